From an optimization exercise on the open Yosys and OpenROAD flow, aimed at small area; shortcuts taken in it are not production practice.
The RTL was checked by simulation tests, not by an equivalence proof against the original design.
Order is by start time. A run may have started before the one above it ended, and the first run may already hold edits.
Some runs may be left out. An edit can pass the tests and still lose a function that they never use.
The clock cells of runs 5 to 17 come from the design's own scripts or RTL, not from TritonCTS.
The clock port is modelled as an ideal driver, which makes a skipped or thinned clock tree look cheaper than it is; a real chip needs a root buffer or a tree.

===== design/flow/config.mk =====
export PLATFORM = sky130hd
export DESIGN_NAME = KFSDRAM
export DESIGN_NICKNAME = KFSDRAM
export VERILOG_FILES = /design/flow/design.v
export SDC_FILE = /design/flow/constraint.sdc
export NUM_CORES = 4
export LEC_CHECK = 0
export CAP_MARGIN = 20
export CORE_MARGIN = 2
export CORE_UTILIZATION = 40
export SLEW_MARGIN = 20

===== design/flow/constraint.sdc =====
create_clock -name core_clock -period 10.0 [get_ports {sdram_clock}]
set_input_delay 2.0000 -clock core_clock [delete_from_list [all_inputs] [get_ports {sdram_clock}]]
set_output_delay 2.0000 -clock core_clock [all_outputs]
set_load 0.01 [all_outputs]

===== design/flow/design.v =====
module KFSDRAM #(
    parameter sdram_col_width       = 10,
    parameter sdram_row_width       = 13,
    parameter sdram_bank_width      = 2,
    parameter sdram_data_width      = 16,
    parameter sdram_no_refresh      = 1'b0,
    parameter sdram_trc             = 16'd5-16'd1,
    parameter sdram_tras            = 16'd8-16'd1,
    parameter sdram_trp             = 16'd2-16'd1,
    parameter sdram_tmrd            = 16'd2-16'd1,
    parameter sdram_trcd            = 16'd6-16'd1,
    parameter sdram_tdpl            = 16'd2-16'd1,
    parameter cas_latency           = 3'b011,
    parameter sdram_init_wait       = 16'd10000,
    parameter sdram_refresh_cycle   = 16'd00750
) (
    input   logic                               sdram_clock,
    input   logic                               sdram_reset,
    input   logic   [sdram_col_width
                    + sdram_row_width
                    + sdram_bank_width-1:0]     address,
    input   logic   [sdram_col_width-1:0]       access_num,
    input   logic   [sdram_data_width-1:0]      data_in,
    output  logic   [sdram_data_width-1:0]      data_out,
    input   logic                               write_request,
    input   logic                               read_request,
    output  logic                               write_flag,
    output  logic                               read_flag,
    output  logic                               idle,
    output  logic   [sdram_row_width-1:0]       sdram_address,
    output  logic                               sdram_cke,
    output  logic                               sdram_cs,
    output  logic                               sdram_ras,
    output  logic                               sdram_cas,
    output  logic                               sdram_we,
    output  logic   [sdram_bank_width-1:0]      sdram_ba,
    input   logic   [sdram_data_width-1:0]      sdram_dq_in,
    output  logic   [sdram_data_width-1:0]      sdram_dq_out,
    output  logic                               sdram_dq_io
);
    typedef enum { INIT, PALL, INIT_CBR_1, INIT_CBR_2, MRS, REFRESH, IDLE, WRITE_ACT, WRITE, PRECHARGE_WAIT, READ_ACT, READ, PRECHARGE } state_t;
    state_t                             state;
    state_t                             next_state;
    logic   [15:0]                      state_counter;
    logic   [15:0]                      refresh_counter;
    logic   [sdram_col_width-1:0]       access_counter;
    logic   [sdram_col_width-1:0]       read_counter;
    logic                               send_cmd_timing;
    logic                               end_read_cmd;
    logic                               read_flag_tmp;
    always_comb begin
        next_state = state;
        casez (state)
            INIT: begin
                if (state_counter == sdram_init_wait)
                    next_state = PALL;
            end
            PALL: begin
                if (state_counter == sdram_trp)
                    next_state = INIT_CBR_1;
            end
            INIT_CBR_1: begin
                if (state_counter == sdram_trc)
                    next_state = INIT_CBR_2;
            end
            INIT_CBR_2: begin
                if (state_counter == sdram_trc)
                    next_state = MRS;
            end
            MRS: begin
                if (state_counter == sdram_tmrd)
                    next_state = IDLE;
            end
            REFRESH: begin
                if (state_counter == sdram_trc)
                    next_state = IDLE;
            end
            IDLE: begin
                if (write_request)
                    next_state = WRITE_ACT;
                else if (read_request)
                    next_state = READ_ACT;
                else if ((~sdram_no_refresh) && (refresh_counter == sdram_refresh_cycle))
                    next_state = REFRESH;
            end
            WRITE_ACT: begin
                if (state_counter == sdram_trcd)
                    next_state = WRITE;
            end
            WRITE: begin
                if (access_counter == (access_num - 1))
                    next_state = PRECHARGE_WAIT;
            end
            PRECHARGE_WAIT: begin
                if (state_counter == sdram_tdpl)
                    next_state = PRECHARGE;
            end
            READ_ACT: begin
                if (state_counter == sdram_trcd)
                    next_state = READ;
            end
            READ: begin
                if ((end_read_cmd) && (read_counter == access_num))
                    next_state = PRECHARGE;
            end
            PRECHARGE: begin
                if (state_counter == sdram_trp)
                    next_state = IDLE;
            end
            default: begin
                next_state = INIT;
            end
        endcase
    end
    always_ff @(posedge sdram_clock, posedge sdram_reset) begin
        if (sdram_reset)
            state <= INIT;
        else
            state <= next_state;
    end
    always_ff @(posedge sdram_clock, posedge sdram_reset) begin
        if (sdram_reset)
            state_counter   <= 0;
        else if (next_state != state)
            state_counter   <= 0;
        else
            state_counter   <= state_counter + 16'h01;
    end
    always_ff @(posedge sdram_clock, posedge sdram_reset) begin
        if (sdram_reset)
            refresh_counter <= 0;
        else if ((~sdram_cs) && (~sdram_ras) & (~sdram_cas) & (sdram_we))
            refresh_counter <= 0;
        else if (refresh_counter != sdram_refresh_cycle)
            refresh_counter <= refresh_counter + 16'h01;
        else
            refresh_counter <= refresh_counter;
    end
    always_ff @(posedge sdram_clock, posedge sdram_reset) begin
        if (sdram_reset)
            access_counter  <= 0;
        else if ((state == WRITE) || (state == READ))
            access_counter  <= access_counter + 1;
        else
            access_counter  <= 0;
    end
    always_ff @(posedge sdram_clock, posedge sdram_reset) begin
        if (sdram_reset)
            read_counter    <= 0;
        else if (state != READ)
            read_counter    <= 0;
        else if (state_counter <= cas_latency)
            read_counter    <= 0;
        else if (read_counter != access_num)
            read_counter    <= read_counter + 1;
        else
            read_counter    <= read_counter;
    end
    assign  send_cmd_timing = state_counter == 0;
    assign  end_read_cmd    = state_counter >= access_num;
    always_ff @(posedge sdram_clock, posedge sdram_reset) begin
        if (sdram_reset) begin
            sdram_address   <= 0;
            sdram_cke       <= 1'b0;
            sdram_cs        <= 1'b1;
            sdram_ras       <= 1'b1;
            sdram_cas       <= 1'b1;
            sdram_we        <= 1'b1;
            sdram_ba        <= 0;
            sdram_dq_out    <= 0;
            sdram_dq_io     <= 1'b1;
        end
        else begin
            casez (state)
                INIT: begin
                    sdram_address   <= 0;
                    sdram_cke       <= 1'b1;
                    sdram_cs        <= 1'b0;
                    sdram_ras       <= 1'b1;
                    sdram_cas       <= 1'b1;
                    sdram_we        <= 1'b1;
                    sdram_ba        <= 0;
                    sdram_dq_out    <= 0;
                    sdram_dq_io     <= 1'b1;
                end
                PALL: begin
                    sdram_address[9:0]  <= 0;
                    sdram_address[10]   <= 1'b1;
                    sdram_address[sdram_row_width-1:11] <= 0;
                    sdram_cke       <= 1'b1;
                    sdram_cs        <= 1'b0;
                    sdram_ras       <= (send_cmd_timing) ? 1'b0 : 1'b1;
                    sdram_cas       <= 1'b1;
                    sdram_we        <= (send_cmd_timing) ? 1'b0 : 1'b1;
                    sdram_ba        <= 0;
                    sdram_dq_out    <= 0;
                    sdram_dq_io     <= 1'b1;
                end
                INIT_CBR_1: begin
                    sdram_address   <= 0;
                    sdram_cke       <= 1'b1;
                    sdram_cs        <= 1'b0;
                    sdram_ras       <= (send_cmd_timing) ? 1'b0 : 1'b1;
                    sdram_cas       <= (send_cmd_timing) ? 1'b0 : 1'b1;
                    sdram_we        <= 1'b1;
                    sdram_ba        <= 0;
                    sdram_dq_out    <= 0;
                    sdram_dq_io     <= 1'b1;
                end
                INIT_CBR_2: begin
                    sdram_address   <= 0;
                    sdram_cke       <= 1'b1;
                    sdram_cs        <= 1'b0;
                    sdram_ras       <= (send_cmd_timing) ? 1'b0 : 1'b1;
                    sdram_cas       <= (send_cmd_timing) ? 1'b0 : 1'b1;
                    sdram_we        <= 1'b1;
                    sdram_ba        <= 0;
                    sdram_dq_out    <= 0;
                    sdram_dq_io     <= 1'b1;
                end
                MRS: begin
                    sdram_address[9:0] <= (send_cmd_timing) ? {2'b000, cas_latency, 4'b0000} : 0;
                    sdram_address[sdram_row_width-1:10] <= 0;
                    sdram_cke       <= 1'b1;
                    sdram_cs        <= 1'b0;
                    sdram_ras       <= (send_cmd_timing) ? 1'b0 : 1'b1;
                    sdram_cas       <= (send_cmd_timing) ? 1'b0 : 1'b1;
                    sdram_we        <= (send_cmd_timing) ? 1'b0 : 1'b1;
                    sdram_ba        <= 0;
                    sdram_dq_out    <= 0;
                    sdram_dq_io     <= 1'b1;
                end
                REFRESH: begin
                    sdram_address   <= 0;
                    sdram_cke       <= 1'b1;
                    sdram_cs        <= 1'b0;
                    sdram_ras       <= (send_cmd_timing) ? 1'b0 : 1'b1;
                    sdram_cas       <= (send_cmd_timing) ? 1'b0 : 1'b1;
                    sdram_we        <= 1'b1;
                    sdram_ba        <= 0;
                    sdram_dq_out    <= 0;
                    sdram_dq_io     <= 1'b1;
                end
                IDLE : begin
                    sdram_address   <= 0;
                    sdram_cke       <= 1'b1;
                    sdram_cs        <= 1'b0;
                    sdram_ras       <= 1'b1;
                    sdram_cas       <= 1'b1;
                    sdram_we        <= 1'b1;
                    sdram_ba        <= 0;
                    sdram_dq_out    <= 0;
                    sdram_dq_io     <= 1'b1;
                end
                WRITE_ACT: begin
                    sdram_address   <= (send_cmd_timing) ? address[(sdram_col_width + sdram_row_width - 1):(sdram_col_width)] : 0;
                    sdram_cke       <= 1'b1;
                    sdram_cs        <= 1'b0;
                    sdram_ras       <= (send_cmd_timing) ? 1'b0 : 1'b1;
                    sdram_cas       <= 1'b1;
                    sdram_we        <= 1'b1;
                    sdram_ba        <= (send_cmd_timing) ? address[(sdram_col_width + sdram_row_width + sdram_bank_width - 1):(sdram_col_width + sdram_row_width)] : 0;
                    sdram_dq_out    <= 0;
                    sdram_dq_io     <= 1'b1;
                end
                WRITE: begin
                    sdram_address[sdram_col_width-1:0]  <= address[sdram_col_width-1:0] + access_counter;
                    sdram_address[sdram_row_width-1:sdram_col_width] <= 0;
                    sdram_cke       <= 1'b1;
                    sdram_cs        <= 1'b0;
                    sdram_ras       <= 1'b1;
                    sdram_cas       <= 1'b0;
                    sdram_we        <= 1'b0;
                    sdram_ba        <= address[(sdram_col_width + sdram_row_width + sdram_bank_width - 1):(sdram_col_width + sdram_row_width)];
                    sdram_dq_out    <= data_in;
                    sdram_dq_io     <= 1'b0;
                end
                PRECHARGE_WAIT: begin
                    sdram_address   <= 0;
                    sdram_cke       <= 1'b1;
                    sdram_cs        <= 1'b0;
                    sdram_ras       <= 1'b1;
                    sdram_cas       <= 1'b1;
                    sdram_we        <= 1'b1;
                    sdram_ba        <= 0;
                    sdram_dq_out    <= 0;
                    sdram_dq_io     <= 1'b1;
                end
                READ_ACT: begin
                    sdram_address   <= (send_cmd_timing) ? address[(sdram_col_width + sdram_row_width - 1):(sdram_col_width)] : 0;
                    sdram_cke       <= 1'b1;
                    sdram_cs        <= 1'b0;
                    sdram_ras       <= (send_cmd_timing) ? 1'b0 : 1'b1;
                    sdram_cas       <= 1'b1;
                    sdram_we        <= 1'b1;
                    sdram_ba        <= (send_cmd_timing) ? address[(sdram_col_width + sdram_row_width + sdram_bank_width - 1):(sdram_col_width + sdram_row_width)] : 0;
                    sdram_dq_out    <= 0;
                    sdram_dq_io     <= 1'b1;
                end
                READ: begin
                    sdram_address[sdram_col_width-1:0]  <= (~end_read_cmd) ? address[sdram_col_width-1:0] + access_counter : 0;
                    sdram_address[sdram_row_width-1:sdram_col_width] <= 0;
                    sdram_cke       <= 1'b1;
                    sdram_cs        <= 1'b0;
                    sdram_ras       <= 1'b1;
                    sdram_cas       <= (~end_read_cmd) ? 1'b0 : 1'b1;
                    sdram_we        <= 1'b1;
                    sdram_ba        <= (~end_read_cmd) ? address[(sdram_col_width + sdram_row_width + sdram_bank_width - 1):(sdram_col_width + sdram_row_width)] : 0;
                    sdram_dq_out    <= 0;
                    sdram_dq_io     <= 1'b1;
                end
                PRECHARGE: begin
                    sdram_address[9:0]  <= 0;
                    sdram_address[10]   <= 1'b1;
                    sdram_address[sdram_row_width-1:11] <= 0;
                    sdram_cke       <= 1'b1;
                    sdram_cs        <= 1'b0;
                    sdram_ras       <= (send_cmd_timing) ? 1'b0 : 1'b1;
                    sdram_cas       <= 1'b1;
                    sdram_we        <= (send_cmd_timing) ? 1'b0 : 1'b1;
                    sdram_ba        <= 0;
                    sdram_dq_out    <= 0;
                    sdram_dq_io     <= 1'b1;
                end
                default: begin
                    sdram_address   <= 0;
                    sdram_cke       <= 1'b0;
                    sdram_cs        <= 1'b1;
                    sdram_ras       <= 1'b1;
                    sdram_cas       <= 1'b1;
                    sdram_we        <= 1'b1;
                    sdram_ba        <= 0;
                    sdram_dq_out    <= 0;
                    sdram_dq_io     <= 1'b1;
                end
            endcase
        end
    end
    always_ff @(posedge sdram_clock, posedge sdram_reset) begin
        if (sdram_reset)
            data_out    <= 0;
        else
            data_out    <= sdram_dq_in;
    end
    assign  idle            = (state == IDLE);
    assign  write_flag      = (state == WRITE);
    assign  read_flag_tmp   = (state == READ) && (next_state == READ)  && (state_counter > cas_latency);
    always_ff @(posedge sdram_clock, posedge sdram_reset) begin
        if (sdram_reset)
            read_flag   <= 1'b0;
        else
            read_flag   <= read_flag_tmp;
    end
endmodule

===== design/flow/run.sh =====
#!/bin/bash
# synth_recipe.tcl (not shown) runs the flow's synth.tcl, then flattens the netlist and writes it again
# the make line also repeats each setting of config.mk as NAME=value (left out here)
make -C /OpenROAD-flow-scripts/flow DESIGN_CONFIG=/design/flow/config.mk WORK_HOME=/design/flow/orfs CLKGATE_MAP_FILE= SYNTH_SCRIPT=/design/flow/synth_recipe.tcl finish

==> out/metrics.cfg, run 1 <==
[timing]
slew_headroom = 0.306
setup_viol = 0
fin_crit_ns = 5.52
skew_ns = 0.0113
slew_violations = 0
setup_tns_ns = 0
rsz0062_at_grt = no
final_hold_viol_count = 0
tightest_slew_ns = 1.04
max_freq_ghz = 0.181
period_share = 0.552

[clocking]
numCtsBuffers = 17
cts_tree = yes
cts.hold.buffers_added = 0
clk_latency_ns = 0.42
cts.path.max_buffers = 2
postCtsSetupRepairBufs = 0
cts_resized = 0
cts_root_buffer = clkbuf_16
clk_pin_slew_worst_paths_ns = 0.06
cts_max_level = 4
clkSinkCount = 138

[final_layout]
final_cell_mix = dfrtp_1, clkdlybuf4s50_1, nor2_1, nand2_1, xor2_1
final_cell_area_mm2 = 0.00891
ff_latch_area_mm2 = 0.00346
final_common_cell = dfrtp_1
antenna_cells = 0
nets = 908
drive_gt1_frac = 0.0742
area_growth_syn_to_layout_pct = 31.9
multi_input_area_mm2 = 0.00319
n_fill_cell = 1439

[worst_setup_path]
cp_max_fo = 18
r2r-start = state_counter[1]
timing.rr.end = state_counter[1]
r2r_setup_slack_ns = 6.44
critPathArrivalTime_ns = 3.52
cp-start-kind = flip-flop
path_class = reg -> out
crit_required_ns = 8.00
end_kind = primary output
rr_worst_depth = 9

[hold_path]
hold_start = refresh_counter[5]
hold_end = refresh_counter[5]
hold_path.class = reg -> reg
hold_path_depth = 2

[synth]
synth_top_area_frac = 0.493
synth_edf_count = 0
synth_seq_area_share = 0.512
ys.flop_type = dfrtp_1
synth-seq-cells = 138
yosysTopAreaCell = dfrtp_1
async_flop_share = 1.00
ys_types = 67
synth.area.top_cells = dfrtp_1, xor2_1, ha_1
postSynthAreaPerCell_um2 = 10.3
syn-instance-count = 658
synth_area_mm2 = 0.00675
synthesis.yosys.warnings = 1

[placed_design]
numPortBuffers = 126
gp_congestion = 0.868
placed_cell_area_mm2 = 0.00832
dp_hpwl_mm = 11.9

[floorplan]
die_h_um = 134
core_mm2 = 0.0165
io_pins = 127
rows = 47
fp.dieArea_mm2 = 0.0179
start_util = 0.409
die_w_um = 134

[detailed_routing]
ant_nets = 0
drt_pass1_iterations = 5
drc = 0
drt-initial-drc-count = 213
routedWlPerCell_um = 15.7
vias = 5388
routed_wl_mm = 16.3
vias_per_cell = 5.17

[grt]
grt_pass1_wl_mm = 27.3
grt_overflow_total = 0
grt_max_degree = 80
grtUsageTotal = 0.193
first_global_vias = 5432
antenna_found_initial = 0

[flow_run]
maxCapViolations = 0

[run_status]
status = timing/DRC/antenna clean

## cell usage after synthesis, drive strengths merged, types with 4 or more instances
cell type	n
nand4	12
a211oi	7
or3	9
nor4	17
dfstp	5
buf	5
clkbuf	19
a22o	9
or4	5
nand2	48
nor2b	5
o21ai	20
ha	27
nor3	10
and3	29
nand3	22
xnor2	29
and2	5
xor2	39
and4	4
nor3b	4
dfrtp	133
o21a	4
a31oi	4
nor2	82
inv	28
nand2b	5
a21oi	23
## registers in the layout, summed over array words and instances, names as in the netlist
register,cells
read_flag,1
state,32
sdram_cas,1
sdram_we,1
read_counter,10
sdram_ba,2
sdram_cs,1
state_counter,16
access_counter,10
sdram_dq_io,1
sdram_address,13
sdram_cke,1
sdram_ras,1
sdram_dq_out,16
refresh_counter,16
data_out,16
## cells by family after synthesis
| group | synth area share |
|---|---|
| other cells | 0.000555 |
| buf+inv | 0.0315 |
| flops | 0.512 |
| mux | 0.00148 |
| fa+ha+maj | 0.0530 |
| simple gates | 0.214 |
| compound gates | 0.0993 |
| xor+xnor | 0.0882 |
## worst max-delay path: stages, from the launching register on
cell and delay (ns):
dfrtp_1 0.35, or4_1 0.58, nor4_1 0.64, and2_1 0.61, nand2_1 0.19, inv_1 0.17, clkdlybuf4s50_1 0.56
## layer usage
metal	global-route usage	routed length, µm	vias to the layer above
met1	0.248	7280	2607
met5	0	0	-
met4	0.0573	181	0
met3	0.0499	1050	13
li1	-	-	2587
met2	0.324	7840	181
## layout make-up
cell class | count | share of cell area
Tap cell | 220 | 0.0309
Clock buffer | 20 | 0.0513
Multi-Input combinational cell | 495 | 0.358
Sequential cell | 138 | 0.388
Clock inverter | 12 | 0.0145
Timing Repair Buffer | 129 | 0.145
Inverter | 28 | 0.0124
## how the worst max path moves through the flow
| stage | from | endpoint | slack [ns] | depth (start not counted) |
|---|---|---|---|---|
| after global routing | state[16] | write_flag | 4.12 | 7 |
| after global placement | access_num[9] | sdram_address[9] | 4.96 | 9 |
| final | state[8] | write_flag | 4.48 | 6 |
| after detailed placement | access_num[3] | state_counter[1] | 4.86 | 8 |
| after floorplan | sdram_reset | access_counter[0] | 4.31 | 1 |
| after CTS | state[16] | write_flag | 4.44 | 7 |
## metrics by stage
step	hold WS, ns	utilization	worst slack (ns)	cells
2_1_floorplan	0.491	-	4.31	685
3_3_place_gp	0.535	0.503	4.96	1010
3_5_place_dp	0.541	0.503	4.86	1010
4_1_cts	0.556	0.539	4.44	1042
5_1_grt	0.594	0.539	4.12	1042
6_report	0.556	0.539	4.48	1042
Power of run 1 is not shown: the default activity estimate is doubtful for this run.
==> inputs of run 2 (changes only) <==
==> design/flow/design.v (replaced) <==
module KFSDRAM (
    input   logic               sdram_clock,
    input   logic               sdram_reset,
    input   logic   [24:0]      address,
    input   logic   [9:0]       access_num,
    input   logic   [15:0]      data_in,
    output  logic   [15:0]      data_out,
    input   logic               write_request,
    input   logic               read_request,
    output  logic               write_flag,
    output  logic               read_flag,
    output  logic               idle,
    output  logic   [12:0]      sdram_address,
    output  logic               sdram_cke,
    output  logic               sdram_cs,
    output  logic               sdram_ras,
    output  logic               sdram_cas,
    output  logic               sdram_we,
    output  logic   [1:0]       sdram_ba,
    input   logic   [15:0]      sdram_dq_in,
    output  logic   [15:0]      sdram_dq_out,
    output  logic               sdram_dq_io
);
    localparam logic [2:0] P_R    = 3'd0;
    localparam logic [2:0] P_INIT = 3'd1;
    localparam logic [2:0] P_SEQI = 3'd2;
    localparam logic [2:0] P_IDLE = 3'd3;
    localparam logic [2:0] P_SEQ  = 3'd4;
    localparam logic [2:0] P_CMD  = 3'd5;
    localparam logic [2:0] P_TAIL = 3'd6;
    localparam logic [2:0] P_PRE  = 3'd7;
    localparam logic [9:0] LF_HIT  = 10'b1101110011;
    localparam logic [9:0] LF_INIT = 10'b1000011101;
    logic   [2:0]   ph;
    logic   [2:0]   ph_n;
    logic   [9:0]   k;
    logic   [9:0]   kp;
    logic   [9:0]   lf;
    logic           due;
    logic           tw;
    logic           tf;
    logic   [15:0]  dq;
    logic   pR, pINIT, pSEQI, pIDLE, pSEQ, pCMD, pTAIL, pPRE;
    logic   idl, req, hit, last, cbr, act, rw_wr;
    logic   [9:0]   col;
    assign pR    = (ph == P_R);
    assign pINIT = (ph == P_INIT);
    assign pSEQI = (ph == P_SEQI);
    assign pIDLE = (ph == P_IDLE);
    assign pSEQ  = (ph == P_SEQ);
    assign pCMD  = (ph == P_CMD);
    assign pTAIL = (ph == P_TAIL);
    assign pPRE  = (ph == P_PRE);
    assign idl  = pIDLE | (pPRE & k[0]);
    assign req  = write_request | read_request | due;
    assign hit  = (lf == LF_HIT);
    assign kp   = k + {9'd0, ~pINIT | hit};
    assign last = ((k + 10'd1) == access_num);
    assign cbr  = (pSEQI & ((k[3:0] == 4'd2) | (k[3:0] == 4'd7)))
                | (pSEQ & tf & k[0] & ~k[1]);
    assign act  = pSEQ & ~tf & k[0] & ~k[1] & ~k[2];
    assign rw_wr = pCMD & tw;
    always_comb begin
        ph_n = ph;
        case (ph)
            P_R:    ph_n = P_INIT;
            P_INIT: if (hit & k[3] & k[0]) ph_n = P_SEQI;
            P_SEQI: if (k[3] & k[2]) ph_n = P_IDLE;
            P_IDLE: if (req) ph_n = P_SEQ;
            P_SEQ:  if (tf ? k[2] : (k[2] & k[1])) ph_n = tf ? P_IDLE : P_CMD;
            P_CMD:  if (last) ph_n = P_TAIL;
            P_TAIL: if (tw ? k[0] : k[2]) ph_n = P_PRE;
            P_PRE:  if (k[0]) ph_n = req ? P_SEQ : P_IDLE;
            default: ph_n = P_R;
        endcase
    end
    always_ff @(posedge sdram_clock, posedge sdram_reset) begin
        if (sdram_reset)
            ph <= P_R;
        else
            ph <= ph_n;
    end
    always_ff @(posedge sdram_clock) begin
        k <= (ph_n != ph) ? 10'd0 : kp;
        if (pR)
            lf <= LF_INIT;
        else if (cbr)
            lf <= 10'd0;
        else
            lf <= {lf[8:0], ~(lf[9] ^ lf[6])};
        due <= ~cbr & (due | hit);
        if (idl) begin
            tw <= write_request;
            tf <= ~write_request & ~read_request;
        end
        dq <= data_in;
    end
    always_ff @(posedge sdram_clock, posedge sdram_reset) begin
        if (sdram_reset)
            data_out <= 16'd0;
        else
            data_out <= sdram_dq_in;
    end
    assign col = address[9:0] + k;
    always_comb begin
        sdram_address = 13'd0;
        if (act)
            sdram_address = address[22:10];
        else if (pCMD)
            sdram_address[9:0] = col;
        else if (pSEQI & (k[3] & k[2]))
            sdram_address[9:0] = 10'h030;
        if ((pSEQI & (k[3:1] == 3'd0)) | pPRE)
            sdram_address[10] = 1'b1;
    end
    assign sdram_ba     = (act | pCMD) ? address[24:23] : 2'd0;
    assign sdram_cke    = ~pR;
    assign sdram_cs     = pR;
    assign sdram_ras    = ~((pSEQI & ((k[3:0] == 4'd0) | (k[3] & k[2]))) | cbr | act | (pPRE & ~k[0]));
    assign sdram_cas    = ~(cbr | (pSEQI & k[3] & k[2]) | pCMD);
    assign sdram_we     = ~((pSEQI & ((k[3:0] == 4'd0) | (k[3] & k[2]))) | rw_wr | (pPRE & ~k[0]));
    assign sdram_dq_io  = ~rw_wr;
    assign sdram_dq_out = dq & {16{rw_wr}};
    assign idle         = idl;
    assign write_flag   = tw & ((pSEQ & k[2] & k[1]) | (pCMD & ~last));
    assign read_flag    = ~tw & ((pCMD & (|k[9:2]))
                               | (pTAIL & ~k[2] & ((|access_num[9:2])
                                                  | (k[1] & access_num[1])
                                                  | ((k[1] | access_num[1]) & k[0] & access_num[0]))));
endmodule
==> run 2 against run 1 <==
Still clean. Utilization rose by 6.5 points. Clock skew about the same. Clock-buffer cell count shrank 8. First-iteration DRC count shrank 31%. Final area shrank 48%. Non-clock buffer count shrank 2. Sequential cell count shrank 80. Critical endpoint is now sdram_address[8].
==> out/metrics.cfg, run 2 <==
[worst_setup_path]
crit_required_ns = 8.00  ; about the same
cp_max_fo = 2  ; -16
path_class = in -> out
worst_path_largest_cell_delay_ns = 0.47  ; -0.17 ns
rr_worst_depth = 8  ; -1
cp-start-kind = primary input
end_kind = primary output
crit_buf_inv = 2  ; unchanged
critPathArrivalTime_ns = 4.50  ; +0.98 ns
slowest_stage = clkdlybuf4s50_1
crit_family = buffers and inverters
crit_chain = clkdlybuf4s50_1 > ha_1 > fa_1 > a21o_1 > a21oi_1 > o21bai_1 > a31oi_1 > mux2i_1 > nand2_1 > clkdlybuf4s50_1
cp.depth = 10  ; +4
crit_top_cell = clkdlybuf4s50_1

[detailed_routing]
vias_per_cell = 5.11  ; -1.1%
drc = 0  ; unchanged
ant_nets = 0  ; unchanged
drt_pass1_iterations = 5  ; unchanged
routed_wl_mm = 8.57  ; -48%
vias = 2858  ; -47%
drt-initial-drc-count = 148  ; -31%
routedWlPerCell_um = 15.3  ; -2.3%

[synth]
synth.area.top_cells = dfxtp_1, dfrtp_1, ha_1
syn-instance-count = 335  ; -49%
ys_types = 61  ; -9.0%
synthTopCellsByCount = dfxtp_1, nand2_1, and3_1, a21oi_1, dfrtp_1
ys.flop_type = dfxtp_1
postSynthAreaPerCell_um2 = 9.23  ; -10%
synth_most_common_cell = dfxtp_1
synthXorXnorAreaFrac = 0.0793  ; -0.00888
synth_top_family_by_area = simple AND/OR/NAND/NOR gates
synthesis.yosys.warnings = 1  ; unchanged
synthAdderAreaFrac = 0.0664  ; +0.0134
synth-seq-cells = 58  ; -58%
yosysTopAreaCell = dfxtp_1
async_flop_share = 0.328  ; -0.672
synth.area.mux_share = 0.00688  ; +0.00540
synth_seq_area_share = 0.413  ; -0.0995
synth_compound_area_frac = 0.154  ; +0.0545
synthSimpleGateAreaFrac = 0.236  ; +0.0227
synth_edf_count = 2  ; +2
synth_top_area_frac = 0.240  ; -0.253
synth_area_mm2 = 0.00309  ; -54%

[placed_design]
gp_congestion = 0.827  ; -4.7%
dp_cells = 543  ; -46%
placed_cell_area_mm2 = 0.00438  ; -47%
numPortBuffers = 126  ; unchanged
dp_hpwl_mm = 6.36  ; -47%

[floorplan]
die_w_um = 91.9  ; -31%
fp.dieArea_mm2 = 0.00845  ; -53%
io_pins = 127  ; unchanged
start_util = 0.406  ; -0.00223
core_mm2 = 0.00761  ; -54%
die_h_um = 91.9  ; -31%
rows = 32  ; -32%

[timing]
max_freq_ghz = 0.154  ; -15%
final_hold_viol_count = 0  ; unchanged
rsz0062_at_grt = no
slew_violations = 0  ; unchanged
period_share = 0.650  ; +0.0982
fin_crit_ns = 6.50  ; +0.982 ns
tightest_slew_ns = 0.814  ; -0.223 ns
setup_viol = 0  ; unchanged
setup_tns_ns = 0  ; unchanged
hold_ws_ns = 0.431  ; -0.125 ns
skew_ns = 0.0108  ; -0.000435 ns
slew_headroom = 0.457  ; +0.151

[final_layout]
antenna_cells = 0  ; unchanged
nets = 538  ; -41%
area_growth_syn_to_layout_pct = 48.8
final_cell_mix = clkdlybuf4s50_1, dfxtp_1, nand2_1, and3_1, a21oi_1
drive_gt1_frac = 0.0547  ; -0.0195
reg_top3 = data_out x16, dq x16
n_fill_cell = 675  ; -53%
final_cell_area_mm2 = 0.00460  ; -48%
final_cells = 559  ; -46%
final_common_cell = clkdlybuf4s50_1

[clocking]
postCtsSetupRepairBufs = 0  ; unchanged
numCtsBuffers = 9  ; -8
cts_tree = yes
cts_root_buffer = clkbuf_8
cts.hold.buffers_added = 0  ; unchanged
clkSinkCount = 58  ; -58%
cts_max_level = 3  ; -1
cts_resized = 0  ; unchanged
cts.path.max_buffers = 2  ; unchanged
clk_latency_ns = 0.34  ; -0.08 ns
clk_pin_slew_worst_paths_ns = 0.07  ; about the same

[grt]
antenna_found_initial = 0  ; unchanged
grt_overflow_total = 0  ; unchanged
grt_max_degree = 26  ; -68%
grt_pass1_wl_mm = 13.7  ; -50%
first_global_vias = 2835  ; -48%
grtUsageTotal = 0.206  ; +0.0128

[run_status]
status = timing/DRC/antenna clean

[hold_path]
hold_path.class = reg -> reg
hold_path_depth = 2  ; unchanged

[flow_run]
maxCapViolations = 0  ; unchanged

-- run 2: cell count changes after synthesis, sizes merged, moves of 9 or more --
cell,before,now
xor2,39,10
nand3,22,13
nand2,48,28
dfrtp,133,19
inv,28,9
nor4,17,5
nand4,12,2
dfxtp,0,37
xnor2,29,18
nor2,82,16
ha,27,14
-- run 2: path summary, 6_finish.rpt --
check	slack, ns	end	startpoint
worst max-delay path	3.50	sdram_address[8]	address[0]
worst min-delay path	0.43	lf[9]	lf[8]
worst max register to register	7.25	k[7]	k[0]
worst min register to register	0.43	lf[9]	lf[8]
max in group asynchronous	7.48	data_out[4]	sdram_reset
min in group asynchronous	2.06	data_out[12]	sdram_reset
-- run 2: cells by family after synthesis --
logic type / Yosys count
buffers and inverters: 30
AND/OR/NAND/NOR: 129
multiplexers: 2
AO/OA/AOI/OAI: 72
XOR/XNOR: 28
flip-flops: 58
adder cells (fa/ha/maj): 16
-- run 2: through the flow --
step,utilization,worst slack [ns]
after global placement,0.576,3.50
after CTS,0.605,3.48
after floorplan,-,4.44
after detailed placement,0.576,3.50
final,0.605,3.50
after global routing,0.605,3.29
-- run 2: area by class of cell --
| class | instances | area (µm²) | share of cell area |
|---|---|---|---|
| Inverter | 9 | 33.8 | 0.00734 |
| Timing Repair Buffer | 127 | 1270 | 0.276 |
| Tap cell | 102 | 128 | 0.0277 |
| Clock buffer | 12 | 166 | 0.0362 |
| Clock inverter | 4 | 48.8 | 0.0106 |
| Multi-Input combinational cell | 247 | 1680 | 0.365 |
| Sequential cell | 58 | 1280 | 0.277 |
-- run 2: routing by layer --
layer,vias to the layer above,routed length (µm),global-route usage
li1,1422,-,-
met5,-,0,0
met3,16,491,0.0394
met1,1327,3790,0.264
met4,0,218,0.101
met2,93,4070,0.334
-- run 2: worst reg2reg max path, stage by stage, from the launching register on --
cell      delay [ns]
dfxtp_1         0.69
inv_1           0.20
ha_1            0.35
xor2_1          0.16
nor3_1          0.24
o211ai_1        0.18
nor4b_1         0.31
a21o_1          0.36
a21oi_1         0.12
Power of run 2 is not shown: the default activity estimate is doubtful for this run.
==> inputs of run 3 (changes only) <==
--- a/design/flow/design.v
+++ b/design/flow/design.v
@@ -54,8 +54,13 @@
     assign idl  = pIDLE | (pPRE & k[0]);
     assign req  = write_request | read_request | due;
     assign hit  = (lf == LF_HIT);
-    assign kp   = k + {9'd0, ~pINIT | hit};
-    assign last = ((k + 10'd1) == access_num);
+    logic   [10:0]  ic;
+    assign ic[0] = ~pINIT | hit;
+    for (genvar i = 0; i < 10; i++) begin : g_inc
+        assign kp[i]    = k[i] ^ ic[i];
+        assign ic[i+1]  = k[i] & ic[i];
+    end
+    assign last = (kp == access_num);
     assign cbr  = (pSEQI & ((k[3:0] == 4'd2) | (k[3:0] == 4'd7)))
                 | (pSEQ & tf & k[0] & ~k[1]);
     assign act  = pSEQ & ~tf & k[0] & ~k[1] & ~k[2];
@@ -101,7 +106,12 @@
         else
             data_out <= sdram_dq_in;
     end
-    assign col = address[9:0] + k;
+    logic   [10:0]  cy;
+    assign cy[0] = 1'b0;
+    for (genvar i = 0; i < 10; i++) begin : g_col
+        assign col[i]   = address[i] ^ k[i] ^ cy[i];
+        assign cy[i+1]  = (address[i] & k[i]) | (address[i] & cy[i]) | (k[i] & cy[i]);
+    end
     always_comb begin
         sdram_address = 13'd0;
         if (act)
==> design/flow/flow/run.sh (new file) <==
#!/bin/bash
# Standard ORFS layout (standard.sh, unchanged synthesis), with two knobs:
#  - every I/O port still gets its own buffer, but the smallest one (buf_1);
#  - CTS without dummy loads, clustering all sinks under few buffers.
set -euo pipefail
export BUFFER_PORTS_ARGS="-buffer_cell sky130_fd_sc_hd__buf_1"
export CTS_ARGS="-sink_clustering_enable -repair_clock_nets -dont_use_dummy_load -buf_list sky130_fd_sc_hd__clkbuf_8 -root_buf sky130_fd_sc_hd__clkbuf_8 -sink_clustering_size 30 -sink_clustering_max_diameter 100"
bash standard.sh > flow_make.log 2>&1
==> design/flow/standard.sh (new file) <==
#!/bin/bash
# synth_recipe.tcl (not shown) runs the flow's synth.tcl, then flattens the netlist and writes it again
# the make line also repeats each setting of config.mk as NAME=value (left out here)
make -C /OpenROAD-flow-scripts/flow DESIGN_CONFIG=/design/flow/config.mk WORK_HOME=/design/flow/orfs CLKGATE_MAP_FILE= SYNTH_SCRIPT=/design/flow/synth_recipe.tcl "${@:-finish}"
removed: design/flow/run.sh
==> run 3 against run 2 <==
Non-clock buffer count is 1 lower. Clock skew is 0.0084 ns higher. Die area is 10% lower. Synthesized area is 11% lower. Utilization is 10 points lower. Critical endpoint is now sdram_address[9]. Largest cell class unchanged. Highest routed layer unchanged.
==> out/metrics.cfg, run 3 <==
[worst_setup_path]
crit_family = adder cells
cp_max_fo = 1  ; -1
critPathArrivalTime_ns = 5.58  ; +1.08 ns
cp.depth = 17  ; +7
path_class = in -> out
slowest_stage = fa_1
crit_top_cell = fa_1
rr_worst_depth = 17  ; +9
crit_required_ns = 8.00  ; about the same
worst_path_largest_cell_delay_ns = 0.39  ; -0.08 ns
crit_chain = buf_1 > ha_1 > inv_1 > fa_1 > fa_1 > fa_1 > inv_1 > fa_1 > fa_1 > inv_1 > fa_1 > fa_1 > fa_1 > xnor2_1 > xnor2_1 > o21ai_0 > buf_1
end_kind = primary output
crit_buf_inv = 5  ; +3
cp-start-kind = primary input

[hold_path]
hold_path.class = reg -> reg
hold_path_depth = 2  ; unchanged

[synth]
yosysTopAreaCell = dfxtp_1
synthAdderAreaFrac = 0.107  ; +0.0406
synth_edf_count = 2  ; unchanged
synth_seq_area_share = 0.462  ; +0.0494
synth-seq-cells = 58  ; unchanged
synthXorXnorAreaFrac = 0.0526  ; -0.0268
synth.area.top_cells = dfxtp_1, dfrtp_1, fa_1
synth_compound_area_frac = 0.121  ; -0.0333
synth_most_common_cell = dfxtp_1
synth_area_mm2 = 0.00276  ; -11%
async_flop_share = 0.328  ; unchanged
synth_top_area_frac = 0.268  ; +0.0287
synth.area.mux_share = 0.00362  ; -0.00325
synthesis.yosys.warnings = 1  ; unchanged
syn-instance-count = 266  ; -21%
ys.flop_type = dfxtp_1
ys_types = 56  ; -8.2%
synth_top_family_by_area = simple AND/OR/NAND/NOR gates
postSynthAreaPerCell_um2 = 10.4  ; +12%
synthSimpleGateAreaFrac = 0.200  ; -0.0361
synthTopCellsByCount = dfxtp_1, nand2_1, and3_1, inv_1, dfrtp_1

[timing]
worst_slack_ns = 2.42  ; -1.08 ns
skew_ns = 0.0192  ; +0.00837 ns
setup_viol = 0  ; unchanged
max_freq_ghz = 0.132  ; -14%
final_hold_viol_count = 0  ; unchanged
period_share = 0.758  ; +0.108
fin_crit_ns = 7.58  ; +1.08 ns
slew_headroom = 0.331  ; -0.126
tightest_slew_ns = 0.997  ; +0.184 ns
rsz0062_at_grt = no
slew_violations = 0  ; unchanged
setup_tns_ns = 0  ; unchanged

[clocking]
cts_root_buffer = clkbuf_8
cts_tree = yes
numCtsBuffers = 9  ; unchanged
clkSinkCount = 58  ; unchanged
cts.path.max_buffers = 2  ; unchanged
cts.hold.buffers_added = 0  ; unchanged
postCtsSetupRepairBufs = 0  ; unchanged
cts_resized = 0  ; unchanged
clk_latency_ns = 0.33  ; about the same
cts_max_level = 3  ; unchanged
clk_pin_slew_worst_paths_ns = 0.07  ; about the same

[detailed_routing]
wl_met3_um = 504  ; +2.6%
routedWlPerCell_um = 14.4  ; -6.2%
vias = 2326  ; -19%
dr_wl_met2_mm = 3.00  ; -26%
vias_per_cell = 4.98  ; -2.6%
drt_pass1_iterations = 4  ; -1
topRoutingLayerUsed = met4
drc = 0  ; unchanged
m1WireLength_mm = 3.08  ; -19%
drt-initial-drc-count = 123  ; -17%
routed_wl_mm = 6.72  ; -22%
ant_nets = 0  ; unchanged

[final_layout]
n_fill_cell = 649  ; -3.9%
final_common_cell = buf_1
final_cell_mix = buf_1, dfxtp_1, nand2_1, and3_1, inv_1
area_growth_syn_to_layout_pct = 22.8
nets = 478  ; -11%
utilization = 0.505  ; -0.0998
antenna_cells = 0  ; unchanged
reg_top3 = data_out x16, dq x16
multi_input_area_mm2 = 0.00134  ; -20%
drive_gt1_frac = 0.0543  ; -0.000441
ff_latch_area_mm2 = 0.00128  ; unchanged

[placed_design]
dp_hpwl_mm = 5.08  ; -20%
numPortBuffers = 126  ; unchanged
place_worst_setup_slack_ns = 2.39  ; -1.11 ns
gp_congestion = 0.906  ; +9.5%

[flow_run]
maxCapViolations = 0  ; unchanged

[grt]
grtUsageTotal = 0.185  ; -0.0216
grt_max_degree = 26  ; unchanged
antenna_found_initial = 0  ; unchanged
grt_pass1_wl_mm = 10.6  ; -23%
first_global_vias = 2185  ; -23%
grt_overflow_total = 0  ; unchanged

[floorplan]
fp.dieArea_mm2 = 0.00758  ; -10%
io_pins = 127  ; unchanged
rows = 30  ; -6.3%
die_w_um = 87.1  ; -5.3%
core_mm2 = 0.00672  ; -12%
start_util = 0.411  ; +0.00457
die_h_um = 87.1  ; -5.3%

[run_status]
status = timing/DRC/antenna clean

run 3: kinds of logic after synthesis:
family | Yosys count
muxes | 1
AOI/OAI and AO/OA | 44
and+or+nand+nor | 93
xor gates and xnor gates | 15
adders and majority gates | 19
buffers and inverters | 36
DFF | 58
run 3: metal layers:
layer	up-vias	global-route usage
met4	0	0.0724
met2	101	0.285
met3	12	0.0569
li1	1162	-
met1	1051	0.241
met5	-	0
run 3: tightest hold or removal path: cells and delay by family, from the launching register on:
family           cells  cell delay, ns
DFF                  1            0.31
and+or+nand+nor      2            0.09
run 3: path summary, 6_finish.rpt:
| check | from | end | slack, ns |
|---|---|---|---|
| worst max-delay path | address[0] | sdram_address[9] | 2.42 |
| worst min register to register | lf[2] | lf[3] | 0.42 |
| worst min-delay path | lf[2] | lf[3] | 0.42 |
| worst max register to register | ph[0] | k[4] | 5.70 |
| min in group asynchronous | sdram_reset | data_out[9] | 1.73 |
| max in group asynchronous | sdram_reset | ph[1] | 7.80 |
run 3: stage by stage:
stage | area [µm²] | instances | hold slack, ns
finish | 3390 | 467 | 0.421
detailed placement | 3270 | 458 | 0.432
global route | 3390 | 467 | 0.453
floorplan | 2760 | 266 | 0.416
global placement | 3270 | 458 | 0.419
CTS | 3390 | 467 | 0.424
run 3: final cells by class:
class	instances	share of cell area
multi-input combinational	172	0.394
sequential	58	0.376
timing repair buffer	126	0.139
clock buffer	9	0.0365
tap	80	0.0295
inverter	22	0.0243
Power of run 3 is not shown: the default activity estimate is doubtful for this run.
==> inputs of run 4 (changes only) <==
==> design/flow/flow/run.sh (replaced) <==
#!/bin/bash
# The standard layout (standard.sh: unchanged synthesis and ORFS steps), with two knobs:
#  - every I/O port still gets its own buffer, but the smallest buffer cell (buf_1);
#  - CTS with clkbuf_4 buffers and no dummy loads.
# All tool output goes to flow_make.log here (ORFS keeps per-step logs under orfs/logs).
set -euo pipefail
export BUFFER_PORTS_ARGS="-buffer_cell sky130_fd_sc_hd__buf_1"
export CTS_ARGS="-sink_clustering_enable -repair_clock_nets -dont_use_dummy_load -buf_list sky130_fd_sc_hd__clkbuf_4 -root_buf sky130_fd_sc_hd__clkbuf_4"
bash standard.sh > flow_make.log 2>&1
==> run 4 against run 3 <==
Synthesized cell count did not move. Non-clock buffer count did not move. Setup slack about the same. Highest routed layer unchanged. Sequential cell count did not move.
==> out/metrics.cfg, run 4 <==
[timing]
setup_viol = 0  ; unchanged
fin_crit_ns = 7.58  ; +0.0000100 ns
period_share = 0.758  ; about the same
skew_ns = 0.0292  ; +0.0100 ns
slew_violations = 0  ; unchanged
worst_slack_ns = 2.42  ; -0.0000100 ns
final_hold_viol_count = 0  ; unchanged
rsz0062_at_grt = no
max_freq_ghz = 0.132  ; unchanged
setup_tns_ns = 0  ; unchanged
tightest_slew_ns = 1.02  ; +0.0232 ns
slew_headroom = 0.316  ; -0.0155

[detailed_routing]
drt-initial-drc-count = 98  ; -20%
drc = 0  ; unchanged
routed_wl_mm = 6.72  ; about the same
routedWlPerCell_um = 14.4  ; about the same
vias = 2359  ; +1.4%
ant_nets = 0  ; unchanged
vias_per_cell = 5.05  ; +1.4%
drt_pass1_iterations = 4  ; unchanged

[placed_design]
place_worst_setup_slack_ns = 2.39  ; unchanged
gp_congestion = 0.906  ; unchanged
numPortBuffers = 126  ; unchanged
dp_hpwl_mm = 5.08  ; unchanged

[worst_setup_path]
cp_max_fo = 1  ; unchanged
end_kind = primary output
r2r-start = ph[0]
rr_worst_depth = 17  ; unchanged
path_class = in -> out
crit_required_ns = 8.00  ; about the same
critPathArrivalTime_ns = 5.58  ; about the same
cp-start-kind = primary input
crit_path_start = address[0]

[floorplan]
rows = 30  ; unchanged
start_util = 0.411  ; unchanged
fp.dieArea_mm2 = 0.00758  ; unchanged
core_mm2 = 0.00672  ; unchanged
die_w_um = 87.1  ; unchanged
io_pins = 127  ; unchanged
die_h_um = 87.1  ; unchanged

[clocking]
clk_latency_ns = 0.41  ; +0.08 ns
clkSinkCount = 58  ; unchanged
cts_tree = yes
cts.hold.buffers_added = 0  ; unchanged
postCtsSetupRepairBufs = 0  ; unchanged
numCtsBuffers = 9  ; unchanged
cts_root_buffer = clkbuf_4
cts_resized = 0  ; unchanged
cts_max_level = 3  ; unchanged
clk_pin_slew_worst_paths_ns = 0.11  ; +0.04 ns
cts.path.max_buffers = 2  ; unchanged

[final_layout]
reg_top3 = data_out x16, dq x16
ff_latch_area_mm2 = 0.00128  ; unchanged
multi_input_area_mm2 = 0.00134  ; unchanged
final_cell_mix = buf_1, dfxtp_1, nand2_1, and3_1, inv_1
final_common_cell = buf_1
drive_gt1_frac = 0.0543  ; unchanged
area_growth_syn_to_layout_pct = 20.8
n_fill_cell = 646  ; -0.46%
antenna_cells = 0  ; unchanged
nets = 478  ; unchanged
utilization = 0.496  ; -0.00838

[hold_path]
hold_path_depth = 2  ; unchanged
hold_start = lf[2]
hold_path.class = reg -> reg

[grt]
grt_max_degree = 26  ; unchanged
antenna_found_initial = 0  ; unchanged
grt_pass1_wl_mm = 10.6  ; -0.13%
grtUsageTotal = 0.185  ; +0.000797
first_global_vias = 2174  ; -0.50%
grt_overflow_total = 0  ; unchanged

[synth]
syn-instance-count = 266  ; unchanged
synth_top_area_frac = 0.268  ; unchanged
synth_most_common_cell = dfxtp_1
synth-seq-cells = 58  ; unchanged
synth.area.top_cells = dfxtp_1, dfrtp_1, fa_1
yosysTopAreaCell = dfxtp_1
synth_seq_area_share = 0.462  ; unchanged
synthTopCellsByCount = dfxtp_1, nand2_1, and3_1, inv_1, dfrtp_1
synthesis.yosys.warnings = 1  ; unchanged
async_flop_share = 0.328  ; unchanged
synth_area_mm2 = 0.00276  ; unchanged
ys.flop_type = dfxtp_1
ys_types = 56  ; unchanged
synth_edf_count = 2  ; unchanged
postSynthAreaPerCell_um2 = 10.4  ; unchanged

[flow_run]
maxCapViolations = 0  ; unchanged

[run_status]
status = timing/DRC/antenna clean

run 4: worst max-delay path, stage by stage:
cell and delay, ns:
buf_1 0.07, ha_1 0.14, inv_1 0.05, fa_1 0.37, fa_1 0.39, fa_1 0.36, inv_1 0.07, fa_1 0.17
fa_1 0.17, inv_1 0.05, fa_1 0.37, fa_1 0.39, fa_1 0.39, xnor2_1 0.14, xnor2_1 0.13, o21ai_0 0.14
buf_1 0.17
run 4: kinds of logic after synthesis:
logic type                 count (synthesis)  synth area share
AOI/OAI and AO/OA                         44             0.121
DFF                                       58             0.462
muxes                                      1           0.00362
and+or+nand+nor                           93             0.200
xor gates and xnor gates                  15            0.0526
adders and majority gates                 19             0.107
buffers and inverters                     36            0.0539
run 4: cell type report:
type	count	area share
Tap cell	80	0.0300
Sequential cell	58	0.383
Inverter	22	0.0248
Timing Repair Buffer	126	0.142
Clock buffer	9	0.0203
Multi-Input combinational cell	172	0.401
run 4: layer usage:
metal	up-vias	track usage	routed length (µm)	share of wire
met5	-	0	0	0
met4	0	0.0909	172	0.026
met3	16	0.0483	499	0.074
met2	117	0.287	3010	0.45
met1	1061	0.240	3040	0.45
li1	1165	-	-	-
run 4: worst paths after layout:
check / end / slack (ns)
worst max-delay path: sdram_address[9] / 2.42
worst min-delay path: lf[3] / 0.41
worst max register to register: k[6] / 5.70
worst min register to register: lf[3] / 0.41
max in group asynchronous: ph[1] / 7.87
min in group asynchronous: data_out[9] / 1.65
run 4: per-stage QoR:
stage	area [µm²]	hold slack [ns]	instances
after global placement	3270	0.419	458
after CTS	3340	0.408	467
final	3340	0.409	467
after floorplan	2760	0.416	266
after global routing	3340	0.449	467
after detailed placement	3270	0.432	458
Power of run 4 is not shown: the default activity estimate is doubtful for this run.
==> inputs of run 5 (changes only) <==
==> design/flow/design.v (replaced) <==
module KFSDRAM (
    input   logic               sdram_clock,
    input   logic               sdram_reset,
    input   logic   [24:0]      address,
    input   logic   [9:0]       access_num,
    input   logic   [15:0]      data_in,
    output  logic   [15:0]      data_out,
    input   logic               write_request,
    input   logic               read_request,
    output  logic               write_flag,
    output  logic               read_flag,
    output  logic               idle,
    output  logic   [12:0]      sdram_address,
    output  logic               sdram_cke,
    output  logic               sdram_cs,
    output  logic               sdram_ras,
    output  logic               sdram_cas,
    output  logic               sdram_we,
    output  logic   [1:0]       sdram_ba,
    input   logic   [15:0]      sdram_dq_in,
    output  logic   [15:0]      sdram_dq_out,
    output  logic               sdram_dq_io
);
    localparam logic [3:0] P_R    = 4'b0000;
    localparam logic [3:0] P_INIT = 4'b0001;
    localparam logic [3:0] P_SEQI = 4'b0010;
    localparam logic [3:0] P_IDLE = 4'b0011;
    localparam logic [9:0] LF_CLR  = 10'b0010111100;
    localparam logic [9:0] LF_INIT = 10'b0011010110;
    logic   [3:0]   ph;
    logic   [3:0]   ph_n;
    logic   [9:0]   k;
    logic   [9:0]   kp;
    logic   [9:0]   lf;
    logic   [15:0]  dq;
    logic   pR, pINIT, pSEQI, pIDLE, pSEQF, pSEQ, pCMD, pTAIL, tw;
    logic   tail_pre, tail_end, idl, req, ones9, due, last, cbr, act, wcmd, adv;
    logic   [9:0]   col;
    assign pR    = (ph == P_R);
    assign pINIT = (ph == P_INIT);
    assign pSEQI = (ph == P_SEQI);
    assign pIDLE = (ph == P_IDLE);
    assign pSEQF = ph[3] & ~ph[1] & ~ph[0];
    assign pSEQ  = ph[3] & ~ph[1] &  ph[0];
    assign pCMD  = ph[3] &  ph[1] & ~ph[0];
    assign pTAIL = ph[3] &  ph[1] &  ph[0];
    assign tw    = ph[2];
    assign tail_pre = pTAIL & (tw ? (k[1] & ~k[0]) : (k[2] & k[0]));
    assign tail_end = pTAIL & (tw ? (k[1] &  k[0]) : (k[2] & k[1]));
    assign idl  = pIDLE | tail_end;
    assign req  = write_request | read_request | due;
    assign ones9 = &lf[8:0];
    assign due  = lf[9] & ones9;
    logic   [10:0]  ic;
    assign ic[0] = ~pINIT | due;
    for (genvar i = 0; i < 10; i++) begin : g_inc
        assign kp[i]    = k[i] ^ ic[i];
        assign ic[i+1]  = k[i] & ic[i];
    end
    assign last = (kp == access_num);
    assign cbr  = (pSEQI & ((k[3:0] == 4'd2) | (k[3:0] == 4'd7)))
                | (pSEQF & k[0] & ~k[1]);
    assign act  = pSEQ & k[0] & ~k[1] & ~k[2];
    assign wcmd = pCMD & tw;
    always_comb begin
        ph_n = ph;
        adv  = 1'b0;
        if (pR) begin
            ph_n = P_INIT;
            adv  = 1'b1;
        end
        if (pINIT & due & k[3] & k[2] & k[0]) begin
            ph_n = P_SEQI;
            adv  = 1'b1;
        end
        if (pSEQI & k[3] & k[2]) begin
            ph_n = P_IDLE;
            adv  = 1'b1;
        end
        if (idl) begin
            ph_n = req ? {1'b1, write_request, 1'b0, write_request | read_request} : P_IDLE;
            adv  = 1'b1;
        end
        if (pSEQF & k[2]) begin
            ph_n = P_IDLE;
            adv  = 1'b1;
        end
        if (pSEQ & k[2] & k[1]) begin
            ph_n = {1'b1, tw, 2'b10};
            adv  = 1'b1;
        end
        if (pCMD & last) begin
            ph_n = {1'b1, tw, 2'b11};
            adv  = 1'b1;
        end
    end
    always_ff @(posedge sdram_clock, posedge sdram_reset) begin
        if (sdram_reset)
            ph <= P_R;
        else
            ph <= ph_n;
    end
    always_ff @(posedge sdram_clock) begin
        k <= adv ? 10'd0 : kp;
        if (pR)
            lf <= LF_INIT;
        else if (cbr | (pINIT & due))
            lf <= LF_CLR;
        else
            lf <= {lf[8:0], ~(lf[9] ^ lf[6]) | ones9};
        dq <= data_in;
    end
    always_ff @(posedge sdram_clock, posedge sdram_reset) begin
        if (sdram_reset)
            data_out <= 16'd0;
        else
            data_out <= sdram_dq_in;
    end
    logic   [10:0]  cy;
    assign cy[0] = 1'b0;
    for (genvar i = 0; i < 10; i++) begin : g_col
        assign col[i]   = address[i] ^ k[i] ^ cy[i];
        assign cy[i+1]  = (address[i] & k[i]) | (address[i] & cy[i]) | (k[i] & cy[i]);
    end
    always_comb begin
        sdram_address = 13'd0;
        if (act)
            sdram_address = address[22:10];
        else if (pCMD)
            sdram_address[9:0] = col;
        else if (pSEQI & (k[3] & k[2]))
            sdram_address[9:0] = 10'h030;
        if ((pSEQI & (k[3:1] == 3'd0)) | tail_pre | tail_end)
            sdram_address[10] = 1'b1;
    end
    assign sdram_ba     = (act | pCMD) ? address[24:23] : 2'd0;
    assign sdram_cke    = ~pR;
    assign sdram_cs     = pR;
    assign sdram_ras    = ~((pSEQI & ((k[3:0] == 4'd0) | (k[3] & k[2]))) | cbr | act | tail_pre);
    assign sdram_cas    = ~(cbr | (pSEQI & k[3] & k[2]) | pCMD);
    assign sdram_we     = ~((pSEQI & ((k[3:0] == 4'd0) | (k[3] & k[2]))) | wcmd | tail_pre);
    assign sdram_dq_io  = ~wcmd;
    assign sdram_dq_out = dq & {16{wcmd}};
    assign idle         = idl;
    assign write_flag   = tw & ((pSEQ & k[2] & k[1]) | (pCMD & ~last));
    assign read_flag    = ~tw & ((pCMD & (|k[9:2]))
                               | (pTAIL & ~k[2] & ((|access_num[9:2])
                                                  | (k[1] & access_num[1])
                                                  | ((k[1] | access_num[1]) & k[0] & access_num[0]))));
endmodule
==> design/flow/flow/run.sh (replaced) <==
#!/bin/bash
# The standard layout (standard.sh: unchanged synthesis and ORFS steps), with two changes:
#  - every I/O port still gets its own buffer, but the smallest buffer cell (buf_1);
#  - clock tree: flow/cts_hook.tcl (sourced by ORFS as PRE_CTS_TCL) builds a balanced
#    two-level tree (port -> one root buffer -> one buffer per group of at most
#    CTS_GROUP nearby flip-flops) in place of TritonCTS.
# All tool output goes to flow_make.log here (ORFS keeps per-step logs under orfs/logs).
set -euo pipefail
export BUFFER_PORTS_ARGS="-buffer_cell sky130_fd_sc_hd__buf_1"
export PRE_CTS_TCL="$(pwd)/flow/cts_hook.tcl"
export CTS_GROUP=14
export CTS_LEAF=sky130_fd_sc_hd__clkbuf_8
export CTS_BIG=sky130_fd_sc_hd__clkbuf_16
bash standard.sh > flow_make.log 2>&1
==> design/flow/flow/cts_hook.tcl (new file) <==
# Sourced by ORFS cts.tcl as PRE_CTS_TCL. Replaces TritonCTS with a small
# two-level clock buffering: the clock port drives one root buffer, which
# drives one leaf buffer per group of nearby flip-flops (groups of at most
# CTS_GROUP sinks, split by recursive bisection so they are balanced).
# Every register gets the same number of buffers on its clock path.
rename clock_tree_synthesis _unused_clock_tree_synthesis

proc _cts_split {items k} {
  # items: list of {pin x y}; split into k groups by recursive bisection
  if {$k <= 1} { return [list $items] }
  set xs [lmap i $items {lindex $i 1}]
  set ys [lmap i $items {lindex $i 2}]
  set dx [expr {[tcl::mathfunc::max {*}$xs] - [tcl::mathfunc::min {*}$xs]}]
  set dy [expr {[tcl::mathfunc::max {*}$ys] - [tcl::mathfunc::min {*}$ys]}]
  set idx [expr {$dx >= $dy ? 1 : 2}]
  set sorted [lsort -real -index $idx $items]
  set k1 [expr {$k / 2}]
  set k2 [expr {$k - $k1}]
  set n [llength $sorted]
  set cut [expr {int(round(double($n) * $k1 / $k))}]
  return [concat [_cts_split [lrange $sorted 0 [expr {$cut - 1}]] $k1] \
                 [_cts_split [lrange $sorted $cut end] $k2]]
}

proc _cts_centroid {items} {
  set sx 0.0; set sy 0.0
  foreach i $items { set sx [expr {$sx + [lindex $i 1]}]; set sy [expr {$sy + [lindex $i 2]}] }
  set n [llength $items]
  return [list [expr {$sx / $n}] [expr {$sy / $n}]]
}

proc _cts_buffer {block cell name loc} {
  set dbu [$block getDbUnitsPerMicron]
  set inst [odb::dbInst_create $block [[ord::get_db] findMaster $cell] $name]
  $inst setLocation [expr {int([lindex $loc 0] * $dbu)}] [expr {int([lindex $loc 1] * $dbu)}]
  $inst setPlacementStatus PLACED
  return $inst
}

proc clock_tree_synthesis {args} {
  set group_max 10
  if {[info exists ::env(CTS_GROUP)]} { set group_max $::env(CTS_GROUP) }
  set leaf_cell sky130_fd_sc_hd__clkbuf_4
  if {[info exists ::env(CTS_LEAF)]} { set leaf_cell $::env(CTS_LEAF) }
  set big_cell sky130_fd_sc_hd__clkbuf_8
  if {[info exists ::env(CTS_BIG)]} { set big_cell $::env(CTS_BIG) }
  set root_cell sky130_fd_sc_hd__clkbuf_2
  set block [ord::get_db_block]
  set dbu [$block getDbUnitsPerMicron]
  set clk [lindex [all_clocks] 0]
  set port [lindex [get_property $clk sources] 0]
  set dbnet [[$block findBTerm [get_full_name $port]] getNet]
  set netname [$dbnet getName]
  set items {}
  foreach it [$dbnet getITerms] {
    set bb [[$it getInst] getBBox]
    lappend items [list $it \
      [expr {([$bb xMin] + [$bb xMax]) / 2.0 / $dbu}] \
      [expr {([$bb yMin] + [$bb yMax]) / 2.0 / $dbu}]]
  }
  set n [llength $items]
  set k [expr {($n + $group_max - 1) / $group_max}]
  puts "cts_hook: $n clock sinks in $k groups"
  set leaves {}
  set g 0
  foreach grp [_cts_split $items $k] {
    set loc [_cts_centroid $grp]
    set inst [_cts_buffer $block $leaf_cell clkleaf_$g $loc]
    set out [odb::dbNet_create $block clknet_leaf_$g]
    $out setSigType CLOCK
    foreach i $grp {
      set it [lindex $i 0]
      $it disconnect
      $it connect $out
    }
    [$inst findITerm A] connect $dbnet
    [$inst findITerm X] connect $out
    lappend leaves [list $inst {*}$loc]
    incr g
  }
  set root [_cts_buffer $block $root_cell clkroot [_cts_centroid $leaves]]
  set out [odb::dbNet_create $block clknet_root]
  $out setSigType CLOCK
  foreach l $leaves {
    set it [[lindex $l 0] findITerm A]
    $it disconnect
    $it connect $out
  }
  [$root findITerm A] connect $dbnet
  [$root findITerm X] connect $out
  set_propagated_clock [all_clocks]
  estimate_parasitics -placement
  # upsize a leaf whose sinks see a slow clock edge
  foreach inst [get_cells clkleaf_*] {
    set onet [get_nets -of_objects [get_pins -of_objects $inst -filter "direction==output"]]
    set worst 0.0
    foreach p [get_pins -of_objects $onet -filter "direction==input"] {
      set s [get_property $p slew_max]
      if {$s > $worst} { set worst $s }
    }
    puts "cts_hook: [get_full_name $inst] worst sink slew $worst"
    if {$worst > 0.095} {
      replace_cell $inst $big_cell
      puts "cts_hook: [get_full_name $inst] -> $big_cell"
    }
  }
  estimate_parasitics -placement
}
==> run 5 against run 4 <==
Die area rose by 2.5%. Wire length is 6.2% higher. Setup slack worse by 0.060 ns. Via count rose by 4.5%. Synthesized area rose by 2.6%. Global-route usage decreased by 1.6 points. Clock skew decreased by 0.018 ns. Utilization increased by 0.23 points. Register-to-register slack got worse by 0.30 ns. Final cell count increased by 4.7%. Final area rose by 2.1%. Hold slack gained 0.046 ns.
==> out/metrics.cfg, run 5 <==
[run_status]
status = timing/DRC/antenna clean

[detailed_routing]
vias_per_cell = 5.04  ; -0.21%
drt_pass1_iterations = 4  ; unchanged
ant_nets = 0  ; unchanged
vias = 2465  ; +4.5%
routedWlPerCell_um = 14.6  ; +1.4%
routed_wl_mm = 7.14  ; +6.2%
drc = 0  ; unchanged
drt-initial-drc-count = 126  ; +29%

[grt]
grt_overflow_total = 0  ; unchanged
grt_pass1_wl_mm = 10.9  ; +3.1%
first_global_vias = 2209  ; +1.6%
grt_max_degree = 27  ; +3.8%
antenna_found_initial = 0  ; unchanged
grtUsageTotal = 0.170  ; -0.0155

[placed_design]
dp_hpwl_mm = 5.37  ; +5.7%
gp_congestion = 0.805  ; -11%
place_worst_setup_slack_ns = 2.35  ; -0.0462 ns
numPortBuffers = 126  ; unchanged

[clocking]
postCtsSetupRepairBufs = 0  ; unchanged
clk_pin_slew_worst_paths_ns = 0.08  ; -0.03 ns
clk_latency_ns = 0.41  ; about the same
cts_resized = 0  ; unchanged
cts.hold.buffers_added = 0  ; unchanged

[final_layout]
ff_latch_area_mm2 = 0.00122  ; -4.3%
n_fill_cell = 696  ; +7.7%
final_cell_mix = buf_1, dfxtp_1, nand2_1, inv_1, dfrtp_1
final_common_cell = buf_1
multi_input_area_mm2 = 0.00144  ; +7.7%
reg_top3 = data_out x16, dq x16
area_growth_syn_to_layout_pct = 20.2
antenna_cells = 0  ; unchanged
nets = 484  ; +1.3%
drive_gt1_frac = 0.0662  ; +0.0119

[timing]
slew_violations = 0  ; unchanged
rsz0062_at_grt = no
max_freq_ghz = 0.131  ; -0.78%
tightest_slew_ns = 1.09  ; +0.0668 ns
worst_slack_ns = 2.36  ; -0.0595 ns
slew_headroom = 0.269  ; -0.0468
skew_ns = 0.0116  ; -0.0176 ns
final_hold_viol_count = 0  ; unchanged
fin_crit_ns = 7.64  ; +0.0595 ns
setup_tns_ns = 0  ; unchanged
period_share = 0.764  ; +0.00596
setup_viol = 0  ; unchanged

[floorplan]
core_mm2 = 0.00683  ; +1.7%
start_util = 0.415  ; +0.00385
fp.dieArea_mm2 = 0.00777  ; +2.5%
rows = 30  ; unchanged
die_h_um = 88.2  ; +1.2%
io_pins = 127  ; unchanged
die_w_um = 88.2  ; +1.2%

[worst_setup_path]
crit_required_ns = 8.00  ; about the same
critPathArrivalTime_ns = 5.64  ; +0.06 ns
timing.rr.end = ph[0]
cp-start-kind = primary input
worst_path_largest_cell_delay_ns = 0.40  ; about the same
end_kind = primary output
crit_path_start = address[0]
slowest_stage = fa_1
rr_worst_depth = 15  ; -2
path_class = in -> out
critPathCapture = sdram_address[9]
cp_max_fo = 1  ; unchanged
crit_top_cell = fa_1
crit_chain = buf_1 > ha_1 > inv_1 > fa_1 > fa_1 > fa_1 > inv_1 > fa_1 > fa_1 > inv_1 > fa_1 > fa_1 > fa_1 > xnor2_1 > xnor2_1 > o21ai_0 > buf_1
r2r-start = ph[2]
r2r_setup_slack_ns = 5.40  ; -0.30 ns

[synth]
synthesis.yosys.warnings = 1  ; unchanged
syn-instance-count = 280  ; +5.3%
synth_edf_count = 0  ; -2
postSynthAreaPerCell_um2 = 10.1  ; -2.5%
synth_most_common_cell = dfxtp_1
yosysTopAreaCell = dfxtp_1
ys.flop_type = dfxtp_1
synth_seq_area_share = 0.431  ; -0.0313
synth_top_area_frac = 0.254  ; -0.0139
async_flop_share = 0.357  ; +0.0296
ys_types = 50  ; -11%
synth-seq-cells = 56  ; -3.4%
synth_area_mm2 = 0.00283  ; +2.6%
synthTopCellsByCount = dfxtp_1, nand2_1, dfrtp_1, inv_1, and3_1
synth.area.top_cells = dfxtp_1, dfrtp_1, fa_1

[flow_run]
maxCapViolations = 0  ; unchanged

[hold_path]
hold_start = lf[1]
hold_path.class = reg -> reg

-- run 5: how the worst min path moves through the flow --
stage            end  slack, ns  depth (start not counted)
5_1_grt        lf[9]       0.49                          1
6_report       lf[2]       0.46                          1
4_1_cts        lf[2]       0.46                          1
3_3_place_gp   lf[4]       0.43                          1
3_5_place_dp   lf[4]       0.43                          1
2_1_floorplan  lf[2]       0.42                          1
-- run 5: critical path: cells and delay by family --
| family | cells | cell delay, ns |
|---|---|---|
| adder cells (fa/ha/maj) | 9 | 2.81 |
| buffers and inverters | 5 | 0.41 |
| AO/OA/AOI/OAI | 1 | 0.14 |
| XOR/XNOR | 2 | 0.27 |
-- run 5: cell families after synthesis --
family | count (synthesis) | share of synthesized area
AOI/OAI and AO/OA | 50 | 0.145
and+or+nand+nor | 99 | 0.201
muxes | 2 | 0.00751
buffers and inverters | 40 | 0.0636
adders and majority gates | 18 | 0.101
DFF | 56 | 0.431
xor gates and xnor gates | 15 | 0.0512
-- run 5: cell type report --
class,instances,share of cell area
Multi-Input combinational cell,184,0.422
Sequential cell,56,0.358
Timing Repair Buffer,126,0.139
Tap cell,96,0.0353
Inverter,22,0.0242
Buffer,5,0.0209
-- run 5: stage by stage --
step	cell area [µm²]	utilization	instances	hold WS (ns)
2_1_floorplan	2830	-	280	0.416
3_3_place_gp	3340	0.488	484	0.428
3_5_place_dp	3340	0.488	484	0.431
4_1_cts	3410	0.499	489	0.461
5_1_grt	3410	0.499	489	0.491
6_report	3410	0.499	489	0.455
-- run 5: per-layer routing --
metal / track usage / wire length (µm) / up-vias
met4: 0.0220 / 80 / 0
met3: 0.0160 / 447 / 11
met2: 0.269 / 3150 / 82
li1: - / - / 1227
met5: 0 / 0 / -
met1: 0.259 / 3460 / 1145
Power of run 5 is not shown: the default activity estimate is doubtful for this run.
==> inputs of run 6 (changes only) <==
==> design/flow/flow/run.sh (replaced) <==
#!/bin/bash
# The standard layout (standard.sh, ORFS steps unchanged) with these changes:
#  - synthesis: the standard flow's synthesis script, but ABC maps with flow/abc.script (area);
#  - every I/O port still gets its own buffer, but the smallest buffer cell (buf_1);
#  - clock tree: flow/cts_hook.tcl (sourced by ORFS as PRE_CTS_TCL) builds a balanced
#    two-level tree (port -> one root buffer -> one buffer per group of at most
#    CTS_GROUP nearby flip-flops) in place of TritonCTS.
# All tool output goes to flow_make.log here (ORFS keeps per-step logs under orfs/logs).
set -euo pipefail
W="$(pwd)"
orig=$(grep -o 'SYNTH_SCRIPT=[^ ]*' standard.sh | head -1 | cut -d= -f2)
export FLOW_SYNTH_SCRIPT="$orig"
export MY_ABC_SCRIPT="$W/flow/abc.script"
sed "s|SYNTH_SCRIPT=[^ ]*|SYNTH_SCRIPT=$W/flow/synth_wrap.tcl|" standard.sh > my_standard.sh
export BUFFER_PORTS_ARGS="-buffer_cell sky130_fd_sc_hd__buf_1"
export PRE_CTS_TCL="$W/flow/cts_hook.tcl"
export CTS_GROUP=14
export CTS_LEAF=sky130_fd_sc_hd__clkbuf_8
export CTS_BIG=sky130_fd_sc_hd__clkbuf_16
bash my_standard.sh > flow_make.log 2>&1
==> design/flow/flow/abc.script (new file) <==
&get -n
&st
&dch -f
&nf -a
&put
==> design/flow/flow/synth_wrap.tcl (new file) <==
# Synthesis wrapper: the standard flow's own synthesis script (FLOW_SYNTH_SCRIPT, which runs ORFS
# synth.tcl unchanged, flattens and renames) with one change: ABC maps the
# combinational logic with flow/abc.script (area-oriented) instead of ORFS's speed
# script. Registers are not touched by ABC, so they keep the standard names and cells.
proc abc {args} {
  set i [lsearch -exact $args -script]
  if {$i >= 0} { lset args [expr {$i + 1}] $::env(MY_ABC_SCRIPT) }
  yosys abc {*}$args
}
source $::env(FLOW_SYNTH_SCRIPT)
==> run 6 against run 5 <==
Sequential share of layout area up 2.9 points. Setup slack better by 0.12 ns. Largest cell class is now registers. Maximum frequency up 1.6%. Final area down 7.5%. Critical endpoint unchanged. Hold slack worse by 0.024 ns.
==> out/metrics.cfg, run 6 <==
[run_status]
status = timing/DRC/antenna clean

[synth]
postSynthAreaPerCell_um2 = 10.2  ; +0.72%
synth_top_area_frac = 0.290  ; +0.0354
async_flop_share = 0.357  ; unchanged
synthesis.yosys.warnings = 1  ; unchanged
syn-instance-count = 244  ; -13%
synth_compound_area_frac = 0.0946  ; -0.0507
synthXorXnorAreaFrac = 0.0528  ; +0.00160
synthSimpleGateAreaFrac = 0.212  ; +0.0114
synth_edf_count = 0  ; unchanged
ys_types = 37  ; -26%
synth_area_mm2 = 0.00249  ; -12%
yosysTopAreaCell = dfxtp_1
synth-seq-cells = 56  ; unchanged
synth.area.mux_share = 0.00453  ; -0.00298
synth_seq_area_share = 0.491  ; +0.0600
synth_most_common_cell = dfxtp_1
synthAdderAreaFrac = 0.115  ; +0.0140
synth.area.top_cells = dfxtp_1, dfrtp_1, fa_1
ys.flop_type = dfxtp_1
synth_top_family_by_area = simple AND/OR/NAND/NOR gates
synthTopCellsByCount = dfxtp_1, and3_1, clkinv_1, dfrtp_1, nand2_1

[worst_setup_path]
rr_worst_depth = 18  ; +3
crit_family = adder cells
crit_top_cell = fa_1
crit_buf_inv = 5  ; unchanged
cp-start-kind = primary input
cp_max_fo = 1  ; unchanged
path_class = in -> out
worst_path_largest_cell_delay_ns = 0.39  ; about the same
crit_required_ns = 8.00  ; about the same
end_kind = primary output
r2r-start = ph[2]
slowest_stage = fa_1
r2r_setup_slack_ns = 5.57  ; +0.17 ns
timing.rr.end = k[3]
crit_chain = buf_1 > ha_1 > clkinv_1 > fa_1 > fa_1 > fa_1 > clkinv_1 > fa_1 > fa_1 > clkinv_1 > fa_1 > fa_1 > fa_1 > xnor2_1 > o21ai_0 > buf_1
critPathArrivalTime_ns = 5.52  ; -0.12 ns

[final_layout]
reg_top3 = data_out x16, dq x16
antenna_cells = 0  ; unchanged
drive_gt1_frac = 0.0186  ; -0.0476
area_growth_syn_to_layout_pct = 26.7
final_cell_mix = buf_1, dfxtp_1, and3_1, clkinv_1, dfrtp_1
n_fill_cell = 576  ; -17%
final_common_cell = buf_1
nets = 468  ; -3.3%
ff_latch_area_mm2 = 0.00122  ; unchanged
multi_input_area_mm2 = 0.00119  ; -17%

[timing]
period_share = 0.752  ; -0.0122
worst_slack_ns = 2.48  ; +0.122 ns
slew_violations = 0  ; unchanged
final_hold_viol_count = 0  ; unchanged
tightest_slew_ns = 0.892  ; -0.196 ns
setup_tns_ns = 0  ; unchanged
rsz0062_at_grt = no
max_freq_ghz = 0.133  ; +1.6%
setup_viol = 0  ; unchanged
fin_crit_ns = 7.52  ; -0.122 ns
slew_headroom = 0.406  ; +0.137
skew_ns = 0.0123  ; +0.000639 ns

[detailed_routing]
ant_nets = 0  ; unchanged
routedWlPerCell_um = 13.3  ; -8.7%
drt_pass1_iterations = 4  ; unchanged
drc = 0  ; unchanged
vias_per_cell = 4.94  ; -2.0%
routed_wl_mm = 6.02  ; -16%
vias = 2232  ; -9.5%
drt-initial-drc-count = 92  ; -27%

[floorplan]
die_w_um = 82.9  ; -6.0%
core_mm2 = 0.00596  ; -13%
rows = 28  ; -6.7%
die_h_um = 82.9  ; -6.0%
start_util = 0.418  ; +0.00281
io_pins = 127  ; unchanged
fp.dieArea_mm2 = 0.00686  ; -12%

[clocking]
cts.hold.buffers_added = 0  ; unchanged
cts_resized = 0  ; unchanged
postCtsSetupRepairBufs = 0  ; unchanged
clk_pin_slew_worst_paths_ns = 0.08  ; about the same
clk_latency_ns = 0.39  ; -0.02 ns

[grt]
busiest_layer = met2
grt_max_degree = 27  ; unchanged
antenna_found_initial = 0  ; unchanged
first_global_vias = 2108  ; -4.6%
grt_overflow_total = 0  ; unchanged
met3_usage = 0.0249  ; +0.00883
grt_pass1_wl_mm = 10.2  ; -6.7%
grtUsageTotal = 0.172  ; +0.00258
gr-usage-met1 = 0.259  ; -0.000271
grt_use_met2 = 0.271  ; +0.00190

[flow_run]
maxCapViolations = 0  ; unchanged

[hold_path]
hold_path.class = reg -> reg
hold_start = lf[5]
hold_path_depth = 2  ; +1
hold_end = lf[6]

[placed_design]
numPortBuffers = 126  ; unchanged
gp_congestion = 0.785  ; -2.6%
dp_hpwl_mm = 4.79  ; -11%
place_worst_setup_slack_ns = 2.46  ; +0.110 ns

[run 6: cell count changes after synthesis, moves of 8 or more]
cell / change
and2_0: +13
and3_1: +8
clkbuf_1: -8
clkinv_1: +20
inv_1: -20
nor4_1: -12
o211ai_2: -11
o21ai_0: +8
o21ai_1: -11
[run 6: worst register-to-register path: cells and delay by family (launching register included)]
kind	cells	cell delay, ns
XOR/XNOR	2	0.33
buffers and inverters	1	0.25
adder cells (fa/ha/maj)	9	1.65
AO/OA/AOI/OAI	1	0.25
flip-flops	1	0.63
AND/OR/NAND/NOR	5	1.25
[run 6: metrics by stage]
step	area (µm²)	instances	util	hold slack, ns
finish	3150	452	0.529	0.431
global route	3150	452	0.529	0.453
detailed placement	3070	447	0.515	0.437
global placement	3070	447	0.515	0.430
floorplan	2490	244	-	0.410
CTS	3150	452	0.529	0.430
[run 6: layout make-up]
cell class / instances / area share
multi-input cells: 168 / 0.378
repair buffers: 128 / 0.155
well taps: 75 / 0.0298
plain buffers: 5 / 0.0262
flip-flops and latches: 56 / 0.387
inverters: 20 / 0.0238
[run 6: layer usage]
metal / part of all wire / vias up / wire length, µm
met5: 0 / - / 0
met4: 0.012 / 0 / 74
met3: 0.077 / 8 / 464
met2: 0.45 / 92 / 2700
met1: 0.46 / 1008 / 2780
li1: - / 1124 / -
[run 6: cell families after synthesis]
logic type / Yosys count
simple gates: 98
flops: 56
compound gates: 36
buf+inv: 20
fa+ha+maj: 18
xor+xnor: 15
mux: 1
[run 6: worst max path at each step]
| stage | slack (ns) | end | cells past startpoint | start |
|---|---|---|---|---|
| detailed placement | 2.46 | sdram_address[9] | 16 | address[0] |
| global route | 2.29 | sdram_address[9] | 16 | address[0] |
| CTS | 2.46 | sdram_address[9] | 16 | address[0] |
| floorplan | 2.72 | sdram_address[9] | 14 | address[0] |
| finish | 2.48 | sdram_address[9] | 16 | address[0] |
| global placement | 2.52 | sdram_address[9] | 16 | address[0] |
Power of run 6 is not shown: the default activity estimate is doubtful for this run.
==> inputs of run 7 (changes only) <==
--- a/design/flow/flow/run.sh
+++ b/design/flow/flow/run.sh
@@ -3,7 +3,8 @@
 #  - synthesis: the standard flow's synthesis script, but ABC maps with flow/abc.script (area);
 #  - every I/O port still gets its own buffer, but the smallest buffer cell (buf_1);
 #  - clock tree: flow/cts_hook.tcl (sourced by ORFS as PRE_CTS_TCL) builds a balanced
-#    two-level tree (port -> one root buffer -> one buffer per group of at most
+#    tree (port -> [one root buffer if more than 4 groups] -> one buffer, sized for slew,
+#    per group of at most
 #    CTS_GROUP nearby flip-flops) in place of TritonCTS.
 # All tool output goes to flow_make.log here (ORFS keeps per-step logs under orfs/logs).
 set -euo pipefail
@@ -15,6 +16,4 @@
 export BUFFER_PORTS_ARGS="-buffer_cell sky130_fd_sc_hd__buf_1"
 export PRE_CTS_TCL="$W/flow/cts_hook.tcl"
 export CTS_GROUP=14
-export CTS_LEAF=sky130_fd_sc_hd__clkbuf_8
-export CTS_BIG=sky130_fd_sc_hd__clkbuf_16
 bash my_standard.sh > flow_make.log 2>&1
--- a/design/flow/flow/cts_hook.tcl
+++ b/design/flow/flow/cts_hook.tcl
@@ -1,6 +1,6 @@
 # Sourced by ORFS cts.tcl as PRE_CTS_TCL. Replaces TritonCTS with a small
-# two-level clock buffering: the clock port drives one root buffer, which
-# drives one leaf buffer per group of nearby flip-flops (groups of at most
+# clock buffering: the clock port drives (through one root buffer when there are more than
+# four groups) one leaf buffer per group of nearby flip-flops (groups of at most
 # CTS_GROUP sinks, split by recursive bisection so they are balanced).
 # Every register gets the same number of buffers on its clock path.
 rename clock_tree_synthesis _unused_clock_tree_synthesis
@@ -40,10 +40,11 @@
 proc clock_tree_synthesis {args} {
   set group_max 10
   if {[info exists ::env(CTS_GROUP)]} { set group_max $::env(CTS_GROUP) }
-  set leaf_cell sky130_fd_sc_hd__clkbuf_4
-  if {[info exists ::env(CTS_LEAF)]} { set leaf_cell $::env(CTS_LEAF) }
-  set big_cell sky130_fd_sc_hd__clkbuf_8
-  if {[info exists ::env(CTS_BIG)]} { set big_cell $::env(CTS_BIG) }
+  set leaf_cells {sky130_fd_sc_hd__clkbuf_2 sky130_fd_sc_hd__clkbuf_4 sky130_fd_sc_hd__clkbuf_8 sky130_fd_sc_hd__clkbuf_16}
+  set leaf_cell [lindex $leaf_cells end]
+  set slew_target 0.110
+  if {[info exists ::env(CTS_SLEW)]} { set slew_target $::env(CTS_SLEW) }
+  set max_direct 4
   set root_cell sky130_fd_sc_hd__clkbuf_2
   set block [ord::get_db_block]
   set dbu [$block getDbUnitsPerMicron]
@@ -78,31 +79,33 @@
     lappend leaves [list $inst {*}$loc]
     incr g
   }
-  set root [_cts_buffer $block $root_cell clkroot [_cts_centroid $leaves]]
-  set out [odb::dbNet_create $block clknet_root]
-  $out setSigType CLOCK
-  foreach l $leaves {
-    set it [[lindex $l 0] findITerm A]
-    $it disconnect
-    $it connect $out
+  if {[llength $leaves] > $max_direct} {
+    set root [_cts_buffer $block $root_cell clkroot [_cts_centroid $leaves]]
+    set out [odb::dbNet_create $block clknet_root]
+    $out setSigType CLOCK
+    foreach l $leaves {
+      set it [[lindex $l 0] findITerm A]
+      $it disconnect
+      $it connect $out
+    }
+    [$root findITerm A] connect $dbnet
+    [$root findITerm X] connect $out
   }
-  [$root findITerm A] connect $dbnet
-  [$root findITerm X] connect $out
   set_propagated_clock [all_clocks]
   estimate_parasitics -placement
-  # upsize a leaf whose sinks see a slow clock edge
   foreach inst [get_cells clkleaf_*] {
     set onet [get_nets -of_objects [get_pins -of_objects $inst -filter "direction==output"]]
-    set worst 0.0
-    foreach p [get_pins -of_objects $onet -filter "direction==input"] {
-      set s [get_property $p slew_max]
-      if {$s > $worst} { set worst $s }
+    foreach cell $leaf_cells {
+      replace_cell $inst $cell
+      estimate_parasitics -placement
+      set worst 0.0
+      foreach p [get_pins -of_objects $onet -filter "direction==input"] {
+        set s [get_property $p slew_max]
+        if {$s > $worst} { set worst $s }
+      }
+      if {$worst <= $slew_target} { break }
     }
-    puts "cts_hook: [get_full_name $inst] worst sink slew $worst"
-    if {$worst > 0.095} {
-      replace_cell $inst $big_cell
-      puts "cts_hook: [get_full_name $inst] -> $big_cell"
-    }
+    puts "cts_hook: [get_full_name $inst] $cell worst sink slew $worst"
   }
   estimate_parasitics -placement
 }
==> run 7 against run 6 <==
Die area is the same. Maximum frequency is essentially flat. Clock skew shrank 0.00050 ns. Synthesized cell count is the same. Register-to-register slack is essentially flat. Utilization shrank 0.46 points. Global-route usage is essentially flat. Final cell count shrank 0.22%. Hold slack gained 0.012 ns. Setup slack is essentially flat. Sequential cell count is the same.
==> out/metrics.cfg, run 7 <==
[run_status]
status = timing/DRC/antenna clean

[synth]
synth_area_mm2 = 0.00249  ; unchanged
synthTopCellsByCount = dfxtp_1, and3_1, clkinv_1, dfrtp_1, nand2_1
ys.flop_type = dfxtp_1
synth_most_common_cell = dfxtp_1
yosysTopAreaCell = dfxtp_1
postSynthAreaPerCell_um2 = 10.2  ; unchanged
ys_types = 37  ; unchanged
synth_top_area_frac = 0.290  ; unchanged
synth-seq-cells = 56  ; unchanged
synth_edf_count = 0  ; unchanged
synth.area.top_cells = dfxtp_1, dfrtp_1, fa_1
synthesis.yosys.warnings = 1  ; unchanged
syn-instance-count = 244  ; unchanged
async_flop_share = 0.357  ; unchanged
synth_seq_area_share = 0.491  ; unchanged

[timing]
skew_ns = 0.0118  ; -0.000502 ns
slew_headroom = 0.412  ; +0.00653
final_hold_viol_count = 0  ; unchanged
rsz0062_at_grt = no
period_share = 0.752  ; about the same
setup_tns_ns = 0  ; unchanged
setup_viol = 0  ; unchanged
max_freq_ghz = 0.133  ; about the same
hold_ws_ns = 0.443  ; +0.0119 ns
tightest_slew_ns = 0.882  ; -0.00979 ns
fin_crit_ns = 7.52  ; +0.0000800 ns
slew_violations = 0  ; unchanged

[worst_setup_path]
crit_required_ns = 8.00  ; about the same
end_kind = primary output
critPathArrivalTime_ns = 5.52  ; about the same
path_class = in -> out
crit_top_cell = fa_1
worst_path_largest_cell_delay_ns = 0.39  ; about the same
r2r_setup_slack_ns = 5.57  ; about the same
slowest_stage = fa_1
crit_chain = buf_1 > ha_1 > clkinv_1 > fa_1 > fa_1 > fa_1 > clkinv_1 > fa_1 > fa_1 > clkinv_1 > fa_1 > fa_1 > fa_1 > xnor2_1 > o21ai_0 > buf_1
crit_buf_inv = 5  ; unchanged
cp_max_fo = 1  ; unchanged
crit_family = adder cells
cp-start-kind = primary input

[placed_design]
numPortBuffers = 126  ; unchanged
placed_cell_area_mm2 = 0.00307  ; unchanged
gp_congestion = 0.785  ; unchanged
dp_hpwl_mm = 4.79  ; unchanged

[grt]
grt_pass1_wl_mm = 10.1  ; -0.27%
antenna_found_initial = 0  ; unchanged
grt_max_degree = 27  ; unchanged
first_global_vias = 2109  ; +0.047%
grt_overflow_total = 0  ; unchanged
grtUsageTotal = 0.172  ; -0.000423

[final_layout]
reg_top3 = data_out x16, dq x16
final_common_cell = buf_1
area_growth_syn_to_layout_pct = 25.6
utilization = 0.525  ; -0.00462
multi_input_area_mm2 = 0.00119  ; unchanged
final_cell_mix = buf_1, dfxtp_1, and3_1, clkinv_1, dfrtp_1
final_cell_area_mm2 = 0.00312  ; -0.87%
n_fill_cell = 581  ; +0.87%
nets = 467  ; -0.21%
drive_gt1_frac = 0.0160  ; -0.00261
antenna_cells = 0  ; unchanged
ff_latch_area_mm2 = 0.00122  ; unchanged

[clocking]
clk_pin_slew_worst_paths_ns = 0.09  ; about the same
postCtsSetupRepairBufs = 0  ; unchanged
cts.hold.buffers_added = 0  ; unchanged
cts_resized = 0  ; unchanged
clk_latency_ns = 0.15  ; -0.24 ns

[detailed_routing]
ant_nets = 0  ; unchanged
m1WireLength_mm = 2.81  ; +0.90%
routed_wl_mm = 6.03  ; +0.17%
vias = 2232  ; unchanged
drc = 0  ; unchanged
drt_pass1_iterations = 4  ; unchanged
vias_per_cell = 4.95  ; +0.22%
routedWlPerCell_um = 13.4  ; +0.39%
topRoutingLayerUsed = met4
drt-initial-drc-count = 110  ; +20%
wl_met3_um = 425  ; -8.4%
dr_wl_met2_mm = 2.70  ; about the same

[floorplan]
start_util = 0.418  ; unchanged
die_w_um = 82.9  ; unchanged
die_h_um = 82.9  ; unchanged
fp.dieArea_mm2 = 0.00686  ; unchanged
rows = 28  ; unchanged
core_mm2 = 0.00596  ; unchanged
io_pins = 127  ; unchanged

[hold_path]
hold_path.class = reg -> reg

[flow_run]
maxCapViolations = 0  ; unchanged

==> run 7: cell counts after synthesis <==
Identical to the previous run, type by type.
==> run 7: stage by stage <==
| step | worst slack, ns | std cells |
|---|---|---|
| final | 2.48 | 451 |
| after global routing | 2.29 | 451 |
| after CTS | 2.46 | 451 |
| after detailed placement | 2.46 | 447 |
| after global placement | 2.52 | 447 |
| after floorplan | 2.72 | 244 |
==> run 7: per-layer routing <==
metal / vias to the layer above / GRT usage
met4: 0 / 0.0268
met1: 1020 / 0.255
met2: 84 / 0.276
li1: 1118 / -
met5: - / 0
met3: 10 / 0.0219
==> run 7: path summary, 6_finish.rpt <==
kind | start | to | depth (start not counted)
worst min register to register | lf[1] | lf[2] | 1
min in group asynchronous | sdram_reset | ph[3] | 2
worst min-delay path | lf[1] | lf[2] | 1
worst max-delay path | address[0] | sdram_address[9] | 16
max in group asynchronous | sdram_reset | data_out[2] | 2
worst max register to register | ph[2] | k[6] | 18
==> run 7: kinds of logic (layout without fill, tap and decap cells) <==
kind of cell / Yosys count / after routing / share of synthesized area
fa+ha+maj: 18 / 18 / 0.115
mux: 1 / 1 / 0.00453
flops: 56 / 56 / 0.491
compound gates: 36 / 36 / 0.0946
xor+xnor: 15 / 15 / 0.0528
simple gates: 98 / 98 / 0.212
buf+inv: 20 / 152 / 0.0302
==> run 7: layout make-up <==
| type | count | area share |
|---|---|---|
| flip-flops and latches | 56 | 0.391 |
| multi-input cells | 168 | 0.381 |
| repair buffers | 128 | 0.156 |
| well taps | 75 | 0.0300 |
| inverters | 20 | 0.0240 |
| plain buffers | 4 | 0.0176 |
Power of run 7 is not shown: the default activity estimate is doubtful for this run.
==> inputs of run 8 (changes only) <==
--- a/design/flow/config.mk
+++ b/design/flow/config.mk
@@ -5,7 +5,7 @@
 export SDC_FILE = /design/flow/constraint.sdc
 export NUM_CORES = 4
 export LEC_CHECK = 0
-export CAP_MARGIN = 20
+export CAP_MARGIN = 0
 export CORE_MARGIN = 2
 export CORE_UTILIZATION = 40
-export SLEW_MARGIN = 20
+export SLEW_MARGIN = 0
==> run 8 against run 7 <==
Critical path type unchanged. Final area unchanged. Setup slack unchanged. Global-route usage unchanged. Clock skew unchanged. Hold slack unchanged. First-iteration DRC count unchanged.
==> out/metrics.cfg, run 8 <==
[run_status]
status = timing/DRC/antenna clean

[timing]
slew_violations = 0  ; unchanged
period_share = 0.752  ; unchanged
fin_crit_ns = 7.52  ; unchanged
setup_viol = 0  ; unchanged
tightest_slew_ns = 0.882  ; unchanged
final_hold_viol_count = 0  ; unchanged
skew_ns = 0.0118  ; unchanged
max_freq_ghz = 0.133  ; unchanged
slew_headroom = 0.412  ; unchanged
setup_tns_ns = 0  ; unchanged
rsz0062_at_grt = no

[clocking]
postCtsSetupRepairBufs = 0  ; unchanged
cts_resized = 0  ; unchanged
clk_latency_ns = 0.15  ; about the same
clk_pin_slew_worst_paths_ns = 0.09  ; about the same
cts.hold.buffers_added = 0  ; unchanged

[detailed_routing]
vias_per_cell = 4.95  ; unchanged
routedWlPerCell_um = 13.4  ; unchanged
vias = 2232  ; unchanged
routed_wl_mm = 6.03  ; unchanged
drt-initial-drc-count = 110  ; unchanged
drt_pass1_iterations = 4  ; unchanged
drc = 0  ; unchanged
ant_nets = 0  ; unchanged

[grt]
grt_pass1_wl_mm = 10.1  ; unchanged
first_global_vias = 2109  ; unchanged
grt_overflow_total = 0  ; unchanged
antenna_found_initial = 0  ; unchanged
grtUsageTotal = 0.172  ; unchanged
grt_max_degree = 27  ; unchanged

[final_layout]
area_growth_syn_to_layout_pct = 25.6  ; unchanged
n_fill_cell = 581  ; unchanged
drive_gt1_frac = 0.0160  ; unchanged
reg_top3 = data_out x16, dq x16
nets = 467  ; unchanged
final_cell_mix = buf_1, dfxtp_1, and3_1, clkinv_1, dfrtp_1
ff_latch_area_mm2 = 0.00122  ; unchanged
antenna_cells = 0  ; unchanged
multi_input_area_mm2 = 0.00119  ; unchanged
final_common_cell = buf_1

[hold_path]
hold_path.class = reg -> reg
hold_path_depth = 1  ; unchanged
hold_end = lf[2]
hold_start = lf[1]

[synth]
synth_top_area_frac = 0.290  ; unchanged
syn-instance-count = 244  ; unchanged
synth_edf_count = 0  ; unchanged
ys.flop_type = dfxtp_1
async_flop_share = 0.357  ; unchanged
synth_most_common_cell = dfxtp_1
synthesis.yosys.warnings = 1  ; unchanged
synth_seq_area_share = 0.491  ; unchanged
synth_area_mm2 = 0.00249  ; unchanged
postSynthAreaPerCell_um2 = 10.2  ; unchanged
ys_types = 37  ; unchanged
yosysTopAreaCell = dfxtp_1
synthTopCellsByCount = dfxtp_1, and3_1, clkinv_1, dfrtp_1, nand2_1
synth.area.top_cells = dfxtp_1, dfrtp_1, fa_1
synth-seq-cells = 56  ; unchanged

[floorplan]
rows = 28  ; unchanged
start_util = 0.418  ; unchanged
core_mm2 = 0.00596  ; unchanged
die_h_um = 82.9  ; unchanged
fp.dieArea_mm2 = 0.00686  ; unchanged
die_w_um = 82.9  ; unchanged
io_pins = 127  ; unchanged

[worst_setup_path]
r2r_setup_slack_ns = 5.57  ; about the same
critPathArrivalTime_ns = 5.52  ; about the same
end_kind = primary output
cp-start-kind = primary input
crit_family = adder cells
worst_path_largest_cell_delay_ns = 0.39  ; about the same
timing.rr.end = k[6]
rr_worst_depth = 18  ; unchanged
r2r-start = ph[2]
crit_buf_inv = 5  ; unchanged
cp_max_fo = 1  ; unchanged
crit_required_ns = 8.00  ; about the same
path_class = in -> out
slowest_stage = fa_1
crit_chain = buf_1 > ha_1 > clkinv_1 > fa_1 > fa_1 > fa_1 > clkinv_1 > fa_1 > fa_1 > clkinv_1 > fa_1 > fa_1 > fa_1 > xnor2_1 > o21ai_0 > buf_1
crit_top_cell = fa_1

[placed_design]
numPortBuffers = 126  ; unchanged
gp_congestion = 0.785  ; unchanged
dp_hpwl_mm = 4.79  ; unchanged

[flow_run]
maxCapViolations = 0  ; unchanged

## run 8: cell counts after synthesis
Identical to the previous run, type by type.
## run 8: worst reg2reg max path, delay by kind of cell (launching register included)
kind                       cells  cell delay (ns)
adders and majority gates      9             1.65
and+or+nand+nor                5             1.23
buffers and inverters          1             0.25
xor gates and xnor gates       2             0.33
AOI/OAI and AO/OA              1             0.25
DFF                            1             0.64
## run 8: routing by layer
layer / global-route usage / vias up / wire [µm]
li1: - / 1118 / -
met1: 0.255 / 1020 / 2810
met2: 0.276 / 84 / 2700
met3: 0.0219 / 10 / 425
met4: 0.0268 / 0 / 97
met5: 0 / - / 0
## run 8: metrics by stage
step                hold WS (ns)  cells   util  instance area (µm²)  setup slack (ns)
CTS                        0.460    451  0.525                 3120              2.46
detailed placement         0.437    447  0.515                 3070              2.46
floorplan                  0.410    244      -                 2490              2.72
finish                     0.443    451  0.525                 3120              2.48
global placement           0.430    447  0.515                 3070              2.52
global route               0.488    451  0.525                 3120              2.29
## run 8: layout make-up
type                            count  share of cell area
Inverter                           20              0.0240
Sequential cell                    56               0.391
Buffer                              4              0.0176
Multi-Input combinational cell    168               0.381
Timing Repair Buffer              128               0.156
Tap cell                           75              0.0300
## run 8: kinds of logic after synthesis
logic type,synth area share
buf+inv,0.0302
mux,0.00453
fa+ha+maj,0.115
compound gates,0.0946
simple gates,0.212
flops,0.491
xor+xnor,0.0528
## run 8: worst max-delay path by stage
stage	depth (start not counted)	to	from	slack, ns
finish	16	sdram_address[9]	address[0]	2.48
global route	16	sdram_address[9]	address[0]	2.29
CTS	16	sdram_address[9]	address[0]	2.46
detailed placement	16	sdram_address[9]	address[0]	2.46
global placement	16	sdram_address[9]	address[0]	2.52
floorplan	14	sdram_address[9]	address[0]	2.72
Power of run 8 is not shown: the default activity estimate is doubtful for this run.
==> inputs of run 9 (changes only) <==
--- a/design/flow/config.mk
+++ b/design/flow/config.mk
@@ -5,7 +5,8 @@
 export SDC_FILE = /design/flow/constraint.sdc
 export NUM_CORES = 4
 export LEC_CHECK = 0
-export CAP_MARGIN = 0
+export CAP_MARGIN = 20
 export CORE_MARGIN = 2
 export CORE_UTILIZATION = 40
-export SLEW_MARGIN = 0
+export GPL_TIMING_DRIVEN = 0
+export SLEW_MARGIN = 20
==> run 9 against run 8 <==
Wire length up 1.9%. Sequential cell count is the same. Critical path type unchanged. Die area unchanged. Sequential share of layout area about the same. Critical path depth did not move. Register-to-register slack got worse by 0.11 ns. Final cell count fell by 0.22%.
==> out/metrics.cfg, run 9 <==
[timing]
period_share = 0.752  ; about the same
worst_slack_ns = 2.48  ; +0.00105 ns
final_hold_viol_count = 0  ; unchanged
setup_tns_ns = 0  ; unchanged
skew_ns = 0.0122  ; +0.000395 ns
rsz0062_at_grt = no
max_freq_ghz = 0.133  ; about the same
fin_crit_ns = 7.52  ; -0.00105 ns
slew_headroom = 0.411  ; -0.00120
slew_violations = 0  ; unchanged
tightest_slew_ns = 0.884  ; +0.00180 ns
setup_viol = 0  ; unchanged

[final_layout]
drive_gt1_frac = 0.0187  ; +0.00271
reg_top3 = data_out x16, dq x16
final_common_cell = buf_1
final_cell_area_mm2 = 0.00313  ; about the same
n_fill_cell = 600  ; +3.3%
final_cell_mix = buf_1, dfxtp_1, and3_1, clkinv_1, dfrtp_1
ff_latch_area_mm2 = 0.00122  ; unchanged
area_growth_syn_to_layout_pct = 25.7  ; about the same
antenna_cells = 0  ; unchanged
nets = 466  ; -0.21%
multi_input_area_mm2 = 0.00120  ; +0.84%

[synth]
synth_most_common_cell = dfxtp_1
ys_types = 37  ; unchanged
synth-seq-cells = 56  ; unchanged
yosysTopAreaCell = dfxtp_1
synth.area.top_cells = dfxtp_1, dfrtp_1, fa_1
postSynthAreaPerCell_um2 = 10.2  ; unchanged
synth_top_area_frac = 0.290  ; unchanged
synth.area.mux_share = 0.00453  ; unchanged
synthAdderAreaFrac = 0.115  ; unchanged
async_flop_share = 0.357  ; unchanged
synth_top_family_by_area = simple AND/OR/NAND/NOR gates
synth_seq_area_share = 0.491  ; unchanged
synthXorXnorAreaFrac = 0.0528  ; unchanged
synth_area_mm2 = 0.00249  ; unchanged
synth_compound_area_frac = 0.0946  ; unchanged
ys.flop_type = dfxtp_1
synthSimpleGateAreaFrac = 0.212  ; unchanged
synthTopCellsByCount = dfxtp_1, and3_1, clkinv_1, dfrtp_1, nand2_1
synth_edf_count = 0  ; unchanged
synthesis.yosys.warnings = 1  ; unchanged
syn-instance-count = 244  ; unchanged

[worst_setup_path]
crit_family = adder cells
end_kind = primary output
cp_max_fo = 1  ; unchanged
crit_chain = buf_1 > ha_1 > clkinv_1 > fa_1 > fa_1 > fa_1 > clkinv_1 > fa_1 > fa_1 > clkinv_1 > fa_1 > fa_1 > fa_1 > xnor2_1 > o21ai_0 > buf_1
cp.depth = 16  ; unchanged
cp-start-kind = primary input
crit_buf_inv = 5  ; unchanged
crit_required_ns = 8.00  ; about the same
r2r-start = ph[2]
slowest_stage = fa_1
path_class = in -> out
crit_top_cell = fa_1
critPathArrivalTime_ns = 5.52  ; about the same
worst_path_largest_cell_delay_ns = 0.39  ; about the same
crit_path_start = address[0]
rr_worst_depth = 17  ; -1

[detailed_routing]
ant_nets = 0  ; unchanged
routedWlPerCell_um = 13.7  ; +2.1%
drt-initial-drc-count = 98  ; -11%
routed_wl_mm = 6.15  ; +1.9%
drc = 0  ; unchanged
vias = 2182  ; -2.2%
vias_per_cell = 4.85  ; -2.0%
drt_pass1_iterations = 4  ; unchanged

[run_status]
status = timing/DRC/antenna clean

[grt]
grt_overflow_total = 0  ; unchanged
met3_usage = 0.0209  ; -0.000994
grt_pass1_wl_mm = 10.4  ; +2.6%
grtUsageTotal = 0.178  ; +0.00630
antenna_found_initial = 0  ; unchanged
grt_use_met2 = 0.298  ; +0.0220
grt_max_degree = 27  ; unchanged
gr-usage-met1 = 0.261  ; +0.00561
busiest_layer = met2
first_global_vias = 2146  ; +1.8%

[floorplan]
start_util = 0.418  ; unchanged
io_pins = 127  ; unchanged
die_w_um = 82.9  ; unchanged
rows = 28  ; unchanged
fp.dieArea_mm2 = 0.00686  ; unchanged
die_h_um = 82.9  ; unchanged
core_mm2 = 0.00596  ; unchanged

[placed_design]
dp_hpwl_mm = 4.89  ; +2.1%
numPortBuffers = 126  ; unchanged
placed_cell_area_mm2 = 0.00307  ; about the same
gp_congestion = 0.778  ; -0.90%
place_worst_setup_slack_ns = 2.46  ; +0.00368 ns

[clocking]
clk_latency_ns = 0.15  ; about the same
clk_pin_slew_worst_paths_ns = 0.09  ; about the same
postCtsSetupRepairBufs = 0  ; unchanged
cts.hold.buffers_added = 0  ; unchanged
cts_resized = 0  ; unchanged

[hold_path]
hold_path.class = reg -> reg
hold_path_depth = 2  ; +1
hold_start = lf[0]

[flow_run]
maxCapViolations = 0  ; unchanged

-- run 9: logic make-up (layout without fill, tap and decap cells) --
logic type | count (synthesis) | in the layout
simple gates | 98 | 98
xor+xnor | 15 | 15
mux | 1 | 1
compound gates | 36 | 36
flops | 56 | 56
fa+ha+maj | 18 | 18
buf+inv | 20 | 151
-- run 9: layer usage --
layer | vias up | share of wire
li1 | 1107 | -
met1 | 984 | 0.46
met2 | 85 | 0.46
met3 | 6 | 0.074
met4 | 0 | 0.0068
met5 | - | 0
-- run 9: worst register-to-register path, stage by stage (launching register included) --
cell	delay [ns]
dfrtp_1	0.65
nor2_1	0.28
nand3_1	0.16
nand2b_1	0.18
ha_1	0.18
ha_1	0.18
ha_1	0.18
ha_1	0.18
ha_1	0.17
ha_1	0.18
ha_1	0.18
ha_1	0.19
ha_1	0.19
xnor2_1	0.23
xnor2_1	0.09
nor4_1	0.62
a211oi_2	0.33
a21o_1	0.27
-- run 9: per-stage QoR --
step / std cells / hold slack (ns) / util
2_1_floorplan: 244 / 0.410 / -
3_3_place_gp: 445 / 0.423 / 0.513
3_5_place_dp: 446 / 0.432 / 0.516
4_1_cts: 450 / 0.450 / 0.525
5_1_grt: 450 / 0.489 / 0.525
6_report: 450 / 0.446 / 0.525
-- run 9: final timing paths --
| path | slack [ns] | endpoint |
|---|---|---|
| max in group asynchronous | 7.82 | data_out[15] |
| worst min-delay path | 0.45 | lf[1] |
| worst max register to register | 5.46 | ph[3] |
| worst min register to register | 0.45 | lf[1] |
| min in group asynchronous | 1.83 | ph[1] |
| worst max-delay path | 2.48 | sdram_address[9] |
-- run 9: final cells by class --
class	instances	area share
multi-input combinational	168	0.384
inverter	20	0.0240
timing repair buffer	127	0.154
tap	75	0.0300
sequential	56	0.391
buffer	4	0.0176
Power of run 9 is not shown: the default activity estimate is doubtful for this run.
==> inputs of run 10 (changes only) <==
--- a/design/flow/design.v
+++ b/design/flow/design.v
@@ -23,8 +23,8 @@
 );
     localparam logic [3:0] P_R    = 4'b0000;
     localparam logic [3:0] P_INIT = 4'b0001;
-    localparam logic [3:0] P_SEQI = 4'b0010;
-    localparam logic [3:0] P_IDLE = 4'b0011;
+    localparam logic [3:0] P_SEQI = 4'b0011;
+    localparam logic [3:0] P_IDLE = 4'b0010;
     localparam logic [9:0] LF_CLR  = 10'b0010111100;
     localparam logic [9:0] LF_INIT = 10'b0011010110;
     logic   [3:0]   ph;
@@ -42,8 +42,8 @@
     assign pIDLE = (ph == P_IDLE);
     assign pSEQF = ph[3] & ~ph[1] & ~ph[0];
     assign pSEQ  = ph[3] & ~ph[1] &  ph[0];
-    assign pCMD  = ph[3] &  ph[1] & ~ph[0];
-    assign pTAIL = ph[3] &  ph[1] &  ph[0];
+    assign pCMD  = ph[3] &  ph[1] &  ph[0];
+    assign pTAIL = ph[3] &  ph[1] & ~ph[0];
     assign tw    = ph[2];
     assign tail_pre = pTAIL & (tw ? (k[1] & ~k[0]) : (k[2] & k[0]));
     assign tail_end = pTAIL & (tw ? (k[1] &  k[0]) : (k[2] & k[1]));
@@ -62,37 +62,20 @@
                 | (pSEQF & k[0] & ~k[1]);
     assign act  = pSEQ & k[0] & ~k[1] & ~k[2];
     assign wcmd = pCMD & tw;
+    logic step, go, rest;
+    assign step = pR | (pINIT & due & k[3] & k[2] & k[0]) | (pSEQI & k[3] & k[2])
+                | (pSEQ & k[2] & k[1]) | (pCMD & last);
+    assign go   = idl & req;
+    assign rest = (idl & ~req) | (pSEQF & k[2]);
+    assign adv  = step | idl | (pSEQF & k[2]);
     always_comb begin
         ph_n = ph;
-        adv  = 1'b0;
-        if (pR) begin
-            ph_n = P_INIT;
-            adv  = 1'b1;
-        end
-        if (pINIT & due & k[3] & k[2] & k[0]) begin
-            ph_n = P_SEQI;
-            adv  = 1'b1;
-        end
-        if (pSEQI & k[3] & k[2]) begin
+        if (step)
+            ph_n[1:0] = {ph[0], ~ph[1]};
+        if (go)
+            ph_n = {1'b1, write_request, 1'b0, write_request | read_request};
+        if (rest)
             ph_n = P_IDLE;
-            adv  = 1'b1;
-        end
-        if (idl) begin
-            ph_n = req ? {1'b1, write_request, 1'b0, write_request | read_request} : P_IDLE;
-            adv  = 1'b1;
-        end
-        if (pSEQF & k[2]) begin
-            ph_n = P_IDLE;
-            adv  = 1'b1;
-        end
-        if (pSEQ & k[2] & k[1]) begin
-            ph_n = {1'b1, tw, 2'b10};
-            adv  = 1'b1;
-        end
-        if (pCMD & last) begin
-            ph_n = {1'b1, tw, 2'b11};
-            adv  = 1'b1;
-        end
     end
     always_ff @(posedge sdram_clock, posedge sdram_reset) begin
         if (sdram_reset)
--- a/design/flow/config.mk
+++ b/design/flow/config.mk
@@ -8,5 +8,4 @@
 export CAP_MARGIN = 20
 export CORE_MARGIN = 2
 export CORE_UTILIZATION = 40
-export GPL_TIMING_DRIVEN = 0
 export SLEW_MARGIN = 20
==> run 10 against run 9 <==
Global-route usage fell by 1.1 points. Register-to-register slack got worse by 0.14 ns. Maximum frequency rose by 0.36%. Sequential share of layout area barely moved. Sequential cell count did not move. Clock skew rose by 0.0019 ns. Hold slack improved by 0.0035 ns. First-iteration DRC count did not move. Utilization fell by 0.063 points. Setup slack improved by 0.027 ns. Critical endpoint is now sdram_address[8].
==> out/metrics.cfg, run 10 <==
[clocking]
cts.hold.buffers_added = 0  ; unchanged
postCtsSetupRepairBufs = 0  ; unchanged
clk_latency_ns = 0.15  ; about the same
clk_pin_slew_worst_paths_ns = 0.08  ; about the same
cts_resized = 0  ; unchanged

[worst_setup_path]
crit_required_ns = 8.00  ; about the same
slowest_stage = fa_1
rr_worst_depth = 18  ; +1
critPathArrivalTime_ns = 5.49  ; -0.03 ns
r2r-start = ph[2]
path_class = in -> out
end_kind = primary output
crit_top_cell = fa_1
crit_path_start = address[0]
crit_chain = buf_1 > ha_1 > clkinv_1 > fa_1 > fa_1 > fa_1 > clkinv_1 > fa_1 > fa_1 > clkinv_1 > fa_1 > fa_1 > clkinv_1 > fa_1 > a22o_1 > buf_1
cp-start-kind = primary input
worst_path_largest_cell_delay_ns = 0.40  ; about the same
cp_max_fo = 1  ; unchanged

[timing]
fin_crit_ns = 7.49  ; -0.0273 ns
slew_headroom = 0.464  ; +0.0533
max_freq_ghz = 0.134  ; +0.36%
slew_violations = 0  ; unchanged
worst_slack_ns = 2.51  ; +0.0273 ns
period_share = 0.749  ; -0.00273
final_hold_viol_count = 0  ; unchanged
setup_tns_ns = 0  ; unchanged
setup_viol = 0  ; unchanged
tightest_slew_ns = 0.804  ; -0.0799 ns
rsz0062_at_grt = no
skew_ns = 0.0141  ; +0.00193 ns

[detailed_routing]
routed_wl_mm = 5.87  ; -4.4%
routedWlPerCell_um = 13.2  ; -3.4%
vias_per_cell = 4.88  ; +0.71%
drc = 0  ; unchanged
vias = 2173  ; -0.41%
ant_nets = 0  ; unchanged
drt-initial-drc-count = 98  ; unchanged
drt_pass1_iterations = 4  ; unchanged

[flow_run]
maxCapViolations = 0  ; unchanged

[floorplan]
fp.dieArea_mm2 = 0.00687  ; about the same
start_util = 0.418  ; about the same
core_mm2 = 0.00596  ; unchanged
rows = 28  ; unchanged
die_w_um = 82.9  ; about the same
die_h_um = 82.9  ; about the same
io_pins = 127  ; unchanged

[synth]
synth.area.top_cells = dfxtp_1, dfrtp_1, fa_1
synth_area_mm2 = 0.00249  ; about the same
postSynthAreaPerCell_um2 = 10.5  ; +2.6%
synth_top_area_frac = 0.290  ; about the same
synth-seq-cells = 56  ; unchanged
synthesis.yosys.warnings = 1  ; unchanged
synthTopCellsByCount = dfxtp_1, clkinv_1, dfrtp_1, and3_1, and2_0
yosysTopAreaCell = dfxtp_1
ys.flop_type = dfxtp_1
synth_most_common_cell = dfxtp_1
synth_seq_area_share = 0.491  ; about the same
async_flop_share = 0.357  ; unchanged
synth_edf_count = 0  ; unchanged
ys_types = 37  ; unchanged
syn-instance-count = 238  ; -2.5%

[final_layout]
drive_gt1_frac = 0.0162  ; -0.00245
ff_latch_area_mm2 = 0.00122  ; unchanged
final_cell_area_mm2 = 0.00312  ; -0.12%
reg_top3 = data_out x16, dq x16
nets = 461  ; -1.1%
multi_input_area_mm2 = 0.00119  ; -0.73%
final_cell_mix = buf_1, dfxtp_1, clkinv_1, dfrtp_1, and3_1
area_growth_syn_to_layout_pct = 25.5
final_common_cell = buf_1
antenna_cells = 0  ; unchanged
utilization = 0.524  ; -0.000630
n_fill_cell = 570  ; -5.0%

[placed_design]
placed_cell_area_mm2 = 0.00307  ; -0.12%
dp_hpwl_mm = 4.75  ; -2.9%
gp_congestion = 0.833  ; +7.1%
numPortBuffers = 126  ; unchanged
place_worst_setup_slack_ns = 2.51  ; +0.0438 ns

[grt]
grt_overflow_total = 0  ; unchanged
antenna_found_initial = 0  ; unchanged
first_global_vias = 2114  ; -1.5%
grt_max_degree = 26  ; -3.7%
grt_pass1_wl_mm = 9.97  ; -4.1%
grtUsageTotal = 0.167  ; -0.0114

[run_status]
status = timing/DRC/antenna clean

[hold_path]
hold_path.class = reg -> reg
hold_path_depth = 1  ; -1
hold_start = lf[1]

-- run 10: changes by cell type in the layout (fill, tap and decap cells not counted), moves of 3 or more --
cell	change
a21oi_1	-5
a22o_1	+3
and3_1	-7
nand2_1	-6
or2_0	-3
or3_1	+3
-- run 10: logic make-up after synthesis --
family	synth area share
buf+inv	0.0302
compound gates	0.0890
flops	0.491
xor+xnor	0.0528
fa+ha+maj	0.115
simple gates	0.209
mux	0.0136
-- run 10: worst paths after layout --
check | to | slack [ns]
min in group asynchronous | ph[3] | 1.82
setup / recovery | sdram_address[8] | 2.51
setup reg to reg | ph[0] | 5.32
max in group asynchronous | data_out[11] | 7.83
hold / removal | lf[2] | 0.45
hold reg to reg | lf[2] | 0.45
-- run 10: per-layer routing --
layer	part of all wire	wire length [µm]	global-route usage	vias to the layer above
li1	-	-	-	1094
met1	0.43	2530	0.220	995
met2	0.50	2920	0.307	77
met3	0.064	373	0.0189	7
met4	0.0087	51	0.0119	0
met5	0	0	0	-
-- run 10: final cells by class --
cell class                      count  share of cell area
Tap cell                           75              0.0300
Inverter                           20              0.0240
Multi-Input combinational cell    162               0.382
Timing Repair Buffer              128               0.155
Buffer                              4              0.0176
Sequential cell                    56               0.391
-- run 10: worst max-delay path: cells and delay by family --
kind | cells | cell delay, ns
compound gates | 1 | 0.21
fa+ha+maj | 9 | 2.80
buf+inv | 6 | 0.48
-- run 10: through the flow --
step | hold WS [ns] | std cells
6_report | 0.449 | 445
5_1_grt | 0.471 | 445
4_1_cts | 0.458 | 445
3_5_place_dp | 0.436 | 441
3_3_place_gp | 0.432 | 440
2_1_floorplan | 0.416 | 238
Power of run 10 is not shown: the default activity estimate is doubtful for this run.
==> inputs of run 11 (changes only) <==
--- a/design/flow/flow/run.sh
+++ b/design/flow/flow/run.sh
@@ -1,6 +1,7 @@
 #!/bin/bash
 # The standard layout (standard.sh, ORFS steps unchanged) with these changes:
-#  - synthesis: the standard flow's synthesis script, but ABC maps with flow/abc.script (area);
+#  - synthesis: the standard flow's synthesis script, but at the ABC step inverted full adders are
+#    flipped (flow/fa_flip.py) and ABC maps with flow/abc.script (area);
 #  - every I/O port still gets its own buffer, but the smallest buffer cell (buf_1);
 #  - clock tree: flow/cts_hook.tcl (sourced by ORFS as PRE_CTS_TCL) builds a balanced
 #    tree (port -> [one root buffer if more than 4 groups] -> one buffer, sized for slew,
@@ -12,6 +13,7 @@
 orig=$(grep -o 'SYNTH_SCRIPT=[^ ]*' standard.sh | head -1 | cut -d= -f2)
 export FLOW_SYNTH_SCRIPT="$orig"
 export MY_ABC_SCRIPT="$W/flow/abc.script"
+export MY_FAFLIP="$W/flow/fa_flip.py"
 sed "s|SYNTH_SCRIPT=[^ ]*|SYNTH_SCRIPT=$W/flow/synth_wrap.tcl|" standard.sh > my_standard.sh
 export BUFFER_PORTS_ARGS="-buffer_cell sky130_fd_sc_hd__buf_1"
 export PRE_CTS_TCL="$W/flow/cts_hook.tcl"
==> design/flow/flow/fa_flip.py (new file) <==
#!/usr/bin/env python3
"""Flip full adders whose A and B inputs both come from inverters.

fa(~a, ~b, ~c) = (~cout, ~sum): such a cell is rewired to take a, b and ~c and
its two outputs are inverted again, so the netlist computes the same function.
ABC then removes the inverter pairs this leaves between adder cells and folds
the others into the logic around them."""
import json, sys
src, dst, top = sys.argv[1], sys.argv[2], sys.argv[3]
d = json.load(open(src))
m = d['modules'][top]
cells = m['cells']
nid = [max([b for n in m['netnames'].values() for b in n['bits'] if isinstance(b, int)] + [0]) + 1]
def newbit():
    nid[0] += 1
    return nid[0]
drv = {}
for name, c in cells.items():
    for p, dirn in c.get('port_directions', {}).items():
        if dirn == 'output':
            for b in c['connections'][p]:
                drv[b] = (name, p)
def not_input(bit):
    x = drv.get(bit)
    if x and cells[x[0]]['type'] == '$_NOT_':
        return cells[x[0]]['connections']['A'][0]
    return None
added = 0
for name, c in list(cells.items()):
    if c['type'] != 'sky130_fd_sc_hd__fa_1':
        continue
    con = c['connections']
    a = not_input(con['A'][0]); b = not_input(con['B'][0])
    if a is None or b is None:
        continue
    cin = con['CIN'][0]
    ci = not_input(cin)
    if ci is None:
        ci = newbit()
        cells[f'$faflip${added}'] = {'hide_name': 1, 'type': '$_NOT_', 'parameters': {}, 'attributes': {},
            'port_directions': {'A': 'input', 'Y': 'output'}, 'connections': {'A': [cin], 'Y': [ci]}}
        added += 1
    con['A'] = [a]; con['B'] = [b]; con['CIN'] = [ci]
    for p in ('COUT', 'SUM'):
        old = con[p][0]; nb = newbit()
        con[p] = [nb]
        cells[f'$faflip${added}'] = {'hide_name': 1, 'type': '$_NOT_', 'parameters': {}, 'attributes': {},
            'port_directions': {'A': 'input', 'Y': 'output'}, 'connections': {'A': [nb], 'Y': [old]}}
        added += 1
    sys.stderr.write(f'fa_flip: flipped {name}\n')
d['modules'] = {top: m}
json.dump(d, open(dst, 'w'))
==> design/flow/flow/synth_wrap.tcl (replaced) <==
# Synthesis wrapper: the standard flow's own synthesis script (FLOW_SYNTH_SCRIPT, which runs ORFS
# synth.tcl unchanged, flattens and renames) with two changes at ORFS's ABC step:
#  - full adders that extract_fa left with inverters on their inputs are flipped
#    (flow/fa_flip.py, same function), so ABC can fold the inverters away;
#  - ABC maps the combinational logic with flow/abc.script (area-oriented) instead of
#    ORFS's speed script.
# Registers are not touched, so they keep the standard names and cells.
proc abc {args} {
  set i [lsearch -exact $args -script]
  if {$i >= 0} { lset args [expr {$i + 1}] $::env(MY_ABC_SCRIPT) }
  if {[info exists ::env(MY_FAFLIP)]} {
    set top $::env(DESIGN_NAME)
    set j1 $::env(RESULTS_DIR)/pre_faflip.json
    set j2 $::env(RESULTS_DIR)/post_faflip.json
    yosys write_json $j1
    exec python3 $::env(MY_FAFLIP) $j1 $j2 $top 2> $::env(RESULTS_DIR)/faflip.log
    yosys delete $top
    yosys read_json $j2
    yosys hierarchy -top $top
  }
  yosys abc {*}$args
}
source $::env(FLOW_SYNTH_SCRIPT)
==> run 11 against run 10 <==
Highest routed layer unchanged. Utilization is 1.8 points lower. Setup slack worse by 0.47 ns. Final cell count down 2.9%. Largest cell class is now multi-input gates. Global-route usage fell by 0.45 points. Clock skew decreased by 0.0051 ns. Sequential share of layout area is 0.48 points lower. Final area up 1.2%. Still clean on timing, DRC and antenna. Register-to-register slack lost 0.25 ns. Maximum frequency decreased by 5.9%. Critical endpoint is now sdram_address[9].
==> out/metrics.cfg, run 11 <==
[detailed_routing]
drc = 0  ; unchanged
drt_pass1_iterations = 4  ; unchanged
vias = 2205  ; +1.5%
routed_wl_mm = 6.01  ; +2.4%
routedWlPerCell_um = 13.9  ; +5.4%
drt-initial-drc-count = 138  ; +41%
ant_nets = 0  ; unchanged
vias_per_cell = 5.10  ; +4.5%

[synth]
ys_types = 43  ; +16%
synthXorXnorAreaFrac = 0.0576  ; +0.00476
synth_top_area_frac = 0.283  ; -0.00627
postSynthAreaPerCell_um2 = 11.1  ; +6.2%
synth.area.top_cells = dfxtp_1, dfrtp_1, fa_1
synth_top_family_by_area = simple AND/OR/NAND/NOR gates
synth_edf_count = 0  ; unchanged
synth_compound_area_frac = 0.0994  ; +0.0104
ys.flop_type = dfxtp_1
synth_seq_area_share = 0.480  ; -0.0106
yosysTopAreaCell = dfxtp_1
synth-seq-cells = 56  ; unchanged
synth.area.mux_share = 0.0133  ; -0.000294
synth_area_mm2 = 0.00254  ; +2.2%
synthesis.yosys.warnings = 1  ; unchanged
synthSimpleGateAreaFrac = 0.221  ; +0.0122
syn-instance-count = 229  ; -3.8%
synth_most_common_cell = dfxtp_1
async_flop_share = 0.357  ; unchanged
synthTopCellsByCount = dfxtp_1, dfrtp_1, and3_1, and2_0, xnor2_1
synthAdderAreaFrac = 0.112  ; -0.00248

[timing]
tightest_slew_ns = 1.04  ; +0.235 ns
fin_crit_ns = 7.96  ; +0.468 ns
final_hold_viol_count = 0  ; unchanged
slew_violations = 0  ; unchanged
rsz0062_at_grt = no
worst_slack_ns = 2.04  ; -0.468 ns
skew_ns = 0.00897  ; -0.00513 ns
slew_headroom = 0.308  ; -0.156
setup_tns_ns = 0  ; unchanged
setup_viol = 0  ; unchanged
max_freq_ghz = 0.126  ; -5.9%
period_share = 0.796  ; +0.0468

[flow_run]
maxCapViolations = 0  ; unchanged

[final_layout]
multi_input_area_mm2 = 0.00129  ; +7.9%
final_cell_area_mm2 = 0.00316  ; +1.2%
nets = 446  ; -3.3%
reg_top3 = data_out x16, dq x16
ff_latch_area_mm2 = 0.00122  ; unchanged
area_growth_syn_to_layout_pct = 24.3
n_fill_cell = 633  ; +11%
final_cell_mix = buf_1, dfxtp_1, dfrtp_1, and3_1, and2_0
drive_gt1_frac = 0.0169  ; +0.000685
antenna_cells = 0  ; unchanged
final_common_cell = buf_1

[grt]
grtUsageTotal = 0.162  ; -0.00454
grt_overflow_total = 0  ; unchanged
antenna_found_initial = 0  ; unchanged
first_global_vias = 2004  ; -5.2%
grt_max_degree = 33  ; +27%
grt_pass1_wl_mm = 9.65  ; -3.2%

[placed_design]
place_worst_setup_slack_ns = 2.01  ; -0.492 ns
numPortBuffers = 126  ; unchanged
gp_congestion = 0.809  ; -2.8%
placed_cell_area_mm2 = 0.00311  ; +1.3%
dp_hpwl_mm = 4.70  ; -0.89%

[floorplan]
die_w_um = 83.7  ; +1.0%
rows = 29  ; +3.6%
die_h_um = 83.7  ; +1.0%
io_pins = 127  ; unchanged
fp.dieArea_mm2 = 0.00701  ; +2.1%
core_mm2 = 0.00624  ; +4.8%
start_util = 0.408  ; -0.0103

[clocking]
cts_resized = 0  ; unchanged
clk_latency_ns = 0.15  ; about the same
cts.hold.buffers_added = 0  ; unchanged
postCtsSetupRepairBufs = 0  ; unchanged
clk_pin_slew_worst_paths_ns = 0.08  ; about the same

[worst_setup_path]
end_kind = primary output
path_class = in -> out
cp_max_fo = 1  ; unchanged
critPathArrivalTime_ns = 5.96  ; +0.47 ns
cp-start-kind = primary input
crit_required_ns = 8.00  ; about the same

[hold_path]
hold_path.class = reg -> reg

[run_status]
status = timing/DRC/antenna clean

[run 11: metrics by stage]
step	hold slack, ns	util	instances
floorplan	0.421	-	229
global route	0.497	0.507	432
CTS	0.455	0.507	432
finish	0.450	0.507	432
global placement	0.442	0.497	428
detailed placement	0.440	0.498	428
[run 11: worst paths after layout]
kind | to | cells past startpoint | start | slack (ns)
max | sdram_address[9] | 14 | address[0] | 2.04
min | lf[9] | 2 | lf[8] | 0.45
max reg2reg | ph[1] | 16 | ph[2] | 5.07
min reg2reg | lf[9] | 2 | lf[8] | 0.45
max in group asynchronous | data_out[6] | 2 | sdram_reset | 7.83
min in group asynchronous | ph[0] | 2 | sdram_reset | 1.83
[run 11: layer usage]
layer  global-route usage  vias up  routed length [µm]  share of wire
met1                0.225     1035                2750           0.46
li1                     -     1092                   -              -
met3               0.0168       12                 318          0.053
met2                0.280       66                2830           0.47
met5                    0        -                   0              0
met4               0.0264        0                 110          0.018
[run 11: logic make-up (layout without fill, tap and decap cells)]
family,Yosys count,in the layout
buffers and inverters,11,137
muxes,3,3
and+or+nand+nor,93,93
adders and majority gates,18,18
DFF,56,56
xor gates and xnor gates,15,15
AOI/OAI and AO/OA,33,33
[run 11: final cells by class]
type / count / area share
multi-input combinational: 162 / 0.407
sequential: 56 / 0.386
timing repair buffer: 127 / 0.152
tap: 77 / 0.0305
buffer: 4 / 0.0174
inverter: 6 / 0.00712
[run 11: critical path, stage by stage]
cell     delay, ns
buf_1         0.08
ha_1          0.20
fa_1          0.39
fa_1          0.39
fa_1          0.38
fa_1          0.38
fa_1          0.38
fa_1          0.39
fa_1          0.39
fa_1          0.38
xor2_1        0.16
xnor2_1       0.13
o21ai_0       0.13
buf_1         0.17
Power of run 11 is not shown: the default activity estimate is doubtful for this run.
==> inputs of run 12 (changes only) <==
==> design/flow/flow/run.sh (replaced) <==
#!/bin/bash
# The standard layout (standard.sh, ORFS steps unchanged) with these changes:
#  - synthesis: the standard flow's synthesis script, but ABC maps with flow/abc.script (area);
#  - every I/O port still gets its own buffer, but the smallest buffer cell (buf_1);
#  - clock tree: flow/cts_hook.tcl (sourced by ORFS as PRE_CTS_TCL) builds a balanced
#    tree (port -> [one root buffer if more than 4 groups] -> one buffer, sized for slew,
#    per group of at most
#    CTS_GROUP nearby flip-flops) in place of TritonCTS.
# All tool output goes to flow_make.log here (ORFS keeps per-step logs under orfs/logs).
set -euo pipefail
W="$(pwd)"
orig=$(grep -o 'SYNTH_SCRIPT=[^ ]*' standard.sh | head -1 | cut -d= -f2)
export FLOW_SYNTH_SCRIPT="$orig"
export MY_ABC_SCRIPT="$W/flow/abc.script"
sed "s|SYNTH_SCRIPT=[^ ]*|SYNTH_SCRIPT=$W/flow/synth_wrap.tcl|" standard.sh > my_standard.sh
export BUFFER_PORTS_ARGS="-buffer_cell sky130_fd_sc_hd__buf_1"
export PRE_CTS_TCL="$W/flow/cts_hook.tcl"
export CTS_GROUP=14
bash my_standard.sh > flow_make.log 2>&1
==> design/flow/flow/abc.script (replaced) <==
strash
dch -f
amap
==> design/flow/flow/synth_wrap.tcl (replaced) <==
# Synthesis wrapper: the standard flow's own synthesis script (FLOW_SYNTH_SCRIPT, which runs ORFS
# synth.tcl unchanged, flattens and renames) with one change: ABC maps the
# combinational logic with flow/abc.script (area-oriented) instead of ORFS's speed
# script. Registers are not touched by ABC, so they keep the standard names and cells.
proc abc {args} {
  set i [lsearch -exact $args -script]
  if {$i >= 0} { lset args [expr {$i + 1}] $::env(MY_ABC_SCRIPT) }
  yosys abc {*}$args
}
source $::env(FLOW_SYNTH_SCRIPT)
removed: design/flow/flow/fa_flip.py
==> run 12 against run 11 <==
Still clean on timing, DRC and antenna. Via count grew 3.3%. Global-route usage up 0.76 points. Die area is 3.0% lower. Sequential share of layout area is 0.53 points higher. Critical path depth is 2 higher. Clock skew fell by 0.0045 ns. Critical path type unchanged. Critical endpoint is now sdram_address[8]. Highest routed layer unchanged.
==> out/metrics.cfg, run 12 <==
[run_status]
status = timing/DRC/antenna clean

[detailed_routing]
vias_per_cell = 4.85  ; -5.0%
routedWlPerCell_um = 12.8  ; -8.1%
ant_nets = 0  ; unchanged
drt-initial-drc-count = 83  ; -40%
dr_wl_met2_mm = 2.90  ; +2.5%
drc = 0  ; unchanged
wl_met3_um = 379  ; +19%
drt_pass1_iterations = 4  ; unchanged
routed_wl_mm = 6.01  ; about the same
topRoutingLayerUsed = met4
m1WireLength_mm = 2.67  ; -3.0%
vias = 2278  ; +3.3%

[clocking]
postCtsSetupRepairBufs = 0  ; unchanged
clk_latency_ns = 0.15  ; about the same
cts_resized = 0  ; unchanged
clk_pin_slew_worst_paths_ns = 0.09  ; about the same
cts.hold.buffers_added = 0  ; unchanged

[synth]
synth_seq_area_share = 0.496  ; +0.0156
synth.area.top_cells = dfxtp_1, dfrtp_1, fa_1
async_flop_share = 0.357  ; unchanged
synth_edf_count = 0  ; unchanged
synth_area_mm2 = 0.00246  ; -3.1%
synth_top_area_frac = 0.293  ; +0.00921
syn-instance-count = 262  ; +14%
postSynthAreaPerCell_um2 = 9.40  ; -15%
yosysTopAreaCell = dfxtp_1
synth_most_common_cell = clkinv_1
ys_types = 31  ; -28%
synthesis.yosys.warnings = 1  ; unchanged
ys.flop_type = dfxtp_1
synth-seq-cells = 56  ; unchanged
synthTopCellsByCount = clkinv_1, dfxtp_1, nor2_1, dfrtp_1, o21ai_0

[timing]
tightest_slew_ns = 0.757  ; -0.281 ns
setup_tns_ns = 0  ; unchanged
period_share = 0.744  ; -0.0519
slew_headroom = 0.493  ; +0.185
hold_ws_ns = 0.443  ; -0.00668 ns
setup_viol = 0  ; unchanged
slew_violations = 0  ; unchanged
rsz0062_at_grt = no
final_hold_viol_count = 0  ; unchanged
fin_crit_ns = 7.44  ; -0.519 ns
skew_ns = 0.00445  ; -0.00452 ns
max_freq_ghz = 0.134  ; +7.0%

[final_layout]
drive_gt1_frac = 0.0228  ; +0.00588
area_growth_syn_to_layout_pct = 26.6
nets = 486  ; +9.0%
antenna_cells = 0  ; unchanged
final_common_cell = buf_1
final_cell_mix = buf_1, clkinv_1, dfxtp_1, nor2_1
reg_top3 = data_out x16, dq x16

[worst_setup_path]
r2r_setup_slack_ns = 5.66  ; +0.59 ns
crit_family = adder cells
crit_top_cell = fa_1
r2r-start = ph[2]
crit_buf_inv = 6  ; +4
path_class = in -> out
slowest_stage = fa_1
end_kind = primary output
crit_required_ns = 8.00  ; about the same
timing.rr.end = ph[1]
worst_path_largest_cell_delay_ns = 0.40  ; about the same
critPathArrivalTime_ns = 5.44  ; -0.52 ns
crit_chain = buf_1 > ha_1 > clkinv_1 > fa_1 > fa_1 > fa_1 > clkinv_1 > fa_1 > fa_1 > clkinv_1 > fa_1 > fa_1 > clkinv_1 > fa_1 > a22o_1 > buf_1
cp_max_fo = 1  ; unchanged
cp-start-kind = primary input
rr_worst_depth = 21  ; +5

[placed_design]
gp_congestion = 0.845  ; +4.4%
numPortBuffers = 126  ; unchanged
dp_hpwl_mm = 4.87  ; +3.6%

[grt]
grtUsageTotal = 0.170  ; +0.00764
grt_pass1_wl_mm = 9.26  ; -4.1%
first_global_vias = 2000  ; -0.20%
antenna_found_initial = 0  ; unchanged
grt_overflow_total = 0  ; unchanged
grt_max_degree = 21  ; -36%

[floorplan]
fp.dieArea_mm2 = 0.00680  ; -3.0%
rows = 28  ; -3.4%
io_pins = 127  ; unchanged
core_mm2 = 0.00592  ; -5.1%
die_w_um = 82.5  ; -1.5%
die_h_um = 82.5  ; -1.5%
start_util = 0.416  ; +0.00852

[hold_path]
hold_path.class = reg -> reg
hold_start = lf[3]
hold_end = lf[4]
hold_path_depth = 1  ; -1

[flow_run]
maxCapViolations = 0  ; unchanged

## run 12: cell count changes after synthesis, sizes merged, moves of 6 or more
cell,delta
and2,-13
o21ai,+18
nor2,+20
nor2b,+7
nand2,+7
clkinv,+33
a22o,-6
xnor2,-12
## run 12: kinds of logic after synthesis
kind of cell / count (synthesis) / share of synthesized area
DFF: 56 / 0.496
xor gates and xnor gates: 1 / 0.00356
adders and majority gates: 18 / 0.116
AOI/OAI and AO/OA: 50 / 0.126
and+or+nand+nor: 98 / 0.199
buffers and inverters: 39 / 0.0594
## run 12: per-stage QoR
stage / util / cells / setup slack, ns / instance area (µm²)
after floorplan: - / 262 / 2.82 / 2460
after global placement: 0.518 / 466 / 2.58 / 3060
after detailed placement: 0.518 / 466 / 2.52 / 3060
after CTS: 0.527 / 470 / 2.52 / 3120
after global routing: 0.527 / 470 / 2.40 / 3120
final: 0.527 / 470 / 2.56 / 3120
## run 12: worst register-to-register path, delay by kind of cell, from the launching register on
family	cells	cell delay (ns)
AO/OA/AOI/OAI	6	0.92
buffers and inverters	1	0.37
adder cells (fa/ha/maj)	9	1.65
AND/OR/NAND/NOR	5	0.68
flip-flops	1	0.60
## run 12: cell type report
type,count,area (µm²)
flip-flops and latches,56,1220
multi-input cells,167,1110
well taps,75,93.8
fillers,624,2800
plain buffers,4,55.1
inverters,39,146
repair buffers,129,495
## run 12: routing by layer
metal,track usage,up-vias
met5,0,-
met3,0.0174,7
met4,0.0183,0
met1,0.240,1015
li1,-,1177
met2,0.291,79
## run 12: how the worst max path moves through the flow
stage               startpoint               end  slack, ns  cells past startpoint
global route        address[0]  sdram_address[8]       2.40                     16
floorplan           address[0]  sdram_address[8]       2.82                     14
CTS                 address[0]  sdram_address[8]       2.52                     16
detailed placement  address[0]  sdram_address[8]       2.52                     16
global placement    address[0]  sdram_address[8]       2.58                     16
finish              address[0]  sdram_address[8]       2.56                     16
Power of run 12 is not shown: the default activity estimate is doubtful for this run.
==> inputs of run 13 (changes only) <==
==> design/flow/flow/abc.script (replaced) <==
&get -n
&st
&dch -f
&nf -a -R 2000
&put
==> run 13 against run 12 <==
Still clean. Synthesized cell count decreased by 9.2%. Sequential share of layout area increased by 0.40 points. Final area decreased by 1.0%. Clock skew increased by 0.0075 ns. Sequential cell count unchanged. Setup slack got worse by 0.051 ns. Register-to-register slack got worse by 0.26 ns. Critical path depth unchanged. Final cell count decreased by 5.5%. Maximum frequency decreased by 0.68%. Synthesized area decreased by 0.20%. Utilization decreased by 0.53 points. Critical endpoint unchanged.
==> out/metrics.cfg, run 13 <==
[worst_setup_path]
crit_buf_inv = 6  ; unchanged
crit_family = adder cells
rr_worst_depth = 17  ; -19%
critPathArrivalTime_ns = 5.49  ; +0.05 ns
r2r_setup_slack_ns = 5.40  ; -0.26 ns
crit_top_cell = fa_1
crit_path_start = address[0]
crit_chain = buf_1 > ha_1 > clkinv_1 > fa_1 > fa_1 > fa_1 > clkinv_1 > fa_1 > fa_1 > clkinv_1 > fa_1 > fa_1 > clkinv_1 > fa_1 > a22o_1 > buf_1
path_class = in -> out
worst_path_largest_cell_delay_ns = 0.40  ; about the same
cp-start-kind = primary input
timing.rr.end = ph[0]
r2r-start = ph[2]
slowest_stage = fa_1
cp_max_fo = 1  ; unchanged
end_kind = primary output
crit_required_ns = 8.00  ; about the same

[synth]
synth_most_common_cell = dfxtp_1
synth_area_mm2 = 0.00246  ; -0.20%
postSynthAreaPerCell_um2 = 10.3  ; +9.9%
syn-instance-count = 238  ; -9.2%
synth_top_area_frac = 0.293  ; +0.000595
synth_edf_count = 0  ; unchanged
ys.flop_type = dfxtp_1
synth_seq_area_share = 0.497  ; +0.00101
synth.area.top_cells = dfxtp_1, dfrtp_1, fa_1
async_flop_share = 0.357  ; unchanged
synthTopCellsByCount = dfxtp_1, dfrtp_1, clkinv_1, and3_1, nand2_1
yosysTopAreaCell = dfxtp_1
ys_types = 36  ; +16%
synthesis.yosys.warnings = 1  ; unchanged
synth-seq-cells = 56  ; unchanged

[grt]
first_global_vias = 1922  ; -3.9%
grt_max_degree = 26  ; +24%
grtUsageTotal = 0.161  ; -0.00873
grt_pass1_wl_mm = 8.86  ; -4.3%
grt_overflow_total = 0  ; unchanged
antenna_found_initial = 0  ; unchanged

[floorplan]
die_h_um = 82.4  ; about the same
rows = 28  ; unchanged
die_w_um = 82.4  ; about the same
fp.dieArea_mm2 = 0.00679  ; -0.19%
start_util = 0.415  ; -0.000845
io_pins = 127  ; unchanged
core_mm2 = 0.00592  ; unchanged

[final_layout]
final_cell_mix = buf_1, dfxtp_1, dfrtp_1, clkinv_1
final_cells = 444  ; -5.5%
area_growth_syn_to_layout_pct = 25.6
antenna_cells = 0  ; unchanged
multi_input_area_mm2 = 0.00117  ; +5.3%
nets = 460  ; -5.3%
ff_latch_area_mm2 = 0.00122  ; unchanged
reg_top3 = data_out x16, dq x16
final_common_cell = buf_1
n_fill_cell = 616  ; -1.3%
drive_gt1_frac = 0.0136  ; -0.00923

[timing]
setup_tns_ns = 0  ; unchanged
tightest_slew_ns = 0.879  ; +0.122 ns
skew_ns = 0.0120  ; +0.00755 ns
slew_violations = 0  ; unchanged
fin_crit_ns = 7.49  ; +0.0511 ns
final_hold_viol_count = 0  ; unchanged
max_freq_ghz = 0.134  ; -0.68%
period_share = 0.749  ; +0.00511
slew_headroom = 0.414  ; -0.0789
setup_viol = 0  ; unchanged
rsz0062_at_grt = no

[detailed_routing]
drt_pass1_iterations = 4  ; unchanged
ant_nets = 0  ; unchanged
vias = 2146  ; -5.8%
drc = 0  ; unchanged
vias_per_cell = 4.83  ; -0.28%
routedWlPerCell_um = 13.3  ; +4.3%
routed_wl_mm = 5.92  ; -1.5%
drt-initial-drc-count = 77  ; -7.2%

[clocking]
cts.hold.buffers_added = 0  ; unchanged
postCtsSetupRepairBufs = 0  ; unchanged
clk_pin_slew_worst_paths_ns = 0.09  ; about the same
clk_latency_ns = 0.15  ; about the same
cts_resized = 0  ; unchanged

[hold_path]
hold_start = lf[3]
hold_path_depth = 1  ; unchanged
hold_end = lf[4]
hold_path.class = reg -> reg

[placed_design]
dp_cells = 440  ; -5.6%
gp_congestion = 0.837  ; -0.89%
numPortBuffers = 126  ; unchanged
dp_hpwl_mm = 4.74  ; -2.8%

[run_status]
status = timing/DRC/antenna clean

[flow_run]
maxCapViolations = 0  ; unchanged

[run 13: changes by cell type after synthesis, sizes merged, moves of 3 or more]
cell	before	now
clkinv	39	19
and2	0	14
nor2	26	14
xnor2	0	10
o21ai	20	11
nor3	10	3
nor2b	7	1
xor2	1	5
a211oi	4	1
a21oi	8	5
[run 13: layout make-up]
class	count	share of cell area
timing repair buffer	127	0.156
sequential	56	0.395
multi-input combinational	163	0.378
inverter	19	0.0231
tap	75	0.0304
buffer	4	0.0178
[run 13: through the flow]
step            util  hold slack (ns)  area (µm²)  setup slack [ns]
2_1_floorplan      -            0.416        2460              2.82
3_3_place_gp   0.512            0.421        3030              2.56
3_5_place_dp   0.512            0.436        3030              2.50
4_1_cts        0.522            0.459        3090              2.48
5_1_grt        0.522            0.487        3090              2.35
6_report       0.522            0.455        3090              2.51
[run 13: metal layers]
layer / track usage / vias to the layer above / part of all wire
li1: - / 1099 / -
met1: 0.218 / 978 / 0.45
met2: 0.285 / 63 / 0.47
met3: 0.0228 / 6 / 0.072
met4: 0.0133 / 0 / 0.0090
met5: 0 / - / 0
[run 13: cell families after synthesis]
group,Yosys count,synth area share
compound gates,32,0.0855
xor+xnor,15,0.0534
fa+ha+maj,18,0.116
buf+inv,19,0.0290
flops,56,0.497
mux,2,0.00865
simple gates,96,0.211
[run 13: worst register-to-register path: stages (launching register included)]
cell      delay [ns]
dfrtp_1         0.63
nor2_1          0.34
nand3b_1        0.13
nand2b_1        0.18
ha_1            0.19
ha_1            0.18
ha_1            0.18
ha_1            0.18
ha_1            0.18
ha_1            0.18
ha_1            0.18
ha_1            0.18
ha_1            0.18
xor2_1          0.18
xor2_1          0.15
nor4_1          0.44
a21oi_1         0.37
mux2_1          0.44
[run 13: worst max-delay path by stage]
stage / to / depth (start not counted)
final: sdram_address[8] / 16
after global routing: sdram_address[8] / 16
after CTS: sdram_address[8] / 16
after detailed placement: sdram_address[8] / 16
after global placement: sdram_address[8] / 16
after floorplan: sdram_address[8] / 14
Power of run 13 is not shown: the default activity estimate is doubtful for this run.
==> inputs of run 14 (changes only) <==
==> design/flow/flow/run.sh (replaced) <==
#!/bin/bash
# The standard layout (standard.sh, ORFS steps unchanged) with these changes:
#  - synthesis: the standard flow's synthesis script (flow/synth_wrap.tcl sources it), but ABC maps the
#    combinational logic with flow/abc.script (area-oriented) instead of ORFS's speed script;
#  - every I/O port still gets its own buffer, but the smallest buffer cell (buf_1);
#  - clock tree: flow/cts_hook.tcl (sourced by ORFS as PRE_CTS_TCL) replaces TritonCTS with
#    one leaf buffer per group of at most CTS_GROUP nearby flip-flops, each sized for the
#    clock slew, driven by the clock port (through a root buffer if more than 4 groups).
# All tool output goes to flow_make.log here (ORFS keeps per-step logs under orfs/logs).
set -euo pipefail
W="$(pwd)"
orig=$(grep -o 'SYNTH_SCRIPT=[^ ]*' standard.sh | head -1 | cut -d= -f2)
export FLOW_SYNTH_SCRIPT="$orig"
export MY_ABC_SCRIPT="$W/flow/abc.script"
sed "s|SYNTH_SCRIPT=[^ ]*|SYNTH_SCRIPT=$W/flow/synth_wrap.tcl|" standard.sh > my_standard.sh
export BUFFER_PORTS_ARGS="-buffer_cell sky130_fd_sc_hd__buf_1"
export PRE_CTS_TCL="$W/flow/cts_hook.tcl"
export CTS_GROUP=14
bash my_standard.sh > flow_make.log 2>&1
==> run 14 against run 13 <==
Still clean. Die area stayed put. Final cell count stayed put. Utilization stayed put. Clock skew stayed put. Synthesized area stayed put. Via count stayed put. First-iteration DRC count stayed put. Sequential share of layout area stayed put. Hold slack stayed put. Critical path type unchanged. Largest cell class unchanged.
==> out/metrics.cfg, run 14 <==
[synth]
synth.area.top_cells = dfxtp_1, dfrtp_1, fa_1
synthTopCellsByCount = dfxtp_1, dfrtp_1, clkinv_1, and3_1, nand2_1
synth_most_common_cell = dfxtp_1
synth_edf_count = 0  ; unchanged
ys_types = 36  ; unchanged
synth_top_area_frac = 0.293  ; unchanged
postSynthAreaPerCell_um2 = 10.3  ; unchanged
synthesis.yosys.warnings = 1  ; unchanged
synth-seq-cells = 56  ; unchanged
synth_seq_area_share = 0.497  ; unchanged
synth_area_mm2 = 0.00246  ; unchanged
yosysTopAreaCell = dfxtp_1
syn-instance-count = 238  ; unchanged
async_flop_share = 0.357  ; unchanged
ys.flop_type = dfxtp_1

[placed_design]
dp_hpwl_mm = 4.74  ; unchanged
gp_congestion = 0.837  ; unchanged
numPortBuffers = 126  ; unchanged

[timing]
slew_headroom = 0.414  ; unchanged
setup_tns_ns = 0  ; unchanged
skew_ns = 0.0120  ; unchanged
max_freq_ghz = 0.134  ; unchanged
final_hold_viol_count = 0  ; unchanged
setup_viol = 0  ; unchanged
rsz0062_at_grt = no
fin_crit_ns = 7.49  ; unchanged
slew_violations = 0  ; unchanged
tightest_slew_ns = 0.879  ; unchanged
period_share = 0.749  ; unchanged

[detailed_routing]
vias = 2146  ; unchanged
routed_wl_mm = 5.92  ; unchanged
routedWlPerCell_um = 13.3  ; unchanged
drc = 0  ; unchanged
drt-initial-drc-count = 77  ; unchanged
vias_per_cell = 4.83  ; unchanged
drt_pass1_iterations = 4  ; unchanged
ant_nets = 0  ; unchanged

[clocking]
postCtsSetupRepairBufs = 0  ; unchanged
cts.hold.buffers_added = 0  ; unchanged
cts_resized = 0  ; unchanged
clk_pin_slew_worst_paths_ns = 0.09  ; about the same
clk_latency_ns = 0.15  ; about the same

[final_layout]
final_cell_mix = buf_1, dfxtp_1, dfrtp_1, clkinv_1
area_growth_syn_to_layout_pct = 25.6  ; unchanged
multi_input_area_mm2 = 0.00117  ; unchanged
ff_latch_area_mm2 = 0.00122  ; unchanged
n_fill_cell = 616  ; unchanged
drive_gt1_frac = 0.0136  ; unchanged
antenna_cells = 0  ; unchanged
nets = 460  ; unchanged
reg_top3 = data_out x16, dq x16
final_common_cell = buf_1

[grt]
grt_overflow_total = 0  ; unchanged
grtUsageTotal = 0.161  ; unchanged
grt_pass1_wl_mm = 8.86  ; unchanged
grt_max_degree = 26  ; unchanged
antenna_found_initial = 0  ; unchanged
first_global_vias = 1922  ; unchanged

[floorplan]
io_pins = 127  ; unchanged
die_h_um = 82.4  ; unchanged
rows = 28  ; unchanged
die_w_um = 82.4  ; unchanged
start_util = 0.415  ; unchanged
fp.dieArea_mm2 = 0.00679  ; unchanged
core_mm2 = 0.00592  ; unchanged

[worst_setup_path]
end_kind = primary output
path_class = in -> out
cp-start-kind = primary input
critPathArrivalTime_ns = 5.49  ; about the same
slowest_stage = fa_1
crit_top_cell = fa_1
crit_chain = buf_1 > ha_1 > clkinv_1 > fa_1 > fa_1 > fa_1 > clkinv_1 > fa_1 > fa_1 > clkinv_1 > fa_1 > fa_1 > clkinv_1 > fa_1 > a22o_1 > buf_1
worst_path_largest_cell_delay_ns = 0.40  ; about the same
crit_required_ns = 8.00  ; about the same
cp_max_fo = 1  ; unchanged

[hold_path]
hold_path.class = reg -> reg

[run_status]
status = timing/DRC/antenna clean

[flow_run]
maxCapViolations = 0  ; unchanged

[run 14: cell counts after synthesis]
No cell type changed its count.
[run 14: final timing paths]
check	end	from	slack, ns	depth (start not counted)
worst min-delay path	lf[4]	lf[3]	0.46	1
max in group asynchronous	data_out[10]	sdram_reset	7.85	2
min in group asynchronous	ph[1]	sdram_reset	1.82	2
worst max register to register	ph[0]	ph[2]	5.40	17
worst min register to register	lf[4]	lf[3]	0.46	1
worst max-delay path	sdram_address[8]	address[0]	2.51	16
[run 14: final cells by class]
| cell class | count | area share |
|---|---|---|
| flip-flops and latches | 56 | 0.395 |
| multi-input cells | 163 | 0.378 |
| repair buffers | 127 | 0.156 |
| well taps | 75 | 0.0304 |
| inverters | 19 | 0.0231 |
| plain buffers | 4 | 0.0178 |
[run 14: metrics by stage]
step | instances | worst slack (ns) | instance area, µm² | utilization | hold slack (ns)
after detailed placement | 440 | 2.50 | 3030 | 0.512 | 0.436
final | 444 | 2.51 | 3090 | 0.522 | 0.455
after floorplan | 238 | 2.82 | 2460 | - | 0.416
after CTS | 444 | 2.48 | 3090 | 0.522 | 0.459
after global placement | 440 | 2.56 | 3030 | 0.512 | 0.421
after global routing | 444 | 2.35 | 3090 | 0.522 | 0.487
[run 14: logic make-up (layout without fill, tap and decap cells)]
logic type,after synthesis,after routing,share of synthesized area
fa+ha+maj,18,18,0.116
compound gates,32,32,0.0855
buf+inv,19,150,0.0290
simple gates,96,96,0.211
flops,56,56,0.497
mux,2,2,0.00865
xor+xnor,15,15,0.0534
[run 14: layer usage]
metal  vias to the layer above  track usage  share of wire
met5                         -            0              0
met4                         0       0.0133         0.0090
met3                         6       0.0228          0.072
met2                        63        0.285           0.47
met1                       978        0.218           0.45
li1                       1099            -              -
[run 14: critical path: cells and delay by family]
kind | cells | cell delay [ns]
AO/OA/AOI/OAI | 1 | 0.21
adder cells (fa/ha/maj) | 9 | 2.78
buffers and inverters | 6 | 0.47
Power of run 14 is not shown: the default activity estimate is doubtful for this run.
==> inputs of run 15 (changes only) <==
--- a/design/flow/flow/run.sh
+++ b/design/flow/flow/run.sh
@@ -12,6 +12,7 @@
 orig=$(grep -o 'SYNTH_SCRIPT=[^ ]*' standard.sh | head -1 | cut -d= -f2)
 export FLOW_SYNTH_SCRIPT="$orig"
 export MY_ABC_SCRIPT="$W/flow/abc.script"
+export MY_FAFLIP="$W/flow/fa_flip.py"
 sed "s|SYNTH_SCRIPT=[^ ]*|SYNTH_SCRIPT=$W/flow/synth_wrap.tcl|" standard.sh > my_standard.sh
 export BUFFER_PORTS_ARGS="-buffer_cell sky130_fd_sc_hd__buf_1"
 export PRE_CTS_TCL="$W/flow/cts_hook.tcl"
==> design/flow/flow/fa_flip.py (new file) <==
#!/usr/bin/env python3
"""Flip full adders whose A and B inputs both come from inverters.

fa(~a, ~b, ~c) = (~cout, ~sum): such a cell is rewired to take a, b and ~c and
its two outputs are inverted again, so the netlist computes the same function.
ABC then removes the inverter pairs this leaves between adder cells and folds
the others into the logic around them."""
import json, sys
src, dst, top = sys.argv[1], sys.argv[2], sys.argv[3]
d = json.load(open(src))
m = d['modules'][top]
cells = m['cells']
nid = [max([b for n in m['netnames'].values() for b in n['bits'] if isinstance(b, int)] + [0]) + 1]
def newbit():
    nid[0] += 1
    return nid[0]
drv = {}
for name, c in cells.items():
    for p, dirn in c.get('port_directions', {}).items():
        if dirn == 'output':
            for b in c['connections'][p]:
                drv[b] = (name, p)
def not_input(bit):
    x = drv.get(bit)
    if x and cells[x[0]]['type'] == '$_NOT_':
        return cells[x[0]]['connections']['A'][0]
    return None
added = 0
for name, c in list(cells.items()):
    if c['type'] != 'sky130_fd_sc_hd__fa_1':
        continue
    con = c['connections']
    a = not_input(con['A'][0]); b = not_input(con['B'][0])
    if a is None or b is None:
        continue
    cin = con['CIN'][0]
    ci = not_input(cin)
    if ci is None:
        ci = newbit()
        cells[f'$faflip${added}'] = {'hide_name': 1, 'type': '$_NOT_', 'parameters': {}, 'attributes': {},
            'port_directions': {'A': 'input', 'Y': 'output'}, 'connections': {'A': [cin], 'Y': [ci]}}
        added += 1
    con['A'] = [a]; con['B'] = [b]; con['CIN'] = [ci]
    for p in ('COUT', 'SUM'):
        old = con[p][0]; nb = newbit()
        con[p] = [nb]
        cells[f'$faflip${added}'] = {'hide_name': 1, 'type': '$_NOT_', 'parameters': {}, 'attributes': {},
            'port_directions': {'A': 'input', 'Y': 'output'}, 'connections': {'A': [nb], 'Y': [old]}}
        added += 1
    sys.stderr.write(f'fa_flip: flipped {name}\n')
d['modules'] = {top: m}
json.dump(d, open(dst, 'w'))
==> design/flow/flow/synth_wrap.tcl (replaced) <==
# Synthesis wrapper: the standard flow's own synthesis script (FLOW_SYNTH_SCRIPT, which runs ORFS
# synth.tcl unchanged, flattens and renames) with two changes at ORFS's ABC step:
#  - full adders that extract_fa left with inverters on their inputs are flipped
#    (flow/fa_flip.py, same function), so ABC can fold the inverters away;
#  - ABC maps the combinational logic with flow/abc.script (area-oriented) instead of
#    ORFS's speed script.
# Registers are not touched, so they keep the standard names and cells.
proc abc {args} {
  set i [lsearch -exact $args -script]
  if {$i >= 0} { lset args [expr {$i + 1}] $::env(MY_ABC_SCRIPT) }
  if {[info exists ::env(MY_FAFLIP)]} {
    set top $::env(DESIGN_NAME)
    set j1 $::env(RESULTS_DIR)/pre_faflip.json
    set j2 $::env(RESULTS_DIR)/post_faflip.json
    yosys write_json $j1
    exec python3 $::env(MY_FAFLIP) $j1 $j2 $top 2> $::env(RESULTS_DIR)/faflip.log
    yosys delete $top
    yosys read_json $j2
    yosys hierarchy -top $top
  }
  yosys abc {*}$args
}
source $::env(FLOW_SYNTH_SCRIPT)
==> run 15 against run 14 <==
Die area down 1.2%. Sequential share of layout area grew 0.67 points. Hold slack gained 0.0049 ns. Setup slack worse by 0.50 ns. Final area is 1.7% lower. First-iteration DRC count is 14% higher. Maximum frequency down 6.2%. Final cell count shrank 3.6%. Synthesized cell count shrank 4.2%. Register-to-register slack is essentially flat.
==> out/metrics.cfg, run 15 <==
[timing]
skew_ns = 0.0111  ; -0.000907 ns
period_share = 0.799  ; +0.0498
fin_crit_ns = 7.99  ; +0.498 ns
max_freq_ghz = 0.125  ; -6.2%
rsz0062_at_grt = no
setup_tns_ns = 0  ; unchanged
tightest_slew_ns = 1.09  ; +0.209 ns
slew_violations = 0  ; unchanged
slew_headroom = 0.274  ; -0.140
worst_slack_ns = 2.01  ; -0.498 ns
setup_viol = 0  ; unchanged
final_hold_viol_count = 0  ; unchanged

[synth]
postSynthAreaPerCell_um2 = 10.7  ; +3.1%
synth.area.top_cells = dfxtp_1, dfrtp_1, fa_1
synth_edf_count = 0  ; unchanged
syn-instance-count = 228  ; -4.2%
ys_types = 35  ; -2.8%
synth_top_area_frac = 0.297  ; +0.00362
synth_most_common_cell = dfxtp_1
synth_seq_area_share = 0.503  ; +0.00614
synthesis.yosys.warnings = 1  ; unchanged
synth_area_mm2 = 0.00243  ; -1.2%
yosysTopAreaCell = dfxtp_1
async_flop_share = 0.357  ; unchanged
synth-seq-cells = 56  ; unchanged
ys.flop_type = dfxtp_1
synthTopCellsByCount = dfxtp_1, dfrtp_1, nand2_1, and3_1, xnor2_1

[clocking]
cts_resized = 0  ; unchanged
clk_pin_slew_worst_paths_ns = 0.09  ; about the same
postCtsSetupRepairBufs = 0  ; unchanged
cts.hold.buffers_added = 0  ; unchanged
clk_latency_ns = 0.15  ; about the same

[floorplan]
die_w_um = 81.9  ; -0.58%
io_pins = 127  ; unchanged
core_mm2 = 0.00589  ; -0.59%
start_util = 0.413  ; -0.00263
die_h_um = 81.9  ; -0.58%
fp.dieArea_mm2 = 0.00671  ; -1.2%
rows = 28  ; unchanged

[final_layout]
nets = 444  ; -3.5%
final_cell_mix = buf_1, dfxtp_1, nand2_1, dfrtp_1, and3_1
drive_gt1_frac = 0.0142  ; +0.000614
antenna_cells = 0  ; unchanged
reg_top3 = data_out x16, dq x16
n_fill_cell = 599  ; -2.8%
area_growth_syn_to_layout_pct = 25.0
final_common_cell = buf_1

[worst_setup_path]
crit_top_cell = fa_1
slowest_stage = fa_1
crit_family = adder cells
crit_required_ns = 8.00  ; about the same
r2r_setup_slack_ns = 5.40  ; about the same
end_kind = primary output
critPathArrivalTime_ns = 5.99  ; +0.50 ns
r2r-start = ph[2]
cp-start-kind = primary input
crit_chain = buf_1 > ha_1 > fa_1 > fa_1 > fa_1 > fa_1 > fa_1 > fa_1 > fa_1 > fa_1 > xnor2_1 > xnor2_1 > a22o_1 > buf_1
path_class = in -> out
worst_path_largest_cell_delay_ns = 0.40  ; about the same
rr_worst_depth = 20  ; +3
crit_path_start = address[0]
timing.rr.end = ph[1]
crit_buf_inv = 2  ; -4
cp_max_fo = 1  ; unchanged

[hold_path]
hold_path_depth = 1  ; unchanged
hold_end = lf[4]
hold_start = lf[3]
hold_path.class = reg -> reg

[grt]
grt_max_degree = 34  ; +31%
grtUsageTotal = 0.169  ; +0.00789
first_global_vias = 1846  ; -4.0%
grt_pass1_wl_mm = 9.06  ; +2.3%
antenna_found_initial = 0  ; unchanged
grt_overflow_total = 0  ; unchanged

[detailed_routing]
ant_nets = 0  ; unchanged
vias_per_cell = 4.97  ; +2.8%
routed_wl_mm = 6.11  ; +3.3%
vias = 2126  ; -0.93%
drt_pass1_iterations = 4  ; unchanged
drt-initial-drc-count = 88  ; +14%
routedWlPerCell_um = 14.3  ; +7.2%
drc = 0  ; unchanged

[run_status]
status = timing/DRC/antenna clean

[placed_design]
dp_hpwl_mm = 4.79  ; +1.2%
gp_congestion = 0.765  ; -8.6%
numPortBuffers = 126  ; unchanged
place_worst_setup_slack_ns = 1.98  ; -0.522 ns

[flow_run]
maxCapViolations = 0  ; unchanged

run 15: cell count changes after synthesis, sizes merged, moves of 5 or more:
cell / previous run / this run
clkinv: 19 / 5
o21ai: 11 / 3
a22o: 4 / 9
buf: 0 / 5
nor3: 3 / 8
run 15: kinds of logic (layout without fill, tap and decap cells):
kind of cell / count (synthesis) / in the layout / share of synthesized area
flip-flops: 56 / 56 / 0.503
multiplexers: 1 / 1 / 0.00464
AO/OA/AOI/OAI: 33 / 33 / 0.0989
adder cells (fa/ha/maj): 18 / 18 / 0.117
AND/OR/NAND/NOR: 95 / 95 / 0.207
buffers and inverters: 10 / 135 / 0.0155
XOR/XNOR: 15 / 15 / 0.0541
run 15: routing by layer:
| layer | global-route usage | wire (µm) |
|---|---|---|
| met1 | 0.238 | 2760 |
| met2 | 0.289 | 2840 |
| met4 | 0.0233 | 81 |
| met5 | 0 | 0 |
| met3 | 0.0176 | 438 |
run 15: through the flow:
| stage | std cells | area (µm²) | hold WS (ns) | utilization |
|---|---|---|---|---|
| after floorplan | 228 | 2430 | 0.415 | - |
| after global placement | 424 | 2980 | 0.431 | 0.507 |
| after detailed placement | 424 | 2980 | 0.435 | 0.507 |
| after CTS | 428 | 3040 | 0.463 | 0.516 |
| after global routing | 428 | 3040 | 0.482 | 0.516 |
| final | 428 | 3040 | 0.460 | 0.516 |
run 15: worst max path at each step:
stage / to / slack [ns] / cells after the start
2_1_floorplan: sdram_address[9] / 1.98 / 17
3_3_place_gp: sdram_address[9] / 2.03 / 14
3_5_place_dp: sdram_address[9] / 1.98 / 14
4_1_cts: sdram_address[9] / 1.98 / 14
5_1_grt: sdram_address[9] / 1.81 / 14
6_report: sdram_address[9] / 2.01 / 14
run 15: final cells by class:
cell class                 instances  area, µm²  share of cell area
sequential                        56       1220               0.402
multi-input combinational        162       1170               0.387
timing repair buffer             126        473               0.156
tap                               75       93.8              0.0309
buffer                             4       55.1              0.0181
inverter                           5       18.8             0.00618
run 15: worst register-to-register path, stage by stage (launching register included):
cell and delay [ns]:
dfrtp_1 0.69, nor2_1 0.32, nand3_1 0.14, nand2b_1 0.18, ha_1 0.19, ha_1 0.18, ha_1 0.18, ha_1 0.19
ha_1 0.18, ha_1 0.19, ha_1 0.18, ha_1 0.18, ha_1 0.19, xnor2_1 0.27, xnor2_1 0.16, nor4_1 0.08
nand2_1 0.07, nand3_1 0.10, nor2_1 0.61, nor3_1 0.09, a21oi_1 0.15
Power of run 15 is not shown: the default activity estimate is doubtful for this run.
==> inputs of run 16 (changes only) <==
--- a/design/flow/flow/run.sh
+++ b/design/flow/flow/run.sh
@@ -1,7 +1,9 @@
 #!/bin/bash
 # The standard layout (standard.sh, ORFS steps unchanged) with these changes:
-#  - synthesis: the standard flow's synthesis script (flow/synth_wrap.tcl sources it), but ABC maps the
-#    combinational logic with flow/abc.script (area-oriented) instead of ORFS's speed script;
+#  - synthesis: the standard flow's synthesis script (flow/synth_wrap.tcl sources it); at ORFS's ABC step,
+#    full adders that extract_fa left with inverted inputs are flipped (flow/fa_flip.py, same
+#    function) and ABC maps the combinational logic with flow/abc.script (area-oriented)
+#    instead of ORFS's speed script;
 #  - every I/O port still gets its own buffer, but the smallest buffer cell (buf_1);
 #  - clock tree: flow/cts_hook.tcl (sourced by ORFS as PRE_CTS_TCL) replaces TritonCTS with
 #    one leaf buffer per group of at most CTS_GROUP nearby flip-flops, each sized for the
==> run 16 against run 15 <==
Sequential cell count is the same. Still clean on timing, DRC and antenna. Final cell count is the same. Global-route usage is the same. Utilization is the same.
==> out/metrics.cfg, run 16 <==
[worst_setup_path]
crit_buf_inv = 2  ; unchanged
critPathArrivalTime_ns = 5.99  ; about the same
cp-start-kind = primary input
end_kind = primary output
crit_chain = buf_1 > ha_1 > fa_1 > fa_1 > fa_1 > fa_1 > fa_1 > fa_1 > fa_1 > fa_1 > xnor2_1 > xnor2_1 > a22o_1 > buf_1
worst_path_largest_cell_delay_ns = 0.40  ; about the same
crit_required_ns = 8.00  ; about the same
crit_family = adder cells
path_class = in -> out
cp_max_fo = 1  ; unchanged
crit_top_cell = fa_1
slowest_stage = fa_1

[synth]
synth_top_area_frac = 0.297  ; unchanged
syn-instance-count = 228  ; unchanged
synth-seq-cells = 56  ; unchanged
yosysTopAreaCell = dfxtp_1
async_flop_share = 0.357  ; unchanged
synth_edf_count = 0  ; unchanged
postSynthAreaPerCell_um2 = 10.7  ; unchanged
synth.area.top_cells = dfxtp_1, dfrtp_1, fa_1
synthTopCellsByCount = dfxtp_1, dfrtp_1, nand2_1, and3_1, xnor2_1
ys_types = 35  ; unchanged
synth_most_common_cell = dfxtp_1
synth_area_mm2 = 0.00243  ; unchanged
synth_seq_area_share = 0.503  ; unchanged
ys.flop_type = dfxtp_1
synthesis.yosys.warnings = 1  ; unchanged

[timing]
rsz0062_at_grt = no
skew_ns = 0.0111  ; unchanged
final_hold_viol_count = 0  ; unchanged
max_freq_ghz = 0.125  ; unchanged
setup_viol = 0  ; unchanged
slew_headroom = 0.274  ; unchanged
period_share = 0.799  ; unchanged
setup_tns_ns = 0  ; unchanged
tightest_slew_ns = 1.09  ; unchanged
slew_violations = 0  ; unchanged
hold_ws_ns = 0.460  ; unchanged
fin_crit_ns = 7.99  ; unchanged

[floorplan]
die_h_um = 81.9  ; unchanged
start_util = 0.413  ; unchanged
rows = 28  ; unchanged
die_w_um = 81.9  ; unchanged
io_pins = 127  ; unchanged
fp.dieArea_mm2 = 0.00671  ; unchanged
core_mm2 = 0.00589  ; unchanged

[final_layout]
nets = 444  ; unchanged
final_cell_area_mm2 = 0.00304  ; unchanged
reg_top3 = data_out x16, dq x16
drive_gt1_frac = 0.0142  ; unchanged
final_common_cell = buf_1
final_cell_mix = buf_1, dfxtp_1, nand2_1, dfrtp_1, and3_1
area_growth_syn_to_layout_pct = 25.0  ; unchanged
antenna_cells = 0  ; unchanged

[placed_design]
gp_congestion = 0.765  ; unchanged
numPortBuffers = 126  ; unchanged
dp_hpwl_mm = 4.79  ; unchanged
placed_cell_area_mm2 = 0.00298  ; unchanged

[grt]
grt_pass1_wl_mm = 9.06  ; unchanged
grt_overflow_total = 0  ; unchanged
first_global_vias = 1846  ; unchanged
antenna_found_initial = 0  ; unchanged
grt_max_degree = 34  ; unchanged
grtUsageTotal = 0.169  ; unchanged

[flow_run]
maxCapViolations = 0  ; unchanged

[run_status]
status = timing/DRC/antenna clean

[clocking]
cts.hold.buffers_added = 0  ; unchanged
clk_latency_ns = 0.15  ; about the same
cts_resized = 0  ; unchanged
clk_pin_slew_worst_paths_ns = 0.09  ; about the same
postCtsSetupRepairBufs = 0  ; unchanged

[detailed_routing]
drt_pass1_iterations = 4  ; unchanged
drt-initial-drc-count = 88  ; unchanged
routed_wl_mm = 6.11  ; unchanged
vias_per_cell = 4.97  ; unchanged
drc = 0  ; unchanged
routedWlPerCell_um = 14.3  ; unchanged
ant_nets = 0  ; unchanged
vias = 2126  ; unchanged

[hold_path]
hold_path.class = reg -> reg

## run 16: cell counts after synthesis
Identical to the previous run, type by type.
## run 16: path summary, 6_finish.rpt
path	start	endpoint	slack, ns	depth (start not counted)
max	address[0]	sdram_address[9]	2.01	14
min	lf[3]	lf[4]	0.46	1
max reg2reg	ph[2]	ph[1]	5.40	20
min reg2reg	lf[3]	lf[4]	0.46	1
max in group asynchronous	sdram_reset	data_out[6]	7.84	2
min in group asynchronous	sdram_reset	ph[1]	1.83	2
## run 16: layout make-up
type	count	area, µm²
Fill cell	599	2850
Sequential cell	56	1220
Multi-Input combinational cell	162	1170
Timing Repair Buffer	126	473
Tap cell	75	93.8
Buffer	4	55.1
Inverter	5	18.8
## run 16: kinds of logic (layout without fill, tap and decap cells)
kind of cell,count (synthesis),in the layout,share of synthesized area
flops,56,56,0.503
simple gates,95,95,0.207
compound gates,33,33,0.0989
xor+xnor,15,15,0.0541
mux,1,1,0.00464
buf+inv,10,135,0.0155
fa+ha+maj,18,18,0.117
## run 16: layer usage
metal | track usage | share of wire
met2 | 0.289 | 0.46
met4 | 0.0233 | 0.013
met1 | 0.238 | 0.45
met3 | 0.0176 | 0.072
met5 | 0 | 0
## run 16: worst reg2reg max path, cell delays in order, from the launching register on
cell	delay [ns]
dfrtp_1	0.69
nor2_1	0.32
nand3_1	0.14
nand2b_1	0.18
ha_1	0.19
ha_1	0.18
ha_1	0.18
ha_1	0.19
ha_1	0.18
ha_1	0.19
ha_1	0.18
ha_1	0.18
ha_1	0.19
xnor2_1	0.27
xnor2_1	0.16
nor4_1	0.08
nand2_1	0.07
nand3_1	0.10
nor2_1	0.61
nor3_1	0.09
a21oi_1	0.15
## run 16: metrics by stage
| stage | util | std cells | setup slack [ns] |
|---|---|---|---|
| after floorplan | - | 228 | 1.98 |
| after global placement | 0.507 | 424 | 2.03 |
| after detailed placement | 0.507 | 424 | 1.98 |
| after CTS | 0.516 | 428 | 1.98 |
| after global routing | 0.516 | 428 | 1.81 |
| final | 0.516 | 428 | 2.01 |
Power of run 16 is not shown: the default activity estimate is doubtful for this run.
==> inputs of run 17 (changes only) <==
--- a/design/flow/design.v
+++ b/design/flow/design.v
@@ -26,7 +26,7 @@
     localparam logic [3:0] P_SEQI = 4'b0011;
     localparam logic [3:0] P_IDLE = 4'b0010;
     localparam logic [9:0] LF_CLR  = 10'b0010111100;
-    localparam logic [9:0] LF_INIT = 10'b0011010110;
+    localparam logic [9:0] LF_INIT = 10'b0011110101;
     logic   [3:0]   ph;
     logic   [3:0]   ph_n;
     logic   [9:0]   k;
@@ -45,8 +45,8 @@
     assign pCMD  = ph[3] &  ph[1] &  ph[0];
     assign pTAIL = ph[3] &  ph[1] & ~ph[0];
     assign tw    = ph[2];
-    assign tail_pre = pTAIL & (tw ? (k[1] & ~k[0]) : (k[2] & k[0]));
-    assign tail_end = pTAIL & (tw ? (k[1] &  k[0]) : (k[2] & k[1]));
+    assign tail_pre = pTAIL & k[2] & k[0];
+    assign tail_end = pTAIL & k[2] & k[1];
     assign idl  = pIDLE | tail_end;
     assign req  = write_request | read_request | due;
     assign ones9 = &lf[8:0];
@@ -63,7 +63,7 @@
     assign act  = pSEQ & k[0] & ~k[1] & ~k[2];
     assign wcmd = pCMD & tw;
     logic step, go, rest;
-    assign step = pR | (pINIT & due & k[3] & k[2] & k[0]) | (pSEQI & k[3] & k[2])
+    assign step = pR | (pINIT & due & k[3] & k[1]) | (pSEQI & k[3] & k[2])
                 | (pSEQ & k[2] & k[1]) | (pCMD & last);
     assign go   = idl & req;
     assign rest = (idl & ~req) | (pSEQF & k[2]);
@@ -84,11 +84,11 @@
             ph <= ph_n;
     end
     always_ff @(posedge sdram_clock) begin
-        k <= adv ? 10'd0 : kp;
-        if (pR)
+        k <= adv ? {8'd0, wcmd, wcmd} : kp;
+        if (pR | cbr)
+            lf <= LF_CLR;
+        else if (pINIT & due)
             lf <= LF_INIT;
-        else if (cbr | (pINIT & due))
-            lf <= LF_CLR;
         else
             lf <= {lf[8:0], ~(lf[9] ^ lf[6]) | ones9};
         dq <= data_in;
==> run 17 against run 16 <==
Critical path depth is the same. Synthesized area down 1.0%. Sequential share of layout area rose by 0.33 points. First-iteration DRC count down 40%. Largest cell class unchanged.
==> out/metrics.cfg, run 17 <==
[worst_setup_path]
rr_worst_depth = 19  ; -5.0%
worst_path_largest_cell_delay_ns = 0.39  ; about the same
critPathArrivalTime_ns = 5.96  ; -0.03 ns
path_class = in -> out
crit_chain = buf_1 > ha_1 > fa_1 > fa_1 > fa_1 > fa_1 > fa_1 > fa_1 > fa_1 > fa_1 > xnor2_1 > xnor2_1 > a22o_1 > buf_1
slowest_stage = fa_1
r2r-start = ph[2]
cp_max_fo = 1  ; unchanged
timing.rr.end = ph[1]
crit_buf_inv = 2  ; unchanged
end_kind = primary output
crit_required_ns = 8.00  ; about the same
crit_family = adder cells
cp-start-kind = primary input
r2r_setup_slack_ns = 5.40  ; about the same
crit_top_cell = fa_1

[detailed_routing]
routed_wl_mm = 5.54  ; -9.4%
vias = 2059  ; -3.2%
drc = 0  ; unchanged
vias_per_cell = 4.87  ; -2.0%
drt-initial-drc-count = 53  ; -40%
ant_nets = 0  ; unchanged
routedWlPerCell_um = 13.1  ; -8.4%
drt_pass1_iterations = 4  ; unchanged

[synth]
synth_area_mm2 = 0.00240  ; -1.0%
synth_seq_area_share = 0.508  ; +0.00524
synth_most_common_cell = dfxtp_1
syn-instance-count = 223  ; -2.2%
synthTopCellsByCount = dfxtp_1, and3_1, dfrtp_1, nand2_1
synth-seq-cells = 56  ; unchanged
synth_top_area_frac = 0.300  ; +0.00309
async_flop_share = 0.357  ; unchanged
postSynthAreaPerCell_um2 = 10.8  ; +1.2%
synth.area.top_cells = dfxtp_1, dfrtp_1, fa_1
yosysTopAreaCell = dfxtp_1
synth_edf_count = 0  ; unchanged
ys_types = 33  ; -5.7%
ys.flop_type = dfxtp_1
synthesis.yosys.warnings = 1  ; unchanged

[final_layout]
final_cell_mix = buf_1, dfxtp_1, and3_1, dfrtp_1, nand2_1
area_growth_syn_to_layout_pct = 25.3
reg_top3 = data_out x16, dq x16
nets = 439  ; -1.1%
drive_gt1_frac = 0.0144  ; +0.000204
n_fill_cell = 580  ; -3.2%
final_common_cell = buf_1
antenna_cells = 0  ; unchanged

[timing]
rsz0062_at_grt = no
fin_crit_ns = 7.96  ; -0.0232 ns
setup_viol = 0  ; unchanged
max_freq_ghz = 0.126  ; +0.29%
period_share = 0.796  ; -0.00233
setup_tns_ns = 0  ; unchanged
slew_violations = 0  ; unchanged
slew_headroom = 0.297  ; +0.0225
final_hold_viol_count = 0  ; unchanged
tightest_slew_ns = 1.06  ; -0.0337 ns
skew_ns = 0.0128  ; +0.00170 ns

[grt]
busiest_layer = met2
grt_use_met2 = 0.277  ; -0.0116
grt_pass1_wl_mm = 8.78  ; -3.1%
gr-usage-met1 = 0.222  ; -0.0162
grt_overflow_total = 0  ; unchanged
first_global_vias = 1887  ; +2.2%
antenna_found_initial = 0  ; unchanged
met3_usage = 0.0220  ; +0.00440
grtUsageTotal = 0.161  ; -0.00797
grt_max_degree = 33  ; -2.9%

[run_status]
status = timing/DRC/antenna clean

[floorplan]
core_mm2 = 0.00585  ; -0.60%
die_h_um = 81.5  ; -0.49%
rows = 28  ; unchanged
start_util = 0.411  ; -0.00181
die_w_um = 81.5  ; -0.49%
fp.dieArea_mm2 = 0.00664  ; -0.99%
io_pins = 127  ; unchanged

[placed_design]
numPortBuffers = 126  ; unchanged
gp_congestion = 0.847  ; +11%
dp_hpwl_mm = 4.35  ; -9.3%

[clocking]
clk_pin_slew_worst_paths_ns = 0.08  ; about the same
cts_resized = 0  ; unchanged
clk_latency_ns = 0.15  ; about the same
postCtsSetupRepairBufs = 0  ; unchanged
cts.hold.buffers_added = 0  ; unchanged

[flow_run]
maxCapViolations = 0  ; unchanged

[hold_path]
hold_start = lf[2]
hold_end = lf[3]
hold_path_depth = 2  ; +1
hold_path.class = reg -> reg

## run 17: cell count changes after synthesis, moves of 2 or more
cell / before / now
nor2_1: 12 / 10
nand2b_1: 3 / 1
or3_1: 3 / 1
and3_1: 19 / 22
or2_0: 0 / 5
a21oi_1: 8 / 6
nand3_1: 5 / 3
a31oi_1: 0 / 2
nor3_1: 8 / 5
o21ai_0: 3 / 5
## run 17: worst min-delay path: stages (launching register included)
cell,delay [ns]
dfxtp_1,0.32
nand2_1,0.05
nand2_1,0.04
## run 17: routing by layer
metal	routed length [µm]	up-vias
li1	-	1041
met4	31	0
met3	447	4
met2	2530	76
met1	2530	938
met5	0	-
## run 17: kinds of logic after synthesis
logic type,after synthesis,share of synthesized area
buffers and inverters,9,0.0141
and+or+nand+nor,91,0.203
adders and majority gates,18,0.119
DFF,56,0.508
AOI/OAI and AO/OA,34,0.102
xor gates and xnor gates,15,0.0547
## run 17: worst max-delay path by stage
stage          startpoint                to  slack, ns  cells past startpoint
2_1_floorplan  address[0]  sdram_address[9]       1.98                     17
3_3_place_gp   address[0]  sdram_address[9]       2.03                     14
3_5_place_dp   address[0]  sdram_address[9]       2.01                     14
4_1_cts        address[0]  sdram_address[9]       2.00                     14
5_1_grt        address[0]  sdram_address[9]       1.91                     14
6_report       address[0]  sdram_address[9]       2.04                     14
## run 17: area by class of cell
cell class | count | area [µm²] | share of cell area
flip-flops and latches | 56 | 1220 | 0.405
multi-input cells | 158 | 1150 | 0.383
repair buffers | 126 | 473 | 0.157
well taps | 75 | 93.8 | 0.0312
plain buffers | 4 | 55.1 | 0.0183
inverters | 4 | 15.0 | 0.00499
## run 17: metrics by stage
stage	setup WS (ns)	hold WS, ns	cells	utilization	instance area, µm²
floorplan	1.98	0.418	223	-	2400
finish	2.04	0.449	423	0.515	3010
detailed placement	2.01	0.440	419	0.505	2960
global placement	2.03	0.434	419	0.505	2960
CTS	2.00	0.455	423	0.515	3010
global route	1.91	0.480	423	0.515	3010
Power of run 17 is not shown: the default activity estimate is doubtful for this run.

afterwards: timing with drivers on the ports:
The flow's constraints put no driver on any port. The routed layouts listed below were extracted and timed again, unchanged, in two steps.
Step 1, drivers: a clkbuf_16 drives sdram_clock and a buf_2 each remaining input, both assumed.
Step 2, shift: input delay + t, output delay - t, t = (earliest + latest rising clock arrival at the registers) / 2. This alone moves slack from input paths to output paths.
a / b / c = ideal ports / drivers / drivers and shift; a / b = the first two.
run	t, ns	setup WS [ns]	clock arrival spread, ns
run 1	0.456	4.481 / 4.439 / 4.862	0.012 / 0.011
run 2	0.367	3.499 / 3.472 / 3.472	0.011 / 0.011
run 3	0.356	2.421 / 2.397 / 2.397	0.019 / 0.020
run 4	0.421	2.421 / 2.397 / 2.397	0.030 / 0.030
run 5	0.434	2.361 / 2.338 / 2.338	0.012 / 0.012
run 6	0.405	2.484 / 2.461 / 2.461	0.014 / 0.014
run 7	0.195	2.483 / 2.461 / 2.461	0.013 / 0.014
run 8	0.195	2.483 / 2.461 / 2.461	0.013 / 0.014
run 9	0.197	2.485 / 2.459 / 2.459	0.013 / 0.013
run 10	0.198	2.512 / 2.488 / 2.488	0.015 / 0.015
run 11	0.200	2.043 / 2.023 / 2.023	0.013 / 0.013
run 12	0.199	2.562 / 2.536 / 2.536	0.008 / 0.009
run 13	0.199	2.511 / 2.486 / 2.486	0.013 / 0.013
run 14	0.199	2.511 / 2.486 / 2.486	0.013 / 0.013
run 15	0.202	2.013 / 1.993 / 1.993	0.012 / 0.012
run 16	0.202	2.013 / 1.993 / 1.993	0.012 / 0.012
run 17	0.200	2.036 / 2.011 / 2.011	0.013 / 0.013
After both steps setup and hold are still met in every run listed. The setup slack of run 2, which loses most, moves by -0.027 ns with the drivers and by -0.027 ns with both steps.
